This is an optimization exercise on Yosys and OpenROAD, whose aim is small area, a short achievable clock period and few clock cycles per item, not a production implementation.
RTL that was checked went through simulation tests only; none was proved equivalent to the original.
Order is by start time. A run may have started before the one above it ended, and the first run may already hold edits.
Some runs may be left out. An edit can pass the tests and still lose a function that they never use.
For runs 7 to 11, 17 and 20, only the layout was checked, not whether the RTL still works.

### flow/constraint.sdc
create_clock -name core_clock -period 6.0 [get_ports {clk}]
set_input_delay 1.2000 -clock core_clock [delete_from_list [all_inputs] [get_ports {clk}]]
set_output_delay 1.2000 -clock core_clock [all_outputs]
set_load 0.01 [all_outputs]
### flow/run.sh
#!/bin/bash
# synth_recipe.tcl (not shown) runs the flow's synth.tcl, then flattens the netlist and writes it again
# the make line also repeats each setting of config.mk as NAME=value (left out here)
make -C /OpenROAD-flow-scripts/flow DESIGN_CONFIG=/design/flow/config.mk WORK_HOME=/design/flow/orfs CLKGATE_MAP_FILE= SYNTH_SCRIPT=/design/flow/synth_recipe.tcl finish
### flow/config.mk
export PLATFORM = sky130hd
export DESIGN_NAME = SIMON_64128
export DESIGN_NICKNAME = SIMON_64128
export VERILOG_FILES = /design/flow/design.v
export SDC_FILE = /design/flow/constraint.sdc
export NUM_CORES = 4
export LEC_CHECK = 0
export CAP_MARGIN = 20
export CORE_MARGIN = 2
export CORE_UTILIZATION = 40
export SLEW_MARGIN = 20
### flow/design.v
module SIMON_function
#(	parameter N = 32		)
 (	input logic [N-1:0] in,
	output logic [N-1:0] out	);
always_comb
begin
	out = ({in[N-2:0], in[N-1]} & {in[N-9:0], in[N-1:N-8]}) ^ {in[N-3:0], in[N-1:N-2]};
end
endmodule
module SIMON_round
#(	parameter N = 32		)
 (	input logic [2*N-1:0] block,
	input logic [N-1:0] key,
	output logic [2*N-1:0] out	);
logic [N-1:0] f;
SIMON_function #(N) func(.in(block[2*N-1:N]), .out(f));
always_comb
begin
	out[N-1:0] = block[2*N-1:N];
	out[2*N-1:N] = block[N-1:0] ^ key ^ f;
end
endmodule
module SIMON_keyexpansion
#(	parameter N = 32		)
 (	input logic [N-1:0] far, k1, k3,
	input logic zb,
	output logic [N-1:0] out		);
logic [N-1:0] t;
always_comb
begin
	t = {k1[2:0], k1[N-1:3]} ^ k3;
	t = t ^ {t[0], t[N-1:1]};
	out = ~far ^ t ^ {{(N-1){1'b0}}, zb} ^ 'd3;
end
endmodule
module SIMON_control
#(	parameter N = 32	)
 (	input logic clk, nR,
	input logic newData, newKey,
	input logic enc_dec, readData,
	input logic [2*N-1:0] plain,
	input logic [4*N-1:0] key,
	output logic ldData, ldKey,
	output logic doneData, doneKey,
	output logic [2*N-1:0] cipher	);
localparam logic [61:0] z = 62'b11110000101100111001010001001000000111101001100011010111011011;
localparam int LAST = 10;
logic [3:0] cnt;
logic busy;		 
logic kpass;	 
logic kvalid;	 
logic enc;		 
logic cdec;		 
logic [2*N-1:0] P, C;
logic [3:0][N-1:0] A, B;
logic last, cfree, step, fin, goKey, goData;
assign last = (cnt == LAST);
assign cfree = ~doneData;
assign fin = busy && last && !kpass && cfree;
assign step = busy && !(last && !kpass && !cfree);
assign ldKey = !busy || fin;
assign ldData = doneKey && ldKey;
assign goKey = newKey && ldKey;
assign goData = newData && ldData;
logic [3:0][N-1:0] rk;
always_comb
	for(int i=0; i<4; i++)
		rk[i] = enc ? A[i] : B[3-i];
logic [4:0][2*N-1:0] r;
assign r[0] = P;
genvar g;
generate
	for(g=0; g<4; g++)
	begin : rounds
		SIMON_round #(N) rd(.block(r[g]), .key(rk[g]), .out(r[g+1]));
	end
endgenerate
logic [7:0][N-1:0] af;	 
logic [7:0][N-1:0] bb;	 
logic [3:0] za, zbk;
always_comb
	for(int i=0; i<4; i++)
	begin
		za[i] = (cnt < 4'd10) ? z[4*cnt + i] : 1'b0;
		zbk[i] = (cnt < 4'd10) ? z[39 - 4*cnt - i] : 1'b0;
	end
assign af[3:0] = A;
assign bb[7:4] = B;
generate
	for(g=0; g<4; g++)
	begin : ksteps
		SIMON_keyexpansion #(N) kf(.far(af[g]), .k1(af[g+3]), .k3(af[g+1]), .zb(za[g]), .out(af[g+4]));
		SIMON_keyexpansion #(N) kb(.far(bb[7-g]), .k1(bb[6-g]), .k3(bb[4-g]), .zb(zbk[g]), .out(bb[3-g]));
	end
endgenerate
always_ff @(posedge clk, negedge nR)
begin
	if(~nR)
	begin
		cnt <= 'b0;
		busy <= 1'b0;
		kpass <= 1'b0;
		kvalid <= 1'b0;
		enc <= 1'b0;
		cdec <= 1'b0;
		doneKey <= 1'b0;
		doneData <= 1'b0;
	end
	else
	begin
		if(goKey)	doneKey <= 1'b1;
		if(doneData && readData)	doneData <= 1'b0;
		if(fin)
		begin
			doneData <= 1'b1;
			cdec <= ~enc;
		end
		if(step)
		begin
			cnt <= last ? 4'd0 : cnt + 4'd1;
			if(last)
			begin
				kvalid <= 1'b1;
				kpass <= 1'b0;
				if(!kpass)	busy <= 1'b0;
			end
		end
		if(goKey)	kvalid <= 1'b0;
		if(goData)
		begin
			busy <= 1'b1;
			cnt <= 'b0;
			enc <= enc_dec;
			kpass <= ~enc_dec && (goKey || !(kvalid || (busy && last)));
		end
	end
end
always_ff @(posedge clk)
begin
	if(goData)	P <= enc_dec ? plain : {plain[N-1:0], plain[2*N-1:N]};
	else if(step && !kpass)	P <= r[4];
	if(fin)	C <= r[4];
end
assign cipher = cdec ? {C[N-1:0], C[2*N-1:N]} : C;
always_ff @(posedge clk)
begin
	if(goKey)
	begin
		A <= key;
		B <= key;
	end
	else if(step)
	begin
		if(last)
		begin
			A <= B;
			B <= A;
		end
		else
		begin
			A <= af[7:4];
			if(kvalid)	B <= bb[3:0];
		end
	end
end
endmodule
module SIMON_64128
#(	parameter N = 32,
	parameter M = 4		)
 (	input logic clk, nR,
	input logic newData, newKey,
	input logic enc_dec, readData,
	input logic [2*N-1:0] plain,
	input logic [M-1:0][N-1:0] key,
	output logic ldData, ldKey,
	output logic doneData, doneKey,
	output logic [2*N-1:0] cipher	);
SIMON_control #(N) control(.*);
endmodule
==> results.py, run 1 <==
metrics = {
    "timing": {
        "worst-slew-pin-transition_ps": 1200,
        "fin_setup_tns_ps": 0,
        "finalSetupViolCount": 0,
        "holdWs_ps": 525,
        "fin_crit_ps": 4930,
        "fmax_ghz": 0.203,
        "drv_slew": 0,
        "finClkSkew_ps": 29.8,
        "rsz0062_at_grt": "no",
        "hold_viol": 0,
        "slew_headroom": 0.202,
        "final.period_utilization": 0.822,
    },
    "grt": {
        "first_global_vias": 26000,
        "grt_use_met1": 0.418,
        "antenna_found_initial": 0,
        "grtUsageMet3": 0.0473,
        "track_usage": 0.294,
        "top_usage_layer": "met2",
        "grt-ovfl-total": 0,
        "grt_max_degree": 181,
        "grt_pass1_wl_um": 198000,
        "met2_usage": 0.467,
    },
    "worst_setup_path": {
        "required_ps": 6460,
        "critical_path_class": "reg -> reg",
        "worstRegToRegCells": 9,
        "critPathMaxStageDelay_ps": 820,
        "path_max_fanout": 54,
        "critPathTopFamily": "XOR/XNOR gates",
        "critPathCaptureType": "flip-flop",
        "critical_path_buf_inv_count": 1,
        "startpoint_type": "flip-flop",
        "worstPathCellList": "buf_12, mux2i_1, xnor3_1, nor2_1, xor2_1, a21oi_1, nor4_1, xnor3_1, a21oi_1",
        "timing.rr.end": "control.P[48]",
        "timing.rr.start": "control.enc",
        "critPathArrivalTime_ps": 5390,
        "r2r_slack_ps": 1070,
        "slowest_stage": "nor4_1",
    },
    "placed_design": {
        "place.gp.congestion": 0.978,
        "placed_area_um2": 40200,
        "hpwl_um": 109000,
        "io_buffers": 265,
    },
    "cts": {
        "htree_num_levels": 2,
        "cts_sinks": 395,
        "postCtsResizedCells": 0,
        "tritoncts": "done",
        "clk_latency_ps": 640,
        "post_cts_buffers": 0,
        "cts_hold_buf": 0,
        "ctsRootBufferMaster": "clkbuf_16",
        "clk_path_buf_depth": 3,
        "cts_made_buffers": 47,
        "clk_pin_slew_ps": 60,
    },
    "worst_hold_path": {
        "min_path_cells": 1,
        "worstHoldStart": "control.doneKey",
        "hold_class": "reg -> reg",
        "min_to": "control.doneKey",
    },
    "yosys": {
        "yosysUniqueCellTypes": 68,
        "syn-instance-count": 3407,
        "yosys_register_bits": 395,
        "avgSynthCellArea_um2": 10.8,
        "synth_flop_cell": "edfxtp_1",
        "synth_fp_nets": 3611,
        "syn-cell-area_um2": 36700,
        "async_reset_ff_frac": 0.0278,
        "synth_edf_count": 384,
        "yosys_warnings": 4,
        "yosysSeqAreaShare": 0.321,
    },
    "final_layout": {
        "final_area_um2": 41700,
        "nNetsFinal": 3700,
        "drive_above_1_share": 0.0722,
        "syn2layout_area_growth_pct": 13.6,
    },
    "floorplan": {
        "die_x_um": 307,
        "ioPinCount": 266,
        "start_util": 0.402,
        "die_h_um": 307,
        "rows": 111,
        "coreArea_um2": 91400,
        "dieArea_um2": 94300,
    },
    "job": {
        "cap_violations": 0,
    },
    "run_status": {
        "outcome": "timing/DRC/antenna clean",
    },
    "detailed_routing": {
        "first_pass_iters": 5,
        "wl_per_cell_um": 29.9,
        "route.detailed.drc": 0,
        "drtAntennaViolNets": 0,
        "vias": 27000,
        "vias_per_cell": 5.73,
        "drt_iter0_markers": 3294,
        "wl_um": 141000,
    },
}
==> routing by layer <==
layer	vias up	part of all wire	wire [µm]
met5	-	0	0
met4	0	0.029	4090
met3	200	0.089	12600
met2	1366	0.45	63600
met1	13400	0.43	60700
li1	12000	-	-
==> state kept, by name, indices dropped and copies added, names as in the netlist <==
| register | flops |
|---|---|
| control.kpass | 1 |
| control.doneKey | 1 |
| control.cnt | 4 |
| control.P | 64 |
| control.doneData | 1 |
| control.busy | 1 |
| control.kvalid | 1 |
| control.cdec | 1 |
| control.B | 128 |
| control.C | 64 |
| control.A | 128 |
| control.enc | 1 |
==> synthesized netlist by cell type (all sizes together), types with 3 or more instances <==
master / n / share of area
xnor2: 577 / 0.14
o21ai: 316 / 0.043
mux2i: 205 / 0.056
ha: 6 / 0.0020
and3b: 3 / 0.00072
a21boi: 3 / 0.00061
dfrtp: 11 / 0.0075
or3: 7 / 0.0012
a31oi: 11 / 0.0019
a211oi: 44 / 0.0090
nor3: 11 / 0.0015
xnor3: 250 / 0.15
xor3: 53 / 0.035
nor2: 237 / 0.026
a21o: 4 / 0.00082
edfxtp: 384 / 0.31
nor4: 34 / 0.0058
o31ai: 4 / 0.00082
nand3: 15 / 0.0020
nand2: 256 / 0.026
clkbuf: 192 / 0.021
nor2b: 42 / 0.0072
and2: 3 / 0.00051
and3: 41 / 0.0070
xor2: 261 / 0.064
inv: 47 / 0.0048
mux2: 64 / 0.020
o211ai: 6 / 0.0012
buf: 72 / 0.010
a21oi: 214 / 0.029
or2: 6 / 0.0010
==> worst reg2reg max path: cells and delay by family, from the launching register on <==
family | cells | cell delay, ps
flip-flops | 1 | 770
buffers and inverters | 1 | 430
AO/OA/AOI/OAI | 2 | 480
AND/OR/NAND/NOR | 2 | 1270
multiplexers | 1 | 520
XOR/XNOR | 3 | 1320
==> placed cells by master, fill, tap and decap left out, types with 14 or more instances in the layout <==
master | synthesis | final
o21ai_0 | 311 | 309
and3_1 | 41 | 40
mux2i_1 | 205 | 205
mux2_2 | 64 | 64
clkinv_2 | 0 | 15
nor2b_1 | 42 | 42
nand2_1 | 256 | 253
clkdlybuf4s50_1 | 0 | 264
edfxtp_1 | 384 | 384
xnor2_1 | 559 | 559
xnor3_1 | 246 | 246
xor2_1 | 256 | 256
buf_4 | 3 | 32
nor2_2 | 25 | 26
nand3_1 | 15 | 14
xor3_1 | 46 | 46
a21oi_1 | 214 | 214
nor2_1 | 212 | 211
xnor2_2 | 16 | 16
clkbuf_16 | 0 | 48
inv_1 | 47 | 46
nor4_1 | 34 | 34
a211oi_1 | 44 | 44
==> cell families after synthesis <==
family / count (synthesis) / share of synthesized area
AO/OA/AOI/OAI: 621 / 0.0911
flip-flops: 395 / 0.321
buffers and inverters: 311 / 0.0356
XOR/XNOR: 1141 / 0.393
adder cells (fa/ha/maj): 6 / 0.00204
AND/OR/NAND/NOR: 664 / 0.0809
multiplexers: 269 / 0.0755
==> final cells by class <==
cell class | count | area [µm²]
diodes | 1 | 2.50
clock buffers | 52 | 1220
clock inverters | 32 | 319
fillers | 8627 | 49700
inverters | 47 | 176
multi-input cells | 2701 | 23700
flip-flops and latches | 395 | 11800
well taps | 1186 | 1480
repair buffers | 304 | 3040
==> worst max-delay path by stage <==
| stage | start | to | slack, ps | cells after the start |
|---|---|---|---|---|
| floorplan | control.cnt[0] | control.B[0] | 160 | 9 |
| detailed placement | control.enc | control.P[48] | 1200 | 9 |
| CTS | control.enc | control.P[48] | 1170 | 9 |
| global placement | control.enc | control.P[48] | 1170 | 9 |
| finish | control.enc | control.P[48] | 1070 | 9 |
| global route | control.enc | control.P[48] | 930 | 9 |
==> through the flow <==
stage / utilization / setup slack, ps / cells
final: 0.457 / 1070 / 4718
after global routing: 0.457 / 934 / 4717
after CTS: 0.457 / 1170 / 4717
after detailed placement: 0.440 / 1200 / 4633
after global placement: 0.440 / 1170 / 4633
after floorplan: - / 163 / 3407
Testbench counts, summed over its fixed seeds: cycles 5,458, blocks 480.
Power of run 1 is not shown: default switching activity piles up to over one toggle a cycle in this logic, so the estimate is an artifact.
==> run 2, diff against run 1 <==
--- a/flow/design.v
+++ b/flow/design.v
@@ -50,16 +50,14 @@
 logic kpass;	 
 logic kvalid;	 
 logic enc;		 
-logic cdec;		 
-logic [2*N-1:0] P, C;
+logic [2*N-1:0] P;
 logic [3:0][N-1:0] A, B;
 logic last, cfree, step, fin, goKey, goData;
 assign last = (cnt == LAST);
-assign cfree = ~doneData;
-assign fin = busy && last && !kpass && cfree;
-assign step = busy && !(last && !kpass && !cfree);
-assign ldKey = !busy || fin;
-assign ldData = doneKey && ldKey;
+assign fin = busy && last && !kpass;
+assign step = busy;
+assign ldKey = !busy;
+assign ldData = doneKey && !busy && (!doneData || readData);
 assign goKey = newKey && ldKey;
 assign goData = newData && ldData;
 logic [3:0][N-1:0] rk;
@@ -102,7 +100,6 @@
 		kpass <= 1'b0;
 		kvalid <= 1'b0;
 		enc <= 1'b0;
-		cdec <= 1'b0;
 		doneKey <= 1'b0;
 		doneData <= 1'b0;
 	end
@@ -110,11 +107,7 @@
 	begin
 		if(goKey)	doneKey <= 1'b1;
 		if(doneData && readData)	doneData <= 1'b0;
-		if(fin)
-		begin
-			doneData <= 1'b1;
-			cdec <= ~enc;
-		end
+		if(fin)	doneData <= 1'b1;
 		if(step)
 		begin
 			cnt <= last ? 4'd0 : cnt + 4'd1;
@@ -131,7 +124,7 @@
 			busy <= 1'b1;
 			cnt <= 'b0;
 			enc <= enc_dec;
-			kpass <= ~enc_dec && (goKey || !(kvalid || (busy && last)));
+			kpass <= ~enc_dec && (goKey || !kvalid);
 		end
 	end
 end
@@ -139,9 +132,8 @@
 begin
 	if(goData)	P <= enc_dec ? plain : {plain[N-1:0], plain[2*N-1:N]};
 	else if(step && !kpass)	P <= r[4];
-	if(fin)	C <= r[4];
 end
-assign cipher = cdec ? {C[N-1:0], C[2*N-1:N]} : C;
+assign cipher = enc ? P : {P[N-1:0], P[2*N-1:N]};
 always_ff @(posedge clk)
 begin
 	if(goKey)
==> run 2 against run 1 <==
Against the previous run:
- wire length shrank 11%
- sequential cell count decreased by 65
- sequential share of layout area is 2.2 points lower
- global-route usage fell by 0.45 points
- non-clock buffer count shrank 9
- synthesized cell count down 7.6%
- fmax increased by 0.66%
- die area is 9.8% lower
- critical path depth increased by 1
- utilization up 0.48 points
- count of clock-buffer cells in the layout decreased by 1
==> results.py, run 2 <==
metrics = {
    "yosys": {
        "synth_common_cells": "xnor2_1 (639), edfxtp_1 (320), o21ai_0 (300)",
        "async_reset_ff_frac": 0.0303,
        "synth.most_common_cell": "xnor2_1",
        "syn-cell-area_um2": 33100,
        "synth_edf_count": 320,
        "synth_fp_nets": 3351,
        "avgSynthCellArea_um2": 10.5,
        "yosysUniqueCellTypes": 53,
        "synth_top_area_cell": "edfxtp_1",
        "syn-instance-count": 3147,
        "synthTopCellsByArea": "edfxtp_1 (29%), xnor2_1 (17%), xnor3_1 (12%)",
        "yosysSeqAreaShare": 0.298,
        "synth_top_area_share": 0.290,
        "synth_flop_cell": "edfxtp_1",
        "yosys_register_bits": 330,
        "yosys_warnings": 4,
    },
    "floorplan": {
        "dieArea_um2": 85000,
        "die_h_um": 292,
        "coreArea_um2": 82000,
        "ioPinCount": 266,
        "rows": 105,
        "start_util": 0.404,
        "die_x_um": 292,
    },
    "cts": {
        "tritoncts": "done",
        "postCtsResizedCells": 0,
        "clk_path_buf_depth": 3,
        "cts_sinks": 330,
        "ctsRootBufferMaster": "clkbuf_16",
        "cts_made_buffers": 42,
        "clk_pin_slew_ps": 70,
        "htree_num_levels": 2,
        "post_cts_buffers": 0,
        "clk_latency_ps": 600,
        "cts_hold_buf": 0,
    },
    "detailed_routing": {
        "drtAntennaViolNets": 0,
        "wl_um": 126000,
        "first_pass_iters": 6,
        "vias_per_cell": 5.64,
        "vias": 24500,
        "drt_iter0_markers": 2969,
        "wl_per_cell_um": 29.0,
        "route.detailed.drc": 0,
    },
    "final_layout": {
        "drive_above_1_share": 0.0707,
        "final_cell_mix": "xnor2_1 (639), edfxtp_1 (320), o21ai_0 (299), mux2i_1 (290), nand2_1 (265)",
        "nNetsFinal": 3452,
        "syn2layout_area_growth_pct": 14.3,
        "largestRegisters": "control.A: 128 flops, control.B: 128 flops, control.P: 64 flops",
        "antennaDiodeCount": 0,
        "final_common_cell": "xnor2_1",
    },
    "worst_setup_path": {
        "required_ps": 6310,
        "worstPathCellList": "buf_4, mux2i_1, xnor3_1, xnor2_1, xnor2_1, xnor2_1, xnor2_1, xnor2_1, xnor2_1, mux2i_1",
        "critPathArrivalTime_ps": 5210,
        "startpoint_type": "flip-flop",
        "path_common_cell": "xnor2_1",
        "critical_path_class": "reg -> reg",
        "slowest_stage": "dfrtp_4",
        "path_max_fanout": 31,
        "critPathCaptureType": "flip-flop",
        "r2r_slack_ps": 1100,
        "critPathMaxStageDelay_ps": 860,
    },
    "timing": {
        "fin_crit_ps": 4900,
        "drv_slew": 0,
        "hold_viol": 0,
        "finalSetupViolCount": 0,
        "fin_setup_tns_ps": 0,
        "slew_headroom": 0.158,
        "finClkSkew_ps": 20.8,
        "worst-slew-pin-transition_ps": 1260,
        "final.period_utilization": 0.816,
        "fmax_ghz": 0.204,
        "rsz0062_at_grt": "no",
    },
    "grt": {
        "grt_max_degree": 152,
        "antenna_found_initial": 0,
        "track_usage": 0.290,
        "grt-ovfl-total": 0,
        "grt_pass1_wl_um": 178000,
        "first_global_vias": 23800,
    },
    "job": {
        "cap_violations": 0,
    },
    "worst_hold_path": {
        "hold_class": "reg -> reg",
    },
    "run_status": {
        "outcome": "timing/DRC/antenna clean",
    },
    "placed_design": {
        "place.gp.congestion": 1.00,
        "hpwl_um": 98100,
        "io_buffers": 265,
    },
}
## run 2: cell types whose count changed after synthesis, sizes merged, moves of 9 or more
| cell | delta |
|---|---|
| xnor3 | -71 |
| edfxtp | -64 |
| a21oi | -56 |
| nor4 | -33 |
| a211oi | -41 |
| nand2 | +11 |
| nor3 | -9 |
| xnor2 | +94 |
| inv | -35 |
| mux2i | +85 |
| buf | +10 |
| clkbuf | -36 |
| and3 | -38 |
| nor2b | -38 |
## run 2: layout make-up
cell class / count / area [µm²]
fillers: 7844 / 44100
multi-input cells: 2567 / 22200
flip-flops and latches: 330 / 9860
repair buffers: 295 / 2960
well taps: 1070 / 1340
clock buffers: 51 / 1130
clock inverters: 26 / 263
inverters: 12 / 45.0
## run 2: worst max-delay path, delay by kind of cell (launching register included)
family,cells,cell delay [ps]
buffers and inverters,1,520
XOR/XNOR,7,2640
flip-flops,1,860
multiplexers,2,540
## run 2: final timing paths
check,start,end,cells past startpoint
min reg2reg,control.doneKey,control.doneKey,1
max reg2reg,control.enc,control.P[54],10
max,control.enc,control.P[54],10
min,control.doneKey,control.doneKey,1
min in group asynchronous,nR,control.doneKey,1
max in group asynchronous,nR,control.enc,1
## run 2: kinds of logic (layout without fill, tap and decap cells)
group,after synthesis,in the layout,share of synthesized area
AO/OA/AOI/OAI,511,511,0.0800
multiplexers,356,356,0.110
XOR/XNOR,1152,1152,0.413
AND/OR/NAND/NOR,542,542,0.0646
buffers and inverters,250,384,0.0319
flip-flops,330,330,0.298
adder cells (fa/ha/maj),6,6,0.00227
## run 2: metal layers
layer  up-vias  share of wire  global-route usage
li1      11000              -                   -
met1     12000           0.43               0.416
met2      1347           0.45               0.451
met3       204          0.088              0.0451
met4         0          0.033              0.0844
met5         -              0                   0
## run 2: metrics by stage
| stage | utilization | setup slack (ps) | hold WS [ps] | instances | cell area (µm²) |
|---|---|---|---|---|---|
| floorplan | - | 142 | 460 | 3147 | 33100 |
| global placement | 0.445 | 1250 | 480 | 4274 | 36400 |
| detailed placement | 0.445 | 1250 | 480 | 4274 | 36400 |
| CTS | 0.462 | 1250 | 494 | 4351 | 37800 |
| global route | 0.462 | 1130 | 549 | 4351 | 37800 |
| finish | 0.462 | 1100 | 496 | 4351 | 37800 |
Testbench counts for the RTL of run 2, summed over its fixed seeds: cycles 5,930, blocks 480.
Power of run 2 is left out for the same reason.
==> run 3, diff against run 2 <==
==> flow/design.v (replaced) <==
module SIMON_function
#(	parameter N = 32		)
 (	input logic [N-1:0] in,
	output logic [N-1:0] out	);
always_comb
begin
	out = ({in[N-2:0], in[N-1]} & {in[N-9:0], in[N-1:N-8]}) ^ {in[N-3:0], in[N-1:N-2]};
end
endmodule
module SIMON_round
#(	parameter N = 32		)
 (	input logic [2*N-1:0] block,
	input logic [N-1:0] key,
	output logic [2*N-1:0] out	);
logic [N-1:0] f;
SIMON_function #(N) func(.in(block[2*N-1:N]), .out(f));
always_comb
begin
	out[N-1:0] = block[2*N-1:N];
	out[2*N-1:N] = block[N-1:0] ^ key ^ f;
end
endmodule
module SIMON_keyexpansion
#(	parameter N = 32		)
 (	input logic [N-1:0] far, k1, k3,
	input logic zb,
	output logic [N-1:0] out		);
logic [N-1:0] t;
always_comb
begin
	t = {k1[2:0], k1[N-1:3]} ^ k3;
	t = t ^ {t[0], t[N-1:1]};
	out = ~far ^ t ^ {{(N-1){1'b0}}, zb} ^ 'd3;
end
endmodule
module SIMON_control
#(	parameter N = 32	)
 (	input logic clk, nR,
	input logic newData, newKey,
	input logic enc_dec, readData,
	input logic [2*N-1:0] plain,
	input logic [4*N-1:0] key,
	output logic ldData, ldKey,
	output logic doneData, doneKey,
	output logic [2*N-1:0] cipher	);
localparam logic [61:0] z = 62'b11110000101100111001010001001000000111101001100011010111011011;
localparam int LAST = 21;
typedef enum logic [2:0] {IDLE, S1, S2, KPASS, PASS} state;
state st;
logic [4:0] cnt;
logic hasblk;	 
logic kvalid;	 
logic enc;		 
logic [2*N-1:0] P;
logic [3:0][N-1:0] A, B;
logic last, run, goKey, goData;
assign last = (cnt == LAST);
assign run = (st == KPASS) || (st == PASS);
assign ldKey = (st == IDLE);
assign ldData = doneKey && (st == IDLE) && (!doneData || readData);
assign goKey = newKey && ldKey;
assign goData = newData && ldData;
logic [2:0][2*N-1:0] r;
logic [1:0][N-1:0] rk;
assign rk[0] = enc ? A[2] : B[3];
assign rk[1] = enc ? A[3] : B[2];
assign r[0] = P;
genvar g;
generate
	for(g=0; g<2; g++)
	begin : rounds
		SIMON_round #(N) rd(.block(r[g]), .key(rk[g]), .out(r[g+1]));
	end
endgenerate
logic [5:0][N-1:0] af, bb;
logic [1:0] za, zbk;
logic [4:0] cb;
function automatic logic zc(input int i);
	zc = (i >= 0 && i < 62) ? z[i] : 1'b0;
endfunction
assign cb = (st == S1) ? 5'd20 : cnt;
always_comb
	for(int i=0; i<2; i++)
	begin
		za[i] = zc(2*cnt - 2 + i);
		zbk[i] = zc(39 - 2*cb - i);
	end
assign af[3:0] = A;
assign bb[5:2] = B;
generate
	for(g=0; g<2; g++)
	begin : ksteps
		SIMON_keyexpansion #(N) kf(.far(af[g]), .k1(af[g+3]), .k3(af[g+1]), .zb(za[g]), .out(af[g+4]));
		SIMON_keyexpansion #(N) kb(.far(bb[5-g]), .k1(bb[4-g]), .k3(bb[2-g]), .zb(zbk[g]), .out(bb[1-g]));
	end
endgenerate
always_ff @(posedge clk, negedge nR)
begin
	if(~nR)
	begin
		st <= IDLE;
		cnt <= 'b0;
		hasblk <= 1'b0;
		kvalid <= 1'b0;
		enc <= 1'b0;
		doneKey <= 1'b0;
		doneData <= 1'b0;
	end
	else
	begin
		if(doneData && readData)	doneData <= 1'b0;
		unique case(st)
		IDLE:
		begin
			cnt <= 'b0;
			if(goKey)
			begin
				doneKey <= 1'b1;
				kvalid <= 1'b0;
				hasblk <= goData;
				st <= S1;
			end
			else if(goData)
				st <= (!enc_dec && !kvalid) ? KPASS : PASS;
			if(goData)	enc <= enc_dec;
		end
		S1:	st <= S2;
		S2:	st <= !hasblk ? IDLE : (!enc ? KPASS : PASS);
		KPASS, PASS:
		begin
			cnt <= last ? 5'd0 : cnt + 5'd1;
			if(last)
			begin
				kvalid <= 1'b1;
				st <= (st == KPASS) ? PASS : IDLE;
				if(st == PASS)	doneData <= 1'b1;
			end
		end
		default:	st <= IDLE;
		endcase
	end
end
always_ff @(posedge clk)
begin
	if(goData)	P <= enc_dec ? plain : {plain[N-1:0], plain[2*N-1:N]};
	else if(st == PASS)	P <= r[2];
end
assign cipher = enc ? P : {P[N-1:0], P[2*N-1:N]};
always_ff @(posedge clk)
begin
	if(goKey)	B <= key;
	else if(st == S1)	B <= {B[1:0], bb[1:0]};
	else if(run)
	begin
		if(last)	B <= A;
		else if(kvalid)	B <= {B[1:0], bb[1:0]};
	end
end
always_ff @(posedge clk)
begin
	if(st == S2)	A <= B;
	else if(run)
	begin
		if(last)	A <= B;
		else	A <= af[5:2];
	end
end
endmodule
module SIMON_64128
#(	parameter N = 32,
	parameter M = 4		)
 (	input logic clk, nR,
	input logic newData, newKey,
	input logic enc_dec, readData,
	input logic [2*N-1:0] plain,
	input logic [M-1:0][N-1:0] key,
	output logic ldData, ldKey,
	output logic doneData, doneKey,
	output logic [2*N-1:0] cipher	);
SIMON_control #(N) control(.*);
endmodule
==> run 3 against run 2 <==
Against the previous run:
- utilization rose by 2.3 points
- sequential share of layout area rose by 10 points
- final area decreased by 28%
- count of clock-buffer cells in the layout decreased by 5
- via count fell by 25%
- sequential cell count is 3 higher
- die area shrank 31%
- critical path depth decreased by 7
- wire length down 39%
- area after synthesis decreased by 31%
- cell count is 23% lower
- worst hold slack gained 19 ps
- critical endpoint is now ldData
- highest routed layer unchanged
==> results.py, run 3 <==
metrics = {
    "final_layout": {
        "drive_above_1_share": 0.0558,
        "final_common_cell": "nand2_1",
        "final_area_um2": 27300,
        "antennaDiodeCount": 0,
        "finalNonFillerCells": 3372,
        "largestRegisters": "control.A: 128 flops, control.B: 128 flops, control.P: 64 flops",
        "final_cell_mix": "nand2_1 (561), xnor2_1 (481), edfxtp_1 (320), clkdlybuf4s50_1 (264), nor2_1 (140)",
        "syn2layout_area_growth_pct": 19.8,
        "nNetsFinal": 2790,
    },
    "floorplan": {
        "ioPinCount": 266,
        "rows": 87,
        "start_util": 0.405,
        "coreArea_um2": 56400,
        "dieArea_um2": 59000,
        "die_h_um": 243,
        "die_x_um": 243,
    },
    "yosys": {
        "yosys_warnings": 4,
        "synth_edf_count": 320,
        "synth_fp_nets": 2601,
        "yosysSeqAreaShare": 0.435,
        "synth_flop_cell": "edfxtp_1",
        "syn-cell-area_um2": 22800,
        "yosysUniqueCellTypes": 56,
        "async_reset_ff_frac": 0.0390,
        "synth_common_cells": "nand2_1 (567), xnor2_1 (481), edfxtp_1 (320)",
        "syn-instance-count": 2397,
        "synthTopCellsByArea": "edfxtp_1 (42%), xnor2_1 (18%), nand2_1 (9.3%)",
        "avgSynthCellArea_um2": 9.52,
        "yosys_register_bits": 333,
        "synth_top_area_cell": "edfxtp_1",
        "synth.most_common_cell": "nand2_1",
        "synth_top_area_share": 0.421,
    },
    "worst_setup_path": {
        "worstRegToRegCells": 7,
        "worstPathCellList": "nor3_1, and3_1, clkdlybuf4s50_1",
        "critical_path_class": "reg -> out",
        "required_ps": 4800,
        "startpoint_type": "flip-flop",
        "slowest_stage": "nor3_1",
        "timing.rr.start": "control.cnt[1]",
        "critPathArrivalTime_ps": 2770,
        "critPathTopFamily": "simple AND/OR/NAND/NOR gates",
        "critPathCaptureType": "output pin",
        "critPathMaxStageDelay_ps": 740,
        "r2r_slack_ps": 2250,
        "timing.rr.end": "control.B[15]",
        "critical_path_buf_inv_count": 1,
        "path_max_fanout": 16,
        "path_depth": 3,
    },
    "cts": {
        "cts_hold_buf": 0,
        "tritoncts": "done",
        "post_cts_buffers": 0,
        "cts_made_buffers": 39,
        "postCtsResizedCells": 0,
        "clk_latency_ps": 560,
        "ctsRootBufferMaster": "clkbuf_16",
        "clk_path_buf_depth": 3,
        "htree_num_levels": 2,
        "clk_pin_slew_ps": 60,
        "cts_sinks": 333,
    },
    "timing": {
        "final.period_utilization": 0.661,
        "fin_setup_tns_ps": 0,
        "finalSetupViolCount": 0,
        "finClkSkew_ps": 16.5,
        "fmax_ghz": 0.252,
        "worst-slew-pin-transition_ps": 1090,
        "fin_crit_ps": 3970,
        "drv_slew": 0,
        "slew_headroom": 0.275,
        "hold_viol": 0,
        "rsz0062_at_grt": "no",
    },
    "placed_design": {
        "placed_area_um2": 26200,
        "io_buffers": 265,
        "hpwl_um": 55000,
        "place.gp.congestion": 0.895,
        "dp_cells": 3301,
    },
    "worst_hold_path": {
        "min_to": "control.doneData",
        "hold_class": "reg -> reg",
        "min_path_cells": 2,
        "worstHoldStart": "control.doneData",
    },
    "grt": {
        "first_global_vias": 18000,
        "grt_pass1_wl_um": 115000,
        "grt_max_degree": 164,
        "antenna_found_initial": 0,
        "grt-ovfl-total": 0,
        "track_usage": 0.255,
    },
    "job": {
        "cap_violations": 0,
    },
    "detailed_routing": {
        "route.detailed.drc": 0,
        "wl_um": 76800,
        "vias_per_cell": 5.46,
        "vias": 18400,
        "drt_iter0_markers": 1984,
        "wl_per_cell_um": 22.8,
        "drtAntennaViolNets": 0,
        "first_pass_iters": 6,
    },
    "run_status": {
        "outcome": "timing/DRC/antenna clean",
    },
}
==> run 3: changes by cell type after synthesis, moves of 34 or more <==
| cell | previous run | this run |
|---|---|---|
| o21ai_0 | 300 | 121 |
| nand2_1 | 267 | 567 |
| mux2i_1 | 290 | 98 |
| buf_2 | 49 | 4 |
| xnor3_1 | 173 | 3 |
| clkbuf_1 | 147 | 113 |
| a21oi_1 | 158 | 106 |
| a31oi_1 | 6 | 66 |
| xor2_1 | 244 | 102 |
| nor2_1 | 238 | 143 |
| xor3_1 | 41 | 0 |
| xnor2_1 | 639 | 481 |
==> run 3: layout make-up <==
type | count | area, µm²
Multi-Input combinational cell | 1926 | 12400
Sequential cell | 333 | 9940
Clock buffer | 46 | 1040
Timing Repair Buffer | 281 | 2830
Inverter | 5 | 18.8
Tap cell | 756 | 946
Clock inverter | 25 | 109
Fill cell | 5337 | 29100
==> run 3: stage by stage <==
stage / util / setup slack [ps] / hold slack, ps
CTS: 0.485 / 2010 / 520
floorplan: - / 692 / 472
global route: 0.485 / 1950 / 544
global placement: 0.464 / 2210 / 491
detailed placement: 0.464 / 2190 / 506
finish: 0.485 / 2030 / 515
==> run 3: kinds of logic (layout without fill, tap and decap cells) <==
family          Yosys count  after routing  synth area share
compound gates          387            387            0.0990
flops                   333            333             0.435
fa+ha+maj                 6              6           0.00329
buf+inv                 138            357            0.0229
mux                     163            163            0.0751
simple gates            784            784             0.138
xor+xnor                586            586             0.227
==> run 3: layer usage <==
layer | GRT usage | up-vias | routed length (µm)
met4 | 0.0778 | 0 | 2170
met3 | 0.0396 | 116 | 6200
met2 | 0.392 | 819 | 34200
met5 | 0 | - | 0
met1 | 0.370 | 8894 | 34200
li1 | - | 8593 | -
==> run 3: how the worst max path moves through the flow <==
stage	slack (ps)	to	from
3_3_place_gp	2210	control.B[9]	newKey
6_report	2030	ldData	control.st[0]
5_1_grt	1950	ldData	control.st[0]
4_1_cts	2010	ldData	control.st[0]
3_5_place_dp	2190	control.B[24]	newKey
2_1_floorplan	690	control.B[0]	control.cnt[1]
==> run 3: worst register-to-register path, stage by stage, from the launching register on <==
cell      delay, ps
dfrtp_1         580
inv_1           200
ha_1            250
nand4b_1        410
nor2_4          820
nand2_2         790
o22ai_1         340
a21oi_1          80
Testbench counts for the RTL of run 3, summed over its fixed seeds: cycles 11,422, blocks 480.
Power of run 3 is left out for the same reason.
==> run 4, diff against run 3 <==
==> flow/design.v: back to that of run 1 <==
--- a/flow/config.mk
+++ b/flow/config.mk
@@ -8,4 +8,5 @@
 export CAP_MARGIN = 20
 export CORE_MARGIN = 2
 export CORE_UTILIZATION = 40
+export SETUP_SLACK_MARGIN = 2.5
 export SLEW_MARGIN = 20
==> run 4 against run 3 <==
Against the previous run:
- utilization is 1.5 points higher
- non-clock buffer count is 182 higher
- register-to-register slack better by 70 ps
- cell count is 45% higher
- area after synthesis is 61% higher
- wire length is 90% higher
- global-route usage is 4.6 points higher
- critical endpoint is now control.C[47]
- highest routed layer unchanged
==> results.py, run 4 <==
metrics = {
    "run_status": {
        "outcome": "timing/DRC/antenna clean",
    },
    "final_layout": {
        "syn2layout_area_growth_pct": 24.4,
        "nNetsFinal": 3864,
        "final_common_cell": "xnor2_1",
        "final_cell_mix": "xnor2_1 (499), edfxtp_1 (384), o21ai_0 (309), clkdlybuf4s50_1 (262), nand2_1 (253)",
        "largestRegisters": "control.A: 128 flops, control.B: 128 flops",
        "n_fill_cell": 8281,
        "antennaDiodeCount": 0,
        "drive_above_1_share": 0.206,
    },
    "yosys": {
        "muxShareOfSynthArea": 0.0755,
        "synth_fp_nets": 3611,
        "yosys_warnings": 4,
        "synth_top_area_share": 0.314,
        "yosysUniqueCellTypes": 68,
        "synth.most_common_cell": "xnor2_1",
        "synthXorXnorAreaFrac": 0.393,
        "synth_flop_cell": "edfxtp_1",
        "synth_top_area_cell": "edfxtp_1",
        "synthTopCellsByArea": "edfxtp_1 (31%), xnor3_1 (15%), xnor2_1 (13%)",
        "avgSynthCellArea_um2": 10.8,
        "yosys_register_bits": 395,
        "synthAdderAreaFrac": 0.00204,
        "synth_edf_count": 384,
        "synth_compound_area_frac": 0.0911,
        "yosys.area_share.simple": 0.0809,
        "synth_common_cells": "xnor2_1 (559), edfxtp_1 (384), o21ai_0 (311)",
        "syn-instance-count": 3407,
        "yosysSeqAreaShare": 0.321,
        "synth_top_family_by_area": "XOR/XNOR gates",
        "syn-cell-area_um2": 36700,
        "async_reset_ff_frac": 0.0278,
    },
    "cts": {
        "ctsRootBufferMaster": "clkbuf_16",
        "cts_hold_buf": 0,
        "cts_sinks": 395,
        "cts_made_buffers": 50,
        "clk_pin_slew_ps": 70,
        "clk_path_buf_depth": 3,
        "htree_num_levels": 2,
        "tritoncts": "done",
        "clk_latency_ps": 620,
    },
    "placed_design": {
        "hpwl_um": 109000,
        "place.gp.congestion": 0.985,
        "io_buffers": 265,
    },
    "worst_setup_path": {
        "critical_path_class": "reg -> reg",
        "path_max_fanout": 4,
        "critPathMaxStageDelay_ps": 600,
        "slowest_stage": "edfxtp_1",
        "critPathArrivalTime_ps": 4170,
        "r2r_slack_ps": 2320,
        "startpoint_type": "flip-flop",
        "required_ps": 6490,
        "critPathCaptureType": "flip-flop",
        "worstPathCellList": "xor2_1, xnor3_2, buf_4, xnor2_1, xnor3_2, and3_4, nor4_2, xnor3_2, buf_4, inv_1",
        "path_common_cell": "xnor3_2",
    },
    "detailed_routing": {
        "drt_iter0_markers": 3566,
        "first_pass_iters": 6,
        "wl_per_cell_um": 30.0,
        "route.detailed.drc": 0,
        "drtAntennaViolNets": 0,
        "vias": 28300,
        "vias_per_cell": 5.79,
        "wl_um": 146000,
    },
    "grt": {
        "grt_max_degree": 129,
        "grt_pass1_wl_um": 203000,
        "track_usage": 0.301,
        "grt-ovfl-total": 0,
        "first_global_vias": 26900,
        "antenna_found_initial": 2,
    },
    "timing": {
        "drv_slew": 0,
        "hold_viol": 0,
        "final.period_utilization": 0.613,
        "rsz0062_at_grt": "yes",
        "fin_setup_tns_ps": 0,
        "slew_headroom": 0.278,
        "finalSetupViolCount": 0,
        "finClkSkew_ps": 19.1,
        "worst-slew-pin-transition_ps": 1080,
        "fin_crit_ps": 3680,
        "fmax_ghz": 0.272,
    },
    "floorplan": {
        "die_h_um": 307,
        "dieArea_um2": 94300,
        "coreArea_um2": 91400,
        "ioPinCount": 266,
        "start_util": 0.402,
        "die_x_um": 307,
        "rows": 111,
    },
    "job": {
        "cap_violations": 0,
    },
    "worst_hold_path": {
        "hold_class": "reg -> reg",
    },
}
run 4: cell types whose count changed after synthesis, sizes merged, moves of 55 or more:
cell / previous run / this run
a21oi: 106 / 214
a31oi: 66 / 11
clkbuf: 113 / 192
edfxtp: 320 / 384
mux2i: 98 / 205
nand2: 567 / 256
nor2: 143 / 237
o21ai: 123 / 316
xnor2: 481 / 577
xnor3: 3 / 250
xor2: 102 / 261
run 4: cells by family (layout without fill, tap and decap cells):
group,after synthesis,in the layout
buffers and inverters,311,598
flip-flops,395,395
AO/OA/AOI/OAI,621,622
AND/OR/NAND/NOR,664,665
adder cells (fa/ha/maj),6,6
multiplexers,269,269
XOR/XNOR,1141,1141
run 4: final timing paths:
check,start,endpoint,cells after the start
max in group asynchronous,nR,control.cdec,1
worst min register to register,control.doneKey,control.doneKey,1
worst min-delay path,control.doneKey,control.doneKey,1
worst max-delay path,control.P[37],control.C[47],10
worst max register to register,control.P[37],control.C[47],10
min in group asynchronous,nR,control.enc,1
run 4: repair_timing:
item | in CTS | in global routing
endpoints found under the setup margin | 340 | 159
pin swaps | 25 | 38
setup buffers | 77 | 78
gates cloned | 4 | 3
gates resized for setup | 304 | 190
run 4: through the flow:
stage               utilization  hold slack [ps]  cell area [µm²]  std cells  setup WS [ps]
floorplan                     -              528            36800       3407           2050
global placement          0.440              501            40200       4632           1380
detailed placement        0.440              515            40200       4632           1450
CTS                       0.481              542            44000       4801           2340
global route              0.500              561            45700       4882           2260
finish                    0.500              541            45700       4882           2320
run 4: per-layer routing:
layer	routed length, µm	share of wire	vias up	GRT usage
li1	-	-	12400	-
met1	61500	0.42	14100	0.427
met2	66600	0.46	1591	0.480
met3	13400	0.092	256	0.0477
met4	4730	0.032	0	0.0799
met5	0	0	-	0
run 4: cell type report:
cell class,count,area [µm²],share of cell area
clock buffers,57,1300,0.0284
clock inverters,31,265,0.00580
inverters,47,189,0.00413
multi-input cells,2703,26200,0.573
flip-flops and latches,395,11800,0.259
well taps,1186,1480,0.0325
repair buffers,463,4470,0.0978
run 4: critical path: cells and delay by family, from the launching register on:
family	cells	cell delay (ps)
buffers and inverters	3	350
XOR/XNOR	5	2130
AND/OR/NAND/NOR	2	470
flip-flops	1	600
Testbench counts for the RTL of run 4, summed over its fixed seeds: cycles 5,458, blocks 480.
Power of run 4 is left out for the same reason.
==> run 5, diff against run 4 <==
--- a/flow/config.mk
+++ b/flow/config.mk
@@ -5,8 +5,9 @@
 export SDC_FILE = /design/flow/constraint.sdc
 export NUM_CORES = 4
 export LEC_CHECK = 0
+export ABC_CLOCK_PERIOD_IN_PS = 3000
 export CAP_MARGIN = 20
 export CORE_MARGIN = 2
 export CORE_UTILIZATION = 40
-export SETUP_SLACK_MARGIN = 2.5
+export SETUP_SLACK_MARGIN = 3.0
 export SLEW_MARGIN = 20
==> run 5 against run 4 <==
Against the previous run:
- critical path depth grew 1
- register-to-register slack gained 150 ps
- utilization grew 10 points
- count of clock-buffer cells in the layout shrank 2
- clock skew grew 24 ps
- global-route usage grew 2.3 points
- sequential share of layout area shrank 4.3 points
- critical endpoint is now control.P[42]
- largest cell class unchanged
==> results.py, run 5 <==
metrics = {
    "floorplan": {
        "start_util": 0.402,
        "dieArea_um2": 94300,
        "ioPinCount": 266,
        "coreArea_um2": 91400,
        "rows": 111,
        "die_x_um": 307,
        "die_h_um": 307,
    },
    "grt": {
        "antenna_found_initial": 2,
        "grt_pass1_wl_um": 218000,
        "grt-ovfl-total": 0,
        "first_global_vias": 29200,
        "grt_max_degree": 176,
        "track_usage": 0.324,
    },
    "cts": {
        "clk_latency_ps": 640,
        "ctsRootBufferMaster": "clkbuf_16",
        "clk_path_buf_depth": 3,
        "tritoncts": "done",
        "cts_made_buffers": 49,
        "clk_pin_slew_ps": 70,
        "htree_num_levels": 2,
        "cts_sinks": 395,
        "cts_hold_buf": 0,
    },
    "worst_setup_path": {
        "critPathCaptureType": "flip-flop",
        "timing.rr.start": "control.enc",
        "timing.rr.end": "control.P[42]",
        "startpoint_type": "flip-flop",
        "crit_start": "control.enc",
        "worstRegToRegCells": 11,
        "path_max_fanout": 6,
        "r2r_slack_ps": 2470,
        "critPathArrivalTime_ps": 3980,
        "required_ps": 6450,
        "critical_path_class": "reg -> reg",
    },
    "job": {
        "cap_violations": 0,
    },
    "worst_hold_path": {
        "min_path_cells": 1,
        "min_to": "control.doneKey",
        "worstHoldStart": "control.doneKey",
        "hold_class": "reg -> reg",
    },
    "timing": {
        "fin_crit_ps": 3530,
        "final.period_utilization": 0.588,
        "drv_slew": 0,
        "finClkSkew_ps": 43.1,
        "rsz0062_at_grt": "yes",
        "holdWs_ps": 546,
        "slew_headroom": 0.198,
        "finalSetupViolCount": 0,
        "fmax_ghz": 0.283,
        "fin_setup_tns_ps": 0,
        "hold_viol": 0,
        "worst-slew-pin-transition_ps": 1200,
    },
    "yosys": {
        "async_reset_ff_frac": 0.0278,
        "synth.most_common_cell": "xnor2_1",
        "syn-instance-count": 3407,
        "synthTopCellsByArea": "edfxtp_1 (31%), xnor3_1 (15%), xnor2_1 (13%)",
        "yosys_warnings": 4,
        "yosys_register_bits": 395,
        "synth_flop_cell": "edfxtp_1",
        "yosysUniqueCellTypes": 68,
        "synth_top_area_cell": "edfxtp_1",
        "synth_common_cells": "xnor2_1 (559), edfxtp_1 (384), o21ai_0 (311)",
        "synth_edf_count": 384,
        "syn-cell-area_um2": 36700,
        "synth_fp_nets": 3611,
        "yosysSeqAreaShare": 0.321,
        "avgSynthCellArea_um2": 10.8,
        "synth_top_area_share": 0.314,
    },
    "detailed_routing": {
        "route.detailed.drc": 0,
        "vias": 31700,
        "first_pass_iters": 7,
        "wl_per_cell_um": 29.4,
        "drtAntennaViolNets": 0,
        "drt_iter0_markers": 4029,
        "wl_um": 162000,
        "vias_per_cell": 5.74,
    },
    "placed_design": {
        "placed_area_um2": 40200,
        "hpwl_um": 110000,
        "place.gp.congestion": 0.978,
        "io_buffers": 265,
    },
    "final_layout": {
        "drive_above_1_share": 0.419,
        "final_common_cell": "buf_4",
        "final_area_um2": 54900,
        "nNetsFinal": 4488,
        "final_cell_mix": "buf_4 (650), edfxtp_1 (384), xnor2_1 (367), o21ai_0 (284), nand2_1 (246)",
        "largestRegisters": "control.A: 128 flops, control.B: 128 flops",
        "syn2layout_area_growth_pct": 49.5,
    },
    "run_status": {
        "outcome": "timing/DRC/antenna clean",
    },
}
[run 5: cell counts after synthesis]
Identical to the previous run, type by type.
[run 5: through the flow]
stage | util | cells | worst slack (ps)
after detailed placement | 0.440 | 4628 | 1180
after global placement | 0.440 | 4628 | 1080
after floorplan | - | 3407 | 2050
after CTS | 0.548 | 5182 | 2510
after global routing | 0.601 | 5510 | 2430
final | 0.601 | 5515 | 2470
[run 5: worst max path at each step]
stage / endpoint / depth (start not counted)
6_report: control.P[42] / 11
5_1_grt: control.P[62] / 14
4_1_cts: control.P[56] / 11
3_5_place_dp: control.P[54] / 9
3_3_place_gp: control.P[55] / 9
2_1_floorplan: control.B[0] / 9
[run 5: layout make-up]
cell class	count	area (µm²)
flip-flops and latches	395	11800
clock inverters	36	387
multi-input cells	2702	29400
fillers	7295	36500
repair inverters	1	5.00
well taps	1186	1480
repair buffers	1088	10300
clock buffers	55	1280
diodes	5	12.5
inverters	47	193
[run 5: cell families after synthesis]
logic type | count (synthesis) | share of synthesized area
simple gates | 664 | 0.0809
mux | 269 | 0.0755
xor+xnor | 1141 | 0.393
fa+ha+maj | 6 | 0.00204
flops | 395 | 0.321
compound gates | 621 | 0.0911
buf+inv | 311 | 0.0356
[run 5: repair_timing]
| action | 4_1_cts | 5_1_grt |
|---|---|---|
| setup buffers | 455 | 323 |
| cloned | 8 | 5 |
| gates resized for setup | 967 | 480 |
| setup endpoints to repair | 735 | 449 |
| pin swaps | 194 | 237 |
[run 5: critical path, cell delays in order (launching register included)]
cell and delay [ps]:
dfrtp_4 500, buf_12 160, buf_12 150, mux2i_4 320
xnor3_2 430, nor2_4 250, xnor3_2 430, buf_4 160
and3_4 180, nor4_2 290, xnor3_1 300, a21oi_1 170
[run 5: per-layer routing]
| metal | vias up | wire, µm | GRT usage |
|---|---|---|---|
| li1 | 13600 | - | - |
| met1 | 15600 | 63700 | 0.451 |
| met2 | 2048 | 73200 | 0.509 |
| met3 | 400 | 17500 | 0.0557 |
| met4 | 2 | 7860 | 0.117 |
| met5 | - | 9 | 0 |
Power of run 5 is left out for the same reason.
==> run 6, diff against run 5 <==
==> flow/design.v: back to that of run 3 <==
--- a/flow/config.mk
+++ b/flow/config.mk
@@ -5,9 +5,8 @@
 export SDC_FILE = /design/flow/constraint.sdc
 export NUM_CORES = 4
 export LEC_CHECK = 0
-export ABC_CLOCK_PERIOD_IN_PS = 3000
 export CAP_MARGIN = 20
 export CORE_MARGIN = 2
 export CORE_UTILIZATION = 40
-export SETUP_SLACK_MARGIN = 3.0
+export SETUP_SLACK_MARGIN = 3.6
 export SLEW_MARGIN = 20
==> run 6 against run 5 <==
Against the previous run:
- still clean
- critical endpoint is now cipher[63]
- synthesized cell count is 30% lower
- worst hold slack got worse by 33 ps
- highest routed layer is now met4
- largest cell class unchanged
- die area down 37%
- sequential share of layout area is 11 points higher
==> results.py, run 6 <==
metrics = {
    "yosys": {
        "avgSynthCellArea_um2": 9.52,
        "syn-instance-count": 2397,
        "synth_top_area_cell": "edfxtp_1",
        "synth_fp_nets": 2601,
        "synth_flop_cell": "edfxtp_1",
        "yosysSeqAreaShare": 0.435,
        "synth_edf_count": 320,
        "synthTopCellsByArea": "edfxtp_1 (42%), xnor2_1 (18%), nand2_1 (9.3%)",
        "yosys_warnings": 4,
        "synth_top_area_share": 0.421,
        "yosysUniqueCellTypes": 56,
        "yosys_register_bits": 333,
        "syn-cell-area_um2": 22800,
        "async_reset_ff_frac": 0.0390,
        "synth.most_common_cell": "nand2_1",
        "synth_common_cells": "nand2_1 (567), xnor2_1 (481), edfxtp_1 (320)",
    },
    "timing": {
        "hold_viol": 0,
        "slew_headroom": 0.341,
        "finClkSkew_ps": 11.0,
        "finalSetupViolCount": 0,
        "fmax_ghz": 0.315,
        "final.period_utilization": 0.530,
        "drv_slew": 0,
        "rsz0062_at_grt": "yes",
        "fin_setup_tns_ps": 0,
        "worst-slew-pin-transition_ps": 988,
        "fin_crit_ps": 3180,
    },
    "floorplan": {
        "coreArea_um2": 56400,
        "rows": 87,
        "ioPinCount": 266,
        "start_util": 0.405,
        "die_x_um": 243,
        "dieArea_um2": 59000,
        "die_h_um": 243,
    },
    "worst_setup_path": {
        "critical_path_buf_inv_count": 4,
        "slowest_stage": "dfrtp_4",
        "critPathTopFamily": "buffers and inverters",
        "critPathCaptureType": "output pin",
        "required_ps": 4800,
        "worstPathCellList": "buf_12, buf_16, buf_12, mux2_4, buf_6",
        "startpoint_type": "flip-flop",
        "critPathArrivalTime_ps": 1980,
        "critical_path_class": "reg -> out",
        "path_common_cell": "buf_12",
        "path_max_fanout": 6,
        "critPathMaxStageDelay_ps": 550,
    },
    "cts": {
        "cts_made_buffers": 39,
        "clk_pin_slew_ps": 60,
        "tritoncts": "done",
        "clk_path_buf_depth": 3,
        "clk_latency_ps": 570,
        "cts_sinks": 333,
        "htree_num_levels": 2,
        "ctsRootBufferMaster": "clkbuf_16",
    },
    "final_layout": {
        "final_cell_mix": "nand2_1 (559), xnor2_1 (429), edfxtp_1 (320), clkdlybuf4s50_1 (194), nor2_1 (133)",
        "largestRegisters": "control.A: 128 flops, control.B: 128 flops, control.P: 64 flops",
        "nNetsFinal": 2897,
        "n_fill_cell": 5015,
        "utilization": 0.540,
        "antennaDiodeCount": 0,
        "drive_above_1_share": 0.166,
        "final_common_cell": "nand2_1",
        "syn2layout_area_growth_pct": 33.4,
    },
    "placed_design": {
        "place.gp.congestion": 0.919,
        "io_buffers": 265,
        "hpwl_um": 54400,
    },
    "detailed_routing": {
        "route.detailed.drc": 0,
        "drt_iter0_markers": 2476,
        "wl_per_cell_um": 25.0,
        "vias_per_cell": 5.69,
        "first_pass_iters": 6,
        "drtAntennaViolNets": 0,
        "vias": 19800,
        "wl_um": 86800,
    },
    "worst_hold_path": {
        "hold_class": "reg -> reg",
    },
    "grt": {
        "antenna_found_initial": 0,
        "track_usage": 0.276,
        "grt-ovfl-total": 0,
        "first_global_vias": 19000,
        "grt_max_degree": 164,
        "grt_pass1_wl_um": 123000,
    },
    "job": {
        "cap_violations": 0,
    },
    "run_status": {
        "outcome": "timing/DRC/antenna clean",
    },
}
[run 6: cell types whose count changed after synthesis, moves of 43 or more]
| cell | delta |
|---|---|
| a31oi_1 | +55 |
| xnor3_1 | -243 |
| clkbuf_1 | -69 |
| inv_1 | -43 |
| nor2_1 | -69 |
| mux2i_1 | -107 |
| nand2_1 | +311 |
| xnor2_1 | -78 |
| xor3_1 | -46 |
| xor2_1 | -154 |
| o21ai_0 | -190 |
| a21oi_1 | -108 |
| edfxtp_1 | -64 |
[run 6: path summary, 6_finish.rpt]
kind / startpoint / endpoint / cells after the start / slack (ps)
hold / removal: control.doneKey / control.doneKey / 1 / 510
setup reg to reg: control.st[1] / control.B[0] / 10 / 3120
max in group asynchronous: nR / control.enc / 1 / 4470
min in group asynchronous: nR / control.st[1] / 1 / 1040
setup / recovery: control.enc / cipher[63] / 5 / 2820
hold reg to reg: control.doneKey / control.doneKey / 1 / 510
[run 6: per-layer routing]
| metal | global-route usage | vias to the layer above | part of all wire |
|---|---|---|---|
| li1 | - | 8824 | - |
| met1 | 0.391 | 9645 | 0.42 |
| met2 | 0.437 | 1156 | 0.46 |
| met3 | 0.0406 | 163 | 0.097 |
| met4 | 0.0848 | 0 | 0.031 |
| met5 | 0 | - | 0 |
[run 6: area by class of cell]
type	instances	area, µm²	area share
clock buffer	52	1070	0.0351
clock inverter	17	154	0.00506
inverter	5	26.3	0.000864
multi-input combinational	1931	13900	0.456
sequential	333	9950	0.327
tap	756	946	0.0311
timing repair buffer	383	4420	0.145
[run 6: what timing repair did]
| item | in CTS | in global routing |
|---|---|---|
| setup endpoints to repair | 582 | 526 |
| buffers inserted | 49 | 32 |
| hold buffers | 0 | 0 |
| pin swaps | 12 | 13 |
| gates resized for setup | 339 | 206 |
| cloned | 19 | 9 |
[run 6: cell families (layout without fill, tap and decap cells)]
logic type      Yosys count  in the layout  synth area share
xor+xnor                586            586             0.227
simple gates            784            789             0.138
flops                   333            333             0.435
mux                     163            163            0.0751
fa+ha+maj                 6              6           0.00329
buf+inv                 138            457            0.0229
compound gates          387            387            0.0990
[run 6: stage by stage]
stage                     std cells  cell area [µm²]  setup slack, ps  hold WS, ps
final                          3477            30400             2820          513
after global routing           3477            30400             2780          549
after CTS                      3436            29500             2680          505
after detailed placement       3299            26600             2120          495
after global placement         3299            26600             2260          486
after floorplan                2397            23500             2470          472
Testbench counts for the RTL of run 6, summed over its fixed seeds: cycles 11,422, blocks 480.
Power of run 6 is left out for the same reason.
==> run 7, diff against run 6 <==
--- a/flow/design.v
+++ b/flow/design.v
@@ -57,7 +57,7 @@
 assign last = (cnt == LAST);
 assign run = (st == KPASS) || (st == PASS);
 assign ldKey = (st == IDLE);
-assign ldData = doneKey && (st == IDLE) && (!doneData || readData);
+assign ldData = doneKey && (st == IDLE) && !doneData;
 assign goKey = newKey && ldKey;
 assign goData = newData && ldData;
 logic [2:0][2*N-1:0] r;
==> run 7 against run 6 <==
Against the previous run:
- fmax shrank 0.14%
- die area is essentially flat
- global-route usage grew 0.34 points
- non-clock buffer count rose by 3
- setup slack got worse by 4.6 ps
- wire length shrank 1.8%
- cell count rose by 0.40%
- critical path depth unchanged
- utilization rose by 0.22 points
- worst hold slack improved by 9.4 ps
==> results.py, run 7 <==
metrics = {
    "run_status": {
        "outcome": "timing/DRC/antenna clean",
    },
    "detailed_routing": {
        "wl_um": 85300,
        "wl_per_cell_um": 24.4,
        "vias_per_cell": 5.64,
        "drtAntennaViolNets": 0,
        "route.detailed.drc": 0,
        "vias": 19700,
        "first_pass_iters": 5,
        "drt_iter0_markers": 2338,
    },
    "final_layout": {
        "largestRegisters": "control.A: 128 flops, control.B: 128 flops, control.P: 64 flops",
        "nNetsFinal": 2911,
        "drive_above_1_share": 0.182,
        "final_cell_mix": "nand2_1 (561), xnor2_1 (414), edfxtp_1 (320), clkdlybuf4s50_1 (194), nor2_1 (120)",
        "n_fill_cell": 4962,
        "syn2layout_area_growth_pct": 33.9,
        "final_common_cell": "nand2_1",
        "antennaDiodeCount": 0,
    },
    "timing": {
        "layout_setup_ws_ps": 2820,
        "fin_crit_ps": 3180,
        "finClkSkew_ps": 22.9,
        "finalSetupViolCount": 0,
        "slew_headroom": 0.479,
        "fmax_ghz": 0.314,
        "holdWs_ps": 523,
        "hold_viol": 0,
        "fin_setup_tns_ps": 0,
        "worst-slew-pin-transition_ps": 781,
        "drv_slew": 0,
        "rsz0062_at_grt": "yes",
        "final.period_utilization": 0.530,
    },
    "cts": {
        "cts_sinks": 333,
        "ctsRootBufferMaster": "clkbuf_16",
        "clk_pin_slew_ps": 60,
        "cts_made_buffers": 39,
        "tritoncts": "done",
        "cts_hold_buf": 0,
        "clk_path_buf_depth": 3,
        "htree_num_levels": 2,
        "clk_latency_ps": 580,
    },
    "job": {
        "cap_violations": 0,
    },
    "yosys": {
        "avgSynthCellArea_um2": 9.50,
        "async_reset_ff_frac": 0.0390,
        "synth_edf_count": 320,
        "synthTopCellsByArea": "edfxtp_1 (42%), xnor2_1 (19%), nand2_1 (9.4%)",
        "synth_top_family_by_area": "XOR/XNOR gates",
        "yosys_register_bits": 333,
        "synth_top_area_cell": "edfxtp_1",
        "syn-cell-area_um2": 22800,
        "yosysSeqAreaShare": 0.435,
        "yosys_warnings": 4,
        "synthXorXnorAreaFrac": 0.227,
        "synthAdderAreaFrac": 0.00329,
        "synth_flop_cell": "edfxtp_1",
        "synth_compound_area_frac": 0.0983,
        "muxShareOfSynthArea": 0.0759,
        "synth.most_common_cell": "nand2_1",
        "synth_common_cells": "nand2_1 (570), xnor2_1 (483), edfxtp_1 (320)",
        "yosys.area_share.simple": 0.137,
        "synth_fp_nets": 2607,
        "synth_top_area_share": 0.421,
        "syn-instance-count": 2403,
        "yosysUniqueCellTypes": 55,
    },
    "placed_design": {
        "place.gp.congestion": 0.909,
        "io_buffers": 265,
        "place_ws_ps": 2060,
        "hpwl_um": 54600,
    },
    "grt": {
        "grt-ovfl-total": 0,
        "track_usage": 0.280,
        "grt_pass1_wl_um": 124000,
        "antenna_found_initial": 0,
        "grt_max_degree": 78,
        "first_global_vias": 19300,
    },
    "worst_setup_path": {
        "critPathTopFamily": "flip-flops",
        "critPathArrivalTime_ps": 1980,
        "path_max_fanout": 5,
        "path_common_cell": "buf_12",
        "critPathCaptureType": "output pin",
        "critical_path_buf_inv_count": 4,
        "startpoint_type": "flip-flop",
        "critPathMaxStageDelay_ps": 550,
        "slowest_stage": "dfrtp_4",
        "required_ps": 4800,
        "critical_path_class": "reg -> out",
        "worstPathCellList": "buf_12, buf_16, buf_12, mux2_4, buf_6",
    },
    "floorplan": {
        "dieArea_um2": 59000,
        "rows": 87,
        "die_x_um": 243,
        "coreArea_um2": 56400,
        "die_h_um": 243,
        "start_util": 0.405,
        "ioPinCount": 266,
    },
    "worst_hold_path": {
        "hold_class": "reg -> reg",
    },
}
## run 7: cell types whose count changed after synthesis, sizes merged, moves of 2 or more
cell / change
inv: +5
nand2b: -4
nand2: +3
nor2: +3
nor2b: +3
buf: -2
mux2i: +2
o21bai: -2
xnor2: +2
## run 7: layer usage
metal | GRT usage | vias up | wire length [µm]
li1 | - | 8862 | -
met1 | 0.393 | 9558 | 35200
met2 | 0.433 | 1113 | 38700
met3 | 0.0512 | 173 | 8460
met4 | 0.0956 | 0 | 2920
met5 | 0 | - | 0
## run 7: kinds of logic (layout without fill, tap and decap cells)
group                      Yosys count  after routing
AOI/OAI and AO/OA                  385            386
xor gates and xnor gates           587            587
adders and majority gates            6              6
buffers and inverters              141            464
DFF                                333            333
muxes                              165            165
and+or+nand+nor                    786            794
## run 7: timing repair
| item | CTS | global route |
|---|---|---|
| cloned | 20 | 2 |
| endpoints found under the setup margin | 684 | 493 |
| buffers inserted | 65 | 28 |
| resized for setup | 417 | 220 |
| pin swaps | 36 | 37 |
## run 7: per-stage QoR
stage	util	std cells	instance area, µm²
after floorplan	-	2403	23300
after global placement	0.469	3307	26400
after detailed placement	0.469	3307	26400
after CTS	0.526	3461	29700
after global routing	0.542	3491	30500
final	0.542	3491	30500
## run 7: area by class of cell
class	instances	area, µm²	share of cell area
inverter	9	43.8	0.00143
timing repair buffer	386	4250	0.139
sequential	333	9950	0.326
clock buffer	48	1010	0.0331
tap	756	946	0.0310
multi-input combinational	1938	14200	0.466
clock inverter	21	101	0.00332
## run 7: tightest hold or removal path, cell delays in order, from the launching register on
cell     delay (ps)
dfrtp_1         370
nand2_1          50
o21ai_0          60
## run 7: final timing paths
check | to | start | slack [ps] | depth (start not counted)
min reg2reg | control.hasblk | control.hasblk | 520 | 2
min | control.hasblk | control.hasblk | 520 | 2
min in group asynchronous | control.enc | nR | 1030 | 1
max reg2reg | control.B[32] | control.st[2] | 3090 | 11
max in group asynchronous | control.cnt[2] | nR | 4490 | 1
max | cipher[33] | control.enc | 2820 | 5
Power of run 7 is left out for the same reason.
==> run 8, diff against run 7 <==
--- a/flow/design.v
+++ b/flow/design.v
@@ -54,10 +54,11 @@
 logic [2*N-1:0] P;
 logic [3:0][N-1:0] A, B;
 logic last, run, goKey, goData;
-assign last = (cnt == LAST);
+state st_n;
+logic doneKey_n, doneData_n;
+logic last_n;
+assign last_n = (cnt_n == LAST);
 assign run = (st == KPASS) || (st == PASS);
-assign ldKey = (st == IDLE);
-assign ldData = doneKey && (st == IDLE) && !doneData;
 assign goKey = newKey && ldKey;
 assign goData = newData && ldData;
 logic [2:0][2*N-1:0] r;
@@ -73,17 +74,18 @@
 	end
 endgenerate
 logic [5:0][N-1:0] af, bb;
-logic [1:0] za, zbk;
-logic [4:0] cb;
+logic [1:0] za, zbk, za_n, zbk_n;
+logic [4:0] cb, cnt_n;
 function automatic logic zc(input int i);
 	zc = (i >= 0 && i < 62) ? z[i] : 1'b0;
 endfunction
-assign cb = (st == S1) ? 5'd20 : cnt;
+assign cnt_n = run ? (last ? 5'd0 : cnt + 5'd1) : 5'd0;
+assign cb = (st_n == S1) ? 5'd20 : cnt_n;
 always_comb
 	for(int i=0; i<2; i++)
 	begin
-		za[i] = zc(2*cnt - 2 + i);
-		zbk[i] = zc(39 - 2*cb - i);
+		za_n[i] = zc(2*cnt_n - 2 + i);
+		zbk_n[i] = zc(39 - 2*cb - i);
 	end
 assign af[3:0] = A;
 assign bb[5:2] = B;
@@ -94,6 +96,27 @@
 		SIMON_keyexpansion #(N) kb(.far(bb[5-g]), .k1(bb[4-g]), .k3(bb[2-g]), .zb(zbk[g]), .out(bb[1-g]));
 	end
 endgenerate
+always_comb
+begin
+	st_n = st;
+	doneKey_n = doneKey || goKey;
+	doneData_n = doneData && !readData;
+	unique case(st)
+	IDLE:
+		if(goKey)	st_n = S1;
+		else if(goData)	st_n = (!enc_dec && !kvalid) ? KPASS : PASS;
+	S1:	st_n = S2;
+	S2:	st_n = !hasblk ? IDLE : (!enc ? KPASS : PASS);
+	KPASS:	if(last)	st_n = PASS;
+	PASS:
+		if(last)
+		begin
+			st_n = IDLE;
+			doneData_n = 1'b1;
+		end
+	default:	st_n = IDLE;
+	endcase
+end
 always_ff @(posedge clk, negedge nR)
 begin
 	if(~nR)
@@ -105,47 +128,41 @@
 		enc <= 1'b0;
 		doneKey <= 1'b0;
 		doneData <= 1'b0;
+		ldKey <= 1'b0;
+		ldData <= 1'b0;
+		last <= 1'b0;
+		za <= 'b0;
+		zbk <= 'b0;
 	end
 	else
 	begin
-		if(doneData && readData)	doneData <= 1'b0;
-		unique case(st)
-		IDLE:
+		st <= st_n;
+		doneKey <= doneKey_n;
+		doneData <= doneData_n;
+		ldKey <= (st_n == IDLE);
+		ldData <= (st_n == IDLE) && doneKey_n && !doneData_n;
+		cnt <= cnt_n;
+		last <= last_n;
+		za <= za_n;
+		zbk <= zbk_n;
+		if(goData)	enc <= enc_dec;
+		if(st == IDLE)
 		begin
-			cnt <= 'b0;
 			if(goKey)
 			begin
-				doneKey <= 1'b1;
 				kvalid <= 1'b0;
 				hasblk <= goData;
-				st <= S1;
-			end
-			else if(goData)
-				st <= (!enc_dec && !kvalid) ? KPASS : PASS;
-			if(goData)	enc <= enc_dec;
-		end
-		S1:	st <= S2;
-		S2:	st <= !hasblk ? IDLE : (!enc ? KPASS : PASS);
-		KPASS, PASS:
-		begin
-			cnt <= last ? 5'd0 : cnt + 5'd1;
-			if(last)
-			begin
-				kvalid <= 1'b1;
-				st <= (st == KPASS) ? PASS : IDLE;
-				if(st == PASS)	doneData <= 1'b1;
 			end
 		end
-		default:	st <= IDLE;
-		endcase
+		if(run && last)	kvalid <= 1'b1;
 	end
 end
 always_ff @(posedge clk)
 begin
 	if(goData)	P <= enc_dec ? plain : {plain[N-1:0], plain[2*N-1:N]};
-	else if(st == PASS)	P <= r[2];
+	else if(st == PASS)	P <= (last && !enc) ? {r[2][N-1:0], r[2][2*N-1:N]} : r[2];
 end
-assign cipher = enc ? P : {P[N-1:0], P[2*N-1:N]};
+assign cipher = P;
 always_ff @(posedge clk)
 begin
 	if(goKey)	B <= key;
==> run 8 against run 7 <==
Against the previous run:
- via count fell by 2.5%
- worst hold slack improved by 15 ps
- setup slack better by 650 ps
- count of clock-buffer cells in the layout grew 7
- utilization decreased by 2.6 points
- sequential share of layout area is 1.4 points higher
- register-to-register slack better by 380 ps
- sequential cell count is 7 higher
- die area rose by 2.3%
- first-iteration DRC count is 25% lower
- cell count is 2.1% lower
- non-clock buffer count increased by 10
- critical path type is now reg -> reg
- highest routed layer is now met5
==> results.py, run 8 <==
metrics = {
    "run_status": {
        "outcome": "timing/DRC/antenna clean",
    },
    "worst_setup_path": {
        "path_max_fanout": 4,
        "startpoint_type": "flip-flop",
        "path_common_cell": "a21oi_2",
        "required_ps": 6450,
        "critical_path_buf_inv_count": 2,
        "critPathMaxStageDelay_ps": 610,
        "slowest_stage": "or4b_4",
        "critical_path_class": "reg -> reg",
        "worstPathCellList": "or4b_4, and2_4, nor2_4, inv_4, ha_4, nor3_4, buf_4, a21oi_2, mux2_4, a21oi_2, a211oi_2",
        "critPathCaptureType": "flip-flop",
        "critPathTopFamily": "simple AND/OR/NAND/NOR gates",
        "critPathArrivalTime_ps": 2980,
    },
    "final_layout": {
        "largestRegisters": "control.A: 128 flops, control.B: 128 flops, control.P: 64 flops",
        "seq_area_um2": 10100,
        "final_cell_mix": "xnor2_1 (517), nand2_1 (357), edfxtp_1 (320), clkdlybuf4s50_1 (195), nor2_1 (145)",
        "nNetsFinal": 2826,
        "multi_input_area_um2": 13700,
        "drive_above_1_share": 0.174,
        "final_common_cell": "xnor2_1",
        "n_fill_cell": 5149,
        "syn2layout_area_growth_pct": 27.5,
    },
    "cts": {
        "tritoncts": "done",
        "ctsRootBufferMaster": "clkbuf_16",
        "cts_hold_buf": 0,
        "cts_sinks": 340,
        "htree_num_levels": 2,
        "clk_latency_ps": 570,
        "clk_pin_slew_ps": 60,
        "cts_made_buffers": 42,
        "clk_path_buf_depth": 3,
    },
    "grt": {
        "grt_max_degree": 109,
        "track_usage": 0.277,
        "antenna_found_initial": 2,
        "first_global_vias": 19000,
        "grt-ovfl-total": 0,
        "grt_pass1_wl_um": 124000,
    },
    "worst_hold_path": {
        "hold_class": "reg -> reg",
    },
    "yosys": {
        "syn-cell-area_um2": 23300,
        "async_reset_ff_frac": 0.0588,
        "synth_compound_area_frac": 0.0985,
        "muxShareOfSynthArea": 0.0902,
        "synth_flop_cell": "edfxtp_1",
        "yosysSeqAreaShare": 0.433,
        "synthTopCellsByArea": "edfxtp_1 (41%), xnor2_1 (21%), nand2_1 (5.8%)",
        "avgSynthCellArea_um2": 10.2,
        "synth_fp_nets": 2499,
        "yosys_warnings": 4,
        "synth_top_area_cell": "edfxtp_1",
        "syn-instance-count": 2294,
        "yosys_register_bits": 340,
        "synthXorXnorAreaFrac": 0.254,
        "synth_top_area_share": 0.412,
        "yosys.area_share.simple": 0.0985,
        "yosysUniqueCellTypes": 62,
        "synth_top_family_by_area": "XOR/XNOR gates",
        "synth_edf_count": 320,
        "synth_common_cells": "xnor2_1 (555), nand2_1 (363), edfxtp_1 (320)",
        "synth.most_common_cell": "xnor2_1",
        "synthAdderAreaFrac": 0.00375,
    },
    "timing": {
        "drv_slew": 0,
        "hold_viol": 0,
        "final.period_utilization": 0.422,
        "fmax_ghz": 0.395,
        "fin_crit_ps": 2530,
        "finalSetupViolCount": 0,
        "layout_setup_ws_ps": 3470,
        "rsz0062_at_grt": "yes",
        "slew_headroom": 0.352,
        "finClkSkew_ps": 8.82,
        "worst-slew-pin-transition_ps": 969,
    },
    "detailed_routing": {
        "vias": 19200,
        "drtAntennaViolNets": 0,
        "vias_per_cell": 5.62,
        "first_pass_iters": 7,
        "drt_iter0_markers": 1750,
        "wl_um": 86500,
        "route.detailed.drc": 0,
        "wl_per_cell_um": 25.3,
    },
    "placed_design": {
        "place_ws_ps": 1970,
        "io_buffers": 265,
        "place.gp.congestion": 0.920,
        "hpwl_um": 57300,
    },
    "job": {
        "cap_violations": 0,
    },
    "floorplan": {
        "rows": 88,
        "start_util": 0.405,
        "ioPinCount": 266,
        "coreArea_um2": 57700,
        "die_h_um": 246,
        "dieArea_um2": 60300,
        "die_x_um": 246,
    },
}
==> run 8: cell count changes in the layout (fill, tap and decap cells not counted), sizes merged, moves of 33 or more <==
| cell | before | now |
|---|---|---|
| a211oi | 35 | 2 |
| a21oi | 107 | 56 |
| nand2 | 577 | 365 |
| nor2b | 39 | 1 |
| o221ai | 2 | 65 |
| xnor2 | 483 | 556 |
==> run 8: cells by family (layout without fill, tap and decap cells) <==
kind of cell / Yosys count / after routing
xor gates and xnor gates: 672 / 672
adders and majority gates: 7 / 7
other: 0 / 1
AOI/OAI and AO/OA: 369 / 371
DFF: 340 / 340
buffers and inverters: 131 / 482
muxes: 201 / 201
and+or+nand+nor: 574 / 580
==> run 8: final timing paths <==
kind / end / startpoint / slack (ps) / cells after the start
hold reg to reg: control.kvalid / control.last / 540 / 1
hold / removal: control.kvalid / control.last / 540 / 1
min in group asynchronous: control.cnt[2] / nR / 1170 / 1
setup reg to reg: control.za[0] / control.last / 3470 / 11
max in group asynchronous: control.enc / nR / 4130 / 1
setup / recovery: control.za[0] / control.last / 3470 / 11
==> run 8: area by class of cell <==
cell class,instances,area share
multi-input combinational,1831,0.460
sequential,340,0.340
timing repair buffer,396,0.119
clock buffer,55,0.0391
tap,765,0.0322
clock inverter,21,0.00731
inverter,10,0.00177
antenna,1,0.0000841
==> run 8: layer usage <==
layer / vias to the layer above / part of all wire / GRT usage
li1: 8719 / - / -
met1: 9500 / 0.41 / 0.367
met2: 832 / 0.48 / 0.451
met3: 152 / 0.072 / 0.0370
met4: 2 / 0.044 / 0.124
met5: - / 0.000093 / 0
==> run 8: worst register-to-register path, stage by stage, from the launching register on <==
cell and delay [ps]:
dfrtp_2 410, or4b_4 610, and2_4 190, nor2_4 120, inv_4 70, ha_4 240, nor3_4 140, buf_4 150
a21oi_2 40, mux2_4 260, a21oi_2 110, a211oi_2 80
==> run 8: through the flow <==
stage	std cells	hold slack (ps)	util	instance area (µm²)	TNS, ps
after floorplan	2294	478	-	23600	-160610
after global placement	3220	518	0.465	26800	0
after detailed placement	3220	535	0.465	26800	0
after CTS	3404	540	0.505	29100	0
after global routing	3419	570	0.516	29800	0
final	3419	538	0.516	29800	0
==> run 8: what timing repair did <==
| item | in CTS | in global routing |
|---|---|---|
| buffers inserted | 100 | 11 |
| gates cloned | 8 | 3 |
| gates resized for setup | 355 | 81 |
| pin swaps | 22 | 13 |
| endpoints found under the setup margin | 566 | 286 |
Power of run 8 is left out for the same reason.
==> run 9, diff against run 8 <==
==> flow/design.v (replaced) <==
module SIMON_function
#(	parameter N = 32		)
 (	input logic [N-1:0] in,
	output logic [N-1:0] out	);
always_comb
begin
	out = ({in[N-2:0], in[N-1]} & {in[N-9:0], in[N-1:N-8]}) ^ {in[N-3:0], in[N-1:N-2]};
end
endmodule
module SIMON_round
#(	parameter N = 32		)
 (	input logic [2*N-1:0] block,
	input logic [N-1:0] key,
	output logic [2*N-1:0] out	);
logic [N-1:0] f;
SIMON_function #(N) func(.in(block[2*N-1:N]), .out(f));
always_comb
begin
	out[N-1:0] = block[2*N-1:N];
	out[2*N-1:N] = block[N-1:0] ^ key ^ f;
end
endmodule
module SIMON_keyexpansion
#(	parameter N = 32		)
 (	input logic [N-1:0] far, k1, k3,
	input logic zb,
	output logic [N-1:0] out		);
logic [N-1:0] t;
always_comb
begin
	t = {k1[2:0], k1[N-1:3]} ^ k3;
	t = t ^ {t[0], t[N-1:1]};
	out = ~far ^ t ^ {{(N-1){1'b0}}, zb} ^ 'd3;
end
endmodule
module SIMON_control
#(	parameter N = 32	)
 (	input logic clk, nR,
	input logic newData, newKey,
	input logic enc_dec, readData,
	input logic [2*N-1:0] plain,
	input logic [4*N-1:0] key,
	output logic ldData, ldKey,
	output logic doneData, doneKey,
	output logic [2*N-1:0] cipher	);
localparam logic [61:0] z = 62'b11110000101100111001010001001000000111101001100011010111011011;
localparam int LAST = 10;
logic [3:0] cnt;
logic busy;		 
logic kpass;	 
logic kvalid;	 
logic enc;		 
logic [2*N-1:0] P, C;
logic [3:0][N-1:0] A, B;
logic last, step, fin, goKey, goData;
logic [3:0] cnt_n;
logic busy_n, kpass_n, kvalid_n, doneKey_n, doneData_n, last_n;
assign fin = busy && last && !kpass && !doneData;
assign step = busy && !(last && !kpass && doneData);
assign goKey = newKey && ldKey;
assign goData = newData && ldData;
logic [3:0][N-1:0] rk;
always_comb
	for(int i=0; i<4; i++)
		rk[i] = enc ? A[i] : B[3-i];
logic [4:0][2*N-1:0] r;
assign r[0] = P;
genvar g;
generate
	for(g=0; g<4; g++)
	begin : rounds
		SIMON_round #(N) rd(.block(r[g]), .key(rk[g]), .out(r[g+1]));
	end
endgenerate
logic [7:0][N-1:0] af;	 
logic [7:0][N-1:0] bb;	 
logic [3:0] za, zbk, za_n, zbk_n;
always_comb
	for(int i=0; i<4; i++)
	begin
		za_n[i] = (cnt_n < 4'd10) ? z[4*cnt_n + i] : 1'b0;
		zbk_n[i] = (cnt_n < 4'd10) ? z[39 - 4*cnt_n - i] : 1'b0;
	end
assign af[3:0] = A;
assign bb[7:4] = B;
generate
	for(g=0; g<4; g++)
	begin : ksteps
		SIMON_keyexpansion #(N) kf(.far(af[g]), .k1(af[g+3]), .k3(af[g+1]), .zb(za[g]), .out(af[g+4]));
		SIMON_keyexpansion #(N) kb(.far(bb[7-g]), .k1(bb[6-g]), .k3(bb[4-g]), .zb(zbk[g]), .out(bb[3-g]));
	end
endgenerate
always_comb
begin
	cnt_n = cnt;
	busy_n = busy;
	kpass_n = kpass;
	kvalid_n = kvalid;
	doneKey_n = doneKey || goKey;
	doneData_n = (doneData && !readData) || fin;
	if(step)
	begin
		cnt_n = last ? 4'd0 : cnt + 4'd1;
		if(last)
		begin
			kvalid_n = 1'b1;
			kpass_n = 1'b0;
			if(!kpass)	busy_n = 1'b0;
		end
	end
	if(goKey)	kvalid_n = 1'b0;
	if(goData)
	begin
		busy_n = 1'b1;
		cnt_n = 'b0;
		kpass_n = ~enc_dec && !kvalid_n;
	end
	last_n = (cnt_n == LAST);
end
always_ff @(posedge clk, negedge nR)
begin
	if(~nR)
	begin
		cnt <= 'b0;
		busy <= 1'b0;
		kpass <= 1'b0;
		kvalid <= 1'b0;
		enc <= 1'b0;
		doneKey <= 1'b0;
		doneData <= 1'b0;
		last <= 1'b0;
		ldKey <= 1'b0;
		ldData <= 1'b0;
		za <= 'b0;
		zbk <= 'b0;
	end
	else
	begin
		cnt <= cnt_n;
		busy <= busy_n;
		kpass <= kpass_n;
		kvalid <= kvalid_n;
		doneKey <= doneKey_n;
		doneData <= doneData_n;
		last <= last_n;
		ldKey <= !busy_n || (last_n && !kpass_n && !doneData_n);
		ldData <= doneKey_n && (!busy_n || (last_n && !kpass_n && !doneData_n));
		za <= za_n;
		zbk <= zbk_n;
		if(goData)	enc <= enc_dec;
	end
end
always_ff @(posedge clk)
begin
	if(goData)	P <= enc_dec ? plain : {plain[N-1:0], plain[2*N-1:N]};
	else if(step && !kpass)	P <= r[4];
	if(fin)	C <= enc ? r[4] : {r[4][N-1:0], r[4][2*N-1:N]};
end
assign cipher = C;
always_ff @(posedge clk)
begin
	if(goKey)
	begin
		A <= key;
		B <= key;
	end
	else if(step)
	begin
		if(last)
		begin
			A <= B;
			B <= A;
		end
		else
		begin
			A <= af[7:4];
			if(kvalid)	B <= bb[3:0];
		end
	end
end
endmodule
module SIMON_64128
#(	parameter N = 32,
	parameter M = 4		)
 (	input logic clk, nR,
	input logic newData, newKey,
	input logic enc_dec, readData,
	input logic [2*N-1:0] plain,
	input logic [M-1:0][N-1:0] key,
	output logic ldData, ldKey,
	output logic doneData, doneKey,
	output logic [2*N-1:0] cipher	);
SIMON_control #(N) control(.*);
endmodule
--- a/flow/config.mk
+++ b/flow/config.mk
@@ -8,5 +8,5 @@
 export CAP_MARGIN = 20
 export CORE_MARGIN = 2
 export CORE_UTILIZATION = 40
-export SETUP_SLACK_MARGIN = 3.6
+export SETUP_SLACK_MARGIN = 2.5
 export SLEW_MARGIN = 20
==> run 9 against run 8 <==
Against the previous run:
- worst hold slack got worse by 32 ps
- fmax fell by 32%
- register-to-register slack worse by 1200 ps
- synthesized cell count rose by 42%
- non-clock buffer count rose by 184
- critical path type unchanged
- largest cell class unchanged
==> results.py, run 9 <==
metrics = {
    "yosys": {
        "synth.most_common_cell": "xnor2_1",
        "yosys_warnings": 4,
        "synth_common_cells": "xnor2_1 (512), edfxtp_1 (384), mux2i_1 (308)",
        "syn-instance-count": 3251,
        "yosysSeqAreaShare": 0.329,
        "synth_fp_nets": 3455,
        "yosysUniqueCellTypes": 58,
        "synth_flop_cell": "edfxtp_1",
        "yosys_register_bits": 405,
        "synthTopCellsByArea": "edfxtp_1 (31%), xnor3_1 (14%), xnor2_1 (12%)",
        "async_reset_ff_frac": 0.0519,
        "synth_edf_count": 384,
        "synth_top_area_cell": "edfxtp_1",
        "syn-cell-area_um2": 36700,
        "synth_top_area_share": 0.315,
        "avgSynthCellArea_um2": 11.3,
    },
    "timing": {
        "layout_setup_ws_ps": 2270,
        "rsz0062_at_grt": "yes",
        "hold_viol": 0,
        "finClkSkew_ps": 31.9,
        "fin_crit_ps": 3730,
        "worst-slew-pin-transition_ps": 1060,
        "slew_headroom": 0.294,
        "fmax_ghz": 0.268,
        "final.period_utilization": 0.622,
        "holdWs_ps": 505,
        "finalSetupViolCount": 0,
        "fin_setup_tns_ps": 0,
        "drv_slew": 0,
    },
    "worst_setup_path": {
        "timing.rr.end": "control.C[9]",
        "slowest_stage": "nor4_4",
        "path_max_fanout": 8,
        "worstPathCellList": "buf_12, buf_16, buf_4, mux2i_4, xnor3_2, nor2_4, buf_6, buf_12, xor2_4, buf_12, a21oi_4, nor4_4, xnor3_2, mux2i_1",
        "path_depth": 14,
        "timing.rr.start": "control.enc",
        "startpoint_type": "flip-flop",
        "worstRegToRegCells": 14,
        "crit_start": "control.enc",
        "critPathCaptureType": "flip-flop",
        "critical_path_buf_inv_count": 6,
        "required_ps": 6420,
        "crit_path_end": "control.C[9]",
        "r2r_slack_ps": 2270,
        "critical_path_class": "reg -> reg",
        "path_common_cell": "buf_12",
        "critPathArrivalTime_ps": 4140,
        "critPathTopFamily": "XOR/XNOR gates",
        "critPathMaxStageDelay_ps": 500,
    },
    "detailed_routing": {
        "route.detailed.drc": 0,
        "vias": 28000,
        "drtAntennaViolNets": 0,
        "wl_um": 146000,
        "wl_per_cell_um": 29.9,
        "vias_per_cell": 5.75,
        "first_pass_iters": 6,
        "drt_iter0_markers": 2962,
    },
    "grt": {
        "track_usage": 0.300,
        "grt_max_degree": 148,
        "first_global_vias": 26800,
        "grt-ovfl-total": 0,
        "antenna_found_initial": 2,
        "grt_pass1_wl_um": 202000,
    },
    "cts": {
        "clk_latency_ps": 610,
        "clk_path_buf_depth": 3,
        "clk_pin_slew_ps": 60,
        "cts_hold_buf": 0,
        "cts_sinks": 405,
        "ctsRootBufferMaster": "clkbuf_16",
        "tritoncts": "done",
        "htree_num_levels": 2,
        "cts_made_buffers": 49,
    },
    "floorplan": {
        "rows": 111,
        "die_x_um": 307,
        "die_h_um": 307,
        "ioPinCount": 266,
        "dieArea_um2": 94100,
        "start_util": 0.402,
        "coreArea_um2": 91200,
    },
    "placed_design": {
        "place.gp.congestion": 0.999,
        "hpwl_um": 107000,
        "io_buffers": 265,
        "place_ws_ps": 667,
    },
    "final_layout": {
        "drive_above_1_share": 0.246,
        "final_common_cell": "xnor2_1",
        "largestRegisters": "control.A: 128 flops, control.B: 128 flops",
        "nNetsFinal": 3842,
        "final_cell_mix": "xnor2_1 (453), edfxtp_1 (384), clkdlybuf4s50_1 (263), mux2i_1 (247), xor2_1 (244)",
        "syn2layout_area_growth_pct": 30.6,
    },
    "job": {
        "cap_violations": 0,
    },
    "worst_hold_path": {
        "hold_class": "reg -> reg",
    },
    "run_status": {
        "outcome": "timing/DRC/antenna clean",
    },
}
run 9: cell count changes after synthesis, sizes merged, moves of 70 or more:
cell,before,now
mux2i,130,308
xor2,114,295
o21ai,151,257
nand2,365,192
xnor3,1,234
mux2,71,1
a21oi,56,188
run 9: worst min-delay path by stage:
stage                     slack [ps]              end             from  cells past startpoint
after detailed placement         490  control.doneKey  control.doneKey                      1
after global routing             550  control.doneKey  control.doneKey                      1
after CTS                        510  control.doneKey  control.doneKey                      1
after global placement           480  control.doneKey  control.doneKey                      1
final                            510  control.doneKey  control.doneKey                      1
after floorplan                  510   control.kvalid   control.kvalid                      2
run 9: final cells by class:
cell class | instances | area (µm²)
Clock buffer | 52 | 1240
Clock inverter | 37 | 302
Fill cell | 7825 | 43400
Inverter | 8 | 37.5
Sequential cell | 405 | 12100
Antenna cell | 1 | 2.50
Tap cell | 1186 | 1480
Timing Repair Buffer | 580 | 5810
Multi-Input combinational cell | 2594 | 26900
run 9: cell families (layout without fill, tap and decap cells):
group,Yosys count,in the layout,synth area share
fa+ha+maj,6,6,0.00205
compound gates,568,568,0.0863
other cells,0,1,0
mux,309,309,0.0844
flops,405,405,0.329
xor+xnor,1148,1148,0.397
simple gates,563,563,0.0716
buf+inv,252,677,0.0298
run 9: layer usage:
metal  GRT usage  share of wire  vias up
met5           0        0.00012        -
met4      0.0956          0.039        2
met3      0.0411          0.084      223
met2       0.468           0.45     1445
met1       0.431           0.43    14100
li1            -              -    12200
run 9: through the flow:
step           cell area [µm²]  std cells  utilization
2_1_floorplan            36700       3251            -
3_3_place_gp             40100       4487        0.440
3_5_place_dp             40100       4487        0.440
4_1_cts                  45300       4735        0.497
5_1_grt                  47900       4862        0.525
6_report                 47900       4863        0.525
run 9: what timing repair did:
action / CTS / global route
gates cloned: 5 / 2
endpoints found under the setup margin: 138 / 119
resized for setup: 438 / 256
pin swaps: 90 / 136
buffers inserted: 154 / 125
Power of run 9 is left out for the same reason.
==> run 10, diff against run 9 <==
==> flow/design.v: back to that of run 8 <==
--- a/flow/config.mk
+++ b/flow/config.mk
@@ -8,5 +8,5 @@
 export CAP_MARGIN = 20
 export CORE_MARGIN = 2
 export CORE_UTILIZATION = 40
-export SETUP_SLACK_MARGIN = 2.5
+export SETUP_SLACK_MARGIN = 3.9
 export SLEW_MARGIN = 20
==> run 10 against run 9 <==
Against the previous run:
- still clean
- count of clock-buffer cells in the layout down 2
- first-iteration DRC count down 29%
- via count down 26%
- area after synthesis down 36%
- fmax up 46%
- sequential share of layout area up 4.9 points
- register-to-register slack better by 1200 ps
- final area down 30%
- sequential cell count down 65
- utilization up 5.8 points
- critical path type unchanged
- highest routed layer is now met4
==> results.py, run 10 <==
metrics = {
    "yosys": {
        "avgSynthCellArea_um2": 10.2,
        "muxShareOfSynthArea": 0.0902,
        "synthXorXnorAreaFrac": 0.254,
        "synth_fp_nets": 2499,
        "yosys.area_share.simple": 0.0985,
        "syn-instance-count": 2294,
        "yosysUniqueCellTypes": 62,
        "synth_top_area_cell": "edfxtp_1",
        "synth_compound_area_frac": 0.0985,
        "synth_top_family_by_area": "XOR/XNOR gates",
        "synthAdderAreaFrac": 0.00375,
        "synth_flop_cell": "edfxtp_1",
        "async_reset_ff_frac": 0.0588,
        "synth_top_area_share": 0.412,
        "yosys_warnings": 4,
        "yosysSeqAreaShare": 0.433,
        "synthTopCellsByArea": "edfxtp_1 (41%), xnor2_1 (21%), nand2_1 (5.8%)",
        "synth_common_cells": "xnor2_1 (555), nand2_1 (363), edfxtp_1 (320)",
        "syn-cell-area_um2": 23300,
        "synth_edf_count": 320,
        "yosys_register_bits": 340,
        "synth.most_common_cell": "xnor2_1",
    },
    "floorplan": {
        "die_h_um": 246,
        "rows": 88,
        "start_util": 0.405,
        "ioPinCount": 266,
        "die_x_um": 246,
        "dieArea_um2": 60300,
        "coreArea_um2": 57700,
    },
    "grt": {
        "first_global_vias": 19700,
        "track_usage": 0.290,
        "grt_max_degree": 94,
        "grt_pass1_wl_um": 130000,
        "grt-ovfl-total": 0,
        "antenna_found_initial": 2,
    },
    "timing": {
        "hold_viol": 0,
        "worst-slew-pin-transition_ps": 971,
        "layout_setup_ws_ps": 3450,
        "holdWs_ps": 535,
        "finalSetupViolCount": 0,
        "finClkSkew_ps": 16.5,
        "fin_crit_ps": 2550,
        "fmax_ghz": 0.392,
        "rsz0062_at_grt": "yes",
        "drv_slew": 0,
        "final.period_utilization": 0.425,
        "fin_setup_tns_ps": 0,
        "slew_headroom": 0.351,
    },
    "worst_setup_path": {
        "critPathCaptureType": "flip-flop",
        "critPathArrivalTime_ps": 3030,
        "startpoint_type": "flip-flop",
        "timing.rr.start": "control.st[1]",
        "critical_path_class": "reg -> reg",
        "timing.rr.end": "control.zbk[1]",
        "r2r_slack_ps": 3450,
        "path_max_fanout": 6,
        "required_ps": 6480,
        "worstRegToRegCells": 9,
    },
    "final_layout": {
        "nNetsFinal": 2965,
        "syn2layout_area_growth_pct": 44.0,
        "n_fill_cell": 4678,
        "largestRegisters": "control.A: 128 flops, control.B: 128 flops, control.P: 64 flops",
        "drive_above_1_share": 0.304,
        "finalNonFillerCells": 3553,
        "final_cell_mix": "xnor2_1 (409), nand2_1 (353), edfxtp_1 (320), clkdlybuf4s50_1 (194), buf_4 (188)",
        "final_common_cell": "xnor2_1",
    },
    "detailed_routing": {
        "first_pass_iters": 5,
        "drt_iter0_markers": 2105,
        "vias_per_cell": 5.81,
        "drtAntennaViolNets": 0,
        "wl_um": 95200,
        "route.detailed.drc": 0,
        "wl_per_cell_um": 26.8,
        "vias": 20700,
    },
    "placed_design": {
        "io_buffers": 265,
        "place_ws_ps": 2070,
        "hpwl_um": 57000,
        "dp_cells": 3221,
        "place.gp.congestion": 0.908,
    },
    "worst_hold_path": {
        "worstHoldStart": "control.hasblk",
        "min_path_cells": 2,
        "hold_class": "reg -> reg",
        "min_to": "control.hasblk",
    },
    "run_status": {
        "outcome": "timing/DRC/antenna clean",
    },
    "cts": {
        "clk_path_buf_depth": 3,
        "clk_pin_slew_ps": 60,
        "htree_num_levels": 2,
        "ctsRootBufferMaster": "clkbuf_16",
        "cts_sinks": 340,
        "cts_hold_buf": 0,
        "cts_made_buffers": 41,
        "clk_latency_ps": 570,
        "tritoncts": "done",
    },
    "job": {
        "cap_violations": 0,
    },
}
-- run 10: changes by cell type in the layout (fill, tap and decap cells not counted), moves of 88 or more --
cell,before,now
o21ai_0,238,107
a21oi_1,136,43
nand2_1,188,353
xnor3_1,144,0
mux2i_1,247,74
xor2_1,244,89
xnor3_2,89,1
-- run 10: cell type report --
type	count	area, µm²	area share
repair buffers	539	5460	0.162
multi-input cells	1828	15800	0.469
well taps	765	957	0.0285
clock inverters	19	189	0.00562
flip-flops and latches	340	10100	0.301
inverters	10	56.3	0.00167
diodes	2	5.00	0.000149
clock buffers	50	1060	0.0315
-- run 10: how the worst max path moves through the flow --
stage	from	cells past startpoint	slack, ps	end
2_1_floorplan	control.st[2]	2	-1250	control.B[0]
3_3_place_gp	newKey	9	2130	control.zbk[1]
3_5_place_dp	newKey	9	2070	control.zbk[1]
4_1_cts	control.last	8	3450	control.zbk[1]
5_1_grt	control.st[1]	10	3370	control.za[1]
6_report	control.st[1]	9	3450	control.zbk[1]
-- run 10: what timing repair did --
action                     CTS  global route
gates resized for setup    550           282
buffers inserted           136            96
pin swaps                   49           145
cloned                      18            11
setup endpoints to repair  723           483
-- run 10: worst max-delay path: stages, from the launching register on --
cell,delay [ps]
dfrtp_2,400
or4b_4,600
a21o_4,270
clkinv_8,50
nor2_4,40
ha_4,230
or3_4,330
and2_4,140
o311a_1,290
nor3_2,100
-- run 10: logic make-up after synthesis --
| logic type | Yosys count |
|---|---|
| AOI/OAI and AO/OA | 369 |
| buffers and inverters | 131 |
| and+or+nand+nor | 574 |
| muxes | 201 |
| DFF | 340 |
| xor gates and xnor gates | 672 |
| adders and majority gates | 7 |
-- run 10: routing by layer --
layer | GRT usage | vias to the layer above | share of wire
met5 | 0 | - | 0
met4 | 0.147 | 0 | 0.062
met3 | 0.0401 | 253 | 0.094
met2 | 0.466 | 1213 | 0.46
met1 | 0.383 | 10200 | 0.38
li1 | - | 8992 | -
-- run 10: stage by stage --
| stage | util | instance area [µm²] |
|---|---|---|
| 5_1_grt | 0.583 | 33600 |
| 6_report | 0.583 | 33600 |
| 3_3_place_gp | 0.465 | 26800 |
| 2_1_floorplan | - | 23800 |
| 4_1_cts | 0.536 | 30900 |
| 3_5_place_dp | 0.465 | 26800 |
Power of run 10 is left out for the same reason.
==> run 11, diff against run 10 <==
--- a/flow/config.mk
+++ b/flow/config.mk
@@ -8,5 +8,6 @@
 export CAP_MARGIN = 20
 export CORE_MARGIN = 2
 export CORE_UTILIZATION = 40
-export SETUP_SLACK_MARGIN = 3.9
+export SETUP_SLACK_MARGIN = 3.6
 export SLEW_MARGIN = 20
+export SYNTH_HIERARCHICAL = 1
==> run 11 against run 10 <==
Against the previous run:
- sequential share of layout area rose by 0.96 points
- global-route usage fell by 3.8 points
- worst hold slack got worse by 14 ps
- final area fell by 3.1%
- largest cell class unchanged
- area after synthesis rose by 8.8%
- critical path type unchanged
- count of clock-buffer cells in the layout rose by 7
- utilization fell by 6.5 points
- non-clock buffer count fell by 57
- critical endpoint is now control.P[41]
- fmax fell by 1.7%
- still clean
==> results.py, run 11 <==
metrics = {
    "yosys": {
        "yosysSeqAreaShare": 0.398,
        "syn-instance-count": 2113,
        "yosys_warnings": 10,
        "yosys_register_bits": 340,
        "synth_common_cells": "nand2_1 (342), edfxtp_1 (320), mux2_2 (193)",
        "synth_fp_nets": 2319,
        "async_reset_ff_frac": 0.0588,
        "avgSynthCellArea_um2": 12.0,
        "yosysUniqueCellTypes": 60,
        "synthTopCellsByArea": "edfxtp_1 (38%), xnor3_1 (11%), mux2_2 (8.6%)",
        "synth_flop_cell": "edfxtp_1",
        "synth.most_common_cell": "nand2_1",
        "synth_top_area_cell": "edfxtp_1",
        "synth_top_area_share": 0.378,
        "synth_edf_count": 320,
        "syn-cell-area_um2": 25400,
    },
    "timing": {
        "hold_viol": 0,
        "drv_slew": 0,
        "fmax_ghz": 0.386,
        "final.period_utilization": 0.432,
        "slew_headroom": 0.514,
        "finClkSkew_ps": 24.2,
        "layout_setup_ws_ps": 3410,
        "fin_crit_ps": 2590,
        "finalSetupViolCount": 0,
        "holdWs_ps": 521,
        "fin_setup_tns_ps": 0,
        "rsz0062_at_grt": "yes",
        "worst-slew-pin-transition_ps": 730,
    },
    "detailed_routing": {
        "route.detailed.drc": 0,
        "drtAntennaViolNets": 0,
        "vias_per_cell": 5.53,
        "vias": 18100,
        "wl_per_cell_um": 26.2,
        "drt_iter0_markers": 1835,
        "wl_um": 85700,
        "first_pass_iters": 5,
    },
    "cts": {
        "ctsRootBufferMaster": "clkbuf_16",
        "cts_sinks": 340,
        "cts_made_buffers": 42,
        "clk_latency_ps": 570,
        "tritoncts": "done",
        "clk_pin_slew_ps": 60,
        "htree_num_levels": 2,
        "clk_path_buf_depth": 3,
    },
    "worst_setup_path": {
        "critPathArrivalTime_ps": 2870,
        "path_max_fanout": 5,
        "r2r_slack_ps": 3410,
        "critical_path_class": "reg -> reg",
        "startpoint_type": "flip-flop",
        "critPathCaptureType": "flip-flop",
        "required_ps": 6280,
    },
    "placed_design": {
        "io_buffers": 265,
        "place.gp.congestion": 0.865,
        "hpwl_um": 55500,
        "place_ws_ps": 2190,
        "dp_cells": 2994,
    },
    "grt": {
        "grt-ovfl-total": 0,
        "track_usage": 0.253,
        "first_global_vias": 17900,
        "antenna_found_initial": 1,
        "grt_max_degree": 131,
        "grt_pass1_wl_um": 122000,
    },
    "final_layout": {
        "largestRegisters": "control.A: 128 flops, control.B: 128 flops, control.P: 64 flops",
        "nNetsFinal": 2608,
        "drive_above_1_share": 0.332,
        "syn2layout_area_growth_pct": 28.4,
        "final_cell_mix": "edfxtp_1 (320), nand2_1 (299), clkdlybuf4s50_1 (193), mux2_2 (165), buf_4 (156)",
        "finalNonFillerCells": 3272,
        "final_common_cell": "edfxtp_1",
    },
    "floorplan": {
        "die_x_um": 256,
        "coreArea_um2": 63000,
        "dieArea_um2": 65500,
        "rows": 92,
        "die_h_um": 256,
        "start_util": 0.403,
        "ioPinCount": 266,
    },
    "job": {
        "cap_violations": 0,
    },
    "worst_hold_path": {
        "hold_class": "reg -> reg",
    },
    "run_status": {
        "outcome": "timing/DRC/antenna clean",
    },
}
## run 11: cell types whose count changed in the layout (fill, tap and decap cells not counted), sizes merged, moves of 36 or more
| cell | change |
|---|---|
| a211oi | +66 |
| a21oi | -36 |
| buf | -47 |
| mux2 | +122 |
| nor2 | -130 |
| nor2b | +64 |
| o221ai | -64 |
| xnor2 | -476 |
| xnor3 | +123 |
| xor3 | +67 |
## run 11: kinds of logic (layout without fill, tap and decap cells)
family | count (synthesis) | after routing | synth area share
buffers and inverters | 256 | 562 | 0.0579
AND/OR/NAND/NOR | 466 | 472 | 0.0793
adder cells (fa/ha/maj) | 9 | 9 | 0.00434
flip-flops | 340 | 340 | 0.398
XOR/XNOR | 399 | 399 | 0.246
other | 0 | 1 | 0
AO/OA/AOI/OAI | 321 | 321 | 0.0775
multiplexers | 322 | 322 | 0.136
## run 11: critical path: stages, from the launching register on
cell	delay [ps]
dfrtp_2	470
buf_12	170
buf_16	140
mux2_4	340
xor3_2	420
buf_6	160
nand2_4	70
xnor2_2	110
xor3_1	260
nand2_1	80
a31oi_1	90
## run 11: cell type report
type | count | area (µm²)
inverter | 13 | 51.3
sequential | 340 | 10100
fill | 5327 | 30400
multi-input combinational | 1523 | 15600
antenna | 1 | 2.50
clock buffer | 57 | 1150
tap | 846 | 1060
clock inverter | 10 | 96.3
timing repair buffer | 482 | 4560
## run 11: worst paths after layout
kind / start / end / depth (start not counted)
max: control.enc / control.P[41] / 10
min: control.hasblk / control.hasblk / 2
max reg2reg: control.enc / control.P[41] / 10
min reg2reg: control.hasblk / control.hasblk / 2
max in group asynchronous: nR / control.last / 1
min in group asynchronous: nR / control.cnt[1] / 1
## run 11: per-layer routing
metal	GRT usage	vias to the layer above	routed length (µm)
li1	-	8056	-
met1	0.352	9095	36200
met2	0.415	820	40600
met3	0.0310	108	6720
met4	0.0708	0	2240
met5	0	-	0
## run 11: repair_timing
action                     in CTS  in global routing
hold buffers                    0                  0
pin swaps                      59                 50
setup buffers                 141                 53
setup endpoints to repair     720                268
gates resized for setup       478                159
gates cloned                   14                  2
## run 11: metrics by stage
step	util	area, µm²
after floorplan	-	25600
after global placement	0.446	28100
after detailed placement	0.446	28100
after CTS	0.497	31300
after global routing	0.518	32600
final	0.518	32600
Power of run 11 is left out for the same reason.
==> run 12, diff against run 11 <==
--- a/flow/design.v
+++ b/flow/design.v
@@ -45,20 +45,21 @@
 	output logic [2*N-1:0] cipher	);
 localparam logic [61:0] z = 62'b11110000101100111001010001001000000111101001100011010111011011;
 localparam int LAST = 21;
-typedef enum logic [2:0] {IDLE, S1, S2, KPASS, PASS} state;
-state st;
-logic [4:0] cnt;
-logic hasblk;	 
+logic run;		 
+logic [4:0] cnt;	 
+logic last;		 
+logic par;		 
+logic ks1, ks2;	 
+logic act;		 
+logic pend;		 
 logic kvalid;	 
 logic enc;		 
 logic [2*N-1:0] P;
 logic [3:0][N-1:0] A, B;
-logic last, run, goKey, goData;
-state st_n;
+logic goKey, goData, start;
+logic run_n, last_n, par_n, ks1_n, ks2_n, act_n, pend_n, kvalid_n;
 logic doneKey_n, doneData_n;
-logic last_n;
-assign last_n = (cnt_n == LAST);
-assign run = (st == KPASS) || (st == PASS);
+logic [4:0] cnt_n;
 assign goKey = newKey && ldKey;
 assign goData = newData && ldData;
 logic [2:0][2*N-1:0] r;
@@ -74,18 +75,15 @@
 	end
 endgenerate
 logic [5:0][N-1:0] af, bb;
-logic [1:0] za, zbk, za_n, zbk_n;
-logic [4:0] cb, cnt_n;
+logic [1:0] za, zbk;
 function automatic logic zc(input int i);
 	zc = (i >= 0 && i < 62) ? z[i] : 1'b0;
 endfunction
-assign cnt_n = run ? (last ? 5'd0 : cnt + 5'd1) : 5'd0;
-assign cb = (st_n == S1) ? 5'd20 : cnt_n;
 always_comb
 	for(int i=0; i<2; i++)
 	begin
-		za_n[i] = zc(2*cnt_n - 2 + i);
-		zbk_n[i] = zc(39 - 2*cb - i);
+		za[i] = zc(2*cnt - 2 + i);
+		zbk[i] = ks1 ? 1'b0 : zc(39 - 2*cnt - i);
 	end
 assign af[3:0] = A;
 assign bb[5:2] = B;
@@ -98,89 +96,114 @@
 endgenerate
 always_comb
 begin
-	st_n = st;
+	run_n = run;
+	cnt_n = cnt;
+	par_n = par;
+	ks1_n = 1'b0;
+	ks2_n = 1'b0;
+	act_n = act;
+	pend_n = pend;
+	kvalid_n = kvalid;
 	doneKey_n = doneKey || goKey;
 	doneData_n = doneData && !readData;
-	unique case(st)
-	IDLE:
-		if(goKey)	st_n = S1;
-		else if(goData)	st_n = (!enc_dec && !kvalid) ? KPASS : PASS;
-	S1:	st_n = S2;
-	S2:	st_n = !hasblk ? IDLE : (!enc ? KPASS : PASS);
-	KPASS:	if(last)	st_n = PASS;
-	PASS:
+	start = 1'b0;		 
+	if(run)
+	begin
+		cnt_n = cnt + 5'd1;
 		if(last)
 		begin
-			st_n = IDLE;
-			doneData_n = 1'b1;
+			run_n = 1'b0;
+			par_n = 1'b0;
+			kvalid_n = 1'b1;
+			act_n = 1'b0;
+			if(act)	doneData_n = 1'b1;
+			start = 1'b1;
 		end
-	default:	st_n = IDLE;
-	endcase
+	end
+	else if(ks1)	ks2_n = 1'b1;
+	else if(ks2)
+	begin
+		par_n = 1'b0;
+		start = 1'b1;
+	end
+	else
+	begin
+		par_n = !par;
+		start = par;
+	end
+	if(goKey)
+	begin
+		kvalid_n = 1'b0;
+		ks1_n = 1'b1;
+		start = 1'b0;
+	end
+	if(goData)	pend_n = 1'b1;
+	if(start && pend_n)
+	begin
+		run_n = 1'b1;
+		cnt_n = 'b0;
+		act_n = (goData ? enc_dec : enc) || kvalid_n;
+		pend_n = !act_n;
+	end
+	last_n = run_n && (cnt_n == LAST);
 end
 always_ff @(posedge clk, negedge nR)
 begin
 	if(~nR)
 	begin
-		st <= IDLE;
+		run <= 1'b0;
 		cnt <= 'b0;
-		hasblk <= 1'b0;
+		last <= 1'b0;
+		par <= 1'b0;
+		ks1 <= 1'b0;
+		ks2 <= 1'b0;
+		act <= 1'b0;
+		pend <= 1'b0;
 		kvalid <= 1'b0;
 		enc <= 1'b0;
 		doneKey <= 1'b0;
 		doneData <= 1'b0;
 		ldKey <= 1'b0;
 		ldData <= 1'b0;
-		last <= 1'b0;
-		za <= 'b0;
-		zbk <= 'b0;
 	end
 	else
 	begin
-		st <= st_n;
+		run <= run_n;
+		cnt <= cnt_n;
+		last <= last_n;
+		par <= par_n;
+		ks1 <= ks1_n;
+		ks2 <= ks2_n;
+		act <= act_n;
+		pend <= pend_n;
+		kvalid <= kvalid_n;
 		doneKey <= doneKey_n;
 		doneData <= doneData_n;
-		ldKey <= (st_n == IDLE);
-		ldData <= (st_n == IDLE) && doneKey_n && !doneData_n;
-		cnt <= cnt_n;
-		last <= last_n;
-		za <= za_n;
-		zbk <= zbk_n;
+		ldKey <= !pend_n && !ks1_n && !ks2_n && (!run_n || last_n);
+		ldData <= doneKey_n && !doneData_n && !pend_n && !run_n && !ks1_n && (ks2_n || par_n);
 		if(goData)	enc <= enc_dec;
-		if(st == IDLE)
-		begin
-			if(goKey)
-			begin
-				kvalid <= 1'b0;
-				hasblk <= goData;
-			end
-		end
-		if(run && last)	kvalid <= 1'b1;
 	end
 end
 always_ff @(posedge clk)
 begin
 	if(goData)	P <= enc_dec ? plain : {plain[N-1:0], plain[2*N-1:N]};
-	else if(st == PASS)	P <= (last && !enc) ? {r[2][N-1:0], r[2][2*N-1:N]} : r[2];
+	else if(run && act)	P <= (last && !enc) ? {r[2][N-1:0], r[2][2*N-1:N]} : r[2];
 end
 assign cipher = P;
 always_ff @(posedge clk)
 begin
 	if(goKey)	B <= key;
-	else if(st == S1)	B <= {B[1:0], bb[1:0]};
-	else if(run)
-	begin
-		if(last)	B <= A;
-		else if(kvalid)	B <= {B[1:0], bb[1:0]};
-	end
+	else if(run && !last)
+	begin
+		if(kvalid)	B <= {B[1:0], bb[1:0]};
+	end
+	else if(ks1)	B <= {B[1:0], bb[1:0]};
+	else if(!ks2)	B <= A;
 end
 always_ff @(posedge clk)
 begin
-	if(st == S2)	A <= B;
-	else if(run)
-	begin
-		if(last)	A <= B;
-		else	A <= af[5:2];
-	end
+	if(run && !last)	A <= af[5:2];
+	else	A <= B;
 end
 endmodule
 module SIMON_64128
--- a/flow/config.mk
+++ b/flow/config.mk
@@ -7,7 +7,6 @@
 export LEC_CHECK = 0
 export CAP_MARGIN = 20
 export CORE_MARGIN = 2
-export CORE_UTILIZATION = 40
+export CORE_UTILIZATION = 60
 export SETUP_SLACK_MARGIN = 3.6
 export SLEW_MARGIN = 20
-export SYNTH_HIERARCHICAL = 1
==> run 12 against run 11 <==
Against the previous run:
- count of clock-buffer cells in the layout unchanged
- highest routed layer unchanged
- sequential share of layout area fell by 0.95 points
- global-route usage up 14 points
- utilization is 28 points higher
==> results.py, run 12 <==
metrics = {
    "yosys": {
        "yosys_warnings": 4,
        "synth.most_common_cell": "nand2_1",
        "synthTopCellsByArea": "edfxtp_1 (26%), xnor2_1 (13%), dfxtp_1 (12%)",
        "synth_top_area_share": 0.260,
        "syn-instance-count": 2491,
        "yosysSeqAreaShare": 0.396,
        "yosysUniqueCellTypes": 54,
        "synth_flop_cell": "edfxtp_1",
        "synth_common_cells": "nand2_1 (528), nor2_1 (330), xnor2_1 (329)",
        "synth_edf_count": 192,
        "synth_top_area_cell": "edfxtp_1",
        "async_reset_ff_frac": 0.0533,
        "yosys_register_bits": 338,
        "avgSynthCellArea_um2": 8.90,
        "syn-cell-area_um2": 22200,
        "synth_fp_nets": 2695,
    },
    "timing": {
        "rsz0062_at_grt": "yes",
        "finClkSkew_ps": 24.1,
        "hold_viol": 0,
        "layout_setup_ws_ps": 3430,
        "finalSetupViolCount": 0,
        "fmax_ghz": 0.389,
        "fin_crit_ps": 2570,
        "fin_setup_tns_ps": 0,
        "slew_headroom": 0.254,
        "drv_slew": 0,
        "final.period_utilization": 0.429,
        "worst-slew-pin-transition_ps": 1110,
    },
    "floorplan": {
        "die_x_um": 196,
        "dieArea_um2": 38500,
        "start_util": 0.607,
        "ioPinCount": 266,
        "die_h_um": 196,
        "coreArea_um2": 36500,
        "rows": 70,
    },
    "final_layout": {
        "antennaDiodeCount": 0,
        "final_common_cell": "nand2_1",
        "drive_above_1_share": 0.196,
        "finalNonFillerCells": 3348,
        "largestRegisters": "control.A: 128 flops, control.B: 128 flops, control.P: 64 flops",
        "syn2layout_area_growth_pct": 31.8,
        "final_cell_mix": "nand2_1 (526), nor2_1 (308), xnor2_1 (268), clkdlybuf4s50_1 (194), edfxtp_1 (192)",
        "nNetsFinal": 3054,
    },
    "run_status": {
        "outcome": "timing/DRC/antenna clean",
    },
    "cts": {
        "cts_made_buffers": 38,
        "ctsRootBufferMaster": "clkbuf_16",
        "clk_path_buf_depth": 3,
        "clk_latency_ps": 560,
        "htree_num_levels": 2,
        "cts_sinks": 338,
        "tritoncts": "done",
        "clk_pin_slew_ps": 60,
    },
    "worst_hold_path": {
        "hold_class": "reg -> reg",
        "worstHoldStart": "control.A[71]",
        "min_to": "control.A[7]",
        "min_path_cells": 2,
    },
    "placed_design": {
        "io_buffers": 265,
        "hpwl_um": 48800,
        "place.gp.congestion": 0.956,
        "place_ws_ps": 2180,
        "dp_cells": 3089,
    },
    "job": {
        "cap_violations": 0,
    },
    "detailed_routing": {
        "wl_um": 78800,
        "wl_per_cell_um": 23.5,
        "vias_per_cell": 6.09,
        "vias": 20400,
        "route.detailed.drc": 0,
        "drt_iter0_markers": 2658,
        "drtAntennaViolNets": 0,
        "first_pass_iters": 7,
    },
    "grt": {
        "track_usage": 0.393,
        "grt_pass1_wl_um": 114000,
        "grt_max_degree": 102,
        "first_global_vias": 19100,
        "antenna_found_initial": 0,
        "grt-ovfl-total": 0,
    },
    "worst_setup_path": {
        "r2r_slack_ps": 3430,
        "critical_path_class": "reg -> reg",
        "timing.rr.start": "control.enc",
        "critPathArrivalTime_ps": 2840,
        "required_ps": 6260,
        "worstRegToRegCells": 8,
        "crit_start": "control.enc",
        "critPathCaptureType": "flip-flop",
        "path_max_fanout": 12,
        "timing.rr.end": "control.P[37]",
        "startpoint_type": "flip-flop",
    },
}
[run 12: changes by cell type after synthesis, moves of 118 or more]
| cell | previous run | this run |
|---|---|---|
| dfxtp_1 | 0 | 128 |
| nor2_1 | 22 | 330 |
| edfxtp_1 | 320 | 192 |
| buf_4 | 129 | 0 |
| nor3_1 | 7 | 125 |
| nand2_1 | 342 | 528 |
| mux2_2 | 193 | 1 |
| xnor2_1 | 80 | 329 |
[run 12: kinds of logic after synthesis]
| logic type | Yosys count | share of synthesized area |
|---|---|---|
| and+or+nand+nor | 1022 | 0.184 |
| xor gates and xnor gates | 540 | 0.253 |
| DFF | 338 | 0.396 |
| AOI/OAI and AO/OA | 291 | 0.0743 |
| buffers and inverters | 159 | 0.0274 |
| muxes | 134 | 0.0606 |
| adders and majority gates | 7 | 0.00384 |
[run 12: through the flow]
| stage | util | hold slack [ps] | instance area (µm²) |
|---|---|---|---|
| 5_1_grt | 0.800 | 527 | 29200 |
| 3_5_place_dp | 0.687 | 479 | 25100 |
| 6_report | 0.800 | 488 | 29200 |
| 2_1_floorplan | - | 455 | 22300 |
| 4_1_cts | 0.777 | 488 | 28400 |
| 3_3_place_gp | 0.687 | 472 | 25100 |
[run 12: area by class of cell]
type,count,area (µm²)
repair buffers,459,4180
fillers,2379,7310
well taps,468,586
clock inverters,13,83.8
flip-flops and latches,338,8800
inverters,8,50.0
multi-input cells,2005,14400
clock buffers,57,1140
[run 12: worst max path at each step]
| stage | end | slack [ps] |
|---|---|---|
| 5_1_grt | control.P[37] | 3380 |
| 3_3_place_gp | control.ldKey | 2250 |
| 2_1_floorplan | control.B[0] | 2550 |
| 4_1_cts | control.P[23] | 3520 |
| 6_report | control.P[37] | 3430 |
| 3_5_place_dp | control.ldKey | 2180 |
[run 12: routing by layer]
layer | global-route usage | vias up | wire [µm]
li1 | - | 9081 | -
met1 | 0.534 | 9579 | 29800
met2 | 0.622 | 1489 | 35400
met3 | 0.0774 | 247 | 9850
met4 | 0.160 | 0 | 3800
met5 | 0 | - | 0
[run 12: timing repair]
| action | in CTS | in global routing |
|---|---|---|
| setup buffers | 135 | 38 |
| hold buffers | 0 | 0 |
| hold endpoints to repair | 0 | 0 |
| gates resized for setup | 399 | 150 |
| cloned | 15 | 1 |
| setup endpoints to repair | 546 | 189 |
| pin swaps | 67 | 41 |
[run 12: critical path, cell delays in order (launching register included)]
cell and delay [ps]:
dfrtp_4 520, buf_16 210, mux2i_2 280, xnor3_2 360, xnor2_1 330, xnor2_2 180
nor2_1 80, nor3_1 250, a21oi_1 60
Testbench counts for the RTL of run 12, summed over its fixed seeds: cycles 11,866, blocks 480.
Power of run 12 is left out for the same reason.
==> run 13, diff against run 12 <==
==> flow/flow/run.sh (new file) <==
#!/bin/bash
# The standard layout (standard.sh, unchanged synthesis and steps), except that
# the port buffers placement inserts on every input and output are plain
# buffers (buf_2) instead of the delay cells buffer_ports picks by default;
# timing repair may still resize them.
set -euo pipefail
export BUFFER_PORTS_ARGS="-buffer_cell sky130_fd_sc_hd__buf_2"
bash standard.sh > standard.log 2>&1
==> flow/standard.sh (new file) <==
#!/bin/bash
# synth_recipe.tcl (not shown) runs the flow's synth.tcl, then flattens the netlist and writes it again
# the make line also repeats each setting of config.mk as NAME=value (left out here)
make -C /OpenROAD-flow-scripts/flow DESIGN_CONFIG=/design/flow/config.mk WORK_HOME=/design/flow/orfs CLKGATE_MAP_FILE= SYNTH_SCRIPT=/design/flow/synth_recipe.tcl "${@:-finish}"
--- a/flow/config.mk
+++ b/flow/config.mk
@@ -7,6 +7,6 @@
 export LEC_CHECK = 0
 export CAP_MARGIN = 20
 export CORE_MARGIN = 2
-export CORE_UTILIZATION = 60
+export CORE_UTILIZATION = 40
 export SETUP_SLACK_MARGIN = 3.6
 export SLEW_MARGIN = 20
removed: flow/run.sh
==> run 13 against run 12 <==
Against the previous run:
- fmax grew 0.75%
- sequential cell count unchanged
- critical path depth stayed put
- final area fell by 2.5%
- critical endpoint is now control.B[0]
==> results.py, run 13 <==
metrics = {
    "run_status": {
        "outcome": "timing/DRC/antenna clean",
    },
    "grt": {
        "antenna_found_initial": 0,
        "grt-ovfl-total": 0,
        "grt_use_met1": 0.384,
        "top_usage_layer": "met2",
        "grtUsageMet3": 0.0532,
        "met2_usage": 0.423,
        "track_usage": 0.271,
        "first_global_vias": 18400,
        "grt_max_degree": 101,
        "grt_pass1_wl_um": 116000,
    },
    "yosys": {
        "synth_flop_cell": "edfxtp_1",
        "yosysSeqAreaShare": 0.396,
        "synth_top_area_cell": "edfxtp_1",
        "yosys_register_bits": 338,
        "synth_fp_nets": 2695,
        "avgSynthCellArea_um2": 8.90,
        "synth.most_common_cell": "nand2_1",
        "synthTopCellsByArea": "edfxtp_1 (26%), xnor2_1 (13%), dfxtp_1 (12%)",
        "syn-instance-count": 2491,
        "yosys_warnings": 4,
        "yosysUniqueCellTypes": 54,
        "synth_top_area_share": 0.260,
        "synth_edf_count": 192,
        "syn-cell-area_um2": 22200,
        "async_reset_ff_frac": 0.0533,
        "synth_common_cells": "nand2_1 (528), nor2_1 (330), xnor2_1 (329)",
    },
    "worst_setup_path": {
        "critPathArrivalTime_ps": 2870,
        "startpoint_type": "flip-flop",
        "worstRegToRegCells": 8,
        "critPathMaxStageDelay_ps": 470,
        "timing.rr.start": "control.B[68]",
        "timing.rr.end": "control.B[0]",
        "slowest_stage": "edfxtp_1",
        "required_ps": 6310,
        "path_common_cell": "xnor2_2",
        "critPathTopFamily": "XOR/XNOR gates",
        "r2r_slack_ps": 3450,
        "crit_start": "control.B[68]",
        "critical_path_buf_inv_count": 1,
        "crit_path_end": "control.B[0]",
        "critPathCaptureType": "flip-flop",
        "worstPathCellList": "xnor2_2, buf_4, xnor2_2, xnor2_2, xnor3_2, xor2_2, nor3b_2, or3_1",
        "path_depth": 8,
        "path_max_fanout": 3,
        "critical_path_class": "reg -> reg",
    },
    "timing": {
        "hold_viol": 0,
        "fin_crit_ps": 2550,
        "finClkSkew_ps": 18.9,
        "holdWs_ps": 512,
        "slew_headroom": 0.278,
        "finalSetupViolCount": 0,
        "rsz0062_at_grt": "yes",
        "worst-slew-pin-transition_ps": 1080,
        "fmax_ghz": 0.392,
        "fin_setup_tns_ps": 0,
        "final.period_utilization": 0.426,
        "drv_slew": 0,
    },
    "cts": {
        "cts_sinks": 338,
        "clk_path_buf_depth": 3,
        "htree_num_levels": 2,
        "clk_pin_slew_ps": 60,
        "cts_made_buffers": 41,
        "clk_latency_ps": 590,
        "tritoncts": "done",
        "ctsRootBufferMaster": "clkbuf_16",
        "cts_hold_buf": 0,
    },
    "final_layout": {
        "largestRegisters": "control.A: 128 flops, control.B: 128 flops, control.P: 64 flops",
        "drive_above_1_share": 0.265,
        "final_cell_mix": "nand2_1 (527), nor2_1 (307), xnor2_1 (268), buf_2 (260), edfxtp_1 (192)",
        "syn2layout_area_growth_pct": 28.4,
        "nNetsFinal": 3051,
        "final_common_cell": "nand2_1",
        "antennaDiodeCount": 0,
    },
    "floorplan": {
        "die_x_um": 239,
        "start_util": 0.403,
        "die_h_um": 239,
        "rows": 86,
        "dieArea_um2": 57300,
        "coreArea_um2": 55000,
        "ioPinCount": 266,
    },
    "placed_design": {
        "hpwl_um": 54500,
        "io_buffers": 265,
        "place.gp.congestion": 0.928,
    },
    "detailed_routing": {
        "wl_per_cell_um": 22.3,
        "vias": 19700,
        "vias_per_cell": 5.43,
        "wl_um": 81000,
        "drtAntennaViolNets": 0,
        "first_pass_iters": 6,
        "drt_iter0_markers": 2439,
        "route.detailed.drc": 0,
    },
    "job": {
        "cap_violations": 0,
    },
    "worst_hold_path": {
        "hold_class": "reg -> reg",
    },
}
-- run 13: cell counts after synthesis --
Identical to the previous run, type by type.
-- run 13: metal layers --
metal | wire length (µm) | vias up | share of wire
li1 | - | 9064 | -
met1 | 34100 | 9403 | 0.42
met2 | 36300 | 1101 | 0.45
met3 | 8610 | 122 | 0.11
met4 | 2040 | 0 | 0.025
met5 | 0 | - | 0
-- run 13: cell type report --
type	count	area (µm²)
timing repair buffer	459	3150
multi-input combinational	1999	14300
sequential	338	8800
fill	4984	26500
clock buffer	64	1180
inverter	8	41.3
clock inverter	12	81.3
tap	748	936
-- run 13: worst min-delay path by stage --
stage                               from            end  cells past startpoint
after floorplan            control.A[98]  control.A[34]                      2
after global placement     control.A[65]   control.A[1]                      2
after detailed placement   control.A[69]   control.A[5]                      2
after CTS                 control.A[114]  control.A[50]                      2
after global routing       control.A[70]   control.A[6]                      2
final                     control.A[114]  control.A[50]                      2
-- run 13: worst min-delay path: stages, from the launching register on --
cell and delay, ps:
dfxtp_1 350, nand2_1 70, nand2_1 40
-- run 13: what timing repair did --
action                     in CTS  in global routing
cloned                          6                  3
hold endpoints to repair        0                  0
setup endpoints to repair     465                227
gates resized for setup       164                148
buffers inserted              104                 69
pin swaps                      32                 75
-- run 13: cells by family after synthesis --
group | count (synthesis) | synth area share
adder cells (fa/ha/maj) | 7 | 0.00384
flip-flops | 338 | 0.396
buffers and inverters | 159 | 0.0274
multiplexers | 134 | 0.0606
XOR/XNOR | 540 | 0.253
AND/OR/NAND/NOR | 1022 | 0.184
AO/OA/AOI/OAI | 291 | 0.0743
-- run 13: per-stage QoR --
step / setup slack [ps] / instances / area [µm²] / utilization
2_1_floorplan: 2550 / 2491 / 22300 / -
3_3_place_gp: 2590 / 3370 / 24100 / 0.439
3_5_place_dp: 2560 / 3370 / 24100 / 0.439
4_1_cts: 3470 / 3556 / 27000 / 0.492
5_1_grt: 3390 / 3628 / 28500 / 0.518
6_report: 3450 / 3628 / 28500 / 0.518
Power of run 13 is left out for the same reason.
==> run 14, diff against run 13 <==
==> flow/run.sh (new file) <==
#!/bin/bash
# synth_recipe.tcl (not shown) runs the flow's synth.tcl, then flattens the netlist and writes it again
# the make line also repeats each setting of config.mk as NAME=value (left out here)
make -C /OpenROAD-flow-scripts/flow DESIGN_CONFIG=/design/flow/config.mk WORK_HOME=/design/flow/orfs CLKGATE_MAP_FILE= SYNTH_SCRIPT=/design/flow/synth_recipe.tcl finish
removed: flow/flow/run.sh
removed: flow/standard.sh
==> run 14 against run 13 <==
Against the previous run:
- still clean
- worst hold slack worse by 3.2 ps
- utilization is 1.8 points higher
- global-route usage increased by 0.50 points
- area after synthesis stayed put
- die area stayed put
- fmax up 1.1%
- register-to-register slack improved by 30 ps
- count of clock-buffer cells in the layout decreased by 3
- clock skew hardly changed
- via count is 0.17% higher
- critical endpoint is now control.P[2]
==> results.py, run 14 <==
metrics = {
    "cts": {
        "cts_sinks": 338,
        "tritoncts": "done",
        "ctsRootBufferMaster": "clkbuf_16",
        "clk_pin_slew_ps": 60,
        "cts_made_buffers": 40,
        "clk_path_buf_depth": 3,
        "clk_latency_ps": 580,
        "htree_num_levels": 2,
    },
    "yosys": {
        "muxShareOfSynthArea": 0.0606,
        "yosysUniqueCellTypes": 54,
        "synth_top_family_by_area": "XOR/XNOR gates",
        "yosys_warnings": 4,
        "async_reset_ff_frac": 0.0533,
        "synth_top_area_share": 0.260,
        "yosys.area_share.simple": 0.184,
        "synth.most_common_cell": "nand2_1",
        "yosys_register_bits": 338,
        "synth_flop_cell": "edfxtp_1",
        "synth_compound_area_frac": 0.0743,
        "syn-cell-area_um2": 22200,
        "synth_top_area_cell": "edfxtp_1",
        "syn-instance-count": 2491,
        "avgSynthCellArea_um2": 8.90,
        "synthTopCellsByArea": "edfxtp_1 (26%), xnor2_1 (13%), dfxtp_1 (12%)",
        "synth_common_cells": "nand2_1 (528), nor2_1 (330), xnor2_1 (329)",
        "yosysSeqAreaShare": 0.396,
        "synthXorXnorAreaFrac": 0.253,
        "synth_fp_nets": 2695,
        "synthAdderAreaFrac": 0.00384,
        "synth_edf_count": 192,
    },
    "floorplan": {
        "coreArea_um2": 55000,
        "ioPinCount": 266,
        "rows": 86,
        "dieArea_um2": 57300,
        "start_util": 0.403,
        "die_h_um": 239,
        "die_x_um": 239,
    },
    "worst_setup_path": {
        "crit_path_end": "control.P[2]",
        "required_ps": 6290,
        "critical_path_buf_inv_count": 2,
        "critPathCaptureType": "flip-flop",
        "worstRegToRegCells": 9,
        "crit_start": "control.enc",
        "timing.rr.end": "control.P[2]",
        "worstPathCellList": "buf_8, buf_16, mux2i_4, xnor3_2, xnor2_2, xnor2_1, nor2_1, nor3_1, a21oi_1",
        "critical_path_class": "reg -> reg",
        "startpoint_type": "flip-flop",
        "path_depth": 9,
        "slowest_stage": "dfrtp_4",
        "path_max_fanout": 7,
        "r2r_slack_ps": 3470,
        "timing.rr.start": "control.enc",
        "critPathMaxStageDelay_ps": 460,
        "critPathTopFamily": "XOR/XNOR gates",
        "critPathArrivalTime_ps": 2810,
    },
    "final_layout": {
        "n_fill_cell": 4936,
        "antennaDiodeCount": 0,
        "syn2layout_area_growth_pct": 33.0,
        "largestRegisters": "control.A: 128 flops, control.B: 128 flops, control.P: 64 flops",
        "drive_above_1_share": 0.190,
        "multi_input_area_um2": 14100,
        "final_common_cell": "nand2_1",
        "nNetsFinal": 3056,
        "utilization": 0.536,
        "seq_area_um2": 8800,
        "final_cell_mix": "nand2_1 (526), nor2_1 (312), xnor2_1 (283), clkdlybuf4s50_1 (195), edfxtp_1 (192)",
    },
    "grt": {
        "track_usage": 0.276,
        "grt_max_degree": 95,
        "grt-ovfl-total": 0,
        "antenna_found_initial": 0,
        "grt_pass1_wl_um": 118000,
        "first_global_vias": 18500,
    },
    "run_status": {
        "outcome": "timing/DRC/antenna clean",
    },
    "placed_design": {
        "place.gp.congestion": 0.892,
        "place_ws_ps": 2140,
        "io_buffers": 265,
        "hpwl_um": 53300,
    },
    "timing": {
        "drv_slew": 0,
        "finalSetupViolCount": 0,
        "fin_setup_tns_ps": 0,
        "holdWs_ps": 509,
        "finClkSkew_ps": 19.3,
        "layout_setup_ws_ps": 3470,
        "fmax_ghz": 0.396,
        "fin_crit_ps": 2530,
        "rsz0062_at_grt": "yes",
        "final.period_utilization": 0.421,
        "slew_headroom": 0.342,
        "worst-slew-pin-transition_ps": 988,
        "hold_viol": 0,
    },
    "detailed_routing": {
        "wl_um": 81200,
        "vias_per_cell": 5.43,
        "route.detailed.drc": 0,
        "first_pass_iters": 5,
        "drtAntennaViolNets": 0,
        "vias": 19700,
        "drt_iter0_markers": 2025,
        "wl_per_cell_um": 22.3,
    },
    "worst_hold_path": {
        "worstHoldStart": "control.A[114]",
        "hold_class": "reg -> reg",
    },
    "job": {
        "cap_violations": 0,
    },
}
## run 14: cell counts after synthesis
No cell type changed its count.
## run 14: worst min path at each step
stage	cells past startpoint	to	slack (ps)
after detailed placement	2	control.A[4]	480
after global placement	2	control.A[1]	470
final	2	control.A[50]	510
after floorplan	2	control.A[34]	450
after global routing	2	control.A[50]	530
after CTS	2	control.A[50]	500
## run 14: per-layer routing
metal / up-vias / track usage / share of wire
met2: 1132 / 0.421 / 0.44
met5: - / 0 / 0
met1: 9343 / 0.381 / 0.41
li1: 9081 / - / -
met3: 167 / 0.0625 / 0.11
met4: 0 / 0.104 / 0.041
## run 14: layout make-up
class,instances,area share
tap,748,0.0317
multi-input combinational,2002,0.480
clock inverter,13,0.00306
sequential,338,0.299
inverter,8,0.00174
clock buffer,61,0.0411
timing repair buffer,462,0.144
## run 14: cell families (layout without fill, tap and decap cells)
family / after synthesis / count (layout)
mux: 134 / 134
fa+ha+maj: 7 / 7
simple gates: 1022 / 1028
xor+xnor: 540 / 540
buf+inv: 159 / 544
flops: 338 / 338
compound gates: 291 / 293
## run 14: timing repair
action,CTS,global route
pin swaps,23,35
setup buffers,127,47
gates cloned,13,1
hold buffers,0,0
hold endpoints to repair,0,0
resized for setup,432,127
endpoints found under the setup margin,559,159
## run 14: metrics by stage
step	instance area (µm²)	instances
CTS	28400	3584
global placement	25500	3370
detailed placement	25500	3370
finish	29500	3632
floorplan	22300	2491
global route	29500	3632
## run 14: worst min-delay path, stage by stage, from the launching register on
cell	delay (ps)
dfxtp_1	350
nand2_1	70
nand2_1	40
Power of run 14 is left out for the same reason.
==> run 15, diff against run 14 <==
--- a/flow/design.v
+++ b/flow/design.v
@@ -181,12 +181,12 @@
 		doneData <= doneData_n;
 		ldKey <= !pend_n && !ks1_n && !ks2_n && (!run_n || last_n);
 		ldData <= doneKey_n && !doneData_n && !pend_n && !run_n && !ks1_n && (ks2_n || par_n);
-		if(goData)	enc <= enc_dec;
+		if(ldData)	enc <= enc_dec;
 	end
 end
 always_ff @(posedge clk)
 begin
-	if(goData)	P <= enc_dec ? plain : {plain[N-1:0], plain[2*N-1:N]};
+	if(ldData)	P <= enc_dec ? plain : {plain[N-1:0], plain[2*N-1:N]};
 	else if(run && act)	P <= (last && !enc) ? {r[2][N-1:0], r[2][2*N-1:N]} : r[2];
 end
 assign cipher = P;
==> flow/flow/run.sh (new file) <==
#!/bin/bash
# The standard layout (standard.sh, unchanged synthesis and steps), except that
# the port buffers placement inserts on every input and output are plain
# buffers (buf_2) instead of the delay cells buffer_ports picks by default;
# timing repair may still resize them.
set -euo pipefail
export BUFFER_PORTS_ARGS="-buffer_cell sky130_fd_sc_hd__buf_2"
bash standard.sh > standard.log 2>&1
==> flow/standard.sh (new file) <==
#!/bin/bash
# synth_recipe.tcl (not shown) runs the flow's synth.tcl, then flattens the netlist and writes it again
# the make line also repeats each setting of config.mk as NAME=value (left out here)
make -C /OpenROAD-flow-scripts/flow DESIGN_CONFIG=/design/flow/config.mk WORK_HOME=/design/flow/orfs CLKGATE_MAP_FILE= SYNTH_SCRIPT=/design/flow/synth_recipe.tcl "${@:-finish}"
removed: flow/run.sh
==> run 15 against run 14 <==
Against the previous run:
- synthesized cell count is 0.72% higher
- count of clock-buffer cells in the layout is 5 lower
- critical endpoint is now control.B[106]
- area after synthesis is 2.2% lower
- global-route usage hardly changed
- cell count is 1.8% lower
- sequential cell count stayed put
- critical path type unchanged
- utilization is 2.3 points lower
==> results.py, run 15 <==
metrics = {
    "final_layout": {
        "largestRegisters": "control.A: 128 flops, control.B: 128 flops, control.P: 64 flops",
        "n_fill_cell": 4906,
        "final_cell_mix": "nand2_1 (557), xnor2_1 (383), nor2_1 (296), buf_2 (259), edfxtp_1 (192)",
        "syn2layout_area_growth_pct": 27.2,
        "drive_above_1_share": 0.244,
        "nNetsFinal": 3045,
        "final_common_cell": "nand2_1",
    },
    "cts": {
        "cts_sinks": 338,
        "cts_hold_buf": 0,
        "clk_latency_ps": 580,
        "ctsRootBufferMaster": "clkbuf_16",
        "htree_num_levels": 2,
        "cts_made_buffers": 40,
        "tritoncts": "done",
        "clk_path_buf_depth": 3,
        "clk_pin_slew_ps": 60,
    },
    "placed_design": {
        "hpwl_um": 52800,
        "io_buffers": 265,
        "place.gp.congestion": 0.868,
    },
    "worst_setup_path": {
        "startpoint_type": "flip-flop",
        "slowest_stage": "dfrtp_2",
        "critical_path_class": "reg -> reg",
        "critPathArrivalTime_ps": 2700,
        "critPathTopFamily": "simple AND/OR/NAND/NOR gates",
        "required_ps": 6220,
        "path_max_fanout": 87,
        "critPathCaptureType": "flip-flop",
        "critical_path_buf_inv_count": 1,
        "critPathMaxStageDelay_ps": 590,
        "worstPathCellList": "nand2b_4, buf_12, nand3_1, o21ai_4, nand2_4",
    },
    "timing": {
        "drv_slew": 0,
        "worst-slew-pin-transition_ps": 1020,
        "fin_crit_ps": 2490,
        "fmax_ghz": 0.402,
        "final.period_utilization": 0.414,
        "fin_setup_tns_ps": 0,
        "hold_viol": 0,
        "rsz0062_at_grt": "yes",
        "slew_headroom": 0.322,
        "holdWs_ps": 495,
        "finalSetupViolCount": 0,
        "finClkSkew_ps": 24.7,
    },
    "floorplan": {
        "coreArea_um2": 53700,
        "rows": 85,
        "dieArea_um2": 56100,
        "start_util": 0.404,
        "ioPinCount": 266,
        "die_x_um": 237,
        "die_h_um": 237,
    },
    "yosys": {
        "synthTopCellsByArea": "edfxtp_1 (27%), xnor2_1 (19%), dfxtp_1 (12%)",
        "synth_top_area_cell": "edfxtp_1",
        "yosys_warnings": 4,
        "synth_common_cells": "nand2_1 (559), xnor2_1 (481), nor2_1 (301)",
        "async_reset_ff_frac": 0.0533,
        "yosys_register_bits": 338,
        "synth_fp_nets": 2716,
        "avgSynthCellArea_um2": 8.64,
        "yosysSeqAreaShare": 0.405,
        "synth.most_common_cell": "nand2_1",
        "yosysUniqueCellTypes": 57,
        "synth_flop_cell": "edfxtp_1",
        "synth_top_area_share": 0.266,
        "syn-cell-area_um2": 21700,
        "syn-instance-count": 2509,
        "synth_edf_count": 192,
    },
    "grt": {
        "grt-ovfl-total": 0,
        "track_usage": 0.276,
        "antenna_found_initial": 0,
        "grt_max_degree": 100,
        "first_global_vias": 18300,
        "grt_pass1_wl_um": 117000,
    },
    "detailed_routing": {
        "drtAntennaViolNets": 0,
        "vias_per_cell": 5.55,
        "vias": 19800,
        "wl_per_cell_um": 22.8,
        "route.detailed.drc": 0,
        "first_pass_iters": 6,
        "wl_um": 81400,
        "drt_iter0_markers": 2531,
    },
    "job": {
        "cap_violations": 0,
    },
    "worst_hold_path": {
        "hold_class": "reg -> reg",
    },
    "run_status": {
        "outcome": "timing/DRC/antenna clean",
    },
}
## run 15: worst register-to-register path: stages, from the launching register on
cell and delay, ps:
dfrtp_2 590, nand2b_4 290, buf_12 340, nand3_1 210
o21ai_4 310, nand2_4 380
## run 15: layout make-up
class | instances | area (µm²) | area share
multi-input cells | 2034 | 13900 | 0.504
flip-flops and latches | 338 | 8800 | 0.319
repair buffers | 415 | 2680 | 0.0973
clock buffers | 56 | 1130 | 0.0411
well taps | 696 | 871 | 0.0316
clock inverters | 18 | 145 | 0.00526
inverters | 9 | 37.5 | 0.00136
diodes | 1 | 2.50 | 0.0000908
## run 15: logic make-up (layout without fill, tap and decap cells)
family | after synthesis | after routing | synth area share
other | 0 | 1 | 0
buffers and inverters | 147 | 498 | 0.0268
and+or+nand+nor | 954 | 964 | 0.173
xor gates and xnor gates | 592 | 592 | 0.243
muxes | 131 | 131 | 0.0608
adders and majority gates | 9 | 9 | 0.00520
AOI/OAI and AO/OA | 338 | 338 | 0.0857
DFF | 338 | 338 | 0.405
## run 15: layer usage
layer / track usage / part of all wire
met1: 0.397 / 0.42
met2: 0.426 / 0.44
met3: 0.0533 / 0.11
met4: 0.0690 / 0.030
met5: 0 / 0
## run 15: final timing paths
path	startpoint	to	slack, ps	cells past startpoint
worst max register to register	control.last	control.B[106]	3510	5
min in group asynchronous	nR	control.cnt[4]	580	1
worst max-delay path	control.last	control.B[106]	3510	5
worst min register to register	control.A[71]	control.A[7]	490	2
worst min-delay path	control.A[71]	control.A[7]	490	2
max in group asynchronous	nR	control.ldKey	5070	1
## run 15: stage by stage
step | util | instances | cell area [µm²] | setup slack, ps
after floorplan | - | 2509 | 21800 | 3520
after global placement | 0.438 | 3345 | 23500 | 2560
after detailed placement | 0.438 | 3345 | 23500 | 2510
after CTS | 0.484 | 3504 | 26000 | 3530
after global routing | 0.513 | 3566 | 27600 | 3440
final | 0.513 | 3567 | 27600 | 3510
## run 15: repair_timing
item / 4_1_cts / 5_1_grt
setup buffers: 76 / 57
pin swaps: 17 / 87
cloned: 9 / 5
gates resized for setup: 94 / 162
endpoints found under the setup margin: 476 / 267
Testbench counts for the RTL of run 15, summed over its fixed seeds: cycles 11,866, blocks 480.
Power of run 15 is left out for the same reason.
==> run 16, diff against run 15 <==
--- a/flow/config.mk
+++ b/flow/config.mk
@@ -8,5 +8,7 @@
 export CAP_MARGIN = 20
 export CORE_MARGIN = 2
 export CORE_UTILIZATION = 40
+export CTS_BUF_LIST = sky130_fd_sc_hd__clkbuf_8
+export CTS_CLUSTER_SIZE = 30
 export SETUP_SLACK_MARGIN = 3.6
 export SLEW_MARGIN = 20
==> run 16 against run 15 <==
Against the previous run:
- area after synthesis is the same
- first-iteration DRC count increased by 5.8%
- register-to-register slack is essentially flat
- fmax shrank 2.6%
- die area unchanged
- non-clock buffer count increased by 63
- final area increased by 3.8%
- utilization grew 1.9 points
- largest cell class unchanged
- critical endpoint is now cipher[51]
- cell count up 2.8%
- clock skew is 0.62 ps higher
- critical path depth decreased by 4
- highest routed layer is now met5
- wire length is 2.9% higher
==> results.py, run 16 <==
metrics = {
    "run_status": {
        "outcome": "timing/DRC/antenna clean",
    },
    "worst_setup_path": {
        "timing.rr.end": "control.B[0]",
        "startpoint_type": "flip-flop",
        "timing.rr.start": "control.B[68]",
        "critPathTopFamily": "flip-flops",
        "worstPathCellList": "buf_2",
        "critPathMaxStageDelay_ps": 490,
        "slowest_stage": "edfxtp_1",
        "r2r_slack_ps": 3520,
        "path_max_fanout": 2,
        "critPathArrivalTime_ps": 1350,
        "required_ps": 4800,
        "critical_path_class": "reg -> out",
        "critical_path_buf_inv_count": 1,
        "worstRegToRegCells": 8,
        "critPathCaptureType": "output pin",
    },
    "final_layout": {
        "largestRegisters": "control.A: 128 flops, control.B: 128 flops, control.P: 64 flops",
        "syn2layout_area_growth_pct": 32.0,
        "final_area_um2": 28600,
        "nNetsFinal": 3127,
        "final_common_cell": "nand2_1",
        "antennaDiodeCount": 0,
        "final_cell_mix": "nand2_1 (556), xnor2_1 (363), nor2_1 (287), buf_2 (256), edfxtp_1 (192)",
        "drive_above_1_share": 0.277,
    },
    "cts": {
        "clk_latency_ps": 680,
        "tritoncts": "done",
        "htree_num_levels": 2,
        "ctsRootBufferMaster": "clkbuf_8",
        "cts_sinks": 338,
        "clk_pin_slew_ps": 70,
        "cts_made_buffers": 59,
        "clk_path_buf_depth": 3,
    },
    "detailed_routing": {
        "vias_per_cell": 5.56,
        "vias": 20400,
        "drt_iter0_markers": 2677,
        "wl_um": 83800,
        "first_pass_iters": 6,
        "wl_per_cell_um": 22.8,
        "drtAntennaViolNets": 0,
        "route.detailed.drc": 0,
    },
    "placed_design": {
        "hpwl_um": 52800,
        "placed_area_um2": 23500,
        "place.gp.congestion": 0.868,
        "io_buffers": 265,
    },
    "grt": {
        "grt_pass1_wl_um": 118000,
        "grt-ovfl-total": 0,
        "first_global_vias": 18900,
        "antenna_found_initial": 1,
        "track_usage": 0.280,
        "grt_max_degree": 100,
    },
    "floorplan": {
        "die_x_um": 237,
        "rows": 85,
        "start_util": 0.404,
        "die_h_um": 237,
        "dieArea_um2": 56100,
        "coreArea_um2": 53700,
        "ioPinCount": 266,
    },
    "yosys": {
        "synth.most_common_cell": "nand2_1",
        "synth_top_area_share": 0.266,
        "syn-instance-count": 2509,
        "synthTopCellsByArea": "edfxtp_1 (27%), xnor2_1 (19%), dfxtp_1 (12%)",
        "yosysSeqAreaShare": 0.405,
        "yosysUniqueCellTypes": 57,
        "avgSynthCellArea_um2": 8.64,
        "yosys_register_bits": 338,
        "synth_flop_cell": "edfxtp_1",
        "synth_common_cells": "nand2_1 (559), xnor2_1 (481), nor2_1 (301)",
        "synth_top_area_cell": "edfxtp_1",
        "synth_edf_count": 192,
        "async_reset_ff_frac": 0.0533,
        "yosys_warnings": 4,
        "syn-cell-area_um2": 21700,
        "synth_fp_nets": 2716,
    },
    "timing": {
        "fmax_ghz": 0.392,
        "finalSetupViolCount": 0,
        "slew_headroom": 0.284,
        "holdWs_ps": 474,
        "worst-slew-pin-transition_ps": 1070,
        "hold_viol": 0,
        "rsz0062_at_grt": "yes",
        "fin_setup_tns_ps": 0,
        "finClkSkew_ps": 25.3,
        "fin_crit_ps": 2550,
        "final.period_utilization": 0.425,
        "drv_slew": 0,
    },
    "job": {
        "cap_violations": 0,
    },
    "worst_hold_path": {
        "hold_class": "in -> async",
    },
}
-- run 16: what timing repair did --
| action | in CTS | in global routing |
|---|---|---|
| resized for setup | 110 | 241 |
| pin swaps | 18 | 123 |
| hold endpoints to repair | 0 | 0 |
| gates cloned | 10 | 5 |
| setup endpoints to repair | 503 | 210 |
| hold buffers | 0 | 0 |
| setup buffers | 126 | 69 |
-- run 16: cells by family (layout without fill, tap and decap cells) --
family,after synthesis,in the layout,synth area share
DFF,338,338,0.405
and+or+nand+nor,954,964,0.173
AOI/OAI and AO/OA,338,338,0.0857
xor gates and xnor gates,592,592,0.243
adders and majority gates,9,9,0.00520
buffers and inverters,147,599,0.0268
muxes,131,131,0.0608
-- run 16: routing by layer --
layer  track usage  vias up  routed length (µm)
met3        0.0648      202                9380
met1         0.386     9768               33900
met2         0.427     1230               37000
met5             0        -                  13
li1              -     9199                   -
met4         0.107        2                3430
-- run 16: area by class of cell --
cell class / instances / area (µm²)
inverter: 9 / 47.5
multi-input combinational: 2034 / 14300
clock buffer: 74 / 1020
clock inverter: 38 / 190
tap: 696 / 871
sequential: 338 / 8800
timing repair buffer: 478 / 3350
fill: 4715 / 25100
-- run 16: how the worst max path moves through the flow --
| stage | from | to | slack [ps] | cells past startpoint |
|---|---|---|---|---|
| final | control.P[51] | cipher[51] | 3450 | 1 |
| after global routing | control.P[55] | cipher[55] | 3420 | 1 |
| after CTS | control.P[55] | cipher[55] | 3420 | 1 |
| after detailed placement | newKey | control.ldKey | 2510 | 8 |
| after global placement | newKey | control.ldKey | 2560 | 8 |
| after floorplan | newKey | control.B[0] | 3520 | 4 |
-- run 16: through the flow --
stage,util,instances,setup WS (ps)
2_1_floorplan,-,2509,3520
3_3_place_gp,0.438,3345,2560
3_5_place_dp,0.438,3345,2510
4_1_cts,0.492,3593,3420
5_1_grt,0.533,3667,3420
6_report,0.533,3667,3450
Power of run 16 is left out for the same reason.
==> run 17, diff against run 16 <==
--- a/flow/design.v
+++ b/flow/design.v
@@ -56,7 +56,13 @@
 logic enc;		 
 logic [2*N-1:0] P;
 logic [3:0][N-1:0] A, B;
+logic a_fwd;	 
+logic b_bwd;	 
+logic b_hold;	 
+logic p_run;	 
+logic p_swap;	 
 logic goKey, goData, start;
+logic enc_n;
 logic run_n, last_n, par_n, ks1_n, ks2_n, act_n, pend_n, kvalid_n;
 logic doneKey_n, doneData_n;
 logic [4:0] cnt_n;
@@ -146,6 +152,7 @@
 		pend_n = !act_n;
 	end
 	last_n = run_n && (cnt_n == LAST);
+	enc_n = ldData ? enc_dec : enc;
 end
 always_ff @(posedge clk, negedge nR)
 begin
@@ -165,6 +172,11 @@
 		doneData <= 1'b0;
 		ldKey <= 1'b0;
 		ldData <= 1'b0;
+		a_fwd <= 1'b0;
+		b_bwd <= 1'b0;
+		b_hold <= 1'b0;
+		p_run <= 1'b0;
+		p_swap <= 1'b0;
 	end
 	else
 	begin
@@ -181,28 +193,29 @@
 		doneData <= doneData_n;
 		ldKey <= !pend_n && !ks1_n && !ks2_n && (!run_n || last_n);
 		ldData <= doneKey_n && !doneData_n && !pend_n && !run_n && !ks1_n && (ks2_n || par_n);
-		if(ldData)	enc <= enc_dec;
+		enc <= enc_n;
+		a_fwd <= run_n && !last_n;
+		b_bwd <= (run_n && !last_n && kvalid_n) || ks1_n;
+		b_hold <= (run_n && !last_n && !kvalid_n) || ks2_n;
+		p_run <= run_n && act_n;
+		p_swap <= last_n && !enc_n;
 	end
 end
 always_ff @(posedge clk)
 begin
 	if(ldData)	P <= enc_dec ? plain : {plain[N-1:0], plain[2*N-1:N]};
-	else if(run && act)	P <= (last && !enc) ? {r[2][N-1:0], r[2][2*N-1:N]} : r[2];
+	else if(p_run)	P <= p_swap ? {r[2][N-1:0], r[2][2*N-1:N]} : r[2];
 end
 assign cipher = P;
 always_ff @(posedge clk)
 begin
 	if(goKey)	B <= key;
-	else if(run && !last)
-	begin
-		if(kvalid)	B <= {B[1:0], bb[1:0]};
-	end
-	else if(ks1)	B <= {B[1:0], bb[1:0]};
-	else if(!ks2)	B <= A;
+	else if(b_bwd)	B <= {B[1:0], bb[1:0]};
+	else if(!b_hold)	B <= A;
 end
 always_ff @(posedge clk)
 begin
-	if(run && !last)	A <= af[5:2];
+	if(a_fwd)	A <= af[5:2];
 	else	A <= B;
 end
 endmodule
--- a/flow/config.mk
+++ b/flow/config.mk
@@ -8,7 +8,5 @@
 export CAP_MARGIN = 20
 export CORE_MARGIN = 2
 export CORE_UTILIZATION = 40
-export CTS_BUF_LIST = sky130_fd_sc_hd__clkbuf_8
-export CTS_CLUSTER_SIZE = 30
 export SETUP_SLACK_MARGIN = 3.6
 export SLEW_MARGIN = 20
==> run 17 against run 16 <==
Against the previous run:
- synthesized cell count decreased by 14%
- utilization decreased by 2.5 points
- worst hold slack improved by 46 ps
- via count decreased by 14%
- global-route usage decreased by 3.0 points
- area after synthesis increased by 2.2%
- count of clock-buffer cells in the layout decreased by 12
- critical endpoint is now control.P[22]
- cell count decreased by 10%
==> results.py, run 17 <==
metrics = {
    "yosys": {
        "synth_edf_count": 192,
        "synth_top_area_cell": "edfxtp_1",
        "synth_fp_nets": 2361,
        "synth.most_common_cell": "xnor2_1",
        "yosysUniqueCellTypes": 59,
        "yosys_warnings": 4,
        "synth_top_area_share": 0.260,
        "synth_common_cells": "xnor2_1 (366), mux2i_1 (227), nor2_1 (206)",
        "synth_flop_cell": "edfxtp_1",
        "yosysSeqAreaShare": 0.402,
        "avgSynthCellArea_um2": 10.3,
        "syn-instance-count": 2154,
        "synthTopCellsByArea": "edfxtp_1 (26%), xnor2_1 (14%), dfxtp_1 (12%)",
        "async_reset_ff_frac": 0.0671,
        "yosys_register_bits": 343,
        "syn-cell-area_um2": 22200,
    },
    "floorplan": {
        "coreArea_um2": 55000,
        "die_x_um": 239,
        "die_h_um": 239,
        "start_util": 0.403,
        "dieArea_um2": 57300,
        "rows": 86,
        "ioPinCount": 266,
    },
    "worst_setup_path": {
        "critPathMaxStageDelay_ps": 490,
        "path_max_fanout": 5,
        "timing.rr.start": "control.enc",
        "critical_path_class": "reg -> reg",
        "required_ps": 6300,
        "critical_path_buf_inv_count": 3,
        "critPathArrivalTime_ps": 2860,
        "worstPathCellList": "buf_12, buf_6, buf_8, mux2i_4, xnor3_2, nor2_2, xnor2_1, nor2_1, o31a_1",
        "crit_start": "control.enc",
        "startpoint_type": "flip-flop",
        "critPathTopFamily": "XOR/XNOR gates",
        "critPathCaptureType": "flip-flop",
        "slowest_stage": "dfrtp_4",
    },
    "final_layout": {
        "largestRegisters": "control.A: 128 flops, control.B: 128 flops, control.P: 64 flops",
        "nNetsFinal": 2717,
        "final_cell_mix": "xnor2_1 (301), buf_2 (260), edfxtp_1 (192), mux2i_1 (188), nor2_1 (186)",
        "finalNonFillerCells": 3290,
        "final_common_cell": "xnor2_1",
        "n_fill_cell": 4958,
        "drive_above_1_share": 0.308,
        "syn2layout_area_growth_pct": 26.0,
    },
    "grt": {
        "antenna_found_initial": 1,
        "grt_max_degree": 136,
        "first_global_vias": 17200,
        "grt-ovfl-total": 0,
        "track_usage": 0.250,
        "grt_pass1_wl_um": 108000,
    },
    "placed_design": {
        "dp_cells": 3062,
        "place.gp.congestion": 0.893,
        "hpwl_um": 51800,
        "place_ws_ps": 2830,
        "io_buffers": 265,
    },
    "cts": {
        "clk_path_buf_depth": 3,
        "clk_pin_slew_ps": 60,
        "ctsRootBufferMaster": "clkbuf_16",
        "tritoncts": "done",
        "cts_made_buffers": 39,
        "cts_sinks": 343,
        "htree_num_levels": 2,
        "clk_latency_ps": 570,
    },
    "timing": {
        "slew_headroom": 0.248,
        "final.period_utilization": 0.425,
        "finalSetupViolCount": 0,
        "rsz0062_at_grt": "yes",
        "finClkSkew_ps": 23.0,
        "fmax_ghz": 0.392,
        "worst-slew-pin-transition_ps": 1130,
        "hold_viol": 0,
        "layout_setup_ws_ps": 3450,
        "fin_crit_ps": 2550,
        "drv_slew": 0,
        "fin_setup_tns_ps": 0,
    },
    "detailed_routing": {
        "wl_per_cell_um": 22.4,
        "drt_iter0_markers": 1842,
        "drtAntennaViolNets": 0,
        "vias_per_cell": 5.34,
        "wl_um": 73600,
        "first_pass_iters": 6,
        "route.detailed.drc": 0,
        "vias": 17600,
    },
    "run_status": {
        "outcome": "timing/DRC/antenna clean",
    },
    "job": {
        "cap_violations": 0,
    },
    "worst_hold_path": {
        "hold_class": "reg -> reg",
        "worstHoldStart": "control.doneKey",
    },
}
-- run 17: final timing paths --
check	to	slack, ps	cells past startpoint
worst max-delay path	control.P[22]	3450	9
worst min-delay path	control.doneKey	520	1
worst max register to register	control.P[22]	3450	9
worst min register to register	control.doneKey	520	1
max in group asynchronous	control.a_fwd	4980	1
min in group asynchronous	control.cnt[0]	610	1
-- run 17: cell type report --
cell class / count / area [µm²] / share of cell area
Clock buffer: 62 / 1140 / 0.0410
Inverter: 12 / 76.3 / 0.00273
Sequential cell: 343 / 8930 / 0.320
Tap cell: 748 / 936 / 0.0335
Antenna cell: 1 / 2.50 / 0.0000896
Multi-Input combinational cell: 1682 / 13900 / 0.497
Clock inverter: 10 / 56.3 / 0.00202
Timing Repair Buffer: 432 / 2890 / 0.103
-- run 17: what timing repair did --
action / 4_1_cts / 5_1_grt
buffers inserted: 121 / 32
pin swaps: 52 / 52
endpoints found under the hold margin: 0 / 0
cloned: 2 / 0
gates resized for setup: 153 / 105
hold buffers: 0 / 0
setup endpoints to repair: 197 / 122
-- run 17: worst register-to-register path: cells and delay by family (launching register included) --
kind | cells | cell delay [ps]
xor+xnor | 2 | 580
buf+inv | 3 | 410
simple gates | 2 | 260
compound gates | 1 | 290
mux | 1 | 250
flops | 1 | 490
-- run 17: metrics by stage --
stage,instance area [µm²],utilization,hold WS (ps)
after floorplan,22300,-,497
after global placement,24100,0.439,492
after detailed placement,24100,0.439,488
after CTS,27000,0.492,516
after global routing,27900,0.508,529
final,27900,0.508,520
-- run 17: metal layers --
metal	wire, µm	vias up	GRT usage	part of all wire
met1	33800	8540	0.365	0.46
met5	13	-	0	0.00018
li1	-	8203	-	-
met2	33100	739	0.393	0.45
met4	1350	2	0.0508	0.018
met3	5280	86	0.0368	0.072
-- run 17: cell families after synthesis --
kind of cell,count (synthesis),share of synthesized area
AOI/OAI and AO/OA,308,0.0793
xor gates and xnor gates,555,0.242
adders and majority gates,9,0.00508
buffers and inverters,129,0.0246
DFF,343,0.402
muxes,323,0.151
and+or+nand+nor,487,0.0953
Power of run 17 is left out for the same reason.
==> run 18, diff against run 17 <==
--- a/flow/design.v
+++ b/flow/design.v
@@ -56,13 +56,7 @@
 logic enc;		 
 logic [2*N-1:0] P;
 logic [3:0][N-1:0] A, B;
-logic a_fwd;	 
-logic b_bwd;	 
-logic b_hold;	 
-logic p_run;	 
-logic p_swap;	 
 logic goKey, goData, start;
-logic enc_n;
 logic run_n, last_n, par_n, ks1_n, ks2_n, act_n, pend_n, kvalid_n;
 logic doneKey_n, doneData_n;
 logic [4:0] cnt_n;
@@ -152,7 +146,6 @@
 		pend_n = !act_n;
 	end
 	last_n = run_n && (cnt_n == LAST);
-	enc_n = ldData ? enc_dec : enc;
 end
 always_ff @(posedge clk, negedge nR)
 begin
@@ -172,11 +165,6 @@
 		doneData <= 1'b0;
 		ldKey <= 1'b0;
 		ldData <= 1'b0;
-		a_fwd <= 1'b0;
-		b_bwd <= 1'b0;
-		b_hold <= 1'b0;
-		p_run <= 1'b0;
-		p_swap <= 1'b0;
 	end
 	else
 	begin
@@ -193,29 +181,28 @@
 		doneData <= doneData_n;
 		ldKey <= !pend_n && !ks1_n && !ks2_n && (!run_n || last_n);
 		ldData <= doneKey_n && !doneData_n && !pend_n && !run_n && !ks1_n && (ks2_n || par_n);
-		enc <= enc_n;
-		a_fwd <= run_n && !last_n;
-		b_bwd <= (run_n && !last_n && kvalid_n) || ks1_n;
-		b_hold <= (run_n && !last_n && !kvalid_n) || ks2_n;
-		p_run <= run_n && act_n;
-		p_swap <= last_n && !enc_n;
+		if(ldData)	enc <= enc_dec;
 	end
 end
 always_ff @(posedge clk)
 begin
 	if(ldData)	P <= enc_dec ? plain : {plain[N-1:0], plain[2*N-1:N]};
-	else if(p_run)	P <= p_swap ? {r[2][N-1:0], r[2][2*N-1:N]} : r[2];
+	else if(run && act)	P <= (last && !enc) ? {r[2][N-1:0], r[2][2*N-1:N]} : r[2];
 end
 assign cipher = P;
 always_ff @(posedge clk)
 begin
 	if(goKey)	B <= key;
-	else if(b_bwd)	B <= {B[1:0], bb[1:0]};
-	else if(!b_hold)	B <= A;
+	else if(run && !last)
+	begin
+		if(kvalid)	B <= {B[1:0], bb[1:0]};
+	end
+	else if(ks1)	B <= {B[1:0], bb[1:0]};
+	else if(!ks2)	B <= A;
 end
 always_ff @(posedge clk)
 begin
-	if(a_fwd)	A <= af[5:2];
+	if(run && !last)	A <= af[5:2];
 	else	A <= B;
 end
 endmodule
--- a/flow/config.mk
+++ b/flow/config.mk
@@ -8,5 +8,5 @@
 export CAP_MARGIN = 20
 export CORE_MARGIN = 2
 export CORE_UTILIZATION = 40
-export SETUP_SLACK_MARGIN = 3.6
+export SETUP_SLACK_MARGIN = 3.3
 export SLEW_MARGIN = 20
==> run 18 against run 17 <==
Against the previous run:
- wire length is 1.7% higher
- fmax decreased by 4.3%
- utilization down 3.5 points
- global-route usage increased by 1.0 points
- critical path depth is 1 higher
- clock skew is 1.3 ps lower
- sequential cell count decreased by 5
- critical path type unchanged
- via count is 5.5% higher
- first-iteration DRC count up 34%
- worst hold slack worse by 31 ps
- non-clock buffer count down 134
- still clean on timing, DRC and antenna
- cell count up 4.6%
==> results.py, run 18 <==
metrics = {
    "run_status": {
        "outcome": "timing/DRC/antenna clean",
    },
    "floorplan": {
        "die_x_um": 237,
        "dieArea_um2": 56100,
        "rows": 85,
        "die_h_um": 237,
        "coreArea_um2": 53700,
        "start_util": 0.404,
        "ioPinCount": 266,
    },
    "cts": {
        "cts_made_buffers": 40,
        "clk_path_buf_depth": 3,
        "tritoncts": "done",
        "htree_num_levels": 2,
        "ctsRootBufferMaster": "clkbuf_16",
        "clk_latency_ps": 580,
        "clk_pin_slew_ps": 60,
        "cts_sinks": 338,
    },
    "yosys": {
        "syn-instance-count": 2509,
        "async_reset_ff_frac": 0.0533,
        "avgSynthCellArea_um2": 8.64,
        "yosysSeqAreaShare": 0.405,
        "synth_top_area_share": 0.266,
        "synth_top_area_cell": "edfxtp_1",
        "yosys_warnings": 4,
        "yosys_register_bits": 338,
        "synth_flop_cell": "edfxtp_1",
        "synthTopCellsByArea": "edfxtp_1 (27%), xnor2_1 (19%), dfxtp_1 (12%)",
        "synth_common_cells": "nand2_1 (559), xnor2_1 (481), nor2_1 (301)",
        "synth.most_common_cell": "nand2_1",
        "synth_edf_count": 192,
        "yosysUniqueCellTypes": 57,
        "synth_fp_nets": 2716,
        "syn-cell-area_um2": 21700,
    },
    "final_layout": {
        "antennaDiodeCount": 0,
        "final_common_cell": "nand2_1",
        "syn2layout_area_growth_pct": 17.2,
        "final_area_um2": 25400,
        "final_cell_mix": "nand2_1 (556), xnor2_1 (460), nor2_1 (300), buf_2 (264), edfxtp_1 (192)",
        "nNetsFinal": 2921,
        "n_fill_cell": 5133,
        "largestRegisters": "control.A: 128 flops, control.B: 128 flops, control.P: 64 flops",
        "drive_above_1_share": 0.158,
    },
    "worst_hold_path": {
        "worstHoldStart": "control.A[66]",
        "hold_class": "reg -> reg",
    },
    "detailed_routing": {
        "drtAntennaViolNets": 0,
        "wl_um": 74800,
        "route.detailed.drc": 0,
        "vias_per_cell": 5.39,
        "vias": 18500,
        "first_pass_iters": 7,
        "drt_iter0_markers": 2471,
        "wl_per_cell_um": 21.7,
    },
    "timing": {
        "rsz0062_at_grt": "yes",
        "finClkSkew_ps": 21.8,
        "hold_viol": 0,
        "holdWs_ps": 489,
        "finalSetupViolCount": 0,
        "fin_crit_ps": 2660,
        "fmax_ghz": 0.375,
        "slew_headroom": 0.334,
        "fin_setup_tns_ps": 0,
        "final.period_utilization": 0.444,
        "worst-slew-pin-transition_ps": 998,
        "drv_slew": 0,
    },
    "worst_setup_path": {
        "startpoint_type": "flip-flop",
        "path_max_fanout": 6,
        "crit_start": "control.cnt[0]",
        "timing.rr.start": "control.cnt[0]",
        "critPathCaptureType": "flip-flop",
        "required_ps": 6500,
        "critical_path_class": "reg -> reg",
        "critPathArrivalTime_ps": 3160,
    },
    "placed_design": {
        "placed_area_um2": 23500,
        "place.gp.congestion": 0.900,
        "hpwl_um": 53000,
        "io_buffers": 265,
    },
    "grt": {
        "first_global_vias": 17500,
        "grt-ovfl-total": 0,
        "track_usage": 0.260,
        "antenna_found_initial": 0,
        "grt_max_degree": 117,
        "grt_pass1_wl_um": 111000,
    },
    "job": {
        "cap_violations": 0,
    },
}
[run 18: worst max-delay path, cell delays in order (launching register included)]
cell and delay, ps:
dfrtp_2 440, buf_4 180, nor3_4 330, a21oi_1 190, o311ai_0 390, o211ai_1 210, o2111ai_4 170, xnor2_2 200
buf_4 170, xnor3_1 190, o21ai_1 120
[run 18: per-layer routing]
layer	part of all wire	global-route usage	wire length, µm
met5	0	0	0
met4	0.022	0.0654	1610
met3	0.096	0.0483	7160
met2	0.43	0.390	32200
met1	0.45	0.385	33900
[run 18: cell families (layout without fill, tap and decap cells)]
| kind of cell | after synthesis | in the layout | synth area share |
|---|---|---|---|
| adders and majority gates | 9 | 9 | 0.00520 |
| buffers and inverters | 147 | 381 | 0.0268 |
| muxes | 131 | 131 | 0.0608 |
| xor gates and xnor gates | 592 | 592 | 0.243 |
| and+or+nand+nor | 954 | 957 | 0.173 |
| DFF | 338 | 338 | 0.405 |
| AOI/OAI and AO/OA | 338 | 338 | 0.0857 |
[run 18: path summary, 6_finish.rpt]
| check | endpoint | slack [ps] | cells after the start |
|---|---|---|---|
| setup / recovery | control.A[125] | 3340 | 10 |
| hold / removal | control.A[2] | 490 | 2 |
| setup reg to reg | control.A[125] | 3340 | 10 |
| hold reg to reg | control.A[2] | 490 | 2 |
| max in group asynchronous | control.ldData | 5080 | 1 |
| min in group asynchronous | control.cnt[2] | 560 | 1 |
[run 18: metrics by stage]
step / util / std cells / worst slack [ps]
3_3_place_gp: 0.438 / 3348 / 2590
2_1_floorplan: - / 2509 / 3350
6_report: 0.473 / 3442 / 3340
5_1_grt: 0.473 / 3442 / 3200
3_5_place_dp: 0.438 / 3348 / 2330
4_1_cts: 0.468 / 3434 / 3280
[run 18: final cells by class]
class | count | area [µm²] | area share
Clock buffer | 65 | 1270 | 0.0499
Clock inverter | 9 | 86.3 | 0.00340
Inverter | 9 | 37.5 | 0.00148
Multi-Input combinational cell | 2027 | 12700 | 0.500
Sequential cell | 338 | 8790 | 0.346
Tap cell | 696 | 871 | 0.0343
Timing Repair Buffer | 298 | 1640 | 0.0644
[run 18: timing repair]
item	CTS	global route
resized for setup	27	37
setup endpoints to repair	328	255
hold buffers	0	0
cloned	3	0
buffers inserted	9	8
pin swaps	4	5
Testbench counts for the RTL of run 18, summed over its fixed seeds: cycles 11,866, blocks 480.
Power of run 18 is left out for the same reason.
==> run 19, diff against run 18 <==
--- a/flow/config.mk
+++ b/flow/config.mk
@@ -8,5 +8,5 @@
 export CAP_MARGIN = 20
 export CORE_MARGIN = 2
 export CORE_UTILIZATION = 40
-export SETUP_SLACK_MARGIN = 3.3
+export SETUP_SLACK_MARGIN = 3.8
 export SLEW_MARGIN = 20
==> run 19 against run 18 <==
Against the previous run:
- cell count grew 8.7%
- largest cell class unchanged
- wire length is 12% higher
- fmax rose by 7.0%
- non-clock buffer count grew 297
- setup slack improved by 170 ps
- critical endpoint is now control.P[6]
- highest routed layer unchanged
- global-route usage increased by 2.2 points
- count of clock-buffer cells in the layout unchanged
==> results.py, run 19 <==
metrics = {
    "run_status": {
        "outcome": "timing/DRC/antenna clean",
    },
    "cts": {
        "htree_num_levels": 2,
        "clk_pin_slew_ps": 60,
        "clk_path_buf_depth": 3,
        "clk_latency_ps": 580,
        "tritoncts": "done",
        "cts_made_buffers": 40,
        "ctsRootBufferMaster": "clkbuf_16",
        "cts_sinks": 338,
    },
    "timing": {
        "finClkSkew_ps": 22.9,
        "final.period_utilization": 0.415,
        "worst-slew-pin-transition_ps": 870,
        "fin_crit_ps": 2490,
        "hold_viol": 0,
        "slew_headroom": 0.420,
        "finalSetupViolCount": 0,
        "drv_slew": 0,
        "rsz0062_at_grt": "yes",
        "fmax_ghz": 0.402,
        "fin_setup_tns_ps": 0,
    },
    "worst_setup_path": {
        "worstPathCellList": "buf_12, buf_6, buf_12, mux2i_4, xnor2_2, buf_4, buf_4, nor2_4, xnor2_2, nor2_1, nor3_1, a21oi_1",
        "startpoint_type": "flip-flop",
        "slowest_stage": "dfrtp_4",
        "path_max_fanout": 7,
        "critPathCaptureType": "flip-flop",
        "critPathArrivalTime_ps": 2770,
        "required_ps": 6280,
        "critPathMaxStageDelay_ps": 520,
        "critical_path_class": "reg -> reg",
    },
    "yosys": {
        "syn-instance-count": 2509,
        "synthAdderAreaFrac": 0.00520,
        "syn-cell-area_um2": 21700,
        "synth_top_area_cell": "edfxtp_1",
        "synth_top_family_by_area": "XOR/XNOR gates",
        "synthXorXnorAreaFrac": 0.243,
        "yosys_warnings": 4,
        "synthTopCellsByArea": "edfxtp_1 (27%), xnor2_1 (19%), dfxtp_1 (12%)",
        "yosysSeqAreaShare": 0.405,
        "synth_common_cells": "nand2_1 (559), xnor2_1 (481), nor2_1 (301)",
        "yosysUniqueCellTypes": 57,
        "avgSynthCellArea_um2": 8.64,
        "yosys_register_bits": 338,
        "yosys.area_share.simple": 0.173,
        "synth_fp_nets": 2716,
        "synth.most_common_cell": "nand2_1",
        "synth_compound_area_frac": 0.0857,
        "synth_flop_cell": "edfxtp_1",
        "async_reset_ff_frac": 0.0533,
        "synth_edf_count": 192,
        "synth_top_area_share": 0.266,
        "muxShareOfSynthArea": 0.0608,
    },
    "detailed_routing": {
        "drtAntennaViolNets": 0,
        "wl_per_cell_um": 22.4,
        "route.detailed.drc": 0,
        "vias": 20600,
        "first_pass_iters": 6,
        "vias_per_cell": 5.49,
        "wl_um": 83700,
        "drt_iter0_markers": 2232,
    },
    "grt": {
        "grt-ovfl-total": 0,
        "grt_pass1_wl_um": 120000,
        "grt_max_degree": 94,
        "antenna_found_initial": 2,
        "track_usage": 0.283,
        "first_global_vias": 19500,
    },
    "floorplan": {
        "die_h_um": 237,
        "dieArea_um2": 56100,
        "coreArea_um2": 53700,
        "start_util": 0.404,
        "die_x_um": 237,
        "ioPinCount": 266,
        "rows": 85,
    },
    "worst_hold_path": {
        "hold_class": "reg -> reg",
    },
    "final_layout": {
        "nNetsFinal": 3221,
        "final_cell_mix": "nand2_1 (555), xnor2_1 (327), nor2_1 (277), buf_4 (265), buf_2 (253)",
        "drive_above_1_share": 0.317,
        "final_common_cell": "nand2_1",
        "largestRegisters": "control.A: 128 flops, control.B: 128 flops, control.P: 64 flops",
        "syn2layout_area_growth_pct": 39.3,
        "final_area_um2": 30200,
    },
    "placed_design": {
        "place.gp.congestion": 0.903,
        "hpwl_um": 52900,
        "io_buffers": 265,
        "placed_area_um2": 23600,
    },
    "job": {
        "cap_violations": 0,
    },
}
-- run 19: cell types whose count changed in the layout (fill, tap and decap cells not counted), sizes merged --
cell      previous run  this run
nand2              561       564
bufinv               1         0
buf                298       595
clkinvlp             1         3
diode                0         1
clkinv               5         7
inv                 11         8
-- run 19: final timing paths --
path	startpoint	to	slack, ps	depth (start not counted)
max reg2reg	control.enc	control.P[6]	3510	12
min in group asynchronous	nR	control.cnt[0]	590	1
max	control.enc	control.P[6]	3510	12
max in group asynchronous	nR	control.ldData	5070	1
min	control.A[65]	control.A[1]	500	2
min reg2reg	control.A[65]	control.A[1]	500	2
-- run 19: routing by layer --
| layer | share of wire | track usage | vias up |
|---|---|---|---|
| met5 | 0 | 0 | - |
| met4 | 0.039 | 0.0936 | 0 |
| met3 | 0.11 | 0.0606 | 188 |
| met2 | 0.44 | 0.433 | 1287 |
| met1 | 0.41 | 0.397 | 9713 |
| li1 | - | - | 9363 |
-- run 19: area by class of cell --
cell class	count	area (µm²)
sequential	338	8800
fill	4500	23500
inverter	9	52.6
antenna	1	2.50
multi-input combinational	2030	14800
timing repair buffer	595	4370
clock buffer	65	1220
tap	696	871
clock inverter	9	50.0
-- run 19: per-stage QoR --
step                      hold WS (ps)   util  std cells  setup WS [ps]
after floorplan                    455      -       2509           3520
after global placement             473  0.440       3348           2730
after detailed placement           480  0.440       3348           2640
after CTS                          484  0.534       3656           3520
after global routing               525  0.562       3742           3430
final                              503  0.562       3743           3510
-- run 19: cells by family (layout without fill, tap and decap cells) --
group | after synthesis | in the layout
fa+ha+maj | 9 | 9
compound gates | 338 | 338
flops | 338 | 338
xor+xnor | 592 | 592
buf+inv | 147 | 678
mux | 131 | 131
simple gates | 954 | 960
other cells | 0 | 1
-- run 19: worst max-delay path, delay by kind of cell, from the launching register on --
| kind | cells | cell delay, ps |
|---|---|---|
| compound gates | 1 | 60 |
| xor+xnor | 2 | 350 |
| buf+inv | 5 | 680 |
| flops | 1 | 520 |
| mux | 1 | 290 |
| simple gates | 3 | 300 |
-- run 19: what timing repair did --
action	CTS	global route
resized for setup	327	134
setup endpoints to repair	497	394
setup buffers	226	86
pin swaps	133	156
hold buffers	0	0
gates cloned	8	0
Power of run 19 is left out for the same reason.
==> run 20, diff against run 19 <==
--- a/flow/design.v
+++ b/flow/design.v
@@ -44,63 +44,66 @@
 	output logic doneData, doneKey,
 	output logic [2*N-1:0] cipher	);
 localparam logic [61:0] z = 62'b11110000101100111001010001001000000111101001100011010111011011;
-localparam int LAST = 21;
+localparam int LAST = 10;
 logic run;		 
-logic [4:0] cnt;	 
+logic [3:0] cnt;	 
 logic last;		 
+logic stw;		 
 logic par;		 
-logic ks1, ks2;	 
+logic ks;		 
 logic act;		 
 logic pend;		 
 logic kvalid;	 
 logic enc;		 
-logic [2*N-1:0] P;
+logic [2*N-1:0] P, C;
 logic [3:0][N-1:0] A, B;
-logic goKey, goData, start;
-logic run_n, last_n, par_n, ks1_n, ks2_n, act_n, pend_n, kvalid_n;
+logic goKey, goData, start, fin;
+logic run_n, last_n, stw_n, par_n, ks_n, act_n, pend_n, kvalid_n, enc_n;
 logic doneKey_n, doneData_n;
-logic [4:0] cnt_n;
+logic [3:0] cnt_n;
 assign goKey = newKey && ldKey;
 assign goData = newData && ldData;
-logic [2:0][2*N-1:0] r;
-logic [1:0][N-1:0] rk;
-assign rk[0] = enc ? A[2] : B[3];
-assign rk[1] = enc ? A[3] : B[2];
+logic [4:0][2*N-1:0] r;
+logic [3:0][N-1:0] rk;
+always_comb
+	for(int i=0; i<4; i++)
+		rk[i] = enc ? A[i] : B[3-i];
 assign r[0] = P;
 genvar g;
 generate
-	for(g=0; g<2; g++)
+	for(g=0; g<4; g++)
 	begin : rounds
 		SIMON_round #(N) rd(.block(r[g]), .key(rk[g]), .out(r[g+1]));
 	end
 endgenerate
-logic [5:0][N-1:0] af, bb;
-logic [1:0] za, zbk;
+logic [7:0][N-1:0] af, bb;
+logic [3:0] za, zbk;
 function automatic logic zc(input int i);
 	zc = (i >= 0 && i < 62) ? z[i] : 1'b0;
 endfunction
 always_comb
-	for(int i=0; i<2; i++)
-	begin
-		za[i] = zc(2*cnt - 2 + i);
-		zbk[i] = ks1 ? 1'b0 : zc(39 - 2*cnt - i);
+	for(int i=0; i<4; i++)
+	begin
+		za[i] = zc(4*cnt + i);
+		zbk[i] = zc(39 - 4*cnt - i);
 	end
 assign af[3:0] = A;
-assign bb[5:2] = B;
+assign bb[7:4] = B;
 generate
-	for(g=0; g<2; g++)
+	for(g=0; g<4; g++)
 	begin : ksteps
 		SIMON_keyexpansion #(N) kf(.far(af[g]), .k1(af[g+3]), .k3(af[g+1]), .zb(za[g]), .out(af[g+4]));
-		SIMON_keyexpansion #(N) kb(.far(bb[5-g]), .k1(bb[4-g]), .k3(bb[2-g]), .zb(zbk[g]), .out(bb[1-g]));
+		SIMON_keyexpansion #(N) kb(.far(bb[7-g]), .k1(bb[6-g]), .k3(bb[4-g]), .zb(zbk[g]), .out(bb[3-g]));
 	end
 endgenerate
+assign fin = last && !stw && !(act && doneData);
 always_comb
 begin
 	run_n = run;
 	cnt_n = cnt;
+	stw_n = 1'b0;
 	par_n = par;
-	ks1_n = 1'b0;
-	ks2_n = 1'b0;
+	ks_n = 1'b0;
 	act_n = act;
 	pend_n = pend;
 	kvalid_n = kvalid;
@@ -109,8 +112,8 @@
 	start = 1'b0;		 
 	if(run)
 	begin
-		cnt_n = cnt + 5'd1;
-		if(last)
+		if(!last)	cnt_n = cnt + 4'd1;
+		else if(fin)
 		begin
 			run_n = 1'b0;
 			par_n = 1'b0;
@@ -119,9 +122,9 @@
 			if(act)	doneData_n = 1'b1;
 			start = 1'b1;
 		end
-	end
-	else if(ks1)	ks2_n = 1'b1;
-	else if(ks2)
+		else	stw_n = !stw;
+	end
+	else if(ks)
 	begin
 		par_n = 1'b0;
 		start = 1'b1;
@@ -134,15 +137,16 @@
 	if(goKey)
 	begin
 		kvalid_n = 1'b0;
-		ks1_n = 1'b1;
+		ks_n = 1'b1;
 		start = 1'b0;
 	end
 	if(goData)	pend_n = 1'b1;
+	enc_n = ldData ? enc_dec : enc;
 	if(start && pend_n)
 	begin
 		run_n = 1'b1;
 		cnt_n = 'b0;
-		act_n = (goData ? enc_dec : enc) || kvalid_n;
+		act_n = enc_n || kvalid_n;
 		pend_n = !act_n;
 	end
 	last_n = run_n && (cnt_n == LAST);
@@ -154,9 +158,9 @@
 		run <= 1'b0;
 		cnt <= 'b0;
 		last <= 1'b0;
+		stw <= 1'b0;
 		par <= 1'b0;
-		ks1 <= 1'b0;
-		ks2 <= 1'b0;
+		ks <= 1'b0;
 		act <= 1'b0;
 		pend <= 1'b0;
 		kvalid <= 1'b0;
@@ -171,38 +175,38 @@
 		run <= run_n;
 		cnt <= cnt_n;
 		last <= last_n;
+		stw <= stw_n;
 		par <= par_n;
-		ks1 <= ks1_n;
-		ks2 <= ks2_n;
+		ks <= ks_n;
 		act <= act_n;
 		pend <= pend_n;
 		kvalid <= kvalid_n;
+		enc <= enc_n;
 		doneKey <= doneKey_n;
 		doneData <= doneData_n;
-		ldKey <= !pend_n && !ks1_n && !ks2_n && (!run_n || last_n);
-		ldData <= doneKey_n && !doneData_n && !pend_n && !run_n && !ks1_n && (ks2_n || par_n);
-		if(ldData)	enc <= enc_dec;
+		ldKey <= !pend_n && !ks_n && (!run_n || (last_n && !stw_n && act_n && !doneData_n));
+		ldData <= doneKey_n && !pend_n && ((!run_n && (ks_n || par_n)) || (last_n && !stw_n && act_n && !doneData_n));
 	end
 end
 always_ff @(posedge clk)
 begin
 	if(ldData)	P <= enc_dec ? plain : {plain[N-1:0], plain[2*N-1:N]};
-	else if(run && act)	P <= (last && !enc) ? {r[2][N-1:0], r[2][2*N-1:N]} : r[2];
-end
-assign cipher = P;
+	else if(run && act && !last)	P <= r[4];
+	if(fin && act)	C <= enc ? r[4] : {r[4][N-1:0], r[4][2*N-1:N]};
+end
+assign cipher = C;
 always_ff @(posedge clk)
 begin
 	if(goKey)	B <= key;
 	else if(run && !last)
 	begin
-		if(kvalid)	B <= {B[1:0], bb[1:0]};
-	end
-	else if(ks1)	B <= {B[1:0], bb[1:0]};
-	else if(!ks2)	B <= A;
+		if(kvalid)	B <= bb[3:0];
+	end
+	else if(!ks)	B <= A;
 end
 always_ff @(posedge clk)
 begin
-	if(run && !last)	A <= af[5:2];
+	if(run && !last)	A <= af[7:4];
 	else	A <= B;
 end
 endmodule
--- a/flow/config.mk
+++ b/flow/config.mk
@@ -8,5 +8,5 @@
 export CAP_MARGIN = 20
 export CORE_MARGIN = 2
 export CORE_UTILIZATION = 40
-export SETUP_SLACK_MARGIN = 3.8
+export SETUP_SLACK_MARGIN = 2.6
 export SLEW_MARGIN = 20
==> run 20 against run 19 <==
Against the previous run:
- first-iteration DRC count grew 20%
- area after synthesis increased by 58%
- critical path depth fell by 2
- sequential share of layout area decreased by 3.7 points
- cell count up 24%
- die area rose by 57%
- still clean on timing, DRC and antenna
- setup slack lost 1200 ps
- global-route usage up 0.82 points
- largest cell class unchanged
- final area is 39% higher
==> results.py, run 20 <==
metrics = {
    "run_status": {
        "outcome": "timing/DRC/antenna clean",
    },
    "timing": {
        "worst-slew-pin-transition_ps": 932,
        "fmax_ghz": 0.269,
        "finalSetupViolCount": 0,
        "rsz0062_at_grt": "yes",
        "drv_slew": 0,
        "fin_crit_ps": 3720,
        "slew_headroom": 0.376,
        "finClkSkew_ps": 24.8,
        "hold_viol": 0,
        "final.period_utilization": 0.619,
    },
    "worst_setup_path": {
        "critPathCaptureType": "flip-flop",
        "worstRegToRegCells": 10,
        "r2r_slack_ps": 2280,
        "critPathArrivalTime_ps": 4180,
        "timing.rr.end": "control.C[45]",
        "timing.rr.start": "control.enc",
        "required_ps": 6460,
        "slowest_stage": "mux2i_1",
        "startpoint_type": "flip-flop",
        "critical_path_class": "reg -> reg",
        "path_max_fanout": 14,
        "critPathMaxStageDelay_ps": 650,
        "worstPathCellList": "buf_12, buf_12, buf_16, mux2i_1, xnor2_2, xnor3_1, and3_2, nor4_4, xnor3_2, mux2i_1",
    },
    "detailed_routing": {
        "vias": 25400,
        "drtAntennaViolNets": 0,
        "route.detailed.drc": 0,
        "drt_iter0_markers": 2679,
        "wl_per_cell_um": 28.0,
        "wl_um": 130000,
        "vias_per_cell": 5.48,
        "first_pass_iters": 5,
    },
    "yosys": {
        "synth.most_common_cell": "xnor2_1",
        "async_reset_ff_frac": 0.0424,
        "synthTopCellsByArea": "edfxtp_1 (22%), xnor3_1 (16%), xnor2_1 (14%)",
        "syn-instance-count": 3179,
        "yosys_warnings": 4,
        "synth_edf_count": 256,
        "synth_top_area_cell": "edfxtp_1",
        "synth_fp_nets": 3384,
        "synth_flop_cell": "edfxtp_1",
        "yosysUniqueCellTypes": 59,
        "synth_common_cells": "xnor2_1 (540), nand2_1 (433), xor2_1 (263)",
        "synth_top_area_share": 0.225,
        "yosys_register_bits": 401,
        "avgSynthCellArea_um2": 10.8,
        "syn-cell-area_um2": 34200,
        "yosysSeqAreaShare": 0.312,
    },
    "cts": {
        "clk_path_buf_depth": 3,
        "tritoncts": "done",
        "cts_made_buffers": 52,
        "clk_pin_slew_ps": 60,
        "htree_num_levels": 2,
        "cts_hold_buf": 0,
        "cts_sinks": 401,
        "clk_latency_ps": 620,
        "ctsRootBufferMaster": "clkbuf_16",
    },
    "final_layout": {
        "final_common_cell": "xnor2_1",
        "syn2layout_area_growth_pct": 22.7,
        "largestRegisters": "control.A: 128 flops, control.B: 128 flops",
        "final_cell_mix": "xnor2_1 (490), nand2_1 (432), buf_2 (266), edfxtp_1 (256), o21ai_0 (246)",
        "nNetsFinal": 3665,
        "antennaDiodeCount": 0,
        "drive_above_1_share": 0.290,
        "finalNonFillerCells": 4645,
    },
    "floorplan": {
        "die_h_um": 296,
        "rows": 107,
        "ioPinCount": 266,
        "coreArea_um2": 85000,
        "dieArea_um2": 87900,
        "die_x_um": 296,
        "start_util": 0.402,
    },
    "worst_hold_path": {
        "min_to": "control.par",
        "min_path_cells": 1,
        "hold_class": "reg -> reg",
        "worstHoldStart": "control.par",
    },
    "grt": {
        "first_global_vias": 24200,
        "antenna_found_initial": 2,
        "grt-ovfl-total": 0,
        "grt_max_degree": 129,
        "track_usage": 0.291,
        "grt_pass1_wl_um": 180000,
    },
    "job": {
        "cap_violations": 0,
    },
    "placed_design": {
        "place.gp.congestion": 1.01,
        "dp_cells": 4368,
        "hpwl_um": 98800,
        "io_buffers": 265,
    },
}
## run 20: cell types whose count changed in the layout (fill, tap and decap cells not counted), moves of 77 or more
cell	before	now
buf_4	265	169
xor2_1	95	227
o21ai_0	63	246
xnor3_2	0	77
nor2_1	277	70
xnor2_1	327	490
mux2i_1	67	182
nand2_1	555	432
xnor3_1	4	165
xnor2_2	143	55
## run 20: logic make-up after synthesis
group,share of synthesized area
buf+inv,0.0311
compound gates,0.0710
simple gates,0.0826
xor+xnor,0.411
mux,0.0891
fa+ha+maj,0.00256
flops,0.312
## run 20: layer usage
metal | GRT usage | vias up | wire [µm]
li1 | - | 11400 | -
met1 | 0.395 | 12600 | 54100
met2 | 0.454 | 1225 | 58400
met3 | 0.0681 | 216 | 12600
met4 | 0.104 | 4 | 5150
met5 | 0 | - | 28
## run 20: critical path: cells and delay by family (launching register included)
family,cells,cell delay (ps)
DFF,1,420
xor gates and xnor gates,3,1180
and+or+nand+nor,2,610
muxes,2,810
buffers and inverters,3,500
## run 20: worst max-delay path by stage
stage	start	to	slack, ps	cells past startpoint
final	control.enc	control.C[45]	2280	10
after global routing	control.enc	control.C[45]	2260	12
after CTS	control.enc	control.P[39]	2330	10
after detailed placement	control.enc	control.P[40]	910	9
after global placement	control.enc	control.P[40]	850	9
after floorplan	control.run	control.B[0]	-1670	5
## run 20: area by class of cell
| type | count | area, µm² |
|---|---|---|
| repair buffers | 471 | 3300 |
| clock inverters | 20 | 148 |
| well taps | 1144 | 1430 |
| flip-flops and latches | 401 | 10700 |
| inverters | 10 | 42.5 |
| fillers | 7652 | 43000 |
| multi-input cells | 2524 | 24900 |
| clock buffers | 75 | 1430 |
## run 20: through the flow
stage | instance area, µm² | setup WS, ps | utilization | setup TNS (ps) | hold slack (ps)
6_report | 42000 | 2280 | 0.494 | 0 | 478
3_3_place_gp | 36200 | 847 | 0.426 | 0 | 463
5_1_grt | 42000 | 2260 | 0.494 | 0 | 484
3_5_place_dp | 36200 | 910 | 0.426 | 0 | 468
4_1_cts | 40300 | 2330 | 0.474 | 0 | 481
2_1_floorplan | 34200 | -1670 | - | -213400 | 451
## run 20: repair_timing
item                       CTS  global route
cloned                       7             1
gates resized for setup    330           200
setup endpoints to repair  141           117
setup buffers               92            82
pin swaps                   44            53
Power of run 20 is left out for the same reason.
==> run 21, diff against run 20 <==
==> flow/design.v: back to that of run 15 <==
--- a/flow/config.mk
+++ b/flow/config.mk
@@ -8,5 +8,5 @@
 export CAP_MARGIN = 20
 export CORE_MARGIN = 2
 export CORE_UTILIZATION = 40
-export SETUP_SLACK_MARGIN = 2.6
+export SETUP_SLACK_MARGIN = 3.0
 export SLEW_MARGIN = 20
==> run 21 against run 20 <==
Against the previous run:
- still clean on timing, DRC and antenna
- clock skew fell by 7.3 ps
- register-to-register slack better by 790 ps
- cell count down 26%
- critical path depth fell by 2
- sequential share of layout area is 9.6 points higher
- final area fell by 40%
- area after synthesis is 37% lower
- synthesized cell count shrank 21%
- wire length shrank 43%
- sequential cell count down 63
- global-route usage shrank 3.6 points
- fmax is 27% higher
- critical path type unchanged
- highest routed layer is now met4
==> results.py, run 21 <==
metrics = {
    "detailed_routing": {
        "wl_per_cell_um": 21.6,
        "vias_per_cell": 5.40,
        "route.detailed.drc": 0,
        "drt_iter0_markers": 2159,
        "wl_um": 73800,
        "drtAntennaViolNets": 0,
        "vias": 18500,
        "first_pass_iters": 6,
    },
    "yosys": {
        "yosys_warnings": 4,
        "yosysUniqueCellTypes": 57,
        "syn-instance-count": 2509,
        "synth_common_cells": "nand2_1 (559), xnor2_1 (481), nor2_1 (301)",
        "synth_top_area_cell": "edfxtp_1",
        "async_reset_ff_frac": 0.0533,
        "avgSynthCellArea_um2": 8.64,
        "yosysSeqAreaShare": 0.405,
        "synthTopCellsByArea": "edfxtp_1 (27%), xnor2_1 (19%), dfxtp_1 (12%)",
        "synth_flop_cell": "edfxtp_1",
        "synth.most_common_cell": "nand2_1",
        "synth_fp_nets": 2716,
        "synth_top_area_share": 0.266,
        "synth_edf_count": 192,
        "syn-cell-area_um2": 21700,
        "yosys_register_bits": 338,
    },
    "job": {
        "cap_violations": 0,
    },
    "timing": {
        "fin_setup_tns_ps": 0,
        "fmax_ghz": 0.342,
        "finalSetupViolCount": 0,
        "rsz0062_at_grt": "yes",
        "slew_headroom": 0.150,
        "final.period_utilization": 0.487,
        "finClkSkew_ps": 17.5,
        "drv_slew": 0,
        "hold_viol": 0,
        "fin_crit_ps": 2920,
        "worst-slew-pin-transition_ps": 1280,
    },
    "run_status": {
        "outcome": "timing/DRC/antenna clean",
    },
    "final_layout": {
        "seq_area_um2": 8800,
        "drive_above_1_share": 0.141,
        "multi_input_area_um2": 12600,
        "final_common_cell": "nand2_1",
        "n_fill_cell": 5169,
        "largestRegisters": "control.A: 128 flops, control.B: 128 flops, control.P: 64 flops",
        "antennaDiodeCount": 0,
        "final_cell_mix": "nand2_1 (556), xnor2_1 (469), nor2_1 (300), buf_2 (264), edfxtp_1 (192)",
        "nNetsFinal": 2901,
        "finalNonFillerCells": 3421,
        "syn2layout_area_growth_pct": 15.7,
    },
    "cts": {
        "clk_pin_slew_ps": 60,
        "cts_sinks": 338,
        "htree_num_levels": 2,
        "clk_path_buf_depth": 3,
        "tritoncts": "done",
        "ctsRootBufferMaster": "clkbuf_16",
        "cts_hold_buf": 0,
        "clk_latency_ps": 570,
        "cts_made_buffers": 40,
    },
    "grt": {
        "first_global_vias": 17500,
        "grt_pass1_wl_um": 109000,
        "grtUsageMet3": 0.0572,
        "met2_usage": 0.382,
        "grt_use_met1": 0.368,
        "top_usage_layer": "met2",
        "grt_max_degree": 227,
        "antenna_found_initial": 0,
        "track_usage": 0.255,
        "grt-ovfl-total": 0,
    },
    "floorplan": {
        "coreArea_um2": 53700,
        "ioPinCount": 266,
        "start_util": 0.404,
        "rows": 85,
        "dieArea_um2": 56100,
        "die_h_um": 237,
        "die_x_um": 237,
    },
    "worst_setup_path": {
        "critPathArrivalTime_ps": 3220,
        "crit_start": "control.enc",
        "timing.rr.end": "control.P[28]",
        "worstRegToRegCells": 8,
        "required_ps": 6300,
        "startpoint_type": "flip-flop",
        "critical_path_class": "reg -> reg",
        "timing.rr.start": "control.enc",
        "critPathCaptureType": "flip-flop",
        "crit_path_end": "control.P[28]",
        "path_max_fanout": 27,
        "r2r_slack_ps": 3080,
    },
    "worst_hold_path": {
        "hold_class": "reg -> reg",
    },
    "placed_design": {
        "hpwl_um": 52400,
        "place.gp.congestion": 0.875,
        "io_buffers": 265,
        "dp_cells": 3344,
    },
}
## run 21: cell type report
type,instances,share of cell area
clock buffers,61,0.0480
clock inverters,12,0.00579
inverters,9,0.00135
multi-input cells,2027,0.501
flip-flops and latches,338,0.351
well taps,696,0.0347
repair buffers,278,0.0585
## run 21: critical path: stages (launching register included)
cell,delay (ps)
dfrtp_4,740
buf_6,420
mux2i_1,590
xnor2_1,160
xnor2_1,160
xnor2_1,240
nor2_1,60
nor3_1,200
a21oi_1,50
## run 21: metrics by stage
stage	util	setup slack [ps]	hold WS [ps]	area [µm²]
2_1_floorplan	-	3010	455	21700
3_3_place_gp	0.438	2400	476	23500
3_5_place_dp	0.438	2370	479	23500
4_1_cts	0.464	2950	491	24900
5_1_grt	0.467	2960	510	25100
6_report	0.467	3080	490	25100
## run 21: how the worst min path moves through the flow
stage,startpoint,end,slack (ps),cells past startpoint
after floorplan,control.A[101],control.A[37],450,2
after global placement,control.A[69],control.A[5],480,2
after detailed placement,control.A[69],control.A[5],480,2
after CTS,control.A[64],control.A[0],490,2
after global routing,control.A[64],control.A[0],510,2
final,control.A[69],control.A[5],490,2
## run 21: logic make-up after synthesis
logic type | share of synthesized area
buf+inv | 0.0268
fa+ha+maj | 0.00520
mux | 0.0608
flops | 0.405
compound gates | 0.0857
simple gates | 0.173
xor+xnor | 0.243
## run 21: timing repair
item                       in CTS  in global routing
setup endpoints to repair     252                202
setup buffers                   1                  0
gates cloned                    2                  1
pin swaps                       1                  0
resized for setup               9                 19
## run 21: metal layers
metal	up-vias	wire, µm
met5	-	0
met4	0	1780
met3	90	7860
met2	912	31200
met1	8748	32900
li1	8715	-
Testbench counts for the RTL of run 21, summed over its fixed seeds: cycles 11,866, blocks 480.
Power of run 21 is left out for the same reason.
==> run 22, diff against run 21 <==
--- a/flow/config.mk
+++ b/flow/config.mk
@@ -8,5 +8,5 @@
 export CAP_MARGIN = 20
 export CORE_MARGIN = 2
 export CORE_UTILIZATION = 40
-export SETUP_SLACK_MARGIN = 3.0
+export SETUP_SLACK_MARGIN = 2.7
 export SLEW_MARGIN = 20
==> run 22 against run 21 <==
Against the previous run:
- largest cell class unchanged
- utilization decreased by 0.24 points
- area after synthesis stayed put
- setup slack worse by 170 ps
- first-iteration DRC count is 1.5% higher
- critical endpoint is now control.P[8]
- final area fell by 0.51%
- global-route usage down 0.13 points
- critical path type unchanged
- synthesized cell count did not move
- via count increased by 0.69%
- still clean on timing, DRC and antenna
==> results.py, run 22 <==
metrics = {
    "run_status": {
        "outcome": "timing/DRC/antenna clean",
    },
    "final_layout": {
        "seq_area_um2": 8790,
        "final_common_cell": "nand2_1",
        "largestRegisters": "control.A: 128 flops, control.B: 128 flops, control.P: 64 flops",
        "antennaDiodeCount": 0,
        "final_cell_mix": "nand2_1 (556), xnor2_1 (481), nor2_1 (300), buf_2 (264), edfxtp_1 (192)",
        "nNetsFinal": 2904,
        "drive_above_1_share": 0.136,
        "syn2layout_area_growth_pct": 15.1,
        "n_fill_cell": 5181,
        "multi_input_area_um2": 12400,
    },
    "worst_setup_path": {
        "worstPathCellList": "buf_4, mux2i_1, xnor2_1, xnor2_1, xnor2_1, nor2_1, nor3_1, a21oi_1",
        "critPathArrivalTime_ps": 3390,
        "crit_start": "control.enc",
        "startpoint_type": "flip-flop",
        "path_common_cell": "xnor2_1",
        "critical_path_class": "reg -> reg",
        "slowest_stage": "dfrtp_4",
        "path_max_fanout": 29,
        "critPathCaptureType": "flip-flop",
        "timing.rr.start": "control.enc",
        "required_ps": 6300,
        "critPathMaxStageDelay_ps": 720,
    },
    "yosys": {
        "syn-cell-area_um2": 21700,
        "synth_fp_nets": 2716,
        "async_reset_ff_frac": 0.0533,
        "yosys_register_bits": 338,
        "yosysSeqAreaShare": 0.405,
        "yosys_warnings": 4,
        "synthTopCellsByArea": "edfxtp_1 (27%), xnor2_1 (19%), dfxtp_1 (12%)",
        "synth_compound_area_frac": 0.0857,
        "synth_common_cells": "nand2_1 (559), xnor2_1 (481), nor2_1 (301)",
        "synth_top_area_cell": "edfxtp_1",
        "yosysUniqueCellTypes": 57,
        "synth_flop_cell": "edfxtp_1",
        "synth_top_area_share": 0.266,
        "synth_edf_count": 192,
        "avgSynthCellArea_um2": 8.64,
        "synth.most_common_cell": "nand2_1",
        "synth_top_family_by_area": "XOR/XNOR gates",
        "syn-instance-count": 2509,
        "yosys.area_share.simple": 0.173,
        "muxShareOfSynthArea": 0.0608,
        "synthXorXnorAreaFrac": 0.243,
        "synthAdderAreaFrac": 0.00520,
    },
    "detailed_routing": {
        "vias": 18600,
        "drtAntennaViolNets": 0,
        "wl_per_cell_um": 21.4,
        "wl_um": 73300,
        "route.detailed.drc": 0,
        "vias_per_cell": 5.43,
        "first_pass_iters": 6,
        "drt_iter0_markers": 2192,
    },
    "timing": {
        "hold_viol": 0,
        "final.period_utilization": 0.515,
        "fin_setup_tns_ps": 0,
        "rsz0062_at_grt": "no",
        "worst-slew-pin-transition_ps": 1090,
        "fmax_ghz": 0.324,
        "drv_slew": 0,
        "finalSetupViolCount": 0,
        "fin_crit_ps": 3090,
        "slew_headroom": 0.273,
        "finClkSkew_ps": 14.6,
    },
    "grt": {
        "grt-ovfl-total": 0,
        "track_usage": 0.254,
        "first_global_vias": 17700,
        "grt_max_degree": 115,
        "antenna_found_initial": 0,
        "grt_pass1_wl_um": 109000,
    },
    "job": {
        "cap_violations": 0,
    },
    "placed_design": {
        "io_buffers": 265,
        "hpwl_um": 53400,
        "place.gp.congestion": 0.917,
    },
    "cts": {
        "clk_latency_ps": 560,
        "cts_sinks": 338,
        "tritoncts": "done",
        "clk_path_buf_depth": 3,
        "htree_num_levels": 2,
        "clk_pin_slew_ps": 60,
        "cts_hold_buf": 0,
        "ctsRootBufferMaster": "clkbuf_16",
        "cts_made_buffers": 39,
    },
    "floorplan": {
        "die_x_um": 237,
        "ioPinCount": 266,
        "coreArea_um2": 53700,
        "start_util": 0.404,
        "rows": 85,
        "dieArea_um2": 56100,
        "die_h_um": 237,
    },
    "worst_hold_path": {
        "hold_class": "reg -> reg",
        "worstHoldStart": "control.A[71]",
    },
}
run 22: cell counts after synthesis:
Identical to the previous run, type by type.
run 22: critical path, delay by kind of cell, from the launching register on:
kind            cells  cell delay (ps)
buf+inv             1              540
mux                 1              180
simple gates        2              310
flops               1              720
xor+xnor            3             1010
compound gates      1               60
run 22: final cells by class:
type,instances,area share
repair buffers,284,0.0613
well taps,696,0.0349
clock inverters,3,0.000602
flip-flops and latches,338,0.352
clock buffers,68,0.0522
inverters,9,0.00135
multi-input cells,2025,0.497
run 22: path summary, 6_finish.rpt:
check	end	slack, ps	depth (start not counted)
max	control.P[8]	2910	8
min	control.A[7]	490	2
max reg2reg	control.P[8]	2910	8
min reg2reg	control.A[7]	490	2
max in group asynchronous	control.enc	5040	1
min in group asynchronous	control.doneData	600	1
run 22: through the flow:
step	instance area, µm²	hold WS [ps]	utilization	setup WS, ps	std cells
2_1_floorplan	21700	455	-	2780	2509
3_3_place_gp	23500	481	0.438	2600	3348
3_5_place_dp	23500	471	0.438	2530	3348
4_1_cts	24900	484	0.463	2700	3419
5_1_grt	24900	512	0.464	2740	3423
6_report	24900	488	0.464	2910	3423
run 22: logic make-up after synthesis:
logic type               after synthesis
AO/OA/AOI/OAI                        338
buffers and inverters                147
AND/OR/NAND/NOR                      954
flip-flops                           338
adder cells (fa/ha/maj)                9
XOR/XNOR                             592
multiplexers                         131
run 22: timing repair:
| item | 4_1_cts | 5_1_grt |
|---|---|---|
| setup buffers | 0 | 1 |
| cloned | 0 | 1 |
| endpoints found under the setup margin | 74 | 105 |
| gates resized for setup | 2 | 5 |
| hold endpoints to repair | 0 | 0 |
| pin swaps | 0 | 0 |
run 22: metal layers:
metal	GRT usage	up-vias	routed length, µm
li1	-	8712	-
met1	0.373	8826	33000
met2	0.381	927	31700
met3	0.0356	127	6280
met4	0.0836	0	2290
met5	0	-	0
Power of run 22 is left out for the same reason.
==> run 23, diff against run 22 <==
--- a/flow/config.mk
+++ b/flow/config.mk
@@ -8,5 +8,6 @@
 export CAP_MARGIN = 20
 export CORE_MARGIN = 2
 export CORE_UTILIZATION = 40
-export SETUP_SLACK_MARGIN = 2.7
+export PLACE_DENSITY = 0.8
+export SETUP_SLACK_MARGIN = 3.3
 export SLEW_MARGIN = 20
==> run 23 against run 22 <==
Against the previous run:
- worst hold slack better by 6.0 ps
- synthesized cell count unchanged
- critical path type unchanged
- sequential share of layout area down 0.45 points
- cell count up 0.58%
- global-route usage up 0.091 points
- critical endpoint is now control.P[5]
- count of clock-buffer cells in the layout down 7
- utilization up 0.63 points
- area after synthesis unchanged
- die area unchanged
- via count up 3.0%
- wire length up 1.5%
- final area up 1.4%
- largest cell class unchanged
==> results.py, run 23 <==
metrics = {
    "final_layout": {
        "drive_above_1_share": 0.154,
        "largestRegisters": "control.A: 128 flops, control.B: 128 flops, control.P: 64 flops",
        "final_cell_mix": "nand2_1 (556), xnor2_1 (459), nor2_1 (300), buf_2 (264), edfxtp_1 (192)",
        "utilization": 0.471,
        "finalNonFillerCells": 3443,
        "final_common_cell": "nand2_1",
        "nNetsFinal": 2920,
        "syn2layout_area_growth_pct": 16.6,
    },
    "placed_design": {
        "hpwl_um": 52600,
        "io_buffers": 265,
        "place.gp.congestion": 0.954,
        "dp_cells": 3344,
        "place_ws_ps": 2580,
    },
    "worst_setup_path": {
        "worstPathCellList": "buf_8, mux2i_1, xnor2_2, xnor2_1, xnor2_1, nor2_1, nor3_1, a21oi_1",
        "path_common_cell": "xnor2_1",
        "path_max_fanout": 11,
        "startpoint_type": "flip-flop",
        "critical_path_buf_inv_count": 1,
        "slowest_stage": "dfrtp_4",
        "critPathTopFamily": "XOR/XNOR gates",
        "critical_path_class": "reg -> reg",
        "critPathCaptureType": "flip-flop",
        "critPathArrivalTime_ps": 2920,
        "required_ps": 6260,
        "critPathMaxStageDelay_ps": 570,
    },
    "worst_hold_path": {
        "hold_class": "reg -> reg",
    },
    "yosys": {
        "syn-cell-area_um2": 21700,
        "synthXorXnorAreaFrac": 0.243,
        "muxShareOfSynthArea": 0.0608,
        "synthTopCellsByArea": "edfxtp_1 (27%), xnor2_1 (19%), dfxtp_1 (12%)",
        "avgSynthCellArea_um2": 8.64,
        "synth_edf_count": 192,
        "yosys_warnings": 4,
        "synth_common_cells": "nand2_1 (559), xnor2_1 (481), nor2_1 (301)",
        "yosys.area_share.simple": 0.173,
        "synth_compound_area_frac": 0.0857,
        "synth.most_common_cell": "nand2_1",
        "yosys_register_bits": 338,
        "synthAdderAreaFrac": 0.00520,
        "synth_top_family_by_area": "XOR/XNOR gates",
        "yosysSeqAreaShare": 0.405,
        "synth_top_area_share": 0.266,
        "synth_top_area_cell": "edfxtp_1",
        "synth_flop_cell": "edfxtp_1",
        "synth_fp_nets": 2716,
        "yosysUniqueCellTypes": 57,
        "syn-instance-count": 2509,
        "async_reset_ff_frac": 0.0533,
    },
    "cts": {
        "clk_path_buf_depth": 3,
        "cts_made_buffers": 38,
        "ctsRootBufferMaster": "clkbuf_16",
        "cts_sinks": 338,
        "tritoncts": "done",
        "clk_pin_slew_ps": 60,
        "htree_num_levels": 2,
        "clk_latency_ps": 570,
    },
    "floorplan": {
        "coreArea_um2": 53700,
        "ioPinCount": 266,
        "start_util": 0.404,
        "die_h_um": 237,
        "die_x_um": 237,
        "dieArea_um2": 56100,
        "rows": 85,
    },
    "detailed_routing": {
        "drtAntennaViolNets": 0,
        "vias": 19100,
        "vias_per_cell": 5.56,
        "first_pass_iters": 6,
        "wl_um": 74400,
        "route.detailed.drc": 0,
        "drt_iter0_markers": 3077,
        "wl_per_cell_um": 21.6,
    },
    "timing": {
        "fin_crit_ps": 2660,
        "slew_headroom": 0.291,
        "layout_setup_ws_ps": 3340,
        "fmax_ghz": 0.376,
        "fin_setup_tns_ps": 0,
        "worst-slew-pin-transition_ps": 1060,
        "finClkSkew_ps": 27.7,
        "hold_viol": 0,
        "final.period_utilization": 0.443,
        "finalSetupViolCount": 0,
        "rsz0062_at_grt": "yes",
        "drv_slew": 0,
    },
    "grt": {
        "track_usage": 0.254,
        "grt_max_degree": 113,
        "antenna_found_initial": 5,
        "first_global_vias": 17600,
        "grt_pass1_wl_um": 108000,
        "grt-ovfl-total": 0,
    },
    "run_status": {
        "outcome": "timing/DRC/antenna clean",
    },
    "job": {
        "cap_violations": 0,
    },
}
-- run 23: cell counts after synthesis --
No cell type changed its count.
-- run 23: worst paths after layout --
path / slack, ps / start / endpoint / cells after the start
hold / removal: 490 / control.A[70] / control.A[6] / 2
hold reg to reg: 490 / control.A[70] / control.A[6] / 2
max in group asynchronous: 5130 / nR / control.enc / 1
min in group asynchronous: 550 / nR / control.cnt[2] / 1
setup / recovery: 3340 / control.enc / control.P[5] / 8
setup reg to reg: 3340 / control.enc / control.P[5] / 8
-- run 23: repair_timing --
action | in CTS | in global routing
gates resized for setup | 21 | 29
setup endpoints to repair | 279 | 329
endpoints found under the hold margin | 0 | 0
gates cloned | 2 | 3
setup buffers | 9 | 10
pin swaps | 2 | 1
hold buffers | 0 | 0
-- run 23: metrics by stage --
step	hold slack (ps)	instance area (µm²)
CTS	487	25000
global route	518	25300
finish	494	25300
global placement	470	23500
floorplan	455	21700
detailed placement	481	23500
-- run 23: layout make-up --
| cell class | count | area, µm² |
|---|---|---|
| clock buffers | 61 | 1160 |
| inverters | 9 | 37.5 |
| repair buffers | 297 | 1640 |
| clock inverters | 8 | 67.6 |
| diodes | 5 | 12.5 |
| well taps | 696 | 871 |
| multi-input cells | 2029 | 12700 |
| flip-flops and latches | 338 | 8800 |
| fillers | 4907 | 28400 |
-- run 23: logic make-up after synthesis --
family | Yosys count
and+or+nand+nor | 954
DFF | 338
muxes | 131
xor gates and xnor gates | 592
adders and majority gates | 9
AOI/OAI and AO/OA | 338
buffers and inverters | 147
-- run 23: layer usage --
metal	share of wire	GRT usage
met2	0.44	0.383
met4	0.036	0.0815
met5	0.00019	0
met3	0.13	0.0556
met1	0.40	0.363
-- run 23: worst reg2reg max path: cells and delay by family (launching register included) --
| kind | cells | cell delay, ps |
|---|---|---|
| buffers and inverters | 1 | 240 |
| muxes | 1 | 560 |
| xor gates and xnor gates | 3 | 660 |
| AOI/OAI and AO/OA | 1 | 60 |
| DFF | 1 | 570 |
| and+or+nand+nor | 2 | 270 |
Power of run 23 is left out for the same reason.
==> run 24, diff against run 23 <==
--- a/flow/config.mk
+++ b/flow/config.mk
@@ -8,6 +8,6 @@
 export CAP_MARGIN = 20
 export CORE_MARGIN = 2
 export CORE_UTILIZATION = 40
-export PLACE_DENSITY = 0.8
+export GPL_ROUTABILITY_DRIVEN = 0
 export SETUP_SLACK_MARGIN = 3.3
 export SLEW_MARGIN = 20
==> run 24 against run 23 <==
Against the previous run:
- sequential share of layout area grew 0.085 points
- via count down 1.7%
- highest routed layer is now met4
- die area did not move
- final area is 0.24% lower
- wire length increased by 1.4%
- still clean
- area after synthesis unchanged
==> results.py, run 24 <==
metrics = {
    "yosys": {
        "synthAdderAreaFrac": 0.00520,
        "yosysUniqueCellTypes": 57,
        "synthXorXnorAreaFrac": 0.243,
        "synth_top_area_cell": "edfxtp_1",
        "syn-cell-area_um2": 21700,
        "async_reset_ff_frac": 0.0533,
        "syn-instance-count": 2509,
        "synth_compound_area_frac": 0.0857,
        "yosys.area_share.simple": 0.173,
        "synth_common_cells": "nand2_1 (559), xnor2_1 (481), nor2_1 (301)",
        "synthTopCellsByArea": "edfxtp_1 (27%), xnor2_1 (19%), dfxtp_1 (12%)",
        "synth_top_area_share": 0.266,
        "synth_fp_nets": 2716,
        "synth_flop_cell": "edfxtp_1",
        "yosysSeqAreaShare": 0.405,
        "muxShareOfSynthArea": 0.0608,
        "yosys_register_bits": 338,
        "avgSynthCellArea_um2": 8.64,
        "synth_top_family_by_area": "XOR/XNOR gates",
        "yosys_warnings": 4,
        "synth_edf_count": 192,
        "synth.most_common_cell": "nand2_1",
    },
    "floorplan": {
        "ioPinCount": 266,
        "dieArea_um2": 56100,
        "start_util": 0.404,
        "coreArea_um2": 53700,
        "rows": 85,
        "die_h_um": 237,
        "die_x_um": 237,
    },
    "final_layout": {
        "final_cell_mix": "nand2_1 (556), xnor2_1 (463), nor2_1 (300), buf_2 (264), edfxtp_1 (192)",
        "final_common_cell": "nand2_1",
        "drive_above_1_share": 0.151,
        "nNetsFinal": 2922,
        "antennaDiodeCount": 0,
        "syn2layout_area_growth_pct": 16.4,
        "n_fill_cell": 5132,
        "largestRegisters": "control.A: 128 flops, control.B: 128 flops, control.P: 64 flops",
    },
    "grt": {
        "grt_max_degree": 103,
        "grt_pass1_wl_um": 111000,
        "antenna_found_initial": 0,
        "grt-ovfl-total": 0,
        "track_usage": 0.260,
        "first_global_vias": 17700,
    },
    "timing": {
        "worst-slew-pin-transition_ps": 1080,
        "rsz0062_at_grt": "yes",
        "hold_viol": 0,
        "fin_crit_ps": 2670,
        "finClkSkew_ps": 12.3,
        "slew_headroom": 0.280,
        "final.period_utilization": 0.445,
        "fmax_ghz": 0.374,
        "finalSetupViolCount": 0,
        "fin_setup_tns_ps": 0,
        "drv_slew": 0,
    },
    "worst_setup_path": {
        "path_max_fanout": 58,
        "critPathArrivalTime_ps": 3070,
        "r2r_slack_ps": 3330,
        "required_ps": 6400,
        "critPathCaptureType": "flip-flop",
        "critical_path_class": "reg -> reg",
        "startpoint_type": "flip-flop",
    },
    "cts": {
        "tritoncts": "done",
        "cts_made_buffers": 39,
        "htree_num_levels": 2,
        "ctsRootBufferMaster": "clkbuf_16",
        "clk_pin_slew_ps": 60,
        "cts_sinks": 338,
        "clk_latency_ps": 570,
        "clk_path_buf_depth": 3,
    },
    "job": {
        "cap_violations": 0,
    },
    "detailed_routing": {
        "first_pass_iters": 8,
        "wl_per_cell_um": 21.9,
        "drt_iter0_markers": 2238,
        "drtAntennaViolNets": 0,
        "vias_per_cell": 5.47,
        "wl_um": 75400,
        "vias": 18800,
        "route.detailed.drc": 0,
    },
    "placed_design": {
        "io_buffers": 265,
        "hpwl_um": 53000,
    },
    "run_status": {
        "outcome": "timing/DRC/antenna clean",
    },
    "worst_hold_path": {
        "hold_class": "reg -> reg",
    },
}
-- run 24: logic make-up (layout without fill, tap and decap cells) --
kind of cell	after synthesis	in the layout
xor+xnor	592	592
compound gates	338	338
fa+ha+maj	9	9
simple gates	954	960
mux	131	131
buf+inv	147	378
flops	338	338
-- run 24: cell type report --
cell class	instances	area (µm²)	area share
Clock buffer	58	1120	0.0444
Inverter	9	37.5	0.00149
Sequential cell	338	8800	0.349
Tap cell	696	871	0.0345
Multi-Input combinational cell	2030	12700	0.503
Timing Repair Buffer	297	1620	0.0641
Clock inverter	14	100	0.00397
-- run 24: through the flow --
stage | cell area, µm² | hold WS (ps) | setup slack (ps) | utilization | cells
floorplan | 21700 | 455 | 3350 | - | 2509
global placement | 23500 | 468 | 2540 | 0.438 | 3347
detailed placement | 23500 | 475 | 2470 | 0.438 | 3347
CTS | 25000 | 486 | 3260 | 0.465 | 3430
global route | 25200 | 515 | 3200 | 0.470 | 3442
finish | 25200 | 492 | 3330 | 0.470 | 3442
-- run 24: worst max-delay path, cell delays in order, from the launching register on --
cell and delay (ps):
dfrtp_2 690, nor2b_4 230, buf_4 480, buf_4 720, nand2_1 100, a31oi_1 220
-- run 24: worst paths after layout --
path	startpoint	to	cells past startpoint
worst max-delay path	control.run	control.B[0]	5
worst min-delay path	control.A[67]	control.A[3]	2
worst max register to register	control.run	control.B[0]	5
worst min register to register	control.A[67]	control.A[3]	2
max in group asynchronous	nR	control.enc	1
min in group asynchronous	nR	control.cnt[2]	1
-- run 24: repair_timing --
action,in CTS,in global routing
pin swaps,3,6
resized for setup,23,29
setup buffers,7,10
hold buffers,0,0
gates cloned,4,2
endpoints found under the setup margin,323,233
-- run 24: per-layer routing --
| layer | part of all wire | routed length (µm) | track usage |
|---|---|---|---|
| met5 | 0 | 0 | 0 |
| met4 | 0.024 | 1800 | 0.0698 |
| met3 | 0.11 | 8010 | 0.0470 |
| met2 | 0.43 | 32700 | 0.394 |
| met1 | 0.44 | 32900 | 0.380 |
Power of run 24 is left out for the same reason.
==> run 25, diff against run 24 <==
==> flow/flow/run.sh (replaced) <==
#!/bin/bash
# The standard layout (standard.sh, unchanged synthesis and steps), except that
# the port buffers placement inserts on every input and output are plain
# buffers (buf_1) instead of the delay cells buffer_ports picks by default;
# timing repair may still resize them.
set -euo pipefail
export BUFFER_PORTS_ARGS="-buffer_cell sky130_fd_sc_hd__buf_1"
bash standard.sh > standard.log 2>&1
--- a/flow/config.mk
+++ b/flow/config.mk
@@ -8,6 +8,5 @@
 export CAP_MARGIN = 20
 export CORE_MARGIN = 2
 export CORE_UTILIZATION = 40
-export GPL_ROUTABILITY_DRIVEN = 0
 export SETUP_SLACK_MARGIN = 3.3
 export SLEW_MARGIN = 20
==> run 25 against run 24 <==
Against the previous run:
- still clean
- utilization down 0.095 points
- clock skew up 22 ps
- global-route usage up 0.61 points
- non-clock buffer count up 2
- register-to-register slack better by 30 ps
- final area down 0.20%
- setup slack better by 30 ps
- wire length up 1.4%
- count of clock-buffer cells in the layout up 5
- highest routed layer unchanged
==> results.py, run 25 <==
metrics = {
    "run_status": {
        "outcome": "timing/DRC/antenna clean",
    },
    "worst_hold_path": {
        "min_to": "control.A[2]",
        "worstHoldStart": "control.A[66]",
        "min_path_cells": 2,
        "hold_class": "reg -> reg",
    },
    "final_layout": {
        "syn2layout_area_growth_pct": 16.1,
        "final_area_um2": 25200,
        "final_common_cell": "nand2_1",
        "utilization": 0.469,
        "antennaDiodeCount": 0,
        "n_fill_cell": 5259,
        "final_cell_mix": "nand2_1 (556), xnor2_1 (458), nor2_1 (300), buf_1 (262), edfxtp_1 (192)",
        "largestRegisters": "control.A: 128 flops, control.B: 128 flops, control.P: 64 flops",
        "nNetsFinal": 2924,
        "drive_above_1_share": 0.0651,
    },
    "cts": {
        "ctsRootBufferMaster": "clkbuf_16",
        "cts_made_buffers": 39,
        "clk_path_buf_depth": 3,
        "clk_pin_slew_ps": 60,
        "cts_sinks": 338,
        "clk_latency_ps": 580,
        "htree_num_levels": 2,
        "cts_hold_buf": 0,
        "tritoncts": "done",
    },
    "timing": {
        "finalSetupViolCount": 0,
        "fin_setup_tns_ps": 0,
        "final.period_utilization": 0.440,
        "fin_crit_ps": 2640,
        "slew_headroom": 0.309,
        "drv_slew": 0,
        "worst-slew-pin-transition_ps": 1040,
        "hold_viol": 0,
        "fmax_ghz": 0.379,
        "layout_setup_ws_ps": 3360,
        "finClkSkew_ps": 33.9,
        "rsz0062_at_grt": "yes",
    },
    "worst_setup_path": {
        "timing.rr.start": "control.cnt[0]",
        "timing.rr.end": "control.A[125]",
        "critPathMaxStageDelay_ps": 510,
        "path_depth": 10,
        "critical_path_class": "reg -> reg",
        "r2r_slack_ps": 3360,
        "worstPathCellList": "buf_12, nor3_4, xnor2_4, mux2_4, a311o_1, o2111ai_2, xnor2_2, buf_4, xnor3_1, o21ai_1",
        "worstRegToRegCells": 10,
        "critPathArrivalTime_ps": 3150,
        "critPathCaptureType": "flip-flop",
        "path_max_fanout": 6,
        "startpoint_type": "flip-flop",
        "critPathTopFamily": "XOR/XNOR gates",
        "critical_path_buf_inv_count": 2,
        "required_ps": 6510,
        "slowest_stage": "dfrtp_4",
    },
    "yosys": {
        "synth_common_cells": "nand2_1 (559), xnor2_1 (481), nor2_1 (301)",
        "avgSynthCellArea_um2": 8.64,
        "synth_top_area_cell": "edfxtp_1",
        "yosysSeqAreaShare": 0.405,
        "synth_fp_nets": 2716,
        "synthTopCellsByArea": "edfxtp_1 (27%), xnor2_1 (19%), dfxtp_1 (12%)",
        "yosys_warnings": 4,
        "syn-cell-area_um2": 21700,
        "synth.most_common_cell": "nand2_1",
        "synth_edf_count": 192,
        "synth_flop_cell": "edfxtp_1",
        "async_reset_ff_frac": 0.0533,
        "yosysUniqueCellTypes": 57,
        "yosys_register_bits": 338,
        "syn-instance-count": 2509,
        "synth_top_area_share": 0.266,
    },
    "placed_design": {
        "io_buffers": 265,
        "place_ws_ps": 2300,
        "place.gp.congestion": 0.909,
        "hpwl_um": 52800,
        "placed_area_um2": 23200,
    },
    "floorplan": {
        "die_h_um": 237,
        "rows": 85,
        "coreArea_um2": 53700,
        "die_x_um": 237,
        "ioPinCount": 266,
        "start_util": 0.404,
        "dieArea_um2": 56100,
    },
    "detailed_routing": {
        "route.detailed.drc": 0,
        "first_pass_iters": 6,
        "vias_per_cell": 5.46,
        "wl_um": 76400,
        "drtAntennaViolNets": 0,
        "vias": 18800,
        "wl_per_cell_um": 22.2,
        "drt_iter0_markers": 2318,
    },
    "grt": {
        "first_global_vias": 17900,
        "grt_max_degree": 93,
        "antenna_found_initial": 0,
        "track_usage": 0.266,
        "grt-ovfl-total": 0,
        "grt_pass1_wl_um": 113000,
    },
    "job": {
        "cap_violations": 0,
    },
}
## run 25: cell counts after synthesis
Identical to the previous run, type by type.
## run 25: area by class of cell
cell class	count	area [µm²]	area share
timing repair buffer	299	1360	0.0540
clock buffer	63	1230	0.0490
tap	696	871	0.0346
clock inverter	9	88.8	0.00353
multi-input combinational	2030	12800	0.508
inverter	9	37.5	0.00149
sequential	338	8800	0.350
## run 25: worst max-delay path by stage
stage / startpoint / to / slack (ps)
floorplan: newKey / control.B[0] / 3350
global placement: newKey / control.ldKey / 2490
detailed placement: newKey / control.ldKey / 2300
finish: control.cnt[0] / control.A[125] / 3360
CTS: control.ldKey / ldKey / 3260
global route: control.run / control.ldKey / 3220
## run 25: timing repair
item	CTS	global route
pin swaps	6	4
gates resized for setup	28	46
setup buffers	15	4
gates cloned	5	1
endpoints found under the setup margin	325	95
## run 25: metal layers
layer / share of wire / track usage / up-vias
met3: 0.10 / 0.0565 / 93
met2: 0.44 / 0.402 / 1011
met5: 0 / 0 / -
li1: - / - / 8760
met1: 0.44 / 0.382 / 8942
met4: 0.022 / 0.0761 / 0
## run 25: stage by stage
stage               hold WS (ps)  cells
global placement             472   3347
CTS                          479   3439
floorplan                    455   2509
global route                 516   3444
finish                       481   3444
detailed placement           484   3347
## run 25: kinds of logic (layout without fill, tap and decap cells)
kind of cell / after synthesis / after routing / synth area share
compound gates: 338 / 338 / 0.0857
flops: 338 / 338 / 0.405
fa+ha+maj: 9 / 9 / 0.00520
xor+xnor: 592 / 592 / 0.243
buf+inv: 147 / 380 / 0.0268
simple gates: 954 / 960 / 0.173
mux: 131 / 131 / 0.0608
## run 25: worst reg2reg max path, delay by kind of cell (launching register included)
| kind | cells | cell delay, ps |
|---|---|---|
| compound gates | 3 | 520 |
| xor+xnor | 3 | 610 |
| buf+inv | 2 | 320 |
| flops | 1 | 510 |
| mux | 1 | 320 |
| simple gates | 1 | 280 |
Power of run 25 is left out for the same reason.
==> run 26, diff against run 25 <==
==> flow/flow/run.sh (replaced) <==
#!/bin/bash
# The standard layout (standard.sh, unchanged synthesis and steps), except that
# the port buffers placement inserts on every input and output are plain
# buffers (buf_2) instead of the delay cells buffer_ports picks by default;
# timing repair may still resize them.
set -euo pipefail
export BUFFER_PORTS_ARGS="-buffer_cell sky130_fd_sc_hd__buf_2"
bash standard.sh > standard.log 2>&1
--- a/flow/config.mk
+++ b/flow/config.mk
@@ -8,5 +8,7 @@
 export CAP_MARGIN = 20
 export CORE_MARGIN = 2
 export CORE_UTILIZATION = 40
-export SETUP_SLACK_MARGIN = 3.3
+export GPL_ROUTABILITY_DRIVEN = 0
+export PLACE_DENSITY = 0.8
+export SETUP_SLACK_MARGIN = 3.55
 export SLEW_MARGIN = 20
==> run 26 against run 25 <==
Against the previous run:
- still clean
- global-route usage down 0.37 points
- wire length grew 2.0%
- via count increased by 5.8%
- clock skew shrank 21 ps
- die area is the same
- critical path depth down 2
- first-iteration DRC count up 16%
- register-to-register slack gained 70 ps
- count of clock-buffer cells in the layout is 1 lower
- fmax rose by 2.7%
- sequential share of layout area is 2.4 points lower
- setup slack improved by 69 ps
- largest cell class unchanged
==> results.py, run 26 <==
metrics = {
    "yosys": {
        "syn-instance-count": 2509,
        "synth_top_area_share": 0.266,
        "synth_top_area_cell": "edfxtp_1",
        "synth_edf_count": 192,
        "yosysSeqAreaShare": 0.405,
        "avgSynthCellArea_um2": 8.64,
        "yosys_register_bits": 338,
        "synthTopCellsByArea": "edfxtp_1 (27%), xnor2_1 (19%), dfxtp_1 (12%)",
        "synth_flop_cell": "edfxtp_1",
        "yosysUniqueCellTypes": 57,
        "async_reset_ff_frac": 0.0533,
        "synth.most_common_cell": "nand2_1",
        "synth_common_cells": "nand2_1 (559), xnor2_1 (481), nor2_1 (301)",
        "yosys_warnings": 4,
        "synth_fp_nets": 2716,
        "syn-cell-area_um2": 21700,
    },
    "cts": {
        "clk_pin_slew_ps": 60,
        "tritoncts": "done",
        "cts_made_buffers": 37,
        "clk_latency_ps": 550,
        "htree_num_levels": 2,
        "clk_path_buf_depth": 3,
        "ctsRootBufferMaster": "clkbuf_16",
        "cts_hold_buf": 0,
        "cts_sinks": 338,
    },
    "worst_setup_path": {
        "path_max_fanout": 11,
        "startpoint_type": "flip-flop",
        "critPathArrivalTime_ps": 2820,
        "critPathCaptureType": "flip-flop",
        "crit_start": "control.enc",
        "timing.rr.start": "control.enc",
        "critical_path_class": "reg -> reg",
        "required_ps": 6240,
    },
    "timing": {
        "worst-slew-pin-transition_ps": 1110,
        "slew_headroom": 0.259,
        "drv_slew": 0,
        "final.period_utilization": 0.429,
        "fin_crit_ps": 2570,
        "rsz0062_at_grt": "yes",
        "fin_setup_tns_ps": 0,
        "finalSetupViolCount": 0,
        "finClkSkew_ps": 12.6,
        "fmax_ghz": 0.389,
        "hold_viol": 0,
    },
    "detailed_routing": {
        "first_pass_iters": 6,
        "vias_per_cell": 5.65,
        "drtAntennaViolNets": 0,
        "wl_per_cell_um": 22.1,
        "wl_um": 77900,
        "route.detailed.drc": 0,
        "vias": 19900,
        "drt_iter0_markers": 2700,
    },
    "final_layout": {
        "seq_area_um2": 8800,
        "largestRegisters": "control.A: 128 flops, control.B: 128 flops, control.P: 64 flops",
        "drive_above_1_share": 0.215,
        "n_fill_cell": 4590,
        "multi_input_area_um2": 13700,
        "nNetsFinal": 2999,
        "final_cell_mix": "nand2_1 (556), xnor2_1 (421), nor2_1 (299), buf_2 (263), edfxtp_1 (192)",
        "final_common_cell": "nand2_1",
        "syn2layout_area_growth_pct": 24.7,
    },
    "floorplan": {
        "ioPinCount": 266,
        "die_h_um": 237,
        "coreArea_um2": 53700,
        "start_util": 0.404,
        "die_x_um": 237,
        "rows": 85,
        "dieArea_um2": 56100,
    },
    "worst_hold_path": {
        "hold_class": "reg -> reg",
        "worstHoldStart": "control.doneKey",
    },
    "placed_design": {
        "hpwl_um": 50500,
        "io_buffers": 265,
    },
    "grt": {
        "grt-ovfl-total": 0,
        "antenna_found_initial": 11,
        "grt_max_degree": 117,
        "track_usage": 0.262,
        "first_global_vias": 18500,
        "grt_pass1_wl_um": 112000,
    },
    "run_status": {
        "outcome": "timing/DRC/antenna clean",
    },
    "job": {
        "cap_violations": 0,
    },
}
==> run 26: cell count changes in the layout (fill, tap and decap cells not counted), sizes merged <==
cell | previous run | this run
diode | 0 | 5
inv | 10 | 7
nand2 | 562 | 564
buf | 297 | 371
clkinvlp | 1 | 3
clkinv | 6 | 3
==> run 26: cell type report <==
cell class,count,area share
Tap cell,696,0.0322
Sequential cell,338,0.326
Timing Repair Buffer,374,0.0873
Clock buffer,62,0.0427
Clock inverter,5,0.00199
Multi-Input combinational cell,2032,0.508
Inverter,9,0.00167
Antenna cell,5,0.000463
==> run 26: critical path: stages, from the launching register on <==
cell and delay [ps]:
dfrtp_4 480, buf_8 230, mux2i_1 520, xnor2_1 160
xnor2_1 170, xnor2_1 300, nor2_1 80, nor3_1 250
a21oi_1 70
==> run 26: final timing paths <==
check | end | slack, ps | cells after the start
worst max-delay path | control.P[24] | 3430 | 8
worst min-delay path | control.doneKey | 490 | 1
worst max register to register | control.P[24] | 3430 | 8
worst min register to register | control.doneKey | 490 | 1
max in group asynchronous | control.cnt[2] | 5100 | 1
min in group asynchronous | control.doneKey | 580 | 1
==> run 26: repair_timing <==
| item | 4_1_cts | 5_1_grt |
|---|---|---|
| setup buffers | 67 | 25 |
| gates cloned | 8 | 4 |
| setup endpoints to repair | 443 | 144 |
| gates resized for setup | 93 | 129 |
| pin swaps | 10 | 23 |
==> run 26: kinds of logic (layout without fill, tap and decap cells) <==
| logic type | Yosys count | count (layout) | synth area share |
|---|---|---|---|
| and+or+nand+nor | 954 | 962 | 0.173 |
| buffers and inverters | 147 | 450 | 0.0268 |
| AOI/OAI and AO/OA | 338 | 338 | 0.0857 |
| DFF | 338 | 338 | 0.405 |
| other | 0 | 5 | 0 |
| adders and majority gates | 9 | 9 | 0.00520 |
| muxes | 131 | 131 | 0.0608 |
| xor gates and xnor gates | 592 | 592 | 0.243 |
==> run 26: stage by stage <==
step | cells | setup slack [ps] | instance area (µm²) | hold WS [ps] | util
after floorplan | 2509 | 3410 | 21800 | 455 | -
after global placement | 3345 | 2550 | 23500 | 471 | 0.438
after detailed placement | 3345 | 2420 | 23500 | 481 | 0.438
after CTS | 3487 | 3480 | 25900 | 492 | 0.481
after global routing | 3517 | 3360 | 27000 | 527 | 0.503
final | 3521 | 3430 | 27000 | 493 | 0.503
==> run 26: per-layer routing <==
| metal | global-route usage | share of wire | wire length (µm) |
|---|---|---|---|
| met2 | 0.415 | 0.44 | 34500 |
| met4 | 0.104 | 0.054 | 4180 |
| met5 | 0 | 0.0012 | 93 |
| met1 | 0.348 | 0.37 | 28800 |
| met3 | 0.0595 | 0.13 | 10300 |
Power of run 26 is left out for the same reason.
==> run 27, diff against run 26 <==
==> flow/flow/run.sh (replaced) <==
#!/bin/bash
# The standard layout (standard.sh, unchanged synthesis and steps), except that
# the port buffers placement inserts on every input and output are plain
# buffers (buf_1) instead of the delay cells buffer_ports picks by default;
# timing repair may still resize them.
set -euo pipefail
export BUFFER_PORTS_ARGS="-buffer_cell sky130_fd_sc_hd__buf_1"
bash standard.sh > standard.log 2>&1
--- a/flow/config.mk
+++ b/flow/config.mk
@@ -10,5 +10,5 @@
 export CORE_UTILIZATION = 40
 export GPL_ROUTABILITY_DRIVEN = 0
 export PLACE_DENSITY = 0.8
-export SETUP_SLACK_MARGIN = 3.55
+export SETUP_SLACK_MARGIN = 3.45
 export SLEW_MARGIN = 20
==> run 27 against run 26 <==
Against the previous run:
- still clean on timing, DRC and antenna
- first-iteration DRC count grew 4.5%
- cell count decreased by 1.5%
- fmax down 1.2%
- sequential cell count unchanged
- non-clock buffer count fell by 54
- final area shrank 5.1%
- critical path depth is the same
- area after synthesis unchanged
- die area did not move
- global-route usage decreased by 0.41 points
- synthesized cell count is the same
- utilization fell by 2.6 points
- critical path type unchanged
==> results.py, run 27 <==
metrics = {
    "run_status": {
        "outcome": "timing/DRC/antenna clean",
    },
    "job": {
        "cap_violations": 0,
    },
    "worst_setup_path": {
        "path_max_fanout": 6,
        "timing.rr.start": "control.enc",
        "critical_path_class": "reg -> reg",
        "critPathArrivalTime_ps": 2870,
        "critPathMaxStageDelay_ps": 560,
        "path_common_cell": "xnor2_1",
        "worstRegToRegCells": 8,
        "r2r_slack_ps": 3400,
        "critPathCaptureType": "flip-flop",
        "critPathTopFamily": "XOR/XNOR gates",
        "worstPathCellList": "buf_12, mux2i_1, xnor2_2, xnor2_1, xnor2_1, nor2_1, nor3_1, a21oi_1",
        "slowest_stage": "mux2i_1",
        "timing.rr.end": "control.P[53]",
        "critical_path_buf_inv_count": 1,
        "crit_start": "control.enc",
        "required_ps": 6260,
        "startpoint_type": "flip-flop",
    },
    "timing": {
        "rsz0062_at_grt": "yes",
        "finalSetupViolCount": 0,
        "final.period_utilization": 0.434,
        "layout_setup_ws_ps": 3400,
        "fmax_ghz": 0.384,
        "worst-slew-pin-transition_ps": 1110,
        "fin_setup_tns_ps": 0,
        "hold_viol": 0,
        "drv_slew": 0,
        "finClkSkew_ps": 12.6,
        "fin_crit_ps": 2600,
        "slew_headroom": 0.257,
    },
    "yosys": {
        "synth_flop_cell": "edfxtp_1",
        "async_reset_ff_frac": 0.0533,
        "yosysSeqAreaShare": 0.405,
        "synth.most_common_cell": "nand2_1",
        "yosys_register_bits": 338,
        "synthTopCellsByArea": "edfxtp_1 (27%), xnor2_1 (19%), dfxtp_1 (12%)",
        "synth_top_area_share": 0.266,
        "syn-cell-area_um2": 21700,
        "synth_top_area_cell": "edfxtp_1",
        "yosys_warnings": 4,
        "syn-instance-count": 2509,
        "yosysUniqueCellTypes": 57,
        "synth_edf_count": 192,
        "synth_fp_nets": 2716,
        "avgSynthCellArea_um2": 8.64,
        "synth_common_cells": "nand2_1 (559), xnor2_1 (481), nor2_1 (301)",
    },
    "worst_hold_path": {
        "min_path_cells": 2,
        "worstHoldStart": "control.A[70]",
        "min_to": "control.A[6]",
        "hold_class": "reg -> reg",
    },
    "placed_design": {
        "io_buffers": 265,
        "hpwl_um": 51000,
        "place_ws_ps": 2380,
    },
    "grt": {
        "grt_pass1_wl_um": 110000,
        "first_global_vias": 18000,
        "track_usage": 0.258,
        "grt-ovfl-total": 0,
        "antenna_found_initial": 6,
        "grt_max_degree": 116,
    },
    "cts": {
        "tritoncts": "done",
        "cts_hold_buf": 0,
        "clk_latency_ps": 560,
        "htree_num_levels": 2,
        "cts_made_buffers": 39,
        "ctsRootBufferMaster": "clkbuf_16",
        "clk_path_buf_depth": 3,
        "clk_pin_slew_ps": 60,
        "cts_sinks": 338,
    },
    "detailed_routing": {
        "drt_iter0_markers": 2821,
        "route.detailed.drc": 0,
        "route.met3.wl_um": 9420,
        "wl_per_cell_um": 21.8,
        "vias": 19200,
        "highest_layer": "met5",
        "drtAntennaViolNets": 0,
        "met2RoutedLength_um": 34000,
        "vias_per_cell": 5.55,
        "first_pass_iters": 6,
        "met1_length_um": 29500,
        "wl_um": 75700,
    },
    "final_layout": {
        "nNetsFinal": 2946,
        "final_cell_mix": "nand2_1 (556), xnor2_1 (446), nor2_1 (300), buf_1 (262), edfxtp_1 (192)",
        "drive_above_1_share": 0.0870,
        "syn2layout_area_growth_pct": 18.3,
        "utilization": 0.477,
        "largestRegisters": "control.A: 128 flops, control.B: 128 flops, control.P: 64 flops",
        "final_common_cell": "nand2_1",
    },
    "floorplan": {
        "die_x_um": 237,
        "coreArea_um2": 53700,
        "ioPinCount": 266,
        "rows": 85,
        "die_h_um": 237,
        "start_util": 0.404,
        "dieArea_um2": 56100,
    },
}
## run 27: changes by cell type in the layout (fill, tap and decap cells not counted), sizes merged
| cell | change |
|---|---|
| clkinv | +4 |
| bufinv | -1 |
| diode | -2 |
| nand2 | -1 |
| clkinvlp | -1 |
| buf | -54 |
| clkbuf | +1 |
| inv | +2 |
## run 27: worst min-delay path, stage by stage (launching register included)
cell and delay (ps):
dfxtp_1 340, nand2_1 70, nand2_1 40
## run 27: cell type report
class                      count  area, µm²
timing repair buffer         320       1530
clock inverter                 9       62.6
fill                        4917      28100
tap                          696        871
multi-input combinational   2031      13100
sequential                   338       8800
antenna                        3       7.51
inverter                       9       37.5
clock buffer                  63       1210
## run 27: metrics by stage
step                      std cells  cell area, µm²  hold slack [ps]
after floorplan                2509           21700              455
after global placement         3343           23200              476
after detailed placement       3343           23200              477
after CTS                      3440           25100              477
after global routing           3467           25600              517
final                          3469           25600              497
## run 27: worst max-delay path by stage
stage                    endpoint  cells after the start
floorplan           control.P[14]                      4
global placement    control.ldKey                      8
detailed placement  control.ldKey                      8
CTS                 control.P[24]                      9
global route         control.B[0]                      8
finish              control.P[53]                      8
## run 27: timing repair
action | CTS | global route
gates cloned | 7 | 1
setup buffers | 18 | 25
gates resized for setup | 75 | 53
endpoints found under the setup margin | 336 | 103
pin swaps | 4 | 5
## run 27: kinds of logic (layout without fill, tap and decap cells)
logic type	count (synthesis)	in the layout	share of synthesized area
flip-flops	338	338	0.405
AO/OA/AOI/OAI	338	338	0.0857
multiplexers	131	131	0.0608
XOR/XNOR	592	592	0.243
AND/OR/NAND/NOR	954	961	0.173
adder cells (fa/ha/maj)	9	9	0.00520
buffers and inverters	147	401	0.0268
other	0	3	0
## run 27: metal layers
layer / vias to the layer above / GRT usage
met5: - / 0
li1: 8800 / -
met2: 1284 / 0.407
met4: 8 / 0.0923
met3: 162 / 0.0568
met1: 8993 / 0.349
Power of run 27 is left out for the same reason.
==> run 28, diff against run 27 <==
==> flow/flow/run.sh (replaced) <==
#!/bin/bash
# The standard layout (standard.sh, unchanged synthesis and steps), except that
# the port buffers placement inserts on every input and output are plain
# buffers (buf_2) instead of the delay cells buffer_ports picks by default;
# timing repair may still resize them.
set -euo pipefail
export BUFFER_PORTS_ARGS="-buffer_cell sky130_fd_sc_hd__buf_2"
bash standard.sh > standard.log 2>&1
==> run 28 against run 27 <==
Against the previous run:
- fmax rose by 1.7%
- utilization rose by 0.10 points
- clock skew rose by 1.4 ps
- largest cell class unchanged
- global-route usage fell by 0.49 points
- area after synthesis did not move
- still clean on timing, DRC and antenna
- wire length fell by 2.8%
==> results.py, run 28 <==
metrics = {
    "run_status": {
        "outcome": "timing/DRC/antenna clean",
    },
    "yosys": {
        "yosysUniqueCellTypes": 57,
        "async_reset_ff_frac": 0.0533,
        "synth.most_common_cell": "nand2_1",
        "yosysSeqAreaShare": 0.405,
        "syn-cell-area_um2": 21700,
        "synth_fp_nets": 2716,
        "synth_flop_cell": "edfxtp_1",
        "synth_top_area_share": 0.266,
        "yosys_warnings": 4,
        "synth_edf_count": 192,
        "synthTopCellsByArea": "edfxtp_1 (27%), xnor2_1 (19%), dfxtp_1 (12%)",
        "avgSynthCellArea_um2": 8.64,
        "synth_top_area_cell": "edfxtp_1",
        "synth_common_cells": "nand2_1 (559), xnor2_1 (481), nor2_1 (301)",
        "yosys_register_bits": 338,
        "syn-instance-count": 2509,
    },
    "worst_setup_path": {
        "startpoint_type": "flip-flop",
        "crit_start": "control.ldKey",
        "required_ps": 4800,
        "timing.rr.end": "control.P[25]",
        "critPathCaptureType": "output pin",
        "critical_path_class": "reg -> out",
        "slowest_stage": "dfrtp_2",
        "critPathTopFamily": "flip-flops",
        "worstRegToRegCells": 8,
        "critical_path_buf_inv_count": 1,
        "critPathArrivalTime_ps": 1360,
        "r2r_slack_ps": 3470,
        "worstPathCellList": "buf_2",
        "timing.rr.start": "control.enc",
        "path_max_fanout": 5,
        "critPathMaxStageDelay_ps": 600,
    },
    "detailed_routing": {
        "drtAntennaViolNets": 0,
        "vias": 19300,
        "vias_per_cell": 5.58,
        "first_pass_iters": 6,
        "wl_per_cell_um": 21.3,
        "wl_um": 73600,
        "drt_iter0_markers": 2814,
        "route.detailed.drc": 0,
    },
    "grt": {
        "first_global_vias": 18000,
        "antenna_found_initial": 2,
        "grt_max_degree": 93,
        "grt-ovfl-total": 0,
        "track_usage": 0.253,
        "grt_pass1_wl_um": 109000,
    },
    "timing": {
        "drv_slew": 0,
        "fmax_ghz": 0.391,
        "final.period_utilization": 0.426,
        "finalSetupViolCount": 0,
        "hold_viol": 0,
        "slew_headroom": 0.410,
        "finClkSkew_ps": 14.1,
        "fin_crit_ps": 2560,
        "rsz0062_at_grt": "yes",
        "fin_setup_tns_ps": 0,
        "worst-slew-pin-transition_ps": 885,
    },
    "final_layout": {
        "syn2layout_area_growth_pct": 18.5,
        "nNetsFinal": 2941,
        "drive_above_1_share": 0.174,
        "largestRegisters": "control.A: 128 flops, control.B: 128 flops, control.P: 64 flops",
        "final_cell_mix": "nand2_1 (556), xnor2_1 (446), nor2_1 (300), buf_2 (264), edfxtp_1 (192)",
        "final_common_cell": "nand2_1",
    },
    "cts": {
        "htree_num_levels": 2,
        "clk_path_buf_depth": 3,
        "ctsRootBufferMaster": "clkbuf_16",
        "cts_made_buffers": 38,
        "cts_sinks": 338,
        "tritoncts": "done",
        "clk_latency_ps": 560,
        "clk_pin_slew_ps": 60,
    },
    "worst_hold_path": {
        "min_path_cells": 2,
        "hold_class": "reg -> reg",
        "min_to": "control.A[3]",
        "worstHoldStart": "control.A[67]",
    },
    "floorplan": {
        "die_x_um": 237,
        "rows": 85,
        "die_h_um": 237,
        "start_util": 0.404,
        "ioPinCount": 266,
        "dieArea_um2": 56100,
        "coreArea_um2": 53700,
    },
    "placed_design": {
        "hpwl_um": 52000,
        "io_buffers": 265,
    },
    "job": {
        "cap_violations": 0,
    },
}
[run 28: cell type report]
cell class	instances	area, µm²
fillers	4806	28000
multi-input cells	2028	12900
flip-flops and latches	338	8800
repair buffers	319	1860
clock buffers	58	1120
well taps	696	871
clock inverters	12	92.6
inverters	9	41.3
diodes	1	2.50
[run 28: worst max-delay path by stage]
stage,endpoint,slack (ps),depth (start not counted)
finish,ldKey,3440,1
global route,control.ldKey,3320,8
CTS,ldKey,3350,1
detailed placement,control.ldKey,2590,8
global placement,control.ldKey,2670,8
floorplan,control.P[14],3410,4
[run 28: layer usage]
layer	wire, µm	global-route usage	vias to the layer above
li1	-	-	8796
met1	29300	0.351	9009
met2	32400	0.393	1320
met3	8680	0.0505	202
met4	3150	0.0930	2
met5	13	0	-
[run 28: repair_timing]
item,in CTS,in global routing
setup endpoints to repair,278,143
gates resized for setup,30,66
buffers inserted,17,20
hold endpoints to repair,0,0
gates cloned,2,2
pin swaps,4,4
hold buffers,0,0
[run 28: kinds of logic after synthesis]
kind of cell / synth area share
AND/OR/NAND/NOR: 0.173
XOR/XNOR: 0.243
buffers and inverters: 0.0268
adder cells (fa/ha/maj): 0.00520
AO/OA/AOI/OAI: 0.0857
flip-flops: 0.405
multiplexers: 0.0608
[run 28: metrics by stage]
stage | setup slack (ps) | hold WS [ps] | cell area [µm²] | std cells | util
after floorplan | 3410 | 455 | 21700 | 2509 | -
after CTS | 3350 | 488 | 25100 | 3438 | 0.468
after global placement | 2670 | 474 | 23500 | 3348 | 0.438
after detailed placement | 2590 | 477 | 23600 | 3349 | 0.439
final | 3440 | 492 | 25700 | 3461 | 0.478
after global routing | 3320 | 498 | 25700 | 3461 | 0.478
Power of run 28 is left out for the same reason.
==> run 29, diff against run 28 <==
--- a/flow/config.mk
+++ b/flow/config.mk
@@ -12,3 +12,4 @@
 export PLACE_DENSITY = 0.8
 export SETUP_SLACK_MARGIN = 3.45
 export SLEW_MARGIN = 20
+export TNS_END_PERCENT = 30
==> run 29 against run 28 <==
Against the previous run:
- global-route usage is 0.54 points higher
- fmax is 2.8% lower
- die area stayed put
- clock skew hardly changed
- sequential cell count stayed put
- wire length is 3.5% higher
- cell count is 0.17% lower
- non-clock buffer count is 9 lower
- setup slack worse by 73 ps
- critical path depth is 7 higher
- largest cell class unchanged
==> results.py, run 29 <==
metrics = {
    "placed_design": {
        "dp_cells": 3345,
        "io_buffers": 265,
        "hpwl_um": 52200,
    },
    "job": {
        "cap_violations": 0,
    },
    "detailed_routing": {
        "wl_um": 76100,
        "vias": 19500,
        "drtAntennaViolNets": 0,
        "first_pass_iters": 7,
        "vias_per_cell": 5.63,
        "drt_iter0_markers": 2864,
        "wl_per_cell_um": 22.0,
        "route.detailed.drc": 0,
    },
    "final_layout": {
        "syn2layout_area_growth_pct": 16.9,
        "multi_input_area_um2": 12700,
        "drive_above_1_share": 0.155,
        "nNetsFinal": 2935,
        "largestRegisters": "control.A: 128 flops, control.B: 128 flops, control.P: 64 flops",
        "final_cell_mix": "nand2_1 (556), xnor2_1 (469), nor2_1 (300), buf_2 (263), edfxtp_1 (192)",
        "finalNonFillerCells": 3455,
        "final_common_cell": "nand2_1",
        "seq_area_um2": 8800,
        "n_fill_cell": 4920,
    },
    "worst_setup_path": {
        "critical_path_class": "reg -> reg",
        "path_max_fanout": 5,
        "critPathArrivalTime_ps": 2890,
        "startpoint_type": "flip-flop",
        "critPathCaptureType": "flip-flop",
        "required_ps": 6260,
    },
    "timing": {
        "hold_viol": 0,
        "finClkSkew_ps": 14.4,
        "finalSetupViolCount": 0,
        "drv_slew": 0,
        "slew_headroom": 0.313,
        "fin_setup_tns_ps": 0,
        "worst-slew-pin-transition_ps": 1030,
        "fmax_ghz": 0.380,
        "rsz0062_at_grt": "yes",
        "fin_crit_ps": 2630,
        "final.period_utilization": 0.438,
    },
    "cts": {
        "htree_num_levels": 2,
        "cts_sinks": 338,
        "clk_path_buf_depth": 3,
        "tritoncts": "done",
        "ctsRootBufferMaster": "clkbuf_16",
        "clk_latency_ps": 550,
        "cts_made_buffers": 37,
        "cts_hold_buf": 0,
        "clk_pin_slew_ps": 60,
    },
    "yosys": {
        "syn-cell-area_um2": 21700,
        "syn-instance-count": 2509,
        "async_reset_ff_frac": 0.0533,
        "yosys_warnings": 4,
        "yosys_register_bits": 338,
        "synth_flop_cell": "edfxtp_1",
        "yosysUniqueCellTypes": 57,
        "synth_common_cells": "nand2_1 (559), xnor2_1 (481), nor2_1 (301)",
        "synthTopCellsByArea": "edfxtp_1 (27%), xnor2_1 (19%), dfxtp_1 (12%)",
        "avgSynthCellArea_um2": 8.64,
        "synth_edf_count": 192,
        "synth_top_area_share": 0.266,
        "synth_fp_nets": 2716,
        "synth.most_common_cell": "nand2_1",
        "synth_top_area_cell": "edfxtp_1",
        "yosysSeqAreaShare": 0.405,
    },
    "grt": {
        "track_usage": 0.259,
        "grt_max_degree": 117,
        "grt_pass1_wl_um": 110000,
        "grt-ovfl-total": 0,
        "first_global_vias": 17900,
        "antenna_found_initial": 15,
    },
    "floorplan": {
        "die_x_um": 237,
        "die_h_um": 237,
        "dieArea_um2": 56100,
        "rows": 85,
        "ioPinCount": 266,
        "start_util": 0.404,
        "coreArea_um2": 53700,
    },
    "run_status": {
        "outcome": "timing/DRC/antenna clean",
    },
    "worst_hold_path": {
        "hold_class": "reg -> reg",
    },
}
## run 29: layout make-up
type | count | area share
multi-input combinational | 2032 | 0.502
sequential | 338 | 0.347
timing repair buffer | 310 | 0.0706
clock buffer | 56 | 0.0414
tap | 696 | 0.0344
clock inverter | 10 | 0.00326
inverter | 9 | 0.00148
antenna | 4 | 0.000395
## run 29: final timing paths
kind / from / cells after the start / endpoint / slack [ps]
hold reg to reg: control.doneKey / 1 / control.doneKey / 490
setup / recovery: control.P[32] / 8 / control.P[3] / 3370
min in group asynchronous: nR / 1 / control.enc / 600
hold / removal: control.doneKey / 1 / control.doneKey / 490
max in group asynchronous: nR / 1 / control.ldData / 5060
setup reg to reg: control.P[32] / 8 / control.P[3] / 3370
## run 29: cells by family after synthesis
family	share of synthesized area
simple gates	0.173
mux	0.0608
xor+xnor	0.243
buf+inv	0.0268
flops	0.405
compound gates	0.0857
fa+ha+maj	0.00520
## run 29: routing by layer
metal	wire length (µm)	share of wire	track usage
met1	29200	0.38	0.346
met2	33500	0.44	0.404
met3	9940	0.13	0.0645
met4	3400	0.045	0.0980
met5	128	0.0017	0
## run 29: repair_timing
action	in CTS	in global routing
endpoints found under the hold margin	0	0
pin swaps	3	11
resized for setup	24	35
endpoints found under the setup margin	344	204
setup buffers	6	25
cloned	6	2
## run 29: per-stage QoR
stage               area, µm²  setup slack, ps   util  hold slack, ps
floorplan               21700             3160      -             455
detailed placement      23500             2460  0.438             478
global placement        23500             2610  0.438             477
finish                  25300             3370  0.472             491
global route            25300             3330  0.472             520
CTS                     24900             3250  0.463             489
## run 29: critical path: stages, from the launching register on
cell	delay, ps
edfxtp_1	550
xnor2_1	260
xnor2_1	120
xnor2_1	660
nor2_1	190
xnor2_1	240
nor2_1	60
nor3_1	190
a21oi_1	80
Power of run 29 is left out for the same reason.
==> run 30, diff against run 29 <==
--- a/flow/config.mk
+++ b/flow/config.mk
@@ -9,7 +9,6 @@
 export CORE_MARGIN = 2
 export CORE_UTILIZATION = 40
 export GPL_ROUTABILITY_DRIVEN = 0
-export PLACE_DENSITY = 0.8
+export PLACE_DENSITY = 0.9
 export SETUP_SLACK_MARGIN = 3.45
 export SLEW_MARGIN = 20
-export TNS_END_PERCENT = 30
==> run 30 against run 29 <==
Against the previous run:
- worst hold slack better by 3.9 ps
- non-clock buffer count increased by 2
- critical path depth up 1
- highest routed layer unchanged
- via count rose by 4.2%
==> results.py, run 30 <==
metrics = {
    "cts": {
        "clk_pin_slew_ps": 60,
        "cts_hold_buf": 0,
        "cts_made_buffers": 39,
        "clk_path_buf_depth": 3,
        "ctsRootBufferMaster": "clkbuf_16",
        "tritoncts": "done",
        "htree_num_levels": 2,
        "clk_latency_ps": 550,
        "cts_sinks": 338,
    },
    "yosys": {
        "yosysUniqueCellTypes": 57,
        "yosysSeqAreaShare": 0.405,
        "synth_fp_nets": 2716,
        "syn-cell-area_um2": 21700,
        "synth_flop_cell": "edfxtp_1",
        "syn-instance-count": 2509,
        "synthTopCellsByArea": "edfxtp_1 (27%), xnor2_1 (19%), dfxtp_1 (12%)",
        "async_reset_ff_frac": 0.0533,
        "synth_top_area_cell": "edfxtp_1",
        "yosys_warnings": 4,
        "synth_top_area_share": 0.266,
        "avgSynthCellArea_um2": 8.64,
        "yosys_register_bits": 338,
        "synth_common_cells": "nand2_1 (559), xnor2_1 (481), nor2_1 (301)",
        "synth_edf_count": 192,
        "synth.most_common_cell": "nand2_1",
    },
    "final_layout": {
        "nNetsFinal": 2940,
        "syn2layout_area_growth_pct": 19.4,
        "largestRegisters": "control.A: 128 flops, control.B: 128 flops, control.P: 64 flops",
        "drive_above_1_share": 0.181,
        "utilization": 0.482,
        "final_cell_mix": "nand2_1 (556), xnor2_1 (444), nor2_1 (299), buf_2 (263), edfxtp_1 (192)",
        "final_common_cell": "nand2_1",
    },
    "timing": {
        "finalSetupViolCount": 0,
        "final.period_utilization": 0.437,
        "slew_headroom": 0.296,
        "finClkSkew_ps": 25.0,
        "fmax_ghz": 0.381,
        "worst-slew-pin-transition_ps": 1060,
        "fin_setup_tns_ps": 0,
        "fin_crit_ps": 2620,
        "drv_slew": 0,
        "hold_viol": 0,
        "rsz0062_at_grt": "yes",
    },
    "floorplan": {
        "start_util": 0.404,
        "dieArea_um2": 56100,
        "ioPinCount": 266,
        "rows": 85,
        "die_x_um": 237,
        "coreArea_um2": 53700,
        "die_h_um": 237,
    },
    "worst_setup_path": {
        "startpoint_type": "flip-flop",
        "timing.rr.end": "control.P[18]",
        "critPathArrivalTime_ps": 2840,
        "path_common_cell": "xnor2_1",
        "critical_path_class": "reg -> reg",
        "worstRegToRegCells": 9,
        "worstPathCellList": "buf_4, buf_16, mux2i_2, xnor2_1, xnor2_1, xnor2_1, nor2_1, nor3_1, a21oi_1",
        "slowest_stage": "dfrtp_4",
        "critical_path_buf_inv_count": 2,
        "critPathCaptureType": "flip-flop",
        "timing.rr.start": "control.enc",
        "critPathMaxStageDelay_ps": 510,
        "r2r_slack_ps": 3380,
        "required_ps": 6220,
        "path_max_fanout": 17,
        "critPathTopFamily": "XOR/XNOR gates",
    },
    "detailed_routing": {
        "vias": 20300,
        "first_pass_iters": 19,
        "route.detailed.drc": 0,
        "drt_iter0_markers": 3594,
        "wl_um": 79600,
        "drtAntennaViolNets": 0,
        "wl_per_cell_um": 23.0,
        "vias_per_cell": 5.85,
    },
    "run_status": {
        "outcome": "timing/DRC/antenna clean",
    },
    "placed_design": {
        "hpwl_um": 52000,
        "io_buffers": 265,
    },
    "grt": {
        "grt-ovfl-total": 0,
        "grt_max_degree": 113,
        "track_usage": 0.260,
        "grt_pass1_wl_um": 112000,
        "first_global_vias": 18600,
        "antenna_found_initial": 3,
    },
    "job": {
        "cap_violations": 0,
    },
    "worst_hold_path": {
        "min_to": "control.doneKey",
        "min_path_cells": 1,
        "worstHoldStart": "control.doneKey",
        "hold_class": "reg -> reg",
    },
}
-- run 30: cell types whose count changed in the layout (fill, tap and decap cells not counted), moves of 4 or more --
cell / before / now
buf_4: 33 / 38
mux2i_4: 1 / 7
xnor2_2: 13 / 37
xnor2_1: 469 / 444
mux2i_1: 126 / 87
clkbuf_8: 3 / 7
mux2i_2: 2 / 35
-- run 30: how the worst max path moves through the flow --
stage | startpoint | to | slack, ps | cells after the start
global placement | newKey | control.ldKey | 2310 | 9
detailed placement | newKey | control.ldKey | 2180 | 9
floorplan | enc_dec | control.P[14] | 3410 | 4
finish | control.enc | control.P[18] | 3380 | 9
global route | control.enc | control.P[30] | 3340 | 9
CTS | control.run | control.B[42] | 3270 | 3
-- run 30: kinds of logic (layout without fill, tap and decap cells) --
group,Yosys count,count (layout),synth area share
XOR/XNOR,592,592,0.243
other,0,4,0
AND/OR/NAND/NOR,954,963,0.173
multiplexers,131,131,0.0608
adder cells (fa/ha/maj),9,9,0.00520
AO/OA/AOI/OAI,338,338,0.0857
buffers and inverters,147,392,0.0268
flip-flops,338,338,0.405
-- run 30: metal layers --
layer / share of wire / GRT usage / up-vias / wire, µm
li1: - / - / 8795 / -
met2: 0.44 / 0.413 / 1759 / 35000
met5: 0.00016 / 0 / - / 13
met4: 0.063 / 0.126 / 2 / 5020
met3: 0.15 / 0.0467 / 372 / 11900
met1: 0.35 / 0.344 / 9334 / 27700
-- run 30: timing repair --
item                                    CTS  global route
pin swaps                                 5            12
buffers inserted                         14            23
endpoints found under the setup margin  357           387
resized for setup                        40            97
cloned                                    7             2
-- run 30: worst reg2reg max path, cell delays in order (launching register included) --
cell,delay (ps)
dfrtp_4,510
buf_4,170
buf_16,200
mux2i_2,450
xnor2_1,160
xnor2_1,270
xnor2_1,170
nor2_1,60
nor3_1,210
a21oi_1,90
-- run 30: final cells by class --
class	count	area, µm²
inverters	9	42.5
well taps	696	871
fillers	4520	27800
clock inverters	10	63.8
flip-flops and latches	338	8800
repair buffers	312	1790
multi-input cells	2033	13100
diodes	4	10.0
clock buffers	61	1170
-- run 30: through the flow --
| step | area [µm²] | setup slack [ps] | instances | hold WS [ps] |
|---|---|---|---|---|
| after global routing | 25900 | 3340 | 3460 | 531 |
| after CTS | 25200 | 3270 | 3434 | 483 |
| after floorplan | 21700 | 3410 | 2509 | 455 |
| after detailed placement | 23500 | 2180 | 3342 | 478 |
| after global placement | 23500 | 2310 | 3342 | 468 |
| final | 25900 | 3380 | 3463 | 495 |
Power of run 30 is left out for the same reason.
==> run 31, diff against run 30 <==
--- a/flow/config.mk
+++ b/flow/config.mk
@@ -9,6 +9,6 @@
 export CORE_MARGIN = 2
 export CORE_UTILIZATION = 40
 export GPL_ROUTABILITY_DRIVEN = 0
-export PLACE_DENSITY = 0.9
-export SETUP_SLACK_MARGIN = 3.45
+export PLACE_DENSITY = 0.8
+export SETUP_SLACK_MARGIN = 3.4
 export SLEW_MARGIN = 20
==> run 31 against run 30 <==
Against the previous run:
- still clean on timing, DRC and antenna
- first-iteration DRC count shrank 17%
- area after synthesis is the same
- sequential share of layout area grew 0.53 points
- synthesized cell count is the same
- sequential cell count is the same
- register-to-register slack is essentially flat
- global-route usage shrank 0.72 points
- utilization shrank 0.74 points
- wire length shrank 7.3%
- count of clock-buffer cells in the layout shrank 5
- critical path type unchanged
- largest cell class unchanged
- highest routed layer unchanged
==> results.py, run 31 <==
metrics = {
    "run_status": {
        "outcome": "timing/DRC/antenna clean",
    },
    "yosys": {
        "syn-instance-count": 2509,
        "yosysSeqAreaShare": 0.405,
        "synth_edf_count": 192,
        "synth.most_common_cell": "nand2_1",
        "synthXorXnorAreaFrac": 0.243,
        "synth_fp_nets": 2716,
        "synth_common_cells": "nand2_1 (559), xnor2_1 (481), nor2_1 (301)",
        "synth_top_area_cell": "edfxtp_1",
        "synth_flop_cell": "edfxtp_1",
        "yosys_register_bits": 338,
        "yosys.area_share.simple": 0.173,
        "synth_compound_area_frac": 0.0857,
        "avgSynthCellArea_um2": 8.64,
        "muxShareOfSynthArea": 0.0608,
        "yosys_warnings": 4,
        "yosysUniqueCellTypes": 57,
        "async_reset_ff_frac": 0.0533,
        "synth_top_family_by_area": "XOR/XNOR gates",
        "synthAdderAreaFrac": 0.00520,
        "synth_top_area_share": 0.266,
        "synthTopCellsByArea": "edfxtp_1 (27%), xnor2_1 (19%), dfxtp_1 (12%)",
        "syn-cell-area_um2": 21700,
    },
    "cts": {
        "cts_made_buffers": 38,
        "cts_hold_buf": 0,
        "clk_path_buf_depth": 3,
        "tritoncts": "done",
        "ctsRootBufferMaster": "clkbuf_16",
        "clk_latency_ps": 570,
        "htree_num_levels": 2,
        "cts_sinks": 338,
        "clk_pin_slew_ps": 60,
    },
    "final_layout": {
        "syn2layout_area_growth_pct": 17.5,
        "drive_above_1_share": 0.164,
        "nNetsFinal": 2920,
        "final_common_cell": "nand2_1",
        "utilization": 0.474,
        "largestRegisters": "control.A: 128 flops, control.B: 128 flops, control.P: 64 flops",
        "final_cell_mix": "nand2_1 (556), xnor2_1 (452), nor2_1 (300), buf_2 (263), edfxtp_1 (192)",
    },
    "worst_setup_path": {
        "critPathArrivalTime_ps": 3030,
        "critPathCaptureType": "flip-flop",
        "crit_start": "control.run",
        "timing.rr.start": "control.run",
        "required_ps": 6390,
        "critical_path_class": "reg -> reg",
        "startpoint_type": "flip-flop",
        "path_max_fanout": 81,
    },
    "floorplan": {
        "start_util": 0.404,
        "dieArea_um2": 56100,
        "die_x_um": 237,
        "rows": 85,
        "die_h_um": 237,
        "coreArea_um2": 53700,
        "ioPinCount": 266,
    },
    "timing": {
        "fin_setup_tns_ps": 0,
        "slew_headroom": 0.297,
        "worst-slew-pin-transition_ps": 1050,
        "hold_viol": 0,
        "layout_setup_ws_ps": 3370,
        "holdWs_ps": 492,
        "fin_crit_ps": 2630,
        "final.period_utilization": 0.439,
        "finalSetupViolCount": 0,
        "fmax_ghz": 0.380,
        "rsz0062_at_grt": "yes",
        "drv_slew": 0,
        "finClkSkew_ps": 27.6,
    },
    "placed_design": {
        "place_ws_ps": 2450,
        "hpwl_um": 50900,
        "io_buffers": 265,
    },
    "worst_hold_path": {
        "worstHoldStart": "control.doneKey",
        "hold_class": "reg -> reg",
    },
    "detailed_routing": {
        "wl_per_cell_um": 21.4,
        "wl_um": 73800,
        "first_pass_iters": 6,
        "route.detailed.drc": 0,
        "drt_iter0_markers": 2983,
        "vias": 19000,
        "drtAntennaViolNets": 0,
        "vias_per_cell": 5.52,
    },
    "grt": {
        "grt_pass1_wl_um": 109000,
        "track_usage": 0.253,
        "first_global_vias": 17900,
        "grt_max_degree": 119,
        "antenna_found_initial": 9,
        "grt-ovfl-total": 0,
    },
    "job": {
        "cap_violations": 0,
    },
}
-- run 31: cell counts after synthesis --
No cell type changed its count.
-- run 31: cell families (layout without fill, tap and decap cells) --
kind of cell             after synthesis  in the layout
AO/OA/AOI/OAI                        338            338
XOR/XNOR                             592            592
adder cells (fa/ha/maj)                9              9
buffers and inverters                147            373
flip-flops                           338            338
multiplexers                         131            131
other                                  0              6
AND/OR/NAND/NOR                      954            961
-- run 31: metal layers --
metal  global-route usage  wire length, µm  vias to the layer above
met4                0.113             3380                       10
met1                0.347            29100                     8853
li1                     -                -                     8753
met2                0.390            32600                     1210
met3               0.0463             8570                      174
met5                    0               54                        -
-- run 31: area by class of cell --
type | instances | area (µm²)
Clock buffer | 56 | 1110
Multi-Input combinational cell | 2031 | 12900
Sequential cell | 338 | 8800
Antenna cell | 6 | 15.0
Inverter | 9 | 37.5
Timing Repair Buffer | 295 | 1640
Fill cell | 4841 | 28200
Clock inverter | 13 | 118
Tap cell | 696 | 871
-- run 31: repair_timing --
item,4_1_cts,5_1_grt
setup buffers,11,7
gates cloned,5,2
setup endpoints to repair,328,111
pin swaps,5,6
gates resized for setup,29,64
-- run 31: through the flow --
stage	std cells	area [µm²]
after global placement	3344	23500
after CTS	3429	25100
after floorplan	2509	21700
after global routing	3438	25500
after detailed placement	3344	23500
final	3444	25500
-- run 31: worst max-delay path: stages, from the launching register on --
cell	delay [ps]
dfrtp_2	630
nor2b_4	580
buf_4	860
nand2_1	150
a31oi_1	240
-- run 31: final timing paths --
kind	depth (start not counted)	slack, ps	end
worst max-delay path	4	3370	control.B[0]
worst min-delay path	1	490	control.doneKey
worst max register to register	4	3370	control.B[0]
worst min register to register	1	490	control.doneKey
max in group asynchronous	1	5090	control.cnt[2]
min in group asynchronous	1	580	control.ks1
Power of run 31 is left out for the same reason.
==> run 32, diff against run 31 <==
--- a/flow/config.mk
+++ b/flow/config.mk
@@ -10,5 +10,5 @@
 export CORE_UTILIZATION = 40
 export GPL_ROUTABILITY_DRIVEN = 0
 export PLACE_DENSITY = 0.8
-export SETUP_SLACK_MARGIN = 3.4
+export SETUP_SLACK_MARGIN = 3.5
 export SLEW_MARGIN = 20
==> run 32 against run 31 <==
Against the previous run:
- cell count is 2.8% higher
- final area is 5.1% higher
- first-iteration DRC count is 4.8% lower
- fmax is 2.7% higher
- setup slack better by 69 ps
- critical path depth is 6 higher
- critical path type unchanged
- highest routed layer unchanged
==> results.py, run 32 <==
metrics = {
    "floorplan": {
        "dieArea_um2": 56100,
        "rows": 85,
        "die_x_um": 237,
        "coreArea_um2": 53700,
        "die_h_um": 237,
        "start_util": 0.404,
        "ioPinCount": 266,
    },
    "grt": {
        "antenna_found_initial": 14,
        "grt_max_degree": 119,
        "grt_pass1_wl_um": 111000,
        "track_usage": 0.260,
        "first_global_vias": 18200,
        "grt-ovfl-total": 0,
    },
    "yosys": {
        "yosys_register_bits": 338,
        "yosysUniqueCellTypes": 57,
        "yosys_warnings": 4,
        "synth_top_area_cell": "edfxtp_1",
        "yosysSeqAreaShare": 0.405,
        "syn-cell-area_um2": 21700,
        "synthTopCellsByArea": "edfxtp_1 (27%), xnor2_1 (19%), dfxtp_1 (12%)",
        "synth_common_cells": "nand2_1 (559), xnor2_1 (481), nor2_1 (301)",
        "syn-instance-count": 2509,
        "synth_edf_count": 192,
        "synth_fp_nets": 2716,
        "async_reset_ff_frac": 0.0533,
        "synth_top_area_share": 0.266,
        "synth.most_common_cell": "nand2_1",
        "synth_flop_cell": "edfxtp_1",
        "avgSynthCellArea_um2": 8.64,
    },
    "cts": {
        "htree_num_levels": 2,
        "cts_sinks": 338,
        "clk_latency_ps": 560,
        "clk_path_buf_depth": 3,
        "clk_pin_slew_ps": 60,
        "ctsRootBufferMaster": "clkbuf_16",
        "cts_hold_buf": 0,
        "cts_made_buffers": 38,
        "tritoncts": "done",
    },
    "worst_setup_path": {
        "critPathArrivalTime_ps": 2870,
        "crit_start": "control.cnt[2]",
        "startpoint_type": "flip-flop",
        "critical_path_buf_inv_count": 2,
        "critPathMaxStageDelay_ps": 450,
        "slowest_stage": "dfrtp_4",
        "critPathTopFamily": "compound AO/OA/AOI/OAI gates",
        "timing.rr.start": "control.cnt[2]",
        "path_max_fanout": 6,
        "critPathCaptureType": "flip-flop",
        "worstPathCellList": "clkinvlp_4, ha_2, inv_1, nor3_1, a221oi_1, o22a_2, xor2_2, nor2_1, a21oi_1, o21ai_1",
        "required_ps": 6300,
        "critical_path_class": "reg -> reg",
    },
    "timing": {
        "slew_headroom": 0.218,
        "finClkSkew_ps": 16.3,
        "hold_viol": 0,
        "fin_setup_tns_ps": 0,
        "holdWs_ps": 485,
        "fmax_ghz": 0.390,
        "final.period_utilization": 0.427,
        "drv_slew": 0,
        "rsz0062_at_grt": "yes",
        "worst-slew-pin-transition_ps": 1170,
        "finalSetupViolCount": 0,
        "fin_crit_ps": 2560,
    },
    "detailed_routing": {
        "wl_um": 79000,
        "drtAntennaViolNets": 0,
        "first_pass_iters": 6,
        "vias_per_cell": 5.64,
        "wl_per_cell_um": 22.3,
        "vias": 20000,
        "drt_iter0_markers": 2841,
        "route.detailed.drc": 0,
    },
    "final_layout": {
        "largestRegisters": "control.A: 128 flops, control.B: 128 flops, control.P: 64 flops",
        "finalNonFillerCells": 3539,
        "syn2layout_area_growth_pct": 23.6,
        "final_cell_mix": "nand2_1 (556), xnor2_1 (439), nor2_1 (300), buf_2 (263), edfxtp_1 (192)",
        "nNetsFinal": 3014,
        "final_common_cell": "nand2_1",
        "drive_above_1_share": 0.207,
    },
    "placed_design": {
        "dp_cells": 3346,
        "io_buffers": 265,
        "hpwl_um": 50700,
    },
    "job": {
        "cap_violations": 0,
    },
    "run_status": {
        "outcome": "timing/DRC/antenna clean",
    },
    "worst_hold_path": {
        "hold_class": "reg -> reg",
        "worstHoldStart": "control.doneKey",
    },
}
==> run 32: worst paths after layout <==
kind	end	slack, ps	cells past startpoint
min reg2reg	control.doneKey	480	1
max	control.B[32]	3440	10
min	control.doneKey	480	1
min in group asynchronous	control.ldKey	570	1
max reg2reg	control.B[32]	3440	10
max in group asynchronous	control.run	5100	1
==> run 32: stage by stage <==
| step | area (µm²) | utilization | setup slack, ps |
|---|---|---|---|
| final | 26800 | 0.499 | 3440 |
| after global routing | 26800 | 0.498 | 3340 |
| after CTS | 25600 | 0.476 | 3430 |
| after detailed placement | 23500 | 0.438 | 2120 |
| after global placement | 23500 | 0.438 | 2170 |
| after floorplan | 21700 | - | 3410 |
==> run 32: timing repair <==
item | CTS | global route
setup endpoints to repair | 393 | 147
cloned | 8 | 5
gates resized for setup | 71 | 113
setup buffers | 50 | 54
pin swaps | 9 | 19
==> run 32: metal layers <==
metal	routed length [µm]	track usage	vias to the layer above
met5	74	0	-
met4	3880	0.0997	14
met3	10700	0.0603	266
met2	35000	0.409	1366
met1	29400	0.348	9345
li1	-	-	8959
==> run 32: cells by family after synthesis <==
kind of cell               share of synthesized area
xor gates and xnor gates                       0.243
muxes                                         0.0608
buffers and inverters                         0.0268
AOI/OAI and AO/OA                             0.0857
and+or+nand+nor                                0.173
DFF                                            0.405
adders and majority gates                    0.00520
==> run 32: cell type report <==
cell class	instances	area, µm²
clock buffers	56	1100
diodes	9	22.5
well taps	696	871
inverters	9	48.8
multi-input cells	2033	13400
clock inverters	11	81.3
fillers	4610	26900
repair buffers	387	2440
flip-flops and latches	338	8800
Power of run 32 is left out for the same reason.

==> static timing again, ports no longer ideal <==
How much do the figures lean on ideal ports? The routed layouts below were timed once more, with nothing changed but the port constraints. Step 1, drivers: a clkbuf_16 drives clk and a buf_2 each remaining input, both assumed. Step 2 moves the port delays by t, midway between the first and last clock arrival at a register: inputs arrive t later, outputs are due t later. That takes back most of the time a late clock gives input paths. a / b / c = ideal / step 1 / step 2; a / b = the first two.
| run | t (ns) | slack for setup (ns) | worst setup path at the end | clock arrival spread, ns |
|---|---|---|---|---|
| run 1 | 0.700 | 1.070 / 1.070 / 1.070 | register to register | 0.033 / 0.033 |
| run 2 | 0.659 | 1.102 / 1.102 / 1.102 | register to register | 0.021 / 0.021 |
| run 3 | 0.607 | 2.034 / 1.977 / 2.089 | input to register | 0.016 / 0.017 |
| run 4 | 0.681 | 2.322 / 2.322 / 2.322 | register to register | 0.019 / 0.019 |
| run 5 | 0.695 | 2.471 / 2.471 / 2.310 | input to register | 0.044 / 0.044 |
| run 6 | 0.617 | 2.822 / 2.765 / 3.078 | input to output | 0.013 / 0.012 |
| run 7 | 0.625 | 2.818 / 2.759 / 3.070 | input to register | 0.024 / 0.025 |
| run 8 | 0.631 | 3.470 / 3.429 / 2.957 | input to register | 0.009 / 0.009 |
| run 9 | 0.660 | 2.270 / 2.270 / 2.129 | input to register | 0.032 / 0.032 |
| run 10 | 0.628 | 3.452 / 3.452 / 2.952 | input to register | 0.018 / 0.018 |
| run 11 | 0.623 | 3.407 / 3.407 / 3.057 | input to register | 0.026 / 0.026 |
| run 12 | 0.601 | 3.427 / 3.427 / 3.052 | input to register | 0.024 / 0.025 |
| run 13 | 0.633 | 3.446 / 3.446 / 3.058 | input to register | 0.022 / 0.022 |
| run 14 | 0.630 | 3.473 / 3.449 / 2.956 | input to register | 0.021 / 0.022 |
| run 15 | 0.625 | 3.514 / 3.497 / 3.076 | input to register | 0.025 / 0.025 |
| run 16 | 0.718 | 3.448 / 3.394 / 2.984 | input to register | 0.028 / 0.028 |
| run 17 | 0.619 | 3.449 / 3.449 / 3.000 | input to register | 0.025 / 0.025 |
| run 18 | 0.624 | 3.335 / 3.335 / 2.751 | input to register | 0.022 / 0.022 |
| run 19 | 0.625 | 3.509 / 3.463 / 3.132 | input to register | 0.023 / 0.023 |
| run 20 | 0.681 | 2.284 / 2.284 / 2.284 | register to register | 0.026 / 0.026 |
| run 21 | 0.615 | 3.077 / 3.077 / 2.701 | input to register | 0.018 / 0.017 |
| run 22 | 0.607 | 2.910 / 2.910 / 2.632 | input to register | 0.016 / 0.016 |
| run 23 | 0.613 | 3.341 / 3.341 / 2.921 | input to register | 0.029 / 0.030 |
| run 24 | 0.625 | 3.329 / 3.289 / 2.812 | input to register | 0.012 / 0.012 |
| run 25 | 0.623 | 3.360 / 3.326 / 2.780 | input to register | 0.035 / 0.035 |
| run 26 | 0.597 | 3.428 / 3.411 / 3.160 | input to register | 0.013 / 0.013 |
| run 27 | 0.613 | 3.398 / 3.396 / 2.931 | input to register | 0.013 / 0.013 |
| run 28 | 0.609 | 3.442 / 3.387 / 2.982 | input to register | 0.015 / 0.015 |
| run 29 | 0.590 | 3.370 / 3.370 / 3.056 | input to register | 0.017 / 0.018 |
| run 30 | 0.595 | 3.377 / 3.377 / 3.002 | input to register | 0.027 / 0.026 |
| run 31 | 0.617 | 3.366 / 3.356 / 2.935 | input to register | 0.028 / 0.028 |
| run 32 | 0.609 | 3.435 / 3.435 / 3.028 | input to register | 0.017 / 0.017 |
After both steps every run listed still meets setup and hold. The setup slack of run 18, which loses most, moves by 0.000 ns with the drivers and by -0.584 ns with both steps.
